Background: an optimization exercise with open tools, aiming at small area. Do not read the settings as production practice.
At most, simulation tests tie the RTL to the original design; equivalence was not proved.
The runs stand in the order in which they began. Some may have run side by side, so a run need not build on the results above it, and the first need not be the original design.
The series may have gaps, and a smaller design here may also do less where the tests do not look.
Only the layout flow was run in runs 4 and 7; the RTL was not checked for function there.

**design/flow/config.mk**
```make
export PLATFORM = sky130hd
export DESIGN_NAME = BlackJack
export DESIGN_NICKNAME = BlackJack
export VERILOG_FILES = /design/flow/design.v
export SDC_FILE = /design/flow/constraint.sdc
export NUM_CORES = 4
export LEC_CHECK = 0
export CAP_MARGIN = 20
export CORE_MARGIN = 2
export CORE_UTILIZATION = 40
export PLACE_DENSITY = 0.6
export SLEW_MARGIN = 20
```
**design/flow/design.v**
```verilog
module EdgeDetector
#(parameter Type = 1)
(
    input sig,   
    input clk,   
    output reg detect  
);           
    reg sig_dly;  
    always @ (posedge clk)
    begin
        sig_dly <= sig;
    end
    always @(*) 
    begin
        case (Type) 
            1 : detect = sig & ~sig_dly;  
            0 : detect = ~sig & sig_dly;  
        endcase
    end
endmodule  
module Debouncer
(
    input i_Clk,        
    input i_Button,          
    output o_ButtonDeb,      
    output o_ButtonDown,     
    output o_ButtonUp        
);
    reg r_ButtonSync, r_Intermediario;
    always @(posedge i_Clk)
    begin
        r_Intermediario <= i_Button;
        r_ButtonSync <= r_Intermediario;
    end
    assign o_ButtonDeb = r_ButtonSync;
    EdgeDetector #(.Type(1)) PosEdge
    (
        .sig(r_ButtonSync),
        .clk(i_Clk),
        .detect(o_ButtonUp)
    );
    EdgeDetector #(.Type(0)) NegEdge
    (
        .sig(r_ButtonSync),
        .clk(i_Clk),
        .detect(o_ButtonDown)
    );
endmodule
module Counter
#(parameter WIDTH=12)
(
    input clk_2K,                
    input i_ActCounter,          
    input i_RstCounter,          
    input i_ResetNeg,            
    input i_ResetDeb,            
    output [WIDTH-1:0] o_Count,  
    output wire o_TwoSec,        
    output reg o_RstOK               
);
    reg [WIDTH-1:0] r_Count;
    always @ (posedge clk_2K)
    begin
        if (i_ResetNeg)
        begin
            r_Count <= 0;
            o_RstOK <= 1;
        end
        else if (!i_ResetDeb)
        begin
            r_Count <= r_Count + 1;
            o_RstOK <= 0;
        end
        else if (i_RstCounter)
        begin
            r_Count <= 0;
            o_RstOK <= 1;
        end
        else if ((i_ActCounter)&&(~&r_Count))
        begin
            r_Count <= r_Count + 1;
            o_RstOK <= 0;
        end
    end
    assign o_TwoSec = 1? ((i_ActCounter)&&(!i_ResetNeg)&&(!i_RstCounter)&&(&r_Count)): 0;
    assign o_Count = r_Count;
endmodule
module Nxt_Addr
(
    input wire [5:0] Addr_i,
    input wire [11:0] Count,  
    output reg [5:0] Addr_j
);
    always @(*)
    begin
        case (Addr_i)                                                                        
            6'b 000000 : Addr_j = (Addr_i + {Count[0], Count[1], Count[2], Count[3], Count[4], Count[5]})   % 6'b 110100;  
            6'b 000001 : Addr_j = (Addr_i + {Count[1], Count[2], Count[6], Count[7], Count[8], Count[9]})   % 6'b 110100;  
            6'b 000010 : Addr_j = (Addr_i + {Count[0], Count[3], Count[4], Count[5], Count[6], Count[10]})  % 6'b 110100;  
            6'b 000011 : Addr_j = (Addr_i + {Count[1], Count[2], Count[3], Count[4], Count[7], Count[8]})   % 6'b 110100;  
            6'b 000100 : Addr_j = (Addr_i + {Count[0], Count[3], Count[5], Count[6], Count[9], Count[10]})  % 6'b 110100;  
            6'b 000101 : Addr_j = (Addr_i + {Count[1], Count[2], Count[3], Count[4], Count[5], Count[7]})   % 6'b 110100;  
            6'b 000110 : Addr_j = (Addr_i + {Count[0], Count[3], Count[6], Count[8], Count[9], Count[10]})  % 6'b 110100;  
            6'b 000111 : Addr_j = (Addr_i + {Count[1], Count[2], Count[3], Count[4], Count[5], Count[6]})   % 6'b 110100;  
            6'b 001000 : Addr_j = (Addr_i + {Count[0], Count[3], Count[7], Count[8], Count[9], Count[10]})  % 6'b 110100;  
            6'b 001001 : Addr_j = (Addr_i + {Count[1], Count[2], Count[3], Count[4], Count[5], Count[11]})  % 6'b 110100;  
            6'b 001010 : Addr_j = (Addr_i + {Count[0], Count[3], Count[6], Count[7], Count[8], Count[9]})   % 6'b 110100;  
            6'b 001011 : Addr_j = (Addr_i + {Count[1], Count[2], Count[3], Count[4], Count[5], Count[10]})  % 6'b 110100;  
            6'b 001100 : Addr_j = (Addr_i + {Count[0], Count[3], Count[6], Count[7], Count[8], Count[11]})  % 6'b 110100;  
            6'b 001101 : Addr_j = (Addr_i + {Count[1], Count[2], Count[3], Count[4], Count[5], Count[9]})   % 6'b 110100;  
            6'b 001110 : Addr_j = (Addr_i + {Count[0], Count[3], Count[6], Count[7], Count[8], Count[10]})  % 6'b 110100;  
            6'b 001111 : Addr_j = (Addr_i + {Count[1], Count[2], Count[3], Count[4], Count[6], Count[9]})   % 6'b 110100;  
            6'b 010000 : Addr_j = (Addr_i + {Count[0], Count[3], Count[5], Count[7], Count[8], Count[10]})  % 6'b 110100;  
            6'b 010001 : Addr_j = (Addr_i + {Count[1], Count[2], Count[3], Count[4], Count[6], Count[11]})  % 6'b 110100;  
            6'b 010010 : Addr_j = (Addr_i + {Count[0], Count[3], Count[5], Count[7], Count[8], Count[9]})   % 6'b 110100;  
            6'b 010011 : Addr_j = (Addr_i + {Count[1], Count[2], Count[3], Count[4], Count[6], Count[10]})  % 6'b 110100;  
            6'b 010100 : Addr_j = (Addr_i + {Count[0], Count[3], Count[5], Count[7], Count[8], Count[11]})  % 6'b 110100;  
            6'b 010101 : Addr_j = (Addr_i + {Count[1], Count[2], Count[3], Count[4], Count[9], Count[10]})  % 6'b 110100;  
            6'b 010110 : Addr_j = (Addr_i + {Count[0], Count[3], Count[5], Count[6], Count[7], Count[8]})   % 6'b 110100;  
            6'b 010111 : Addr_j = (Addr_i + {Count[1], Count[2], Count[3], Count[4], Count[9], Count[11]})  % 6'b 110100;  
            6'b 011000 : Addr_j = (Addr_i + {Count[0], Count[3], Count[5], Count[6], Count[7], Count[10]})  % 6'b 110100;  
            6'b 011001 : Addr_j = (Addr_i + {Count[1], Count[2], Count[3], Count[4], Count[5], Count[8]})   % 6'b 110100;  
            6'b 011010 : Addr_j = (Addr_i + {Count[0], Count[3], Count[6], Count[7], Count[9], Count[10]})  % 6'b 110100;  
            6'b 011011 : Addr_j = (Addr_i + {Count[1], Count[2], Count[3], Count[4], Count[6], Count[8]})   % 6'b 110100;  
            6'b 011100 : Addr_j = (Addr_i + {Count[0], Count[3], Count[5], Count[7], Count[9], Count[10]})  % 6'b 110100;  
            6'b 011101 : Addr_j = (Addr_i + {Count[1], Count[2], Count[3], Count[4], Count[8], Count[11]})  % 6'b 110100;  
            6'b 011110 : Addr_j = (Addr_i + {Count[0], Count[3], Count[5], Count[6], Count[7], Count[9]})   % 6'b 110100;  
            6'b 011111 : Addr_j = (Addr_i + {Count[1], Count[2], Count[3], Count[4], Count[8], Count[10]})  % 6'b 110100;  
            6'b 100000 : Addr_j = (Addr_i + {Count[0], Count[3], Count[5], Count[6], Count[7], Count[11]})  % 6'b 110100;  
            6'b 100001 : Addr_j = (Addr_i + {Count[1], Count[2], Count[3], Count[4], Count[8], Count[9]})   % 6'b 110100;  
            6'b 100010 : Addr_j = (Addr_i + {Count[0], Count[3], Count[5], Count[6], Count[10], Count[11]}) % 6'b 110100;  
            6'b 100011 : Addr_j = (Addr_i + {Count[1], Count[2], Count[3], Count[4], Count[7], Count[9]})   % 6'b 110100;  
            6'b 100100 : Addr_j = (Addr_i + {Count[0], Count[3], Count[5], Count[6], Count[8], Count[10]})  % 6'b 110100;  
            6'b 100101 : Addr_j = (Addr_i + {Count[1], Count[2], Count[3], Count[4], Count[7], Count[11]})  % 6'b 110100;  
            6'b 100110 : Addr_j = (Addr_i + {Count[0], Count[3], Count[5], Count[6], Count[8], Count[9]})   % 6'b 110100;  
            6'b 100111 : Addr_j = (Addr_i + {Count[1], Count[2], Count[3], Count[4], Count[7], Count[10]})  % 6'b 110100;  
            6'b 101000 : Addr_j = (Addr_i + {Count[0], Count[3], Count[5], Count[6], Count[8], Count[11]})  % 6'b 110100;  
            6'b 101001 : Addr_j = (Addr_i + {Count[1], Count[2], Count[3], Count[5], Count[7], Count[9]})   % 6'b 110100;  
            6'b 101010 : Addr_j = (Addr_i + {Count[0], Count[3], Count[4], Count[6], Count[8], Count[10]})  % 6'b 110100;  
            6'b 101011 : Addr_j = (Addr_i + {Count[1], Count[2], Count[3], Count[5], Count[7], Count[11]})  % 6'b 110100;  
            6'b 101100 : Addr_j = (Addr_i + {Count[0], Count[3], Count[4], Count[6], Count[8], Count[9]})   % 6'b 110100;  
            6'b 101101 : Addr_j = (Addr_i + {Count[1], Count[2], Count[3], Count[4], Count[10], Count[11]}) % 6'b 110100;  
            6'b 101110 : Addr_j = (Addr_i + {Count[0], Count[5], Count[6], Count[7], Count[8], Count[9]})   % 6'b 110100;  
            6'b 101111 : Addr_j = (Addr_i + {Count[1], Count[2], Count[3], Count[4], Count[6], Count[7]})   % 6'b 110100;  
            6'b 110000 : Addr_j = (Addr_i + {Count[0], Count[3], Count[5], Count[8], Count[9], Count[10]})  % 6'b 110100;  
            6'b 110001 : Addr_j = (Addr_i + {Count[1], Count[2], Count[3], Count[5], Count[6], Count[7]})   % 6'b 110100;  
            6'b 110010 : Addr_j = (Addr_i + {Count[0], Count[3], Count[4], Count[8], Count[9], Count[10]})  % 6'b 110100;  
            6'b 110011 : Addr_j = (Addr_i + {Count[1], Count[2], Count[3], Count[5], Count[6], Count[11]})  % 6'b 110100;  
            default : Addr_j = 6'b 000000;
        endcase
    end
endmodule  
module Shuffler
(
    input [3:0] i_MemData,
    input i_ActShuffler,
    input [5:0] i_Addr_J,
    input clk,
    output reg o_Shuffled,
    output reg [3:0] o_Data,
    output reg [5:0] o_Address,
    output reg o_MemClk,
    output reg o_Write,
    output reg [5:0] vo_Addr_I
);
reg [3:0] vc_Data_I, vc_Data_J;
reg [3:0] A_State, F_State;
parameter   Start           = 4'b 0000,
            InitOutputs     = 4'b 0001,
            I_ReadMemOut    = 4'b 0010,
            I_StoreMemOut   = 4'b 0011,
            GetNxtAddr      = 4'b 0100,
            J_ReadMemOut    = 4'b 0101,
            J_StoreMemOut   = 4'b 0110,
            J_WriteMemAddr  = 4'b 0111,
            ChangeAddr      = 4'b 1000,
            I_WriteMemAddr  = 4'b 1001,
            IfState         = 4'b 1010,
            IncreaseAddr    = 4'b 1011,
            Shuffled        = 4'b 1100;
always @(posedge clk)
begin
    if(!i_ActShuffler)
    begin
        A_State <= Start;
        vo_Addr_I <= 0;
    end
    else
    begin
        A_State <= F_State;
        case (F_State)
            IncreaseAddr :
                vo_Addr_I <= vo_Addr_I + 1;
            I_StoreMemOut :
                vc_Data_I <= i_MemData;
            J_StoreMemOut :
                vc_Data_J = i_MemData;
        endcase
    end
end
always @(*)
begin
    case (A_State)
        Start :
            F_State = InitOutputs;
        InitOutputs :
            F_State = I_ReadMemOut;
        I_ReadMemOut :
            F_State = I_StoreMemOut;
        I_StoreMemOut :
            F_State = GetNxtAddr;
        GetNxtAddr :
            F_State = J_ReadMemOut;
        J_ReadMemOut :
            F_State = J_StoreMemOut;
        J_StoreMemOut :
            F_State = J_WriteMemAddr;
        J_WriteMemAddr :
            F_State = ChangeAddr;
        ChangeAddr :
            F_State = I_WriteMemAddr;
        I_WriteMemAddr :
            F_State = IfState;
        IfState :
            if (vo_Addr_I < 51)
                F_State = IncreaseAddr;
            else
                F_State = Shuffled;
        IncreaseAddr :
            F_State = InitOutputs;
        Shuffled :
            F_State = Shuffled;
        default : 
            F_State = Start;
    endcase
end
always @(*)
begin
    o_Shuffled = 0;
    o_MemClk = 0;
    o_Write = 0;
    o_Address = vo_Addr_I;
    o_Data = vc_Data_I;
    case (A_State)
        InitOutputs :
            o_Address = vo_Addr_I;
        I_ReadMemOut :
            begin
                o_MemClk = 1;
                o_Address = vo_Addr_I;
            end
        I_StoreMemOut :
            o_Address = vo_Addr_I;
        GetNxtAddr :
            o_Address = i_Addr_J;
        J_ReadMemOut :
            begin
                o_MemClk = 1;
                o_Address = i_Addr_J;
            end
        J_StoreMemOut :
            begin
                o_Data = vc_Data_I;
                o_MemClk = 0;
                o_Write = 1;
                o_Address = i_Addr_J;
            end
        J_WriteMemAddr :
            begin
                o_Data = vc_Data_I;
                o_MemClk = 1;
                o_Write = 1;
                o_Address = i_Addr_J;
            end
        ChangeAddr :
            begin
                o_Data = vc_Data_J;
                o_MemClk = 0;
                o_Write = 1;
                o_Address = vo_Addr_I;
            end
        I_WriteMemAddr :
            begin
                o_Data = vc_Data_J;
                o_MemClk = 1;
                o_Write = 1;
                o_Address = vo_Addr_I;
            end
        Shuffled :
            o_Shuffled = 1;
    endcase
end
endmodule  
module MemAcessMux
(
    input ActShuffler,
    input [5:0] i_ShufflerAddr,
    input [5:0] i_AdderAddress,
    output reg [5:0] o_Address,
    input i_ShufflerClk,
    input i_AdderClk,
    output reg o_MemClk
);
    always @(*)
    begin
        case (ActShuffler)
            1'b 1 :
                begin
                    o_Address = i_ShufflerAddr;
                    o_MemClk = i_ShufflerClk;
                end
            1'b 0 :
                begin
                    o_Address = i_AdderAddress;
                    o_MemClk = i_AdderClk;
                end
        endcase
    end
endmodule  
module RAM
(
    input        clock,
    input        i_Reset,
    input        strobe,
    input        wren,
    input  [5:0] address,
    input  [3:0] data,
    output reg [3:0] q
);
    reg [3:0] mem [0:63];
    integer n;
    always @(posedge clock)
    begin
        if (i_Reset)
        begin
            for (n = 0; n < 64; n = n + 1)
                mem[n] <= (n < 52) ? (n % 13) : 4'd0;
        end
        else if (strobe && wren)
            mem[address] <= data;
    end
    always @(posedge clock)
        q <= mem[address];
endmodule  
module CardEvaluator
(
    input wire [3:0] i_Card,
    output reg [3:0] o_Value
);
    always @(*)
    begin
        case (i_Card)                            
            4'b 0000    : o_Value = 4'b 0001;    
            4'b 0001    : o_Value = 4'b 0010;    
            4'b 0010    : o_Value = 4'b 0011;    
            4'b 0011    : o_Value = 4'b 0100;    
            4'b 0100    : o_Value = 4'b 0101;    
            4'b 0101    : o_Value = 4'b 0110;    
            4'b 0110    : o_Value = 4'b 0111;    
            4'b 0111    : o_Value = 4'b 1000;    
            4'b 1000    : o_Value = 4'b 1001;    
            4'b 1001    : o_Value = 4'b 1010;    
            4'b 1010    : o_Value = 4'b 1010;    
            4'b 1011    : o_Value = 4'b 1010;    
            4'b 1100    : o_Value = 4'b 1010;    
            default     : o_Value = 4'b 0000;
        endcase
    end
endmodule  
module CardAdder
(
    input [3:0] i_Card,          
    input [3:0] i_Value,         
    input i_Card2P,              
    input i_Card2D,              
    input i_Reset,               
    input i_Clock,               
    output [5:0] o_Address,      
    output reg o_MemClk,         
    output [5:0] o_DealerHnd,    
    output [5:0] o_PlayerHnd,    
    output reg o_CardOK          
);
reg [5:0] vc_HndD, vc_HndP;
reg vc_Ace_D, vc_Ace_P;
reg vc_Face_D, vc_Face_P;
reg [3:0] A_State, F_State;
reg [5:0] r_Addr;
parameter   Start           = 4'b 0000,
            Wait_FSM        = 4'b 0001,
            ReadMem         = 4'b 0010,
            Value2Dealer    = 4'b 0011,
            Value2Player    = 4'b 0100,
            DealerWithAce   = 4'b 0101,
            DealerWithFace  = 4'b 0110,
            PlayerWithAce   = 4'b 0111,
            PlayerWithFace  = 4'b 1000,
            PlusTenDealer   = 4'b 1001,
            PlusTenPlayer   = 4'b 1010,
            CardOK          = 4'b 1011;
always @(posedge i_Clock)
begin
    if(i_Reset)
    begin
        A_State <= Start;
        r_Addr <= 0;
        vc_HndD <= 0;
        vc_HndP <= 0;
        vc_Ace_D <= 0;
        vc_Ace_P <= 0;
        vc_Face_D <= 0;
        vc_Face_P <= 0;
    end
    else
    begin
        A_State <= F_State;
        case (F_State)
            Value2Dealer :
                begin
                    r_Addr <= r_Addr + 1;
                    vc_HndD <= vc_HndD + i_Value;
                end
            Value2Player :
                begin
                    r_Addr <= r_Addr + 1;
                    vc_HndP <= vc_HndP + i_Value;
                end
            PlusTenDealer :
                vc_HndD <= vc_HndD + 10;
            PlusTenPlayer :
                vc_HndP <= vc_HndP + 10;
            DealerWithAce :
                vc_Ace_D <= 1;
            DealerWithFace :
                vc_Face_D <= 1;
            PlayerWithAce :
                vc_Ace_P <= 1;
            PlayerWithFace :
                vc_Face_P <= 1;
        endcase
    end
end
always @(*)
begin
    case (A_State)
        Start:
            if (i_Reset)
                F_State = Start;
            else
                F_State = Wait_FSM;
        Wait_FSM :
            if (i_Card2D || i_Card2P)
                F_State = ReadMem;
            else
                F_State = Wait_FSM;
        ReadMem :
            if (r_Addr > 51)
                F_State = Start;
            else if (i_Card2D)
                F_State = Value2Dealer;
            else if (i_Card2P)
                F_State = Value2Player;
            else
                F_State = ReadMem;
        Value2Dealer :
            if (i_Card == 4'b 0000)
                F_State = DealerWithAce;
            else if (i_Card == 4'b 1010 || i_Card == 4'b 1011 || i_Card == 4'b 1100)
                F_State = DealerWithFace;
            else
                F_State = CardOK;
        Value2Player :
            if (i_Card == 4'b 0000)
                F_State = PlayerWithAce;
            else if (i_Card == 4'b 1010 || i_Card == 4'b 1011 || i_Card == 4'b 1100)
                F_State = PlayerWithFace;
            else
                F_State = CardOK;
        DealerWithAce :
            if (vc_Face_D)
                F_State = PlusTenDealer;
            else
                F_State = CardOK;
        DealerWithFace :
            if (vc_Ace_D)
                F_State = PlusTenDealer;
            else
                F_State = CardOK;
        PlayerWithAce :
            if (vc_Face_P)
                F_State = PlusTenPlayer;
            else
                F_State = CardOK;
        PlayerWithFace :
            if (vc_Ace_P)
                F_State = PlusTenPlayer;
            else
                F_State = CardOK;
        PlusTenDealer :
            F_State = CardOK;
        PlusTenPlayer :
            F_State = CardOK;
        CardOK :
            if (i_Card2D || i_Card2P)
                F_State = CardOK;
            else
                F_State = Wait_FSM;
        default :
            F_State = Start;
    endcase
end
always @(*)
begin
    o_CardOK = 0;
    o_MemClk = 0;
    case (A_State)        
        ReadMem:
            o_MemClk = 1;
        CardOK :
            o_CardOK = 1;
    endcase
end
assign o_Address = r_Addr;
assign o_DealerHnd = vc_HndD;
assign o_PlayerHnd = vc_HndP;
endmodule  
module BlackJackController
(
    input i_Clk,         
    input i_Reset,               
    input i_Stay,                
    input i_Hit,                 
    output reg o_Win,            
    output reg o_Lose,           
    output reg o_Tie,            
    output reg o_Hit_P,          
    output reg o_Hit_D,          
    output reg o_Stay_P,         
    output reg o_Stay_D,         
    output reg o_ShwHnd_P,
    output reg o_ShwHnd_D,
    input vi_TwoSec,             
    input vi_RstOK,              
    output reg vo_ActCounter,    
    output reg vo_RstCounter,    
    input vi_Shuffled,           
    output reg vo_ActShuffler,   
    input vi_CardOK,             
    input [5:0] vi_HandP,        
    input [5:0] vi_HandD,        
    output reg vo_Card2Player,   
    output reg vo_Card2Dealer    
);
reg vc_HitPlayer;    
reg vc_FirstTurn;    
reg [4:0] A_State, F_State;
parameter   Start           = 5'b 00000,
            ShuffleDeck     = 5'b 00001,
            PlayerWith1Card = 5'b 00010,
            D1_RstCardFSM   = 5'b 00011,         
            DealerWith1Card = 5'b 00100,
            P_RstCardFSM    = 5'b 00101,
            PlayerWith2Card = 5'b 00110,
            D2_RstCardFSM   = 5'b 00111,
            DealerWith2Card = 5'b 01000,
            PlayerTurn      = 5'b 01001,
            DealerTurn      = 5'b 01010,
            PlayerHit       = 5'b 01011,
            DealerHit       = 5'b 01100,
            PlayerStay      = 5'b 01101,
            DealerStay      = 5'b 01110,
            CardToPlayer    = 5'b 01111,
            CardToDealer    = 5'b 10000,
            WinState        = 5'b 10001,
            TieState        = 5'b 10010,
            LoseState       = 5'b 10011,
            Measurement     = 5'b 10100,
            DealerBlackJack = 5'b 10101;
always @(posedge i_Clk)
begin
    if(i_Reset)
    begin
        A_State <= Start;
        vc_HitPlayer <= 0;
        vc_FirstTurn <= 1;
    end
    else
    begin
        A_State <= F_State;
        if(F_State == DealerTurn)
            vc_FirstTurn <= 0;
        if(F_State == PlayerHit)
            vc_HitPlayer <= 1;
    end
end
always @(*)
begin
    case (A_State)
        Start :
            if(i_Reset)
                F_State = Start;
            else
                F_State = ShuffleDeck;
        ShuffleDeck :
            if(!vi_Shuffled)
                F_State = ShuffleDeck;
            else
                F_State = PlayerWith1Card;
        PlayerWith1Card :
            if(!vi_CardOK)
                F_State = PlayerWith1Card;
            else
                F_State = D1_RstCardFSM;
        D1_RstCardFSM :
            if(vi_CardOK)
                F_State = D1_RstCardFSM;
            else
                F_State = DealerWith1Card;
        DealerWith1Card :
            if(!vi_CardOK)
                F_State = DealerWith1Card;
            else
                F_State = P_RstCardFSM;
        P_RstCardFSM :
            if (vi_CardOK)
                F_State = P_RstCardFSM;
            else
                F_State = PlayerWith2Card;
        PlayerWith2Card :
            if(!vi_CardOK)
                F_State = PlayerWith2Card;
            else
                F_State = D2_RstCardFSM;
        D2_RstCardFSM :
            if (vi_CardOK)
                F_State = D2_RstCardFSM;
            else
                F_State = DealerWith2Card;
        DealerWith2Card :
            if(!vi_CardOK)
                F_State = DealerWith2Card;
            else
                F_State = PlayerTurn;
        PlayerTurn :
            if (!vi_RstOK)
                F_State = PlayerTurn;
            else if(i_Hit)  
                F_State = CardToPlayer;
            else if (i_Stay)
                F_State = PlayerStay;
            else
                F_State = PlayerTurn;
        DealerTurn :
            if (!vi_RstOK)
                F_State = DealerTurn;
            else if(vi_HandD <= 16)
                F_State = CardToDealer;
            else
                F_State = DealerStay;
        PlayerHit :
            if(!vi_TwoSec)
                F_State = PlayerHit;
            else if (vi_HandP <= 21)
                F_State = PlayerTurn;
            else
                F_State = LoseState;
        DealerHit :
            if(!vi_TwoSec)
                F_State = DealerHit;
            else if (vi_HandD <= 21)
                F_State = DealerTurn;
            else
                F_State = WinState;
        PlayerStay :
            if(!vi_TwoSec)
                F_State = PlayerStay;
            else if (!vc_FirstTurn)
                F_State = Measurement;
            else if (vi_HandD == 21)
                F_State = DealerBlackJack;
            else
                F_State = DealerTurn;
        DealerStay :
            if(!vi_TwoSec)
                F_State = DealerStay;
            else if (vc_HitPlayer || vi_HandP < 21)
                F_State = PlayerTurn;
            else if (vi_HandP == 21)
                F_State = WinState;
            else
                F_State = DealerStay;
        CardToPlayer :
            if(vi_CardOK)
                F_State = PlayerHit;
            else
                F_State = CardToPlayer;
        CardToDealer :
            if(vi_CardOK)
                F_State = DealerHit;
            else
                F_State = CardToDealer;
        WinState :
            if(i_Reset)
                F_State = Start;
            else
                F_State = WinState;
        TieState :
            if(i_Reset)
                F_State = Start;
            else
                F_State = TieState;
        LoseState :
            if(i_Reset)
                F_State = Start;
            else
                F_State = LoseState;
        Measurement :
            if(vi_HandP == vi_HandD)
                F_State = TieState;
            else if (vi_HandP < vi_HandD)
                F_State = LoseState;
            else
                F_State = WinState;
        DealerBlackJack :
            if(vc_HitPlayer)
                F_State = LoseState;
            else if (vi_HandP == vi_HandD)
                F_State = TieState;
            else
                F_State = LoseState;
        default :
            F_State = Start;
    endcase
end
always @(*)
begin
    o_Win = 0;
    o_Lose = 0;
    o_Tie = 0;
    o_Hit_P = 0;
    o_Hit_D = 0;
    o_Stay_P = 0;
    o_Stay_D = 0;
    o_ShwHnd_P = 1;
    o_ShwHnd_D = 0;
    vo_ActCounter = 0;
    vo_RstCounter = 0;
    vo_Card2Player = 0;
    vo_Card2Dealer = 0;
    vo_ActShuffler = 0;
    case (A_State)        
        ShuffleDeck :
            vo_ActShuffler = 1;
        PlayerWith1Card :
            vo_Card2Player = 1;
        DealerWith1Card :
            vo_Card2Dealer = 1;
        PlayerWith2Card :
            vo_Card2Player = 1;
        DealerWith2Card :
            vo_Card2Dealer = 1;
        PlayerTurn :
            vo_RstCounter = 1;
        DealerTurn :
            vo_RstCounter = 1;
        PlayerHit :
            begin
                o_Hit_P = 1;
                vo_ActCounter = 1;
            end
        DealerHit :
            begin
                o_Hit_D = 1;
                vo_ActCounter = 1;
            end
        PlayerStay :
            begin
                o_Stay_P = 1;
                vo_ActCounter = 1;
            end
        DealerStay :
            begin
                o_Stay_D = 1;
                vo_ActCounter = 1;
            end
        CardToPlayer :
            vo_Card2Player = 1;
        CardToDealer :
            vo_Card2Dealer = 1;
        WinState :
            begin
                o_Win = 1;
                o_ShwHnd_D = 1;
            end
        TieState :
            begin
                o_Tie = 1;
                o_ShwHnd_D = 1;
            end
        LoseState :
            begin
                o_Lose = 1;
                o_ShwHnd_D = 1;
            end
    endcase
    if (i_Reset)
    begin
        vo_ActCounter = 0;
        vo_RstCounter = 0;
    end
end
endmodule  
module displaydecoder (hand,enable,displayu,displayd);
input [5:0]hand;
input enable;
output [0:6]displayu;
output [0:6]displayd;
wire [5:0]hand;  
wire enable;  
reg [0:6]displayu;  
reg [0:6]displayd;  
always @(*)  
	begin
		if (enable==1'b1)  
			case(hand)
				6'b000000: displayu = 7'b0000001;  
				6'b000001: displayu = 7'b1001111;  
				6'b000010: displayu = 7'b0010010;  
				6'b000011: displayu = 7'b0000110;  
				6'b000100: displayu = 7'b1001100;  
				6'b000101: displayu = 7'b0100100;  
				6'b000110: displayu = 7'b0100000;  
				6'b000111: displayu = 7'b0001111;  
				6'b001000: displayu = 7'b0000000;  
				6'b001001: displayu = 7'b0000100;  
				6'b001010: displayu = 7'b0000001;  
				6'b001011: displayu = 7'b1001111;  
				6'b001100: displayu = 7'b0010010;  
				6'b001101: displayu = 7'b0000110;  
				6'b001110: displayu = 7'b1001100;  
				6'b001111: displayu = 7'b0100100;  
				6'b010000: displayu = 7'b0100000;  
				6'b010001: displayu = 7'b0001111;  
				6'b010010: displayu = 7'b0000000;  
				6'b010011: displayu = 7'b0000100;  
				6'b010100: displayu = 7'b0000001;  
				6'b010101: displayu = 7'b1001111;  
				6'b010110: displayu = 7'b0010010;  
				6'b010111: displayu = 7'b0000110;  
				6'b011000: displayu = 7'b1001100;  
				6'b011001: displayu = 7'b0100100;  
				6'b011010: displayu = 7'b0100000;  
				6'b011011: displayu = 7'b0001111;  
				6'b011100: displayu = 7'b0000000;  
				6'b011101: displayu = 7'b0000100;  
				6'b011110: displayu = 7'b0000001;  
				6'b011111: displayu = 7'b1001111;  
				6'b100000: displayu = 7'b0010010;  
				6'b100001: displayu = 7'b0000110;  
				6'b100010: displayu = 7'b1001100;  
				6'b100011: displayu = 7'b0100100;  
				6'b100100: displayu = 7'b0100000;  
				6'b100101: displayu = 7'b0001111;  
				6'b100110: displayu = 7'b0000000;  
				6'b100111: displayu = 7'b0000100;  
				6'b101000: displayu = 7'b0000001;  
				default: displayu = 7'b0110000;  
			endcase
		else
			displayu = 7'b1111111;  
	end	
always @(*)  
	begin
		if (enable==1'b1)  
			case(hand)
				6'b000000: displayd = 7'b0000001;  
				6'b000001: displayd = 7'b0000001;  
				6'b000010: displayd = 7'b0000001;  
				6'b000011: displayd = 7'b0000001;  
				6'b000100: displayd = 7'b0000001;  
				6'b000101: displayd = 7'b0000001;  
				6'b000110: displayd = 7'b0000001;  
				6'b000111: displayd = 7'b0000001;  
				6'b001000: displayd = 7'b0000001;  
				6'b001001: displayd = 7'b0000001;  
				6'b001010: displayd = 7'b1001111;  
				6'b001011: displayd = 7'b1001111;  
				6'b001100: displayd = 7'b1001111;  
				6'b001101: displayd = 7'b1001111;  
				6'b001110: displayd = 7'b1001111;  
				6'b001111: displayd = 7'b1001111;  
				6'b010000: displayd = 7'b1001111;  
				6'b010001: displayd = 7'b1001111;  
				6'b010010: displayd = 7'b1001111;  
				6'b010011: displayd = 7'b1001111;  
				6'b010100: displayd = 7'b0010010;  
				6'b010101: displayd = 7'b0010010;  
				6'b010110: displayd = 7'b0010010;  
				6'b010111: displayd = 7'b0010010;  
				6'b011000: displayd = 7'b0010010;  
				6'b011001: displayd = 7'b0010010;  
				6'b011010: displayd = 7'b0010010;  
				6'b011011: displayd = 7'b0010010;  
				6'b011100: displayd = 7'b0010010;  
				6'b011101: displayd = 7'b0010010;  
				6'b011110: displayd = 7'b0000110;  
				6'b011111: displayd = 7'b0000110;  
				6'b100000: displayd = 7'b0000110;  
				6'b100001: displayd = 7'b0000110;  
				6'b100010: displayd = 7'b0000110;  
				6'b100011: displayd = 7'b0000110;  
				6'b100100: displayd = 7'b0000110;  
				6'b100101: displayd = 7'b0000110;  
				6'b100110: displayd = 7'b0000110;  
				6'b100111: displayd = 7'b0000110;  
				6'b101000: displayd = 7'b1001100;  
				default: displayd = 7'b0110000;  
			endcase
		else
			displayd = 7'b1111111;  
	end
endmodule
module BlackJack(
	inclk0,
	i_Reset,
	i_Stay,
	i_Hit,
	o_Win,
	o_Lose,
	o_Tie,
	o_Hit_P,
	o_Hit_D,
	o_Stay_P,
	o_Stay_D,
	o_HitDeb,
	o_HitNE,
	o_StayDeb,
	o_StayNE,
	DealerHndDisplayD,
	DealerHndDisplayU,
	PlayerHndDisplayD,
	PlayerHndDisplayU
);
input wire	inclk0;
input wire	i_Reset;
input wire	i_Stay;
input wire	i_Hit;
output wire	o_Win;
output wire	o_Lose;
output wire	o_Tie;
output wire	o_Hit_P;
output wire	o_Hit_D;
output wire	o_Stay_P;
output wire	o_Stay_D;
output wire	o_HitDeb;
output wire	o_HitNE;
output wire	o_StayDeb;
output wire	o_StayNE;
output wire	[0:6] DealerHndDisplayD;
output wire	[0:6] DealerHndDisplayU;
output wire	[0:6] PlayerHndDisplayD;
output wire	[0:6] PlayerHndDisplayU;
wire	clk;
wire	clk_PLL;
wire	[5:0] w_A_Addr;
wire	w_A_MemClk;
wire	w_ActCounter;
wire	w_ActShuffler;
wire	w_Card2Dealer;
wire	w_Card2Player;
wire	w_CardOK;
wire	[3:0] w_CardValue;
wire	[11:0] w_Count;
wire	w_CountRstOK;
wire	[5:0] w_DealerHnd;
wire	w_HitPE;
wire	[5:0] w_MemAddr;
wire	w_MemClk;
wire	[3:0] w_MemData;
wire	[5:0] w_PlayerHnd;
wire	w_ResetDeb;
wire	w_ResetNE;
wire	w_ResetPE;
wire	w_RstCounter;
wire	[5:0] w_S_Addr;
wire	[5:0] w_S_Addr_I;
wire	[5:0] w_S_Addr_J;
wire	[3:0] w_S_Data;
wire	w_S_MemClk;
wire	w_ShowHndD;
wire	w_ShowHndP;
wire	w_Shuffled;
wire	w_StayPE;
wire	w_TwoSec;
wire	w_WriteEnable;
wire	w_HitDeb;
wire	w_HitNE;
wire	w_StayDeb;
wire	w_StayNE;
wire	w_MuxTestEnable;
wire	[5:0] w_TestAddr;
wire 	w_TestClk;
CardEvaluator	b2v_CardEvaluatorDecoder(
	.i_Card(w_MemData),
	.o_Value(w_CardValue));
Counter	b2v_Contador(
	.clk_2K(clk),
	.i_ActCounter(w_ActCounter),
	.i_RstCounter(w_RstCounter),
	.i_ResetNeg(w_ResetNE),
	.i_ResetDeb(w_ResetDeb),
	.o_TwoSec(w_TwoSec),
	.o_RstOK(w_CountRstOK),
	.o_Count(w_Count));
	defparam	b2v_Contador.WIDTH = 12;
displaydecoder	b2v_DealerHand(
	.enable(w_ShowHndD),
	.hand(w_DealerHnd),
	.displayd(DealerHndDisplayD),
	.displayu(DealerHndDisplayU));
CardAdder	b2v_FSM_CardAdder(
	.i_Card2P(w_Card2Player),
	.i_Card2D(w_Card2Dealer),
	.i_Reset(w_ResetPE),
	.i_Clock(clk),
	.i_Card(w_MemData),
	.i_Value(w_CardValue),
	.o_MemClk(w_A_MemClk),
	.o_CardOK(w_CardOK),
	.o_Address(w_A_Addr),
	.o_DealerHnd(w_DealerHnd),
	.o_PlayerHnd(w_PlayerHnd));
	defparam	b2v_FSM_CardAdder.CardOK = 4'b1011;
	defparam	b2v_FSM_CardAdder.DealerWithAce = 4'b0101;
	defparam	b2v_FSM_CardAdder.DealerWithFace = 4'b0110;
	defparam	b2v_FSM_CardAdder.PlayerWithAce = 4'b0111;
	defparam	b2v_FSM_CardAdder.PlayerWithFace = 4'b1000;
	defparam	b2v_FSM_CardAdder.PlusTenDealer = 4'b1001;
	defparam	b2v_FSM_CardAdder.PlusTenPlayer = 4'b1010;
	defparam	b2v_FSM_CardAdder.ReadMem = 4'b0010;
	defparam	b2v_FSM_CardAdder.Start = 4'b0000;
	defparam	b2v_FSM_CardAdder.Value2Dealer = 4'b0011;
	defparam	b2v_FSM_CardAdder.Value2Player = 4'b0100;
	defparam	b2v_FSM_CardAdder.Wait_FSM = 4'b0001;
Shuffler	b2v_FSM_Embaralhador(
	.i_ActShuffler(w_ActShuffler),
	.clk(clk),
	.i_Addr_J(w_S_Addr_J),
	.i_MemData(w_MemData),
	.o_Shuffled(w_Shuffled),
	.o_MemClk(w_S_MemClk),
	.o_Write(w_WriteEnable),
	.o_Address(w_S_Addr),
	.o_Data(w_S_Data),
	.vo_Addr_I(w_S_Addr_I));
	defparam	b2v_FSM_Embaralhador.ChangeAddr = 4'b1000;
	defparam	b2v_FSM_Embaralhador.GetNxtAddr = 4'b0100;
	defparam	b2v_FSM_Embaralhador.I_ReadMemOut = 4'b0010;
	defparam	b2v_FSM_Embaralhador.I_StoreMemOut = 4'b0011;
	defparam	b2v_FSM_Embaralhador.I_WriteMemAddr = 4'b1001;
	defparam	b2v_FSM_Embaralhador.IfState = 4'b1010;
	defparam	b2v_FSM_Embaralhador.IncreaseAddr = 4'b1011;
	defparam	b2v_FSM_Embaralhador.InitOutputs = 4'b0001;
	defparam	b2v_FSM_Embaralhador.J_ReadMemOut = 4'b0101;
	defparam	b2v_FSM_Embaralhador.J_StoreMemOut = 4'b0110;
	defparam	b2v_FSM_Embaralhador.J_WriteMemAddr = 4'b0111;
	defparam	b2v_FSM_Embaralhador.Shuffled = 4'b1100;
	defparam	b2v_FSM_Embaralhador.Start = 4'b0000;
BlackJackController	b2v_FSM_Global(
	.i_Clk(clk),
	.i_Reset(w_ResetPE),
	.i_Stay(w_StayPE),
	.i_Hit(w_HitPE),
	.vi_TwoSec(w_TwoSec),
	.vi_RstOK(w_CountRstOK),
	.vi_Shuffled(w_Shuffled),
	.vi_CardOK(w_CardOK),
	.vi_HandD(w_DealerHnd),
	.vi_HandP(w_PlayerHnd),
	.o_Win(o_Win),
	.o_Lose(o_Lose),
	.o_Tie(o_Tie),
	.o_Hit_P(o_Hit_P),
	.o_Hit_D(o_Hit_D),
	.o_Stay_P(o_Stay_P),
	.o_Stay_D(o_Stay_D),
	.o_ShwHnd_P(w_ShowHndP),
	.o_ShwHnd_D(w_ShowHndD),
	.vo_ActCounter(w_ActCounter),
	.vo_RstCounter(w_RstCounter),
	.vo_ActShuffler(w_ActShuffler),
	.vo_Card2Player(w_Card2Player),
	.vo_Card2Dealer(w_Card2Dealer));
	defparam	b2v_FSM_Global.CardToDealer = 5'b10000;
	defparam	b2v_FSM_Global.CardToPlayer = 5'b01111;
	defparam	b2v_FSM_Global.D1_RstCardFSM = 5'b00011;
	defparam	b2v_FSM_Global.D2_RstCardFSM = 5'b00111;
	defparam	b2v_FSM_Global.DealerBlackJack = 5'b10101;
	defparam	b2v_FSM_Global.DealerHit = 5'b01100;
	defparam	b2v_FSM_Global.DealerStay = 5'b01110;
	defparam	b2v_FSM_Global.DealerTurn = 5'b01010;
	defparam	b2v_FSM_Global.DealerWith1Card = 5'b00100;
	defparam	b2v_FSM_Global.DealerWith2Card = 5'b01000;
	defparam	b2v_FSM_Global.LoseState = 5'b10011;
	defparam	b2v_FSM_Global.Measurement = 5'b10100;
	defparam	b2v_FSM_Global.P_RstCardFSM = 5'b00101;
	defparam	b2v_FSM_Global.PlayerHit = 5'b01011;
	defparam	b2v_FSM_Global.PlayerStay = 5'b01101;
	defparam	b2v_FSM_Global.PlayerTurn = 5'b01001;
	defparam	b2v_FSM_Global.PlayerWith1Card = 5'b00010;
	defparam	b2v_FSM_Global.PlayerWith2Card = 5'b00110;
	defparam	b2v_FSM_Global.ShuffleDeck = 5'b00001;
	defparam	b2v_FSM_Global.Start = 5'b00000;
	defparam	b2v_FSM_Global.TieState = 5'b10010;
	defparam	b2v_FSM_Global.WinState = 5'b10001;
MemAcessMux	b2v_MemAcessMux(
	.ActShuffler(w_ActShuffler),
	.i_ShufflerClk(w_S_MemClk),
	.i_AdderClk(w_A_MemClk),
	.i_AdderAddress(w_A_Addr),
	.i_ShufflerAddr(w_S_Addr),
	.o_MemClk(w_MemClk),
	.o_Address(w_MemAddr));
Nxt_Addr	b2v_NxtAddr_Decoder(
	.Addr_i(w_S_Addr_I),
	.Count(w_Count),
	.Addr_j(w_S_Addr_J));
displaydecoder	b2v_PlayerHand(
	.enable(w_ShowHndP),
	.hand(w_PlayerHnd),
	.displayd(PlayerHndDisplayD),
	.displayu(PlayerHndDisplayU));
RAM	b2v_RAM(
	.wren(w_WriteEnable),
	.clock(clk),
	.strobe(w_MemClk),
	.i_Reset(w_ResetPE),
	.address(w_MemAddr),
	.data(w_S_Data),
	.q(w_MemData));
Debouncer	b2v_ResetButtonDebouncer(
	.i_Clk(clk),
	.i_Button(i_Reset),
	.o_ButtonDeb(w_ResetDeb),
	.o_ButtonDown(w_ResetNE),
	.o_ButtonUp(w_ResetPE));
Debouncer	b2v_HitButtonDebouncer(
	.i_Clk(clk),
	.i_Button(i_Hit),
	.o_ButtonDeb(w_HitDeb),
	.o_ButtonDown(w_HitNE),
	.o_ButtonUp(w_HitPE));
Debouncer	b2v_StayButtonDebouncer(
	.i_Clk(clk),
	.i_Button(i_Stay),
	.o_ButtonDeb(w_StayDeb),
	.o_ButtonDown(w_StayNE),
	.o_ButtonUp(w_StayPE));
assign	clk = inclk0;
assign	o_HitDeb = w_HitDeb;
assign	o_HitNE = w_HitNE;
assign	o_StayDeb = w_StayDeb;
assign	o_StayNE = w_StayNE;
endmodule
```
**design/flow/constraint.sdc**
```tcl
create_clock -name core_clock -period 10.0 [get_ports {inclk0}]
set_input_delay 2.0000 -clock core_clock [delete_from_list [all_inputs] [get_ports {inclk0}]]
set_output_delay 2.0000 -clock core_clock [all_outputs]
set_load 0.01 [all_outputs]
```
**design/flow/run.sh**
```bash
#!/bin/bash
# synth_recipe.tcl (not shown) runs the flow's synth.tcl, then flattens the netlist and writes it again
# the make line also repeats each setting of config.mk as NAME=value (left out here)
make -C /OpenROAD-flow-scripts/flow DESIGN_CONFIG=/design/flow/config.mk WORK_HOME=/design/flow/orfs CLKGATE_MAP_FILE= SYNTH_SCRIPT=/design/flow/synth_recipe.tcl finish
```
==> results of run 1 <==
## cell type report
| cell class | count | area (um2) | share of cell area (%) |
|---|---|---|---|
| clock inverters | 21 | 220 | 0.940 |
| well taps | 688 | 861 | 3.67 |
| clock buffers | 53 | 1110 | 4.76 |
| repair buffers | 72 | 646 | 2.76 |
| flip-flops and latches | 372 | 10100 | 43.1 |
| multi-input cells | 1815 | 10300 | 43.9 |
| inverters | 56 | 210 | 0.897 |
## sequential cells by signal (all words and copies together), names as in the netlist, 4 cells and up, named ones only
| signal | cells |
|---|---|
| b2v_FSM_Embaralhador.vc_Data_J | 4 |
| b2v_FSM_Embaralhador.vc_Data_I | 4 |
| b2v_FSM_CardAdder.A_State | 4 |
| b2v_RAM.q | 4 |
| b2v_FSM_Embaralhador.vo_Addr_I | 6 |
| b2v_FSM_CardAdder.vc_HndP | 6 |
| b2v_Contador.r_Count | 12 |
| b2v_FSM_CardAdder.r_Addr | 6 |
| b2v_RAM.mem | 256 |
| PlayerHndDisplayD | 6 |
| b2v_FSM_Embaralhador.A_State | 4 |
| PlayerHndDisplayU | 7 |
| b2v_FSM_Global.A_State | 5 |
| b2v_FSM_CardAdder.vc_HndD | 6 |
## per-layer routing
metal / global-route usage (%) / up-vias / wire length (um)
met1: 31.4 / 8793 / 27600
met4: 7.06 / 0 / 1690
met2: 36.3 / 863 / 29700
li1: - / 8546 / -
met5: 0 / - / 0
met3: 3.95 / 124 / 5320
## per-stage QoR
step	util (%)	setup slack, ps	area (um2)
3_5_place_dp	42.0	2640	22100
4_1_cts	44.5	2610	23400
2_1_floorplan	-	4190	21300
6_report	44.6	2470	23400
5_1_grt	44.6	2010	23400
3_3_place_gp	42.0	2850	22100
## cell usage after synthesis (7+ instances only)
master / count / area [um2]
o32ai_1: 8 / 70.1
edfxtp_1: 264 / 7930
o22ai_1: 28 / 175
a221oi_1: 9 / 78.8
mux2i_1: 47 / 470
inv_1: 49 / 184
a22oi_1: 10 / 75.1
buf_2: 35 / 175
a211oi_1: 22 / 165
nor3b_1: 10 / 75.1
nand4_1: 13 / 81.3
a21oi_1: 122 / 611
nor2_1: 321 / 1200
nand2_1: 449 / 1690
buf_4: 19 / 143
o21ai_0: 115 / 576
dfxtp_1: 108 / 2160
o31ai_1: 7 / 52.6
nand3_1: 97 / 485
clkbuf_1: 104 / 390
and3_1: 42 / 263
nor3_1: 51 / 255
a31oi_1: 32 / 200
nor2b_1: 26 / 163
a311o_1: 10 / 100
o221ai_1: 7 / 61.3
and2_1: 23 / 144
nand2b_1: 46 / 288
a21o_1: 13 / 97.6
o21ai_1: 32 / 160
mux2_2: 9 / 101
o21a_1: 7 / 52.6
ha_1: 49 / 613
o211ai_1: 17 / 128
or3_1: 8 / 50.1
a311oi_1: 13 / 114
xor2_1: 14 / 123
xnor2_1: 23 / 201
## final timing paths
| kind | endpoint | slack (ps) | cells past startpoint |
|---|---|---|---|
| min reg2reg | b2v_ResetButtonDebouncer.r_ButtonSync | 320 | 0 |
| max reg2reg | b2v_RAM.mem[60][1] | 2470 | 20 |
| max | b2v_RAM.mem[60][1] | 2470 | 20 |
| min | b2v_ResetButtonDebouncer.r_ButtonSync | 320 | 0 |
## worst register-to-register path, delay by kind of cell (launching register included)
| kind | cells | cell delay (ps) |
|---|---|---|
| AOI/OAI and AO/OA | 6 | 1930 |
| and+or+nand+nor | 11 | 3990 |
| buffers and inverters | 1 | 110 |
| DFF | 1 | 500 |
| adders and majority gates | 2 | 740 |
## cell families after synthesis
logic type,after synthesis,synth area share [%]
xor gates and xnor gates,37,1.52
buffers and inverters,226,4.76
muxes,57,2.79
AOI/OAI and AO/OA,539,16.6
DFF,372,47.4
and+or+nand+nor,1130,23.8
adders and majority gates,52,3.16
==> out/qor.csv, run 1 <==
metric,value,unit
status,"complete, no violations",
critical-path maximum fanout,24,
gr ovfl total,0,
hold_ws,324,ps
Final TNS setup,0,ps
cts hold-fix bufs,0,
Port Buffers,42,
Setup Buffers After CTS,0,
H-tree Lvls,2,
Setup crit end kind,flip-flop,
io pins,43,
slew margin rel.,17.6,%
skew final,21.3,ps
initial antenna violation count,0,
CP bufs+invs,1,
Antenna Cells,0,
worst-path cell chain,inv_1 -> ha_1 -> or2_1 -> nand3_1 -> o211ai_1 -> nor4_4 -> nand2_1 -> a21oi_1 -> ha_1 -> a21o_1 -> a21oi_1 -> nor4b_1 -> or3_1 -> o21ai_1 -> nand3_1 -> a31oi_4 -> nand2_2 -> nor2_1 -> nand3_1 -> nand2_1,
Antenna Nets Post-Route,0,
WS Path Type,flip-flop to flip-flop,
Final Hold Vio Count,0,
CP dominant cell by count,nand3_1,
FMAX,133,MHz
Hold WC Path Type,flip-flop to flip-flop,
fin cells,3077,
"CTS clk-pin slew, worst paths",60,ps
largest net degree at the start of global routing,73,
Worst Setup SP,b2v_FSM_Embaralhador.vo_Addr_I[1],
"most common cell after layout, fill and taps aside",nand2_1,
CTS tree,yes,
fin crit share,75.3,%
num rows,84,
Setup Viol. Count Final,0,
RSZ-0062 raised after global routing,false,
HPWL after DPL,43200,um
post-synthesis area per instance,8.83,um2
starting density of the core,40.5,%
Clock Latency Late Sink,570,ps
Die H,235,um
vias in the first global route,17600,
layout cells sized above 1,5.94,%
DRC Markers,0,
YS warnings,12,
number of synthesized flops with an enable pin,264,
Worst-Margin Slew,1230,ps
most frequent cells in the layout,"nand2_1 (449), nor2_1 (319), edfxtp_1 (264), a21oi_1 (122), o21ai_0 (114)",
crit-path leading delay family,simple AND/OR/NAND/NOR gates,
post-cts repair resize count,0,
CP required,10270,ps
DR WL/cell,20.9,um
DIE AREA,55100,um2
Startpoint Class,flip-flop,
Via density,5.96,
gpl congestion,0.935,
Placed Cells incl. Taps,3003,
Cells after Synth,2413,
DIE WIDTH,235,um
Core Region,52600,um2
Syn-to-layout area delta,9.99,%
Worst path max stage delay,990,ps
number of register bits inferred by synthesis,372,
CTS max path bufs,3,
register area share after synthesis,47.4,%
Max Slew Vio Count,0,
clock sink count,372,
DR pass1 iterations,6,
Post-Route WL,64300,um
TritonCTS buffer count,41,
Vias,18300,
max_cap viols,0,
"Distinct cells, synth",101,
Syn Std Cell Area,21300,um2
global-route wire length before repair,101000,um
"Top FF cell, synth",edfxtp_1,
Total GRT Usage,22.7,%
worst reg2reg path startpoint,b2v_FSM_Embaralhador.vo_Addr_I[1],
HP Start,b2v_ResetButtonDebouncer.r_Intermediario,
minimum clock period,7530,ps
Worst path slowest cell,nor2_1,
fillers,5117,
fin nets,2414,
DRT iter0 DRCs,1855,
CTS root buffer,clkbuf_16,
WP data arrival,7800,ps
Synth async-reset ratio,0,%
Power of run 1 is not shown: the default activity estimate is doubtful for this run.
==> run 2, diff against run 1 <==
--- a/design/flow/design.v
+++ b/design/flow/design.v
@@ -87,260 +87,213 @@
 endmodule
 module Nxt_Addr
 (
-    input wire [5:0] Addr_i,
-    input wire [11:0] Count,  
-    output reg [5:0] Addr_j
+    input  wire [5:0]  i,
+    input  wire [11:0] c,
+    output wire [5:0]  j
 );
+    reg [5:0] s;
     always @(*)
     begin
-        case (Addr_i)                                                                        
-            6'b 000000 : Addr_j = (Addr_i + {Count[0], Count[1], Count[2], Count[3], Count[4], Count[5]})   % 6'b 110100;  
-            6'b 000001 : Addr_j = (Addr_i + {Count[1], Count[2], Count[6], Count[7], Count[8], Count[9]})   % 6'b 110100;  
-            6'b 000010 : Addr_j = (Addr_i + {Count[0], Count[3], Count[4], Count[5], Count[6], Count[10]})  % 6'b 110100;  
-            6'b 000011 : Addr_j = (Addr_i + {Count[1], Count[2], Count[3], Count[4], Count[7], Count[8]})   % 6'b 110100;  
-            6'b 000100 : Addr_j = (Addr_i + {Count[0], Count[3], Count[5], Count[6], Count[9], Count[10]})  % 6'b 110100;  
-            6'b 000101 : Addr_j = (Addr_i + {Count[1], Count[2], Count[3], Count[4], Count[5], Count[7]})   % 6'b 110100;  
-            6'b 000110 : Addr_j = (Addr_i + {Count[0], Count[3], Count[6], Count[8], Count[9], Count[10]})  % 6'b 110100;  
-            6'b 000111 : Addr_j = (Addr_i + {Count[1], Count[2], Count[3], Count[4], Count[5], Count[6]})   % 6'b 110100;  
-            6'b 001000 : Addr_j = (Addr_i + {Count[0], Count[3], Count[7], Count[8], Count[9], Count[10]})  % 6'b 110100;  
-            6'b 001001 : Addr_j = (Addr_i + {Count[1], Count[2], Count[3], Count[4], Count[5], Count[11]})  % 6'b 110100;  
-            6'b 001010 : Addr_j = (Addr_i + {Count[0], Count[3], Count[6], Count[7], Count[8], Count[9]})   % 6'b 110100;  
-            6'b 001011 : Addr_j = (Addr_i + {Count[1], Count[2], Count[3], Count[4], Count[5], Count[10]})  % 6'b 110100;  
-            6'b 001100 : Addr_j = (Addr_i + {Count[0], Count[3], Count[6], Count[7], Count[8], Count[11]})  % 6'b 110100;  
-            6'b 001101 : Addr_j = (Addr_i + {Count[1], Count[2], Count[3], Count[4], Count[5], Count[9]})   % 6'b 110100;  
-            6'b 001110 : Addr_j = (Addr_i + {Count[0], Count[3], Count[6], Count[7], Count[8], Count[10]})  % 6'b 110100;  
-            6'b 001111 : Addr_j = (Addr_i + {Count[1], Count[2], Count[3], Count[4], Count[6], Count[9]})   % 6'b 110100;  
-            6'b 010000 : Addr_j = (Addr_i + {Count[0], Count[3], Count[5], Count[7], Count[8], Count[10]})  % 6'b 110100;  
-            6'b 010001 : Addr_j = (Addr_i + {Count[1], Count[2], Count[3], Count[4], Count[6], Count[11]})  % 6'b 110100;  
-            6'b 010010 : Addr_j = (Addr_i + {Count[0], Count[3], Count[5], Count[7], Count[8], Count[9]})   % 6'b 110100;  
-            6'b 010011 : Addr_j = (Addr_i + {Count[1], Count[2], Count[3], Count[4], Count[6], Count[10]})  % 6'b 110100;  
-            6'b 010100 : Addr_j = (Addr_i + {Count[0], Count[3], Count[5], Count[7], Count[8], Count[11]})  % 6'b 110100;  
-            6'b 010101 : Addr_j = (Addr_i + {Count[1], Count[2], Count[3], Count[4], Count[9], Count[10]})  % 6'b 110100;  
-            6'b 010110 : Addr_j = (Addr_i + {Count[0], Count[3], Count[5], Count[6], Count[7], Count[8]})   % 6'b 110100;  
-            6'b 010111 : Addr_j = (Addr_i + {Count[1], Count[2], Count[3], Count[4], Count[9], Count[11]})  % 6'b 110100;  
-            6'b 011000 : Addr_j = (Addr_i + {Count[0], Count[3], Count[5], Count[6], Count[7], Count[10]})  % 6'b 110100;  
-            6'b 011001 : Addr_j = (Addr_i + {Count[1], Count[2], Count[3], Count[4], Count[5], Count[8]})   % 6'b 110100;  
-            6'b 011010 : Addr_j = (Addr_i + {Count[0], Count[3], Count[6], Count[7], Count[9], Count[10]})  % 6'b 110100;  
-            6'b 011011 : Addr_j = (Addr_i + {Count[1], Count[2], Count[3], Count[4], Count[6], Count[8]})   % 6'b 110100;  
-            6'b 011100 : Addr_j = (Addr_i + {Count[0], Count[3], Count[5], Count[7], Count[9], Count[10]})  % 6'b 110100;  
-            6'b 011101 : Addr_j = (Addr_i + {Count[1], Count[2], Count[3], Count[4], Count[8], Count[11]})  % 6'b 110100;  
-            6'b 011110 : Addr_j = (Addr_i + {Count[0], Count[3], Count[5], Count[6], Count[7], Count[9]})   % 6'b 110100;  
-            6'b 011111 : Addr_j = (Addr_i + {Count[1], Count[2], Count[3], Count[4], Count[8], Count[10]})  % 6'b 110100;  
-            6'b 100000 : Addr_j = (Addr_i + {Count[0], Count[3], Count[5], Count[6], Count[7], Count[11]})  % 6'b 110100;  
-            6'b 100001 : Addr_j = (Addr_i + {Count[1], Count[2], Count[3], Count[4], Count[8], Count[9]})   % 6'b 110100;  
-            6'b 100010 : Addr_j = (Addr_i + {Count[0], Count[3], Count[5], Count[6], Count[10], Count[11]}) % 6'b 110100;  
-            6'b 100011 : Addr_j = (Addr_i + {Count[1], Count[2], Count[3], Count[4], Count[7], Count[9]})   % 6'b 110100;  
-            6'b 100100 : Addr_j = (Addr_i + {Count[0], Count[3], Count[5], Count[6], Count[8], Count[10]})  % 6'b 110100;  
-            6'b 100101 : Addr_j = (Addr_i + {Count[1], Count[2], Count[3], Count[4], Count[7], Count[11]})  % 6'b 110100;  
-            6'b 100110 : Addr_j = (Addr_i + {Count[0], Count[3], Count[5], Count[6], Count[8], Count[9]})   % 6'b 110100;  
-            6'b 100111 : Addr_j = (Addr_i + {Count[1], Count[2], Count[3], Count[4], Count[7], Count[10]})  % 6'b 110100;  
-            6'b 101000 : Addr_j = (Addr_i + {Count[0], Count[3], Count[5], Count[6], Count[8], Count[11]})  % 6'b 110100;  
-            6'b 101001 : Addr_j = (Addr_i + {Count[1], Count[2], Count[3], Count[5], Count[7], Count[9]})   % 6'b 110100;  
-            6'b 101010 : Addr_j = (Addr_i + {Count[0], Count[3], Count[4], Count[6], Count[8], Count[10]})  % 6'b 110100;  
-            6'b 101011 : Addr_j = (Addr_i + {Count[1], Count[2], Count[3], Count[5], Count[7], Count[11]})  % 6'b 110100;  
-            6'b 101100 : Addr_j = (Addr_i + {Count[0], Count[3], Count[4], Count[6], Count[8], Count[9]})   % 6'b 110100;  
-            6'b 101101 : Addr_j = (Addr_i + {Count[1], Count[2], Count[3], Count[4], Count[10], Count[11]}) % 6'b 110100;  
-            6'b 101110 : Addr_j = (Addr_i + {Count[0], Count[5], Count[6], Count[7], Count[8], Count[9]})   % 6'b 110100;  
-            6'b 101111 : Addr_j = (Addr_i + {Count[1], Count[2], Count[3], Count[4], Count[6], Count[7]})   % 6'b 110100;  
-            6'b 110000 : Addr_j = (Addr_i + {Count[0], Count[3], Count[5], Count[8], Count[9], Count[10]})  % 6'b 110100;  
-            6'b 110001 : Addr_j = (Addr_i + {Count[1], Count[2], Count[3], Count[5], Count[6], Count[7]})   % 6'b 110100;  
-            6'b 110010 : Addr_j = (Addr_i + {Count[0], Count[3], Count[4], Count[8], Count[9], Count[10]})  % 6'b 110100;  
-            6'b 110011 : Addr_j = (Addr_i + {Count[1], Count[2], Count[3], Count[5], Count[6], Count[11]})  % 6'b 110100;  
-            default : Addr_j = 6'b 000000;
+        case (i)
+            6'd0: s = {c[0], c[1], c[2], c[3], c[4], c[5]};
+            6'd1: s = {c[1], c[2], c[6], c[7], c[8], c[9]};
+            6'd2: s = {c[0], c[3], c[4], c[5], c[6], c[10]};
+            6'd3: s = {c[1], c[2], c[3], c[4], c[7], c[8]};
+            6'd4: s = {c[0], c[3], c[5], c[6], c[9], c[10]};
+            6'd5: s = {c[1], c[2], c[3], c[4], c[5], c[7]};
+            6'd6: s = {c[0], c[3], c[6], c[8], c[9], c[10]};
+            6'd7: s = {c[1], c[2], c[3], c[4], c[5], c[6]};
+            6'd8: s = {c[0], c[3], c[7], c[8], c[9], c[10]};
+            6'd9: s = {c[1], c[2], c[3], c[4], c[5], c[11]};
+            6'd10: s = {c[0], c[3], c[6], c[7], c[8], c[9]};
+            6'd11: s = {c[1], c[2], c[3], c[4], c[5], c[10]};
+            6'd12: s = {c[0], c[3], c[6], c[7], c[8], c[11]};
+            6'd13: s = {c[1], c[2], c[3], c[4], c[5], c[9]};
+            6'd14: s = {c[0], c[3], c[6], c[7], c[8], c[10]};
+            6'd15: s = {c[1], c[2], c[3], c[4], c[6], c[9]};
+            6'd16: s = {c[0], c[3], c[5], c[7], c[8], c[10]};
+            6'd17: s = {c[1], c[2], c[3], c[4], c[6], c[11]};
+            6'd18: s = {c[0], c[3], c[5], c[7], c[8], c[9]};
+            6'd19: s = {c[1], c[2], c[3], c[4], c[6], c[10]};
+            6'd20: s = {c[0], c[3], c[5], c[7], c[8], c[11]};
+            6'd21: s = {c[1], c[2], c[3], c[4], c[9], c[10]};
+            6'd22: s = {c[0], c[3], c[5], c[6], c[7], c[8]};
+            6'd23: s = {c[1], c[2], c[3], c[4], c[9], c[11]};
+            6'd24: s = {c[0], c[3], c[5], c[6], c[7], c[10]};
+            6'd25: s = {c[1], c[2], c[3], c[4], c[5], c[8]};
+            6'd26: s = {c[0], c[3], c[6], c[7], c[9], c[10]};
+            6'd27: s = {c[1], c[2], c[3], c[4], c[6], c[8]};
+            6'd28: s = {c[0], c[3], c[5], c[7], c[9], c[10]};
+            6'd29: s = {c[1], c[2], c[3], c[4], c[8], c[11]};
+            6'd30: s = {c[0], c[3], c[5], c[6], c[7], c[9]};
+            6'd31: s = {c[1], c[2], c[3], c[4], c[8], c[10]};
+            6'd32: s = {c[0], c[3], c[5], c[6], c[7], c[11]};
+            6'd33: s = {c[1], c[2], c[3], c[4], c[8], c[9]};
+            6'd34: s = {c[0], c[3], c[5], c[6], c[10], c[11]};
+            6'd35: s = {c[1], c[2], c[3], c[4], c[7], c[9]};
+            6'd36: s = {c[0], c[3], c[5], c[6], c[8], c[10]};
+            6'd37: s = {c[1], c[2], c[3], c[4], c[7], c[11]};
+            6'd38: s = {c[0], c[3], c[5], c[6], c[8], c[9]};
+            6'd39: s = {c[1], c[2], c[3], c[4], c[7], c[10]};
+            6'd40: s = {c[0], c[3], c[5], c[6], c[8], c[11]};
+            6'd41: s = {c[1], c[2], c[3], c[5], c[7], c[9]};
+            6'd42: s = {c[0], c[3], c[4], c[6], c[8], c[10]};
+            6'd43: s = {c[1], c[2], c[3], c[5], c[7], c[11]};
+            6'd44: s = {c[0], c[3], c[4], c[6], c[8], c[9]};
+            6'd45: s = {c[1], c[2], c[3], c[4], c[10], c[11]};
+            6'd46: s = {c[0], c[5], c[6], c[7], c[8], c[9]};
+            6'd47: s = {c[1], c[2], c[3], c[4], c[6], c[7]};
+            6'd48: s = {c[0], c[3], c[5], c[8], c[9], c[10]};
+            6'd49: s = {c[1], c[2], c[3], c[5], c[6], c[7]};
+            6'd50: s = {c[0], c[3], c[4], c[8], c[9], c[10]};
+            6'd51: s = {c[1], c[2], c[3], c[5], c[6], c[11]};
+            default: s = 6'd0;
         endcase
     end
-endmodule  
-module Shuffler
+    wire [5:0] t = i + s;
+    assign j = (t >= 6'd52) ? t - 6'd52 : t;
+endmodule
+module RAM
 (
-    input [3:0] i_MemData,
-    input i_ActShuffler,
-    input [5:0] i_Addr_J,
-    input clk,
-    output reg o_Shuffled,
-    output reg [3:0] o_Data,
-    output reg [5:0] o_Address,
-    output reg o_MemClk,
-    output reg o_Write,
-    output reg [5:0] vo_Addr_I
+    input             clock,
+    input             i_ResetPE,    
+    input             i_ResetNE,    
+    input             i_Start,      
+    input             i_Shuffle,    
+    input      [11:0] i_Count,      
+    input      [5:0]  i_Addr,       
+    output            o_Shuffled,
+    output reg [3:0]  q
 );
-reg [3:0] vc_Data_I, vc_Data_J;
-reg [3:0] A_State, F_State;
-parameter   Start           = 4'b 0000,
-            InitOutputs     = 4'b 0001,
-            I_ReadMemOut    = 4'b 0010,
-            I_StoreMemOut   = 4'b 0011,
-            GetNxtAddr      = 4'b 0100,
-            J_ReadMemOut    = 4'b 0101,
-            J_StoreMemOut   = 4'b 0110,
-            J_WriteMemAddr  = 4'b 0111,
-            ChangeAddr      = 4'b 1000,
-            I_WriteMemAddr  = 4'b 1001,
-            IfState         = 4'b 1010,
-            IncreaseAddr    = 4'b 1011,
-            Shuffled        = 4'b 1100;
-always @(posedge clk)
-begin
-    if(!i_ActShuffler)
-    begin
-        A_State <= Start;
-        vo_Addr_I <= 0;
-    end
-    else
-    begin
-        A_State <= F_State;
-        case (F_State)
-            IncreaseAddr :
-                vo_Addr_I <= vo_Addr_I + 1;
-            I_StoreMemOut :
-                vc_Data_I <= i_MemData;
-            J_StoreMemOut :
-                vc_Data_J = i_MemData;
+    localparam K0 = 47;
+    reg [9:0] u;
+    always @(posedge clock)
+        if (!i_Shuffle)
+            u <= 10'd0;
+        else if (u != 10'd572)
+            u <= u + 10'd1;
+    assign o_Shuffled = (u == 10'd572);
+    reg [11:0] seed;
+    reg signed [10:0] E;       
+    reg frz;
+    reg wmode;                 
+    reg tr_run;
+    reg [2:0] round;           
+    reg [5:0] tr_i;
+    reg tr_A;                  
+    reg skipI;
+    reg [5:0] pos0, pos1, pos2;
+    reg [3:0] R [0:9];         
+    reg [3:0] C5;
+    wire active = i_Start | i_Shuffle;
+    wire early = active & i_ResetNE & (E >= 11'sd52);
+    wire isA = wmode & (tr_i <= 6'd2) & ~tr_A;
+    wire signed [10:0] Ec = isA ? E : E + 11'sd3;
+    wire [11:0] c_tr = (wmode & ~Ec[10]) ? {1'b0, Ec} : seed;
+    wire fwd = i_Shuffle & ~wmode & (u == 10'd524 || u == 10'd535 || u == 10'd546 || u == 10'd557 || u == 10'd568);
+    reg [5:0] i_fwd;
+    always @(*)
+        case (u)
+            10'd524: i_fwd = 6'd47;
+            10'd535: i_fwd = 6'd48;
+            10'd546: i_fwd = 6'd49;
+            10'd557: i_fwd = 6'd50;
+            default: i_fwd = 6'd51;
         endcase
-    end
-end
-always @(*)
-begin
-    case (A_State)
-        Start :
-            F_State = InitOutputs;
-        InitOutputs :
-            F_State = I_ReadMemOut;
-        I_ReadMemOut :
-            F_State = I_StoreMemOut;
-        I_StoreMemOut :
-            F_State = GetNxtAddr;
-        GetNxtAddr :
-            F_State = J_ReadMemOut;
-        J_ReadMemOut :
-            F_State = J_StoreMemOut;
-        J_StoreMemOut :
-            F_State = J_WriteMemAddr;
-        J_WriteMemAddr :
-            F_State = ChangeAddr;
-        ChangeAddr :
-            F_State = I_WriteMemAddr;
-        I_WriteMemAddr :
-            F_State = IfState;
-        IfState :
-            if (vo_Addr_I < 51)
-                F_State = IncreaseAddr;
-            else
-                F_State = Shuffled;
-        IncreaseAddr :
-            F_State = InitOutputs;
-        Shuffled :
-            F_State = Shuffled;
-        default : 
-            F_State = Start;
-    endcase
-end
-always @(*)
-begin
-    o_Shuffled = 0;
-    o_MemClk = 0;
-    o_Write = 0;
-    o_Address = vo_Addr_I;
-    o_Data = vc_Data_I;
-    case (A_State)
-        InitOutputs :
-            o_Address = vo_Addr_I;
-        I_ReadMemOut :
-            begin
-                o_MemClk = 1;
-                o_Address = vo_Addr_I;
-            end
-        I_StoreMemOut :
-            o_Address = vo_Addr_I;
-        GetNxtAddr :
-            o_Address = i_Addr_J;
-        J_ReadMemOut :
-            begin
-                o_MemClk = 1;
-                o_Address = i_Addr_J;
-            end
-        J_StoreMemOut :
-            begin
-                o_Data = vc_Data_I;
-                o_MemClk = 0;
-                o_Write = 1;
-                o_Address = i_Addr_J;
-            end
-        J_WriteMemAddr :
+    wire [5:0] na_i = fwd ? i_fwd : tr_i;
+    wire [11:0] na_c = fwd ? i_Count : c_tr;
+    wire [5:0] j;
+    Nxt_Addr na(.i(na_i), .c(na_c), .j(j));
+    function [3:0] mod13(input [5:0] p);
+        mod13 = (p >= 6'd39) ? p - 6'd39 : (p >= 6'd26) ? p - 6'd26 : (p >= 6'd13) ? p - 6'd13 : p;
+    endfunction
+    function [3:0] cidx(input [5:0] p);    
+        cidx = (p <= 6'd4) ? p[3:0] : (p >= 6'd47 && p <= 6'd51) ? p - 6'd42 : 4'd15;
+    endfunction
+    reg [5:0] p0n, p1n, p2n;
+    always @(*)
+        case (round)
+            3'd0: begin p0n = 6'd3;  p1n = 6'd4;  p2n = 6'd47; end
+            3'd1: begin p0n = 6'd48; p1n = 6'd49; p2n = 6'd50; end
+            default: begin p0n = 6'd51; p1n = 6'd51; p2n = 6'd51; end
+        endcase
+    function [5:0] stepB(input [5:0] p, input skip);
+        stepB = skip ? p : (p == tr_i) ? j : (p == j) ? tr_i : p;
+    endfunction
+    integer k;
+    always @(posedge clock)
+    begin
+        if (i_ResetPE)
+            begin E <= 11'sd565; frz <= 1'b0; end
+        else if (tr_run & wmode & ~isA & (tr_i != 6'd63))
+            E <= E - 11'sd11;
+        else if (!frz)
+        begin
+            if (i_ResetNE) frz <= 1'b1;
+            else if (active) E <= E - 11'sd1;
+        end
+        if (i_ResetPE)
+            seed <= i_Count;
+        if (i_ResetPE)
+        begin
+            tr_run <= 1'b1; wmode <= 1'b0; round <= 3'd0; tr_i <= K0 - 1;
+            tr_A <= 1'b0; skipI <= 1'b0;
+            pos0 <= 6'd0; pos1 <= 6'd1; pos2 <= 6'd2;
+        end
+        else if (early)
+        begin
+            tr_run <= 1'b1; wmode <= 1'b1; round <= 3'd4; tr_i <= 6'd51;
+            tr_A <= 1'b0; skipI <= 1'b0;
+            pos0 <= 6'd0; pos1 <= 6'd1; pos2 <= 6'd2;
+        end
+        else if (tr_run)
+        begin
+            if (tr_i == 6'd63)
             begin
-                o_Data = vc_Data_I;
-                o_MemClk = 1;
-                o_Write = 1;
-                o_Address = i_Addr_J;
+                case (round)
+                    3'd0, 3'd4: begin R[0] <= mod13(pos0); R[1] <= mod13(pos1); R[2] <= mod13(pos2); end
+                    3'd1: begin R[3] <= mod13(pos0); R[4] <= mod13(pos1); R[5] <= mod13(pos2); end
+                    3'd2: begin R[6] <= mod13(pos0); R[7] <= mod13(pos1); R[8] <= mod13(pos2); end
+                    3'd3: R[9] <= mod13(pos0);
+                    default: C5 <= mod13(pos0);
+                endcase
+                if (round <= 3'd2)
+                begin
+                    round <= round + 3'd1; tr_i <= K0 - 1;
+                    pos0 <= p0n; pos1 <= p1n; pos2 <= p2n;
+                end
+                else
+                    tr_run <= 1'b0;
             end
-        ChangeAddr :
+            else if (isA)
             begin
-                o_Data = vc_Data_J;
-                o_MemClk = 0;
-                o_Write = 1;
-                o_Address = vo_Addr_I;
+                tr_A <= 1'b1;
+                case (tr_i[1:0])
+                    2'd0: if (pos0 == 6'd0) begin pos0 <= j; skipI <= 1'b1; end
+                    2'd1: if (pos1 == 6'd1) begin pos1 <= j; skipI <= 1'b1; end
+                    default: if (pos2 == 6'd2) begin pos2 <= j; skipI <= 1'b1; end
+                endcase
             end
-        I_WriteMemAddr :
+            else
             begin
-                o_Data = vc_Data_J;
-                o_MemClk = 1;
-                o_Write = 1;
-                o_Address = vo_Addr_I;
+                pos0 <= stepB(pos0, skipI & (tr_i == 6'd0));
+                pos1 <= stepB(pos1, skipI & (tr_i == 6'd1));
+                pos2 <= stepB(pos2, skipI & (tr_i == 6'd2));
+                tr_i <= tr_i - 6'd1;
+                tr_A <= 1'b0; skipI <= 1'b0;
             end
-        Shuffled :
-            o_Shuffled = 1;
-    endcase
-end
-endmodule  
-module MemAcessMux
-(
-    input ActShuffler,
-    input [5:0] i_ShufflerAddr,
-    input [5:0] i_AdderAddress,
-    output reg [5:0] o_Address,
-    input i_ShufflerClk,
-    input i_AdderClk,
-    output reg o_MemClk
-);
-    always @(*)
-    begin
-        case (ActShuffler)
-            1'b 1 :
-                begin
-                    o_Address = i_ShufflerAddr;
-                    o_MemClk = i_ShufflerClk;
-                end
-            1'b 0 :
-                begin
-                    o_Address = i_AdderAddress;
-                    o_MemClk = i_AdderClk;
-                end
-        endcase
-    end
-endmodule  
-module RAM
-(
-    input        clock,
-    input        i_Reset,
-    input        strobe,
-    input        wren,
-    input  [5:0] address,
-    input  [3:0] data,
-    output reg [3:0] q
-);
-    reg [3:0] mem [0:63];
-    integer n;
-    always @(posedge clock)
-    begin
-        if (i_Reset)
+        end
+        else if (!active)
         begin
-            for (n = 0; n < 64; n = n + 1)
-                mem[n] <= (n < 52) ? (n % 13) : 4'd0;
+            tr_run <= 1'b1; wmode <= 1'b0; round <= 3'd5; tr_i <= 6'd51;
+            tr_A <= 1'b0; skipI <= 1'b0;
+            pos0 <= i_Addr;
         end
-        else if (strobe && wren)
-            mem[address] <= data;
+        if (fwd && cidx(j) != 4'd15 && j != i_fwd)
+            R[cidx(j)] <= R[i_fwd - 6'd42];
     end
     always @(posedge clock)
-        q <= mem[address];
+        q <= (i_Addr <= 6'd4) ? R[i_Addr[2:0]] : C5;
 endmodule  
 module CardEvaluator
 (
@@ -545,6 +498,7 @@
     output reg vo_RstCounter,    
     input vi_Shuffled,           
     output reg vo_ActShuffler,   
+    output o_Start,              
     input vi_CardOK,             
     input [5:0] vi_HandP,        
     input [5:0] vi_HandD,        
@@ -576,6 +530,7 @@
             LoseState       = 5'b 10011,
             Measurement     = 5'b 10100,
             DealerBlackJack = 5'b 10101;
+assign o_Start = (A_State == Start);
 always @(posedge i_Clk)
 begin
     if(i_Reset)
@@ -966,6 +921,7 @@
 wire	w_A_MemClk;
 wire	w_ActCounter;
 wire	w_ActShuffler;
+wire	w_CtrlStart;
 wire	w_Card2Dealer;
 wire	w_Card2Player;
 wire	w_CardOK;
@@ -1042,30 +998,6 @@
 	defparam	b2v_FSM_CardAdder.Value2Dealer = 4'b0011;
 	defparam	b2v_FSM_CardAdder.Value2Player = 4'b0100;
 	defparam	b2v_FSM_CardAdder.Wait_FSM = 4'b0001;
-Shuffler	b2v_FSM_Embaralhador(
-	.i_ActShuffler(w_ActShuffler),
-	.clk(clk),
-	.i_Addr_J(w_S_Addr_J),
-	.i_MemData(w_MemData),
-	.o_Shuffled(w_Shuffled),
-	.o_MemClk(w_S_MemClk),
-	.o_Write(w_WriteEnable),
-	.o_Address(w_S_Addr),
-	.o_Data(w_S_Data),
-	.vo_Addr_I(w_S_Addr_I));
-	defparam	b2v_FSM_Embaralhador.ChangeAddr = 4'b1000;
-	defparam	b2v_FSM_Embaralhador.GetNxtAddr = 4'b0100;
-	defparam	b2v_FSM_Embaralhador.I_ReadMemOut = 4'b0010;
-	defparam	b2v_FSM_Embaralhador.I_StoreMemOut = 4'b0011;
-	defparam	b2v_FSM_Embaralhador.I_WriteMemAddr = 4'b1001;
-	defparam	b2v_FSM_Embaralhador.IfState = 4'b1010;
-	defparam	b2v_FSM_Embaralhador.IncreaseAddr = 4'b1011;
-	defparam	b2v_FSM_Embaralhador.InitOutputs = 4'b0001;
-	defparam	b2v_FSM_Embaralhador.J_ReadMemOut = 4'b0101;
-	defparam	b2v_FSM_Embaralhador.J_StoreMemOut = 4'b0110;
-	defparam	b2v_FSM_Embaralhador.J_WriteMemAddr = 4'b0111;
-	defparam	b2v_FSM_Embaralhador.Shuffled = 4'b1100;
-	defparam	b2v_FSM_Embaralhador.Start = 4'b0000;
 BlackJackController	b2v_FSM_Global(
 	.i_Clk(clk),
 	.i_Reset(w_ResetPE),
@@ -1089,6 +1021,7 @@
 	.vo_ActCounter(w_ActCounter),
 	.vo_RstCounter(w_RstCounter),
 	.vo_ActShuffler(w_ActShuffler),
+	.o_Start(w_CtrlStart),
 	.vo_Card2Player(w_Card2Player),
 	.vo_Card2Dealer(w_Card2Dealer));
 	defparam	b2v_FSM_Global.CardToDealer = 5'b10000;
@@ -1113,30 +1046,20 @@
 	defparam	b2v_FSM_Global.Start = 5'b00000;
 	defparam	b2v_FSM_Global.TieState = 5'b10010;
 	defparam	b2v_FSM_Global.WinState = 5'b10001;
-MemAcessMux	b2v_MemAcessMux(
-	.ActShuffler(w_ActShuffler),
-	.i_ShufflerClk(w_S_MemClk),
-	.i_AdderClk(w_A_MemClk),
-	.i_AdderAddress(w_A_Addr),
-	.i_ShufflerAddr(w_S_Addr),
-	.o_MemClk(w_MemClk),
-	.o_Address(w_MemAddr));
-Nxt_Addr	b2v_NxtAddr_Decoder(
-	.Addr_i(w_S_Addr_I),
-	.Count(w_Count),
-	.Addr_j(w_S_Addr_J));
 displaydecoder	b2v_PlayerHand(
 	.enable(w_ShowHndP),
 	.hand(w_PlayerHnd),
 	.displayd(PlayerHndDisplayD),
 	.displayu(PlayerHndDisplayU));
 RAM	b2v_RAM(
-	.wren(w_WriteEnable),
 	.clock(clk),
-	.strobe(w_MemClk),
-	.i_Reset(w_ResetPE),
-	.address(w_MemAddr),
-	.data(w_S_Data),
+	.i_ResetPE(w_ResetPE),
+	.i_ResetNE(w_ResetNE),
+	.i_Start(w_CtrlStart),
+	.i_Shuffle(w_ActShuffler),
+	.i_Count(w_Count),
+	.i_Addr(w_A_Addr),
+	.o_Shuffled(w_Shuffled),
 	.q(w_MemData));
 Debouncer	b2v_ResetButtonDebouncer(
 	.i_Clk(clk),
==> run 2 against run 1 <==
Still clean on timing, DRC and antenna. Via count fell by 13%. Non-clock buffer count decreased by 3. Die area shrank 17%. Sequential share of layout area down 14 points. First-iteration DRC count shrank 27%. Design area shrank 17%. Synthesized cell count is 14% lower. Clock-buffer cell count fell by 22. Sequential cell count down 134. Hold slack better by 1.5 ps. Register-to-register slack got worse by 610 ps. Global-route usage up 0.10 points. Critical endpoint is now b2v_RAM.R[2][0].
==> out/qor.csv, run 2 <==
metric,value,unit
gpl congestion,0.971,
DIE WIDTH,213,um
placed instance area,18500,um2
Synth async-reset ratio,0,%
Setup crit end kind,flip-flop,
FMAX,123,MHz
Syn Std Cell Area,17500,um2
YS warnings,10,
TritonCTS buffer count,28,
Setup Buffers After CTS,0,
Syn-to-layout area delta,10.8,%
Via density,5.93,
DRT iter0 DRCs,1346,
initial antenna violation count,0,
"CTS clk-pin slew, worst paths",60,ps
CTS root buffer,clkbuf_16,
io pins,43,
"most common cell after layout, fill and taps aside",nand2_1,
register area share after synthesis,31.7,%
Total GRT Usage,22.8,%
minimum clock period,8140,ps
Die H,213,um
gr ovfl total,0,
RSZ-0062 raised after global routing,false,
H-tree Lvls,1,
reg2reg path depth,24,
Post-Route WL,53000,um
Worst Setup SP,b2v_RAM.u[7],
global-route wire length before repair,82900,um
layout cells sized above 1,8.61,%
Core Region,43200,um2
Final Hold Vio Count,0,
post-synthesis area per instance,8.41,um2
"Distinct cells, synth",116,
cts hold-fix bufs,0,
skew final,34.4,ps
max_cap viols,0,
Area contributors post-synth,"dfxtp_1 (18%), edfxtp_1 (14%), ha_1 (6.0%), mux2i_1 (4.3%), nand2_1 (4.2%)",
Worst-Margin Slew,1010,ps
critical-path maximum fanout,33,
num rows,76,
DR WL/cell,19.7,um
Cells after Synth,2085,
clock sink count,238,
Port Buffers,42,
fillers,4272,
top post-synthesis cells by count,"nand2_1 (196), nor2_1 (183), dfxtp_1 (158)",
Synth top area share,18.0,%
Finished Core Util,45.0,%
Setup Viol. Count Final,0,
GR Layer Usage met1,32.3,%
fin nets,2172,
DRC Markers,0,
fin crit share,81.4,%
Hold Crit Depth,0,
most numerous cell in the Yosys netlist,nand2_1,
most frequent cells in the layout,"nand2_1 (196), nor2_1 (182), dfxtp_1 (158), a21oi_1 (140), o21ai_0 (135)",
DIE AREA,45500,um2
WS Path Type,flip-flop to flip-flop,
max reg flops,64,
post-cts repair resize count,0,
DR pass1 iterations,7,
CTS max path bufs,3,
vias in the first global route,14900,
most used routing layer,met2,
register name with the most flops,b2v_RAM.R,
WP data arrival,8460,ps
status,"complete, no violations",
met3 GRT Util,3.03,%
Antenna Cells,0,
CP required,10320,ps
largest net degree at the start of global routing,58,
"Top FF cell, synth",dfxtp_1,
met2 Usage GRT,36.7,%
Vias,15900,
"area leader, netlist",dfxtp_1,
worst reg2reg path startpoint,b2v_RAM.u[7],
CTS tree,yes,
Startpoint Class,flip-flop,
number of synthesized flops with an enable pin,80,
Final TNS setup,0,ps
hold_ws,325,ps
Max Slew Vio Count,0,
HP Start,b2v_ResetButtonDebouncer.r_Intermediario,
slew margin rel.,31.5,%
Finished Cell Area,19400,um2
starting density of the core,40.6,%
slack of the worst reg-to-reg path,1860,ps
Clock Latency Late Sink,570,ps
HPWL after DPL,38900,um
Antenna Nets Post-Route,0,
number of register bits inferred by synthesis,238,
Hold WC Path Type,flip-flop to flip-flop,
-- run 2: changes by cell type after synthesis, moves of 27 or more --
cell      change
inv_1        +47
edfxtp_1    -184
dfxtp_1      +50
o21ai_1      -27
nor2_1      -138
mux2i_1      +29
nand2_1     -253
ha_1         +35
xnor2_1      +30
-- run 2: worst max-delay path: stages, from the launching register on --
cell and delay, ps:
dfxtp_1 350, or4b_1 800, nor2_8 250, o31a_2 690, o21ai_1 110, buf_4 270, inv_2 280, a221oi_1 160
o31ai_1 280, o221ai_1 180, nor4_1 550, inv_1 130, ha_1 310, a21oi_1 340, maj3_1 260, xnor2_1 90
inv_1 180, ha_1 360, inv_1 160, a31oi_1 360, nor2_1 160, xnor2_1 580, and3b_1 370, and3_1 320
mux2_2 360
-- run 2: cell families (layout without fill, tap and decap cells) --
| family | count (synthesis) | after routing | share of synthesized area [%] |
|---|---|---|---|
| compound gates | 576 | 576 | 22.1 |
| flops | 238 | 238 | 31.7 |
| buf+inv | 229 | 223 | 5.25 |
| simple gates | 730 | 730 | 20.7 |
| fa+ha+maj | 90 | 90 | 6.56 |
| xor+xnor | 92 | 92 | 4.79 |
| other cells | 1 | 24 | 0.0214 |
| mux | 129 | 129 | 8.85 |
-- run 2: path summary, 6_finish.rpt --
| kind | end |
|---|---|
| worst max register to register | b2v_RAM.R[2][0] |
| worst min register to register | b2v_ResetButtonDebouncer.r_ButtonSync |
| worst min-delay path | b2v_ResetButtonDebouncer.r_ButtonSync |
| worst max-delay path | b2v_RAM.R[2][0] |
-- run 2: through the flow --
stage,setup slack [ps],std cells
global placement,2080,2635
floorplan,3150,2108
finish,1860,2687
CTS,2030,2687
detailed placement,2010,2635
global route,1360,2687
-- run 2: metal layers --
layer,vias to the layer above,wire length (um)
li1,7638,-
met1,7646,24300
met2,567,24100
met3,78,3480
met4,0,1090
met5,-,0
-- run 2: final cells by class --
type	count	area, um2	area share (%)
clock buffers	31	743	3.82
clock inverters	21	233	1.20
inverters	102	383	1.97
multi-input cells	1641	11200	57.4
flip-flops and latches	238	5570	28.6
well taps	585	732	3.77
repair buffers	69	623	3.21
Power of run 2 is not shown: the default activity estimate is doubtful for this run.
==> run 3, diff against run 2 <==
--- a/design/flow/config.mk
+++ b/design/flow/config.mk
@@ -5,6 +5,7 @@
 export SDC_FILE = /design/flow/constraint.sdc
 export NUM_CORES = 4
 export LEC_CHECK = 0
+export ABC_AREA = 1
 export CAP_MARGIN = 20
 export CORE_MARGIN = 2
 export CORE_UTILIZATION = 40
==> run 3 against run 2 <==
Largest cell class unchanged. Register-to-register slack got worse by 90 ps. Critical endpoint is now b2v_RAM.R[0][0]. Critical path depth rose by 12. Sequential share of layout area rose by 0.55 points.
==> out/qor.csv, run 3 <==
metric,value,unit
DR pass1 iterations,6,
status,"complete, no violations",
max reg flops,64,
Critical Path Sink,b2v_RAM.R[0][0],
post-synthesis area per instance,6.78,um2
HPWL after DPL,40500,um
WS Path Type,flip-flop to flip-flop,
Hold Crit Depth,0,
io pins,43,
Setup Viol. Count Final,0,
Synth async-reset ratio,0,%
Port Buffers,42,
Die H,211,um
CP bufs+invs,4,
"most common cell after layout, fill and taps aside",nand2_1,
Area contributors post-synth,"dfxtp_1 (18%), edfxtp_1 (14%), nand2_1 (12%), inv_1 (7.4%), nor2_1 (6.3%)",
"CTS clk-pin slew, worst paths",60,ps
Metal-1 WL,24400,um
number of register bits inferred by synthesis,238,
Startpoint Class,flip-flop,
CTS max path bufs,3,
Worst path max stage delay,820,ps
FMAX,121,MHz
fin nets,2660,
reg2reg path depth,36,
slack of the worst reg-to-reg path,1770,ps
register area share after synthesis,32.4,%
Setup crit end kind,flip-flop,
Vias,17200,
register name with the most flops,b2v_RAM.R,
DR WL/cell,17.0,um
DRT iter0 DRCs,1618,
gr ovfl total,0,
initial antenna violation count,1,
Worst-Margin Slew,1180,ps
Setup Buffers After CTS,0,
vias in the first global route,16100,
Clock Latency Late Sink,570,ps
post-cts repair resize count,0,
max_cap viols,0,
H-tree Lvls,1,
Synth top area share,18.4,%
Cells after Synth,2538,
num rows,75,
slew margin rel.,20.5,%
RSZ-0062 raised after global routing,false,
Hold WC Path Type,flip-flop to flip-flop,
most frequent cells in the layout,"nand2_1 (549), inv_1 (337), nor2_1 (286), a21oi_1 (178), o21ai_0 (171)",
metal2 WL,24000,um
clock sink count,238,
DRC Markers,0,
CTS root buffer,clkbuf_16,
cts hold-fix bufs,0,
global-route wire length before repair,85000,um
Via density,5.50,
fillers,4335,
Syn-to-layout area delta,10.9,%
"Top FF cell, synth",dfxtp_1,
DIE WIDTH,211,um
gpl congestion,0.944,
HP Start,b2v_StayButtonDebouncer.r_Intermediario,
CTS tree,yes,
"Distinct cells, synth",69,
Max Slew Vio Count,0,
CP dominant cell by count,nand2_1,
YS warnings,10,
DIE AREA,44700,um2
WP data arrival,8440,ps
Antenna Cells,0,
worst reg2reg endpoint,b2v_RAM.R[0][0],
crit-path leading delay family,simple AND/OR/NAND/NOR gates,
worst reg2reg path startpoint,b2v_RAM.u[0],
Post-Route WL,53200,um
Syn Std Cell Area,17200,um2
Final TNS setup,0,ps
skew final,26.2,ps
final setup margin,1770,ps
"area leader, netlist",dfxtp_1,
starting density of the core,40.7,%
number of synthesized flops with an enable pin,80,
largest net degree at the start of global routing,52,
fin crit share,82.3,%
Worst path slowest cell,fa_1,
critical-path maximum fanout,24,
Antenna Nets Post-Route,0,
Core Region,42200,um2
minimum clock period,8230,ps
top post-synthesis cells by count,"nand2_1 (549), inv_1 (337), nor2_1 (287)",
TritonCTS buffer count,28,
met3 WL,3040,um
layout cells sized above 1,6.29,%
CP required,10200,ps
Total GRT Usage,23.5,%
Final Hold Vio Count,0,
dpl ws,1730,ps
critical path depth,36,
most numerous cell in the Yosys netlist,nand2_1,
Worst Setup SP,b2v_RAM.u[0],
Top Layer Used,met4,
-- run 3: cell types whose count changed after synthesis, sizes merged, moves of 19 or more --
cell | previous run | this run
nand2 | 196 | 580
inv | 99 | 360
nor2 | 184 | 310
nand3 | 71 | 176
mux2i | 76 | 0
o21ai | 140 | 190
xnor2 | 54 | 10
clkbuf | 93 | 51
nand2b | 42 | 0
mux2 | 37 | 0
a21oi | 145 | 180
nor2b | 29 | 0
nand4 | 25 | 44
-- run 3: logic make-up (layout without fill, tap and decap cells) --
logic type | Yosys count | in the layout | share of synthesized area [%]
buffers and inverters | 444 | 473 | 10.1
and+or+nand+nor | 1203 | 1203 | 31.0
adders and majority gates | 88 | 88 | 6.58
DFF | 238 | 238 | 32.4
AOI/OAI and AO/OA | 526 | 526 | 18.0
xor gates and xnor gates | 38 | 38 | 1.98
other | 1 | 24 | 0.0218
-- run 3: cell type report --
class                           instances  area [um2]  share of cell area, %
Tap cell                              539         674                   3.54
Timing Repair Buffer                   54         515                   2.70
Clock buffer                           38         779                   4.09
Inverter                              367        1380                   7.22
Clock inverter                         14         153                  0.801
Multi-Input combinational cell       1879       10000                   52.5
Sequential cell                       238        5570                   29.2
-- run 3: layer usage --
metal,GRT usage (%),vias up
met5,0,-
met4,7.84,0
met3,2.54,136
met2,38.7,617
met1,32.2,7930
li1,-,8521
-- run 3: worst min path at each step --
stage,to,slack (ps)
2_1_floorplan,b2v_HitButtonDebouncer.r_ButtonSync,310
3_3_place_gp,b2v_HitButtonDebouncer.r_ButtonSync,310
3_5_place_dp,b2v_HitButtonDebouncer.r_ButtonSync,310
4_1_cts,b2v_HitButtonDebouncer.r_ButtonSync,330
5_1_grt,b2v_HitButtonDebouncer.r_ButtonSync,340
6_report,b2v_StayButtonDebouncer.r_ButtonSync,330
-- run 3: worst register-to-register path: cells and delay by family, from the launching register on --
family          cells  cell delay, ps
fa+ha+maj           3            1270
simple gates       24            4520
compound gates      5            1060
flops               1             390
buf+inv             4             620
-- run 3: metrics by stage --
step           cells  utilization [%]  hold slack, ps  area, um2
3_5_place_dp    3076             42.9             315      18100
3_3_place_gp    3076             42.9             311      18100
2_1_floorplan   2561                -             310      17300
6_report        3129             45.2             327      19100
5_1_grt         3129             45.2             337      19100
4_1_cts         3128             45.1             328      19000
Power of run 3 is not shown: the default activity estimate is doubtful for this run.
==> run 4, diff against run 3 <==
==> design/flow/design.v (replaced) <==
module BlackJack(
	inclk0,
	i_Reset,
	i_Stay,
	i_Hit,
	o_Win,
	o_Lose,
	o_Tie,
	o_Hit_P,
	o_Hit_D,
	o_Stay_P,
	o_Stay_D,
	o_HitDeb,
	o_HitNE,
	o_StayDeb,
	o_StayNE,
	DealerHndDisplayD,
	DealerHndDisplayU,
	PlayerHndDisplayD,
	PlayerHndDisplayU
);
input wire	inclk0;
input wire	i_Reset;
input wire	i_Stay;
input wire	i_Hit;
output wire	o_Win;
output wire	o_Lose;
output wire	o_Tie;
output wire	o_Hit_P;
output wire	o_Hit_D;
output wire	o_Stay_P;
output wire	o_Stay_D;
output wire	o_HitDeb;
output wire	o_HitNE;
output wire	o_StayDeb;
output wire	o_StayNE;
output wire	[0:6] DealerHndDisplayD;
output wire	[0:6] DealerHndDisplayU;
output wire	[0:6] PlayerHndDisplayD;
output wire	[0:6] PlayerHndDisplayU;
wire clk = inclk0;
reg rs1, rs2, rd, hs1, hs2, hd, ss1, ss2, sd;
always @(posedge clk)
begin
    rs1 <= i_Reset; rs2 <= rs1; rd <= rs2;
    hs1 <= i_Hit;   hs2 <= hs1; hd <= hs2;
    ss1 <= i_Stay;  ss2 <= ss1; sd <= ss2;
end
wire ResetPE = rs2 & ~rd;
wire ResetNE = ~rs2 & rd;
wire ResetDeb = rs2;
wire HitPE = hs2 & ~hd;
wire StayPE = ss2 & ~sd;
assign o_HitDeb = hs2;
assign o_HitNE = ~hs2 & hd;
assign o_StayDeb = ss2;
assign o_StayNE = ~ss2 & sd;
localparam  Start           = 5'd0,
            ShuffleDeck     = 5'd1,
            PlayerWith1Card = 5'd2,
            D1_RstCardFSM   = 5'd3,
            DealerWith1Card = 5'd4,
            P_RstCardFSM    = 5'd5,
            PlayerWith2Card = 5'd6,
            D2_RstCardFSM   = 5'd7,
            DealerWith2Card = 5'd8,
            PlayerTurn      = 5'd9,
            DealerTurn      = 5'd10,
            PlayerHit       = 5'd11,
            DealerHit       = 5'd12,
            PlayerStay      = 5'd13,
            DealerStay      = 5'd14,
            CardToPlayer    = 5'd15,
            CardToDealer    = 5'd16,
            WinState        = 5'd17,
            TieState        = 5'd18,
            LoseState       = 5'd19,
            Measurement     = 5'd20,
            DealerBlackJack = 5'd21;
reg [4:0] st, nst;
reg hitP, first;
reg [2:0] PT, DT;
reg [3:0] PU, DU;
wire Shuffled;
wire CardOK;
wire TwoSec;
reg  RstOK;
wire P_le21 = (PT < 3'd2) | ((PT == 3'd2) & (PU <= 4'd1));
wire P_lt21 = (PT < 3'd2) | ((PT == 3'd2) & (PU == 4'd0));
wire P_eq21 = (PT == 3'd2) & (PU == 4'd1);
wire D_le16 = (DT == 3'd0) | ((DT == 3'd1) & (DU <= 4'd6));
wire D_le21 = (DT < 3'd2) | ((DT == 3'd2) & (DU <= 4'd1));
wire D_eq21 = (DT == 3'd2) & (DU == 4'd1);
wire PD_eq = (PT == DT) & (PU == DU);
wire PD_lt = (PT < DT) | ((PT == DT) & (PU < DU));
always @(posedge clk)
begin
    if (ResetPE)
    begin
        st <= Start;
        hitP <= 1'b0;
        first <= 1'b1;
    end
    else
    begin
        st <= nst;
        if (nst == DealerTurn)
            first <= 1'b0;
        if (nst == PlayerHit)
            hitP <= 1'b1;
    end
end
always @(*)
begin
    case (st)
        Start:           nst = ShuffleDeck;
        ShuffleDeck:     nst = Shuffled ? PlayerWith1Card : ShuffleDeck;
        PlayerWith1Card: nst = CardOK ? D1_RstCardFSM : PlayerWith1Card;
        D1_RstCardFSM:   nst = CardOK ? D1_RstCardFSM : DealerWith1Card;
        DealerWith1Card: nst = CardOK ? P_RstCardFSM : DealerWith1Card;
        P_RstCardFSM:    nst = CardOK ? P_RstCardFSM : PlayerWith2Card;
        PlayerWith2Card: nst = CardOK ? D2_RstCardFSM : PlayerWith2Card;
        D2_RstCardFSM:   nst = CardOK ? D2_RstCardFSM : DealerWith2Card;
        DealerWith2Card: nst = CardOK ? PlayerTurn : DealerWith2Card;
        PlayerTurn:
            if (!RstOK)      nst = PlayerTurn;
            else if (HitPE)  nst = CardToPlayer;
            else if (StayPE) nst = PlayerStay;
            else             nst = PlayerTurn;
        DealerTurn:
            if (!RstOK)      nst = DealerTurn;
            else if (D_le16) nst = CardToDealer;
            else             nst = DealerStay;
        PlayerHit:
            if (!TwoSec)     nst = PlayerHit;
            else if (P_le21) nst = PlayerTurn;
            else             nst = LoseState;
        DealerHit:
            if (!TwoSec)     nst = DealerHit;
            else if (D_le21) nst = DealerTurn;
            else             nst = WinState;
        PlayerStay:
            if (!TwoSec)     nst = PlayerStay;
            else if (!first) nst = Measurement;
            else if (D_eq21) nst = DealerBlackJack;
            else             nst = DealerTurn;
        DealerStay:
            if (!TwoSec)     nst = DealerStay;
            else if (hitP || P_lt21) nst = PlayerTurn;
            else if (P_eq21) nst = WinState;
            else             nst = DealerStay;
        CardToPlayer:    nst = CardOK ? PlayerHit : CardToPlayer;
        CardToDealer:    nst = CardOK ? DealerHit : CardToDealer;
        WinState:        nst = WinState;
        TieState:        nst = TieState;
        LoseState:       nst = LoseState;
        Measurement:
            if (PD_eq)       nst = TieState;
            else if (PD_lt)  nst = LoseState;
            else             nst = WinState;
        DealerBlackJack:
            if (hitP)        nst = LoseState;
            else if (PD_eq)  nst = TieState;
            else             nst = LoseState;
        default:         nst = Start;
    endcase
end
assign o_Win    = (st == WinState);
assign o_Lose   = (st == LoseState);
assign o_Tie    = (st == TieState);
assign o_Hit_P  = (st == PlayerHit);
assign o_Hit_D  = (st == DealerHit);
assign o_Stay_P = (st == PlayerStay);
assign o_Stay_D = (st == DealerStay);
wire ShowD = o_Win | o_Lose | o_Tie;
wire ActC = (o_Hit_P | o_Hit_D | o_Stay_P | o_Stay_D) & ~ResetPE;
wire RstC = ((st == PlayerTurn) | (st == DealerTurn)) & ~ResetPE;
wire Card2P = (st == PlayerWith1Card) | (st == PlayerWith2Card) | (st == CardToPlayer);
wire Card2D = (st == DealerWith1Card) | (st == DealerWith2Card) | (st == CardToDealer);
wire c_Start = (st == Start);
wire c_Shuffle = (st == ShuffleDeck);
reg [11:0] cnt;
always @(posedge clk)
begin
    if (ResetNE)
        begin cnt <= 12'd0; RstOK <= 1'b1; end
    else if (!ResetDeb)
        begin cnt <= cnt + 12'd1; RstOK <= 1'b0; end
    else if (RstC)
        begin cnt <= 12'd0; RstOK <= 1'b1; end
    else if (ActC && ~&cnt)
        begin cnt <= cnt + 12'd1; RstOK <= 1'b0; end
end
assign TwoSec = ActC & ~ResetNE & ~RstC & (&cnt);
localparam  A_Start          = 4'd0,
            A_Wait           = 4'd1,
            A_ReadMem        = 4'd2,
            A_Value2Dealer   = 4'd3,
            A_Value2Player   = 4'd4,
            A_DealerWithAce  = 4'd5,
            A_DealerWithFace = 4'd6,
            A_PlayerWithAce  = 4'd7,
            A_PlayerWithFace = 4'd8,
            A_PlusTenDealer  = 4'd9,
            A_PlusTenPlayer  = 4'd10,
            A_CardOK         = 4'd11;
reg [3:0] ca, nca;
reg [4:0] addr;           
reg AceD, AceP, FaceD, FaceP;
reg clsAce, clsFace;      
wire [3:0] card;          
always @(*)
begin
    case (ca)
        A_Start:          nca = A_Wait;
        A_Wait:           nca = (Card2D | Card2P) ? A_ReadMem : A_Wait;
        A_ReadMem:        nca = Card2D ? A_Value2Dealer : Card2P ? A_Value2Player : A_ReadMem;
        A_Value2Dealer:   nca = clsAce ? A_DealerWithAce : clsFace ? A_DealerWithFace : A_CardOK;
        A_Value2Player:   nca = clsAce ? A_PlayerWithAce : clsFace ? A_PlayerWithFace : A_CardOK;
        A_DealerWithAce:  nca = FaceD ? A_PlusTenDealer : A_CardOK;
        A_DealerWithFace: nca = AceD ? A_PlusTenDealer : A_CardOK;
        A_PlayerWithAce:  nca = FaceP ? A_PlusTenPlayer : A_CardOK;
        A_PlayerWithFace: nca = AceP ? A_PlusTenPlayer : A_CardOK;
        A_PlusTenDealer:  nca = A_CardOK;
        A_PlusTenPlayer:  nca = A_CardOK;
        A_CardOK:         nca = (Card2D | Card2P) ? A_CardOK : A_Wait;
        default:          nca = A_Start;
    endcase
end
assign CardOK = (ca == A_CardOK);
wire toD = (nca == A_Value2Dealer) | (nca == A_PlusTenDealer);
wire toP = (nca == A_Value2Player) | (nca == A_PlusTenPlayer);
wire plus10 = (nca == A_PlusTenDealer) | (nca == A_PlusTenPlayer) | (card >= 4'd9);
wire [2:0] hT = toD ? DT : PT;
wire [3:0] hU = toD ? DU : PU;
wire [4:0] us = {1'b0, hU} + {1'b0, card} + 5'd1;
wire ucar = (us >= 5'd10);
wire [3:0] nU = plus10 ? hU : (ucar ? us[3:0] - 4'd10 : us[3:0]);
wire [2:0] nT = hT + {2'b0, plus10 | ucar};
always @(posedge clk)
begin
    clsAce <= (card == 4'd0);
    clsFace <= (card >= 4'd10);
    if (ResetPE)
    begin
        ca <= A_Start;
        addr <= 5'd0;
        DT <= 3'd0; DU <= 4'd0; PT <= 3'd0; PU <= 4'd0;
        AceD <= 1'b0; AceP <= 1'b0; FaceD <= 1'b0; FaceP <= 1'b0;
    end
    else
    begin
        ca <= nca;
        if ((nca == A_Value2Dealer) | (nca == A_Value2Player))
            addr <= addr + 5'd1;
        if (toD) begin DT <= nT; DU <= nU; end
        if (toP) begin PT <= nT; PU <= nU; end
        if (nca == A_DealerWithAce)  AceD <= 1'b1;
        if (nca == A_DealerWithFace) FaceD <= 1'b1;
        if (nca == A_PlayerWithAce)  AceP <= 1'b1;
        if (nca == A_PlayerWithFace) FaceP <= 1'b1;
    end
end
function [0:6] seg7(input [3:0] d);
    seg7 = (d == 4'd0) ? 7'b0000001 :
           (d == 4'd1) ? 7'b1001111 :
           (d == 4'd2) ? 7'b0010010 :
           (d == 4'd3) ? 7'b0000110 :
           (d == 4'd4) ? 7'b1001100 :
           (d == 4'd5) ? 7'b0100100 :
           (d == 4'd6) ? 7'b0100000 :
           (d == 4'd7) ? 7'b0001111 :
           (d == 4'd8) ? 7'b0000000 : 7'b0000100;
endfunction
reg [0:6] sPT, sPU, sDT, sDU;
always @(*)
begin
    sPT = seg7({1'b0, PT});
    sPU = seg7(PU);
    sDT = seg7({1'b0, DT});
    sDU = seg7(DU);
end
wire PErr = PT[2] & (PU != 4'd0);      
wire DErr = DT[2] & (DU != 4'd0);
assign PlayerHndDisplayD = PErr ? 7'b0110000 : sPT;
assign PlayerHndDisplayU = PErr ? 7'b0110000 : sPU;
assign DealerHndDisplayD = !ShowD ? 7'b1111111 : DErr ? 7'b0110000 : sDT;
assign DealerHndDisplayU = !ShowD ? 7'b1111111 : DErr ? 7'b0110000 : sDU;
wire active = c_Start | c_Shuffle;
reg [11:0] seed;
reg signed [10:0] E;
reg wmode;
reg tr_run;
reg [2:0] round;           
reg [5:0] tr_i;
reg tr_A;
reg skipI;
reg [5:0] pos0, pos1, pos2;
reg [3:0] R0, R1, R2, R3, R4, R47, R48, R49, R50, R51;
reg [3:0] C5;
wire early = active & ResetNE & (E >= 11'sd52);
wire isA = wmode & (tr_i <= 6'd2) & ~tr_A;
wire stepB = tr_run & (tr_i != 6'd63) & ~isA;
wire signed [10:0] Ec = isA ? E : E + 11'sd3;
wire [11:0] c_tr = (wmode & ~Ec[10]) ? {1'b0, Ec} : seed;
assign Shuffled = wmode ? (E == -11'sd523) : (E == -11'sd8);
reg fwd;
reg [5:0] i_fwd;
always @(*)
begin
    fwd = ~wmode & c_Shuffle;
    case (E)
        11'sd40: i_fwd = 6'd47;
        11'sd29: i_fwd = 6'd48;
        11'sd18: i_fwd = 6'd49;
        11'sd7:  i_fwd = 6'd50;
        -11'sd4: i_fwd = 6'd51;
        default: begin i_fwd = 6'd51; fwd = 1'b0; end
    endcase
end
wire [5:0] na_i = fwd ? i_fwd : tr_i;
wire [11:0] c = fwd ? cnt : c_tr;    
reg [5:0] na_s;
always @(*)
begin
    case (na_i)
            6'd0: na_s = {c[0], c[1], c[2], c[3], c[4], c[5]};
            6'd1: na_s = {c[1], c[2], c[6], c[7], c[8], c[9]};
            6'd2: na_s = {c[0], c[3], c[4], c[5], c[6], c[10]};
            6'd3: na_s = {c[1], c[2], c[3], c[4], c[7], c[8]};
            6'd4: na_s = {c[0], c[3], c[5], c[6], c[9], c[10]};
            6'd5: na_s = {c[1], c[2], c[3], c[4], c[5], c[7]};
            6'd6: na_s = {c[0], c[3], c[6], c[8], c[9], c[10]};
            6'd7: na_s = {c[1], c[2], c[3], c[4], c[5], c[6]};
            6'd8: na_s = {c[0], c[3], c[7], c[8], c[9], c[10]};
            6'd9: na_s = {c[1], c[2], c[3], c[4], c[5], c[11]};
            6'd10: na_s = {c[0], c[3], c[6], c[7], c[8], c[9]};
            6'd11: na_s = {c[1], c[2], c[3], c[4], c[5], c[10]};
            6'd12: na_s = {c[0], c[3], c[6], c[7], c[8], c[11]};
            6'd13: na_s = {c[1], c[2], c[3], c[4], c[5], c[9]};
            6'd14: na_s = {c[0], c[3], c[6], c[7], c[8], c[10]};
            6'd15: na_s = {c[1], c[2], c[3], c[4], c[6], c[9]};
            6'd16: na_s = {c[0], c[3], c[5], c[7], c[8], c[10]};
            6'd17: na_s = {c[1], c[2], c[3], c[4], c[6], c[11]};
            6'd18: na_s = {c[0], c[3], c[5], c[7], c[8], c[9]};
            6'd19: na_s = {c[1], c[2], c[3], c[4], c[6], c[10]};
            6'd20: na_s = {c[0], c[3], c[5], c[7], c[8], c[11]};
            6'd21: na_s = {c[1], c[2], c[3], c[4], c[9], c[10]};
            6'd22: na_s = {c[0], c[3], c[5], c[6], c[7], c[8]};
            6'd23: na_s = {c[1], c[2], c[3], c[4], c[9], c[11]};
            6'd24: na_s = {c[0], c[3], c[5], c[6], c[7], c[10]};
            6'd25: na_s = {c[1], c[2], c[3], c[4], c[5], c[8]};
            6'd26: na_s = {c[0], c[3], c[6], c[7], c[9], c[10]};
            6'd27: na_s = {c[1], c[2], c[3], c[4], c[6], c[8]};
            6'd28: na_s = {c[0], c[3], c[5], c[7], c[9], c[10]};
            6'd29: na_s = {c[1], c[2], c[3], c[4], c[8], c[11]};
            6'd30: na_s = {c[0], c[3], c[5], c[6], c[7], c[9]};
            6'd31: na_s = {c[1], c[2], c[3], c[4], c[8], c[10]};
            6'd32: na_s = {c[0], c[3], c[5], c[6], c[7], c[11]};
            6'd33: na_s = {c[1], c[2], c[3], c[4], c[8], c[9]};
            6'd34: na_s = {c[0], c[3], c[5], c[6], c[10], c[11]};
            6'd35: na_s = {c[1], c[2], c[3], c[4], c[7], c[9]};
            6'd36: na_s = {c[0], c[3], c[5], c[6], c[8], c[10]};
            6'd37: na_s = {c[1], c[2], c[3], c[4], c[7], c[11]};
            6'd38: na_s = {c[0], c[3], c[5], c[6], c[8], c[9]};
            6'd39: na_s = {c[1], c[2], c[3], c[4], c[7], c[10]};
            6'd40: na_s = {c[0], c[3], c[5], c[6], c[8], c[11]};
            6'd41: na_s = {c[1], c[2], c[3], c[5], c[7], c[9]};
            6'd42: na_s = {c[0], c[3], c[4], c[6], c[8], c[10]};
            6'd43: na_s = {c[1], c[2], c[3], c[5], c[7], c[11]};
            6'd44: na_s = {c[0], c[3], c[4], c[6], c[8], c[9]};
            6'd45: na_s = {c[1], c[2], c[3], c[4], c[10], c[11]};
            6'd46: na_s = {c[0], c[5], c[6], c[7], c[8], c[9]};
            6'd47: na_s = {c[1], c[2], c[3], c[4], c[6], c[7]};
            6'd48: na_s = {c[0], c[3], c[5], c[8], c[9], c[10]};
            6'd49: na_s = {c[1], c[2], c[3], c[5], c[6], c[7]};
            6'd50: na_s = {c[0], c[3], c[4], c[8], c[9], c[10]};
            6'd51: na_s = {c[1], c[2], c[3], c[5], c[6], c[11]};
        default: na_s = 6'd0;
    endcase
end
wire [5:0] na_t = na_i + na_s;
wire [5:0] j = (na_t >= 6'd52) ? na_t - 6'd52 : na_t;
function [3:0] mod13(input [5:0] p);
    mod13 = (p >= 6'd39) ? p - 6'd39 : (p >= 6'd26) ? p - 6'd26 : (p >= 6'd13) ? p - 6'd13 : p;
endfunction
function [5:0] stepP(input [5:0] p, input skip);
    stepP = skip ? p : (p == tr_i) ? j : (p == j) ? tr_i : p;
endfunction
reg [5:0] p0n, p1n, p2n;
always @(*)
    case (round)
        3'd0:    begin p0n = 6'd3;  p1n = 6'd4;  p2n = 6'd47; end
        3'd1:    begin p0n = 6'd48; p1n = 6'd49; p2n = 6'd50; end
        default: begin p0n = 6'd51; p1n = 6'd51; p2n = 6'd51; end
    endcase
reg [3:0] fsrc;
always @(*)
    case (E)
        11'sd40: fsrc = R47;
        11'sd29: fsrc = R48;
        11'sd18: fsrc = R49;
        11'sd7:  fsrc = R50;
        default: fsrc = R51;
    endcase
wire [3:0] m0 = mod13(pos0), m1 = mod13(pos1), m2 = mod13(pos2);
wire wb = tr_run & (tr_i == 6'd63);
always @(posedge clk)
begin
    if (ResetPE)
        E <= 11'sd565;
    else if (tr_run & wmode)
        begin if (stepB) E <= E - 11'sd11; end
    else if (active & ~early)
        E <= E - 11'sd1;
    if (ResetPE)
        seed <= cnt;
    if (ResetPE | early)
    begin
        tr_run <= 1'b1; wmode <= early; round <= early ? 3'd4 : 3'd0;
        tr_i <= early ? 6'd51 : 6'd46;
        tr_A <= 1'b0; skipI <= 1'b0;
        pos0 <= 6'd0; pos1 <= 6'd1; pos2 <= 6'd2;
    end
    else if (tr_run)
    begin
        if (wb)
        begin
            if (round <= 3'd2)
            begin
                round <= round + 3'd1; tr_i <= 6'd46;
                pos0 <= p0n; pos1 <= p1n; pos2 <= p2n;
            end
            else
                tr_run <= 1'b0;
        end
        else if (isA)
        begin
            tr_A <= 1'b1;
            case (tr_i[1:0])
                2'd0:    if (pos0 == 6'd0) begin pos0 <= j; skipI <= 1'b1; end
                2'd1:    if (pos1 == 6'd1) begin pos1 <= j; skipI <= 1'b1; end
                default: if (pos2 == 6'd2) begin pos2 <= j; skipI <= 1'b1; end
            endcase
        end
        else
        begin
            pos0 <= stepP(pos0, skipI & (tr_i == 6'd0));
            pos1 <= stepP(pos1, skipI & (tr_i == 6'd1));
            pos2 <= stepP(pos2, skipI & (tr_i == 6'd2));
            tr_i <= tr_i - 6'd1;
            tr_A <= 1'b0; skipI <= 1'b0;
        end
    end
    else if (!active)
    begin
        tr_run <= 1'b1; wmode <= 1'b0; round <= 3'd5; tr_i <= 6'd51;
        tr_A <= 1'b0; skipI <= 1'b0;
        pos0 <= {1'b0, addr};
    end
    if (wb & ((round == 3'd0) | (round == 3'd4))) begin R0 <= m0; R1 <= m1; R2 <= m2; end
    if (wb & (round == 3'd1)) begin R3 <= m0; R4 <= m1; R47 <= m2; end
    if (wb & (round == 3'd2)) begin R48 <= m0; R49 <= m1; R50 <= m2; end
    if (wb & (round == 3'd3)) R51 <= m0;
    if (wb & (round == 3'd5)) C5 <= m0;
    if (fwd & (j != i_fwd))
    begin
        case (j)
            6'd0:  R0  <= fsrc;
            6'd1:  R1  <= fsrc;
            6'd2:  R2  <= fsrc;
            6'd3:  R3  <= fsrc;
            6'd4:  R4  <= fsrc;
            6'd48: R48 <= fsrc;
            6'd49: R49 <= fsrc;
            6'd50: R50 <= fsrc;
            6'd51: R51 <= fsrc;
            default: ;
        endcase
    end
end
reg [3:0] cardr;
always @(*)
    case (addr)
        5'd0: cardr = R0;
        5'd1: cardr = R1;
        5'd2: cardr = R2;
        5'd3: cardr = R3;
        5'd4: cardr = R4;
        default: cardr = C5;
    endcase
assign card = cardr;
endmodule
==> run 4 against run 3 <==
Still clean on timing, DRC and antenna. Sequential share of layout area decreased by 6.3 points. Design area fell by 21%. Fmax grew 15%. Clock-buffer cell count down 19. Register-to-register slack improved by 1100 ps. Non-clock buffer count decreased by 6. Area after synthesis decreased by 20%. Critical path depth is 5 lower. Synthesized cell count shrank 15%. Global-route usage is 1.7 points higher. First-iteration DRC count fell by 10%. Final cell count shrank 15%. Largest cell class unchanged.
==> out/qor.csv, run 4 <==
metric,value,unit
YS warnings,1,
skew final,18.4,ps
Die H,189,um
CP bufs+invs,3,
post-synthesis area per instance,6.31,um2
FMAX,140,MHz
layout cells sized above 1,7.32,%
DRT iter0 DRCs,1449,
RSZ-0062 raised after global routing,false,
critical-path maximum fanout,18,
CTS tree,yes,
fin nets,2256,
DR pass1 iterations,6,
gpl congestion,1.00,
most frequent cells in the layout,"nand2_1 (509), inv_1 (292), nor2_1 (265), o21ai_0 (162), nand3_1 (147)",
Final TNS setup,0,ps
Synth top area share,18.4,%
worst reg2reg path startpoint,tr_i[0],
CP dominant cell by count,nand2_1,
DRC Markers,0,
"Top FF cell, synth",dfxtp_1,
post-cts repair resize count,0,
Setup Viol. Count Final,0,
Antenna Nets Post-Route,0,
CTS root buffer,clkbuf_16,
register area share after synthesis,25.0,%
Worst-Margin Slew,995,ps
Final Hold Vio Count,0,
global-route wire length before repair,72300,um
Core Region,33600,um2
Syn Std Cell Area,13700,um2
max_cap viols,0,
DR WL/cell,17.1,um
Cells after Synth,2167,
Clock Latency Late Sink,460,ps
number of synthesized flops with an enable pin,30,
Port Buffers,42,
starting density of the core,40.7,%
Worst path slowest cell,fa_1,
fin crit share,71.6,%
Synth async-reset ratio,0,%
TritonCTS buffer count,17,
status,"complete, no violations",
cts hold-fix bufs,0,
most numerous cell in the Yosys netlist,nand2_1,
largest net degree at the start of global routing,36,
Area contributors post-synth,"dfxtp_1 (18%), nand2_1 (14%), inv_1 (8.0%), nor2_1 (7.3%), edfxtp_1 (6.6%)",
H-tree Lvls,4,
vias in the first global route,13700,
minimum clock period,7160,ps
Post-Route WL,45400,um
top post-synthesis cells by count,"nand2_1 (509), inv_1 (292), nor2_1 (266)",
Vias,14700,
initial antenna violation count,0,
Antenna Cells,0,
Hold WC Path Type,flip-flop to flip-flop,
Setup crit end kind,flip-flop,
CTS max path bufs,2,
WP data arrival,7520,ps
HPWL after DPL,35200,um
Total GRT Usage,25.2,%
Startpoint Class,flip-flop,
Worst path max stage delay,710,ps
Max Slew Vio Count,0,
gr ovfl total,0,
crit-path leading delay family,simple AND/OR/NAND/NOR gates,
slew margin rel.,32.6,%
HP Start,rs1,
"area leader, netlist",dfxtp_1,
io pins,43,
DIE AREA,35700,um2
Setup Buffers After CTS,0,
CP required,10350,ps
"most common cell after layout, fill and taps aside",nand2_1,
Via density,5.54,
num rows,67,
Syn-to-layout area delta,9.52,%
"CTS clk-pin slew, worst paths",70,ps
DIE WIDTH,189,um
"Distinct cells, synth",68,
WS Path Type,flip-flop to flip-flop,
clock sink count,156,
Worst Setup SP,tr_i[0],
number of register bits inferred by synthesis,156,
[run 4: cell types whose count changed in the layout (fill, tap and decap cells not counted), sizes merged, moves of 9 or more]
cell / delta
a21oi: -87
dfxtp: -32
inv: -33
conb: -24
nand3: -14
nor2: -22
o21ai: -17
edfxtp: -50
o221ai: -9
ha: -21
clkbuf: -19
nand2: -27
o211ai: +10
[run 4: metal layers]
layer  up-vias  track usage, %  routed length, um
li1       7235               -                  -
met2       619            42.2              21100
met3       106            3.37               3080
met5         -               0                  0
met4         0            9.44               1360
met1      6707            33.1              19800
[run 4: cell type report]
cell class / count / area, um2
fill: 3568 / 18600
clock inverter: 13 / 120
timing repair buffer: 48 / 465
sequential: 156 / 3420
inverter: 324 / 1230
tap: 448 / 561
multi-input combinational: 1639 / 8740
clock buffer: 19 / 443
[run 4: cell families after synthesis]
logic type	Yosys count	share of synthesized area, %
adders and majority gates	66	6.20
and+or+nand+nor	1130	37.6
muxes	1	0.0732
AOI/OAI and AO/OA	407	17.7
buffers and inverters	372	11.2
DFF	156	25.0
xor gates and xnor gates	35	2.24
[run 4: path summary, 6_finish.rpt]
kind | endpoint | depth (start not counted) | slack (ps)
hold / removal | rs2 | 0 | 330
hold reg to reg | rs2 | 0 | 330
setup reg to reg | pos0[4] | 31 | 2840
setup / recovery | pos0[4] | 31 | 2840
[run 4: through the flow]
step | setup slack [ps] | instance area, um2 | utilization, % | std cells | hold slack (ps)
4_1_cts | 2970 | 15000 | 44.6 | 2647 | 335
5_1_grt | 2230 | 15000 | 44.6 | 2647 | 337
2_1_floorplan | 4950 | 13700 | - | 2167 | 310
3_3_place_gp | 2920 | 14400 | 42.9 | 2615 | 312
6_report | 2840 | 15000 | 44.6 | 2647 | 334
3_5_place_dp | 3020 | 14400 | 42.9 | 2615 | 319
Power of run 4 is not shown: the default activity estimate is doubtful for this run.
==> run 5, diff against run 4 <==
--- a/design/flow/design.v
+++ b/design/flow/design.v
@@ -209,6 +209,8 @@
 reg AceD, AceP, FaceD, FaceP;
 reg clsAce, clsFace;      
 wire [3:0] card;          
+wire deal = (ca == A_ReadMem) & (Card2D | Card2P);    
+wire [4:0] addr_inc = addr + 5'd1;
 always @(*)
 begin
     case (ca)
@@ -251,8 +253,8 @@
     else
     begin
         ca <= nca;
-        if ((nca == A_Value2Dealer) | (nca == A_Value2Player))
-            addr <= addr + 5'd1;
+        if (deal)
+            addr <= addr_inc;
         if (toD) begin DT <= nT; DU <= nU; end
         if (toP) begin PT <= nT; PU <= nU; end
         if (nca == A_DealerWithAce)  AceD <= 1'b1;
@@ -296,8 +298,7 @@
 reg tr_A;
 reg skipI;
 reg [5:0] pos0, pos1, pos2;
-reg [3:0] R0, R1, R2, R3, R4, R47, R48, R49, R50, R51;
-reg [3:0] C5;
+reg [3:0] R0, R1, R2, R47, R48, R49, R50, R51;
 wire early = active & ResetNE & (E >= 11'sd52);
 wire isA = wmode & (tr_i <= 6'd2) & ~tr_A;
 wire stepB = tr_run & (tr_i != 6'd63) & ~isA;
@@ -390,9 +391,9 @@
 reg [5:0] p0n, p1n, p2n;
 always @(*)
     case (round)
-        3'd0:    begin p0n = 6'd3;  p1n = 6'd4;  p2n = 6'd47; end
-        3'd1:    begin p0n = 6'd48; p1n = 6'd49; p2n = 6'd50; end
-        default: begin p0n = 6'd51; p1n = 6'd51; p2n = 6'd51; end
+        3'd0:    begin p0n = 6'd47; p1n = 6'd48; p2n = 6'd49; end
+        3'd1:    begin p0n = 6'd50; p1n = 6'd51; p2n = 6'd51; end
+        default: begin p0n = 6'd0;  p1n = 6'd3;  p2n = 6'd4;  end
     endcase
 reg [3:0] fsrc;
 always @(*)
@@ -422,13 +423,19 @@
         tr_A <= 1'b0; skipI <= 1'b0;
         pos0 <= 6'd0; pos1 <= 6'd1; pos2 <= 6'd2;
     end
+    else if (~active & deal)
+    begin
+        tr_run <= 1'b1; wmode <= 1'b0; round <= 3'd5; tr_i <= 6'd51;
+        tr_A <= 1'b0; skipI <= 1'b0;
+        pos0 <= {1'b0, addr_inc};
+    end
     else if (tr_run)
     begin
         if (wb)
         begin
             if (round <= 3'd2)
             begin
-                round <= round + 3'd1; tr_i <= 6'd46;
+                round <= round + 3'd1; tr_i <= (round == 3'd2) ? 6'd51 : 6'd46;
                 pos0 <= p0n; pos1 <= p1n; pos2 <= p2n;
             end
             else
@@ -446,31 +453,24 @@
         else
         begin
             pos0 <= stepP(pos0, skipI & (tr_i == 6'd0));
-            pos1 <= stepP(pos1, skipI & (tr_i == 6'd1));
-            pos2 <= stepP(pos2, skipI & (tr_i == 6'd2));
+            if (round != 3'd5)
+            begin
+                pos1 <= stepP(pos1, skipI & (tr_i == 6'd1));
+                pos2 <= stepP(pos2, skipI & (tr_i == 6'd2));
+            end
             tr_i <= tr_i - 6'd1;
             tr_A <= 1'b0; skipI <= 1'b0;
         end
     end
-    else if (!active)
-    begin
-        tr_run <= 1'b1; wmode <= 1'b0; round <= 3'd5; tr_i <= 6'd51;
-        tr_A <= 1'b0; skipI <= 1'b0;
-        pos0 <= {1'b0, addr};
-    end
     if (wb & ((round == 3'd0) | (round == 3'd4))) begin R0 <= m0; R1 <= m1; R2 <= m2; end
-    if (wb & (round == 3'd1)) begin R3 <= m0; R4 <= m1; R47 <= m2; end
-    if (wb & (round == 3'd2)) begin R48 <= m0; R49 <= m1; R50 <= m2; end
-    if (wb & (round == 3'd3)) R51 <= m0;
-    if (wb & (round == 3'd5)) C5 <= m0;
+    if (wb & (round == 3'd1)) begin R47 <= m0; R48 <= m1; R49 <= m2; end
+    if (wb & (round == 3'd2)) begin R50 <= m0; R51 <= m1; end
     if (fwd & (j != i_fwd))
     begin
         case (j)
             6'd0:  R0  <= fsrc;
             6'd1:  R1  <= fsrc;
             6'd2:  R2  <= fsrc;
-            6'd3:  R3  <= fsrc;
-            6'd4:  R4  <= fsrc;
             6'd48: R48 <= fsrc;
             6'd49: R49 <= fsrc;
             6'd50: R50 <= fsrc;
@@ -485,9 +485,9 @@
         5'd0: cardr = R0;
         5'd1: cardr = R1;
         5'd2: cardr = R2;
-        5'd3: cardr = R3;
-        5'd4: cardr = R4;
-        default: cardr = C5;
+        5'd3: cardr = m1;
+        5'd4: cardr = m2;
+        default: cardr = m0;
     endcase
 assign card = cardr;
 endmodule
==> run 5 against run 4 <==
Sequential cell count decreased by 12. Clock-buffer cell count increased by 6. Highest routed layer unchanged. Critical endpoint is now R51[1]. Die area decreased by 2.0%. Synthesized cell count decreased by 0.42%. Worst setup slack got worse by 120 ps. Clock skew decreased by 9.1 ps. Design area decreased by 1.7%. Core utilization decreased by 0.31 points.
==> out/qor.csv, run 5 <==
metric,value,unit
status,"complete, no violations",
DRC Markers,0,
Antenna Cells,0,
CTS tree,yes,
critical-path maximum fanout,17,
post-synthesis area per instance,6.21,um2
most numerous cell in the Yosys netlist,nand2_1,
DIE AREA,35000,um2
"area leader, netlist",dfxtp_1,
Die H,187,um
Setup Viol. Count Final,0,
Post-Route WL,44700,um
Total GRT Usage,25.2,%
Vias,14500,
Hold WC Path Type,flip-flop to flip-flop,
max_cap viols,0,
Via density,5.53,
"Top FF cell, synth",dfxtp_1,
register area share after synthesis,23.5,%
TritonCTS buffer count,17,
top post-synthesis cells by count,"nand2_1 (510), inv_1 (286), nor2_1 (265)",
skew final,9.29,ps
Port Buffers,42,
WS Path Type,flip-flop to flip-flop,
Syn Std Cell Area,13400,um2
Worst path slowest cell,fa_1,
DRT iter0 DRCs,1432,
io pins,43,
CP dominant cell by count,nand2_1,
global-route wire length before repair,71600,um
CTS root buffer,clkbuf_16,
clock sink count,144,
DR pass1 iterations,6,
gr ovfl total,0,
H-tree Lvls,4,
Final TNS setup,0,ps
WP data arrival,7650,ps
fin nets,2231,
vias in the first global route,13500,
largest net degree at the start of global routing,37,
number of synthesized flops with an enable pin,26,
"Distinct cells, synth",60,
Setup Buffers After CTS,0,
YS warnings,1,
Core Region,33300,um2
HPWL after DPL,34600,um
layout cells sized above 1,7.04,%
Synth async-reset ratio,0,%
FMAX,137,MHz
fin crit share,72.8,%
"CTS clk-pin slew, worst paths",60,ps
initial antenna violation count,0,
Finished Core Util,44.3,%
Setup crit end kind,flip-flop,
cts hold-fix bufs,0,
Worst path max stage delay,880,ps
minimum clock period,7280,ps
fillers,3554,
Clock Latency Late Sink,430,ps
gpl congestion,0.974,
Synth top area share,17.6,%
DIE WIDTH,187,um
CP required,10370,ps
DR WL/cell,17.0,um
Cells after Synth,2158,
Area contributors post-synth,"dfxtp_1 (18%), nand2_1 (14%), inv_1 (8.0%), nor2_1 (7.4%), o21ai_0 (6.1%)",
"most common cell after layout, fill and taps aside",nand2_1,
num rows,67,
most frequent cells in the layout,"nand2_1 (510), inv_1 (286), nor2_1 (264), o21ai_0 (162), nand3_1 (154)",
dpl ws,2880,ps
slew margin rel.,30.7,%
number of register bits inferred by synthesis,144,
Worst-Margin Slew,1030,ps
starting density of the core,40.3,%
CTS max path bufs,2,
Syn-to-layout area delta,9.95,%
post-cts repair resize count,0,
Max Slew Vio Count,0,
Antenna Nets Post-Route,0,
Final Hold Vio Count,0,
final setup margin,2720,ps
Startpoint Class,flip-flop,
RSZ-0062 raised after global routing,false,
run 5: logic make-up after synthesis:
logic type,synth area share [%]
XOR/XNOR,2.61
AO/OA/AOI/OAI,18.1
buffers and inverters,11.4
AND/OR/NAND/NOR,38.0
flip-flops,23.5
multiplexers,0.0747
adder cells (fa/ha/maj),6.33
run 5: final cells by class:
cell class	instances	area (um2)	area share, %
well taps	448	561	3.80
clock buffers	25	549	3.73
clock inverters	7	116	0.790
repair buffers	46	450	3.06
inverters	314	1180	8.02
multi-input cells	1638	8730	59.3
flip-flops and latches	144	3140	21.3
run 5: metal layers:
metal / vias to the layer above / track usage (%) / part of all wire, % / wire length (um)
li1: 7186 / - / - / -
met1: 6679 / 33.8 / 45 / 20100
met2: 528 / 41.1 / 46 / 20400
met3: 105 / 3.25 / 6.0 / 2680
met4: 0 / 9.95 / 3.4 / 1500
met5: - / 0 / 0 / 0
run 5: final timing paths:
kind,startpoint,end,slack (ps),cells after the start
worst max-delay path,tr_i[0],R51[1],2720,32
worst min register to register,hs1,hs2,320,0
worst max register to register,tr_i[0],R51[1],2720,32
worst min-delay path,hs1,hs2,320,0
run 5: through the flow:
step           cells  cell area, um2  hold WS [ps]
3_3_place_gp    2590           14100           315
4_1_cts         2622           14700           326
5_1_grt         2622           14700           338
3_5_place_dp    2590           14100           314
2_1_floorplan   2158           13400           310
6_report        2622           14700           325
run 5: critical path: cells and delay by family, from the launching register on:
kind	cells	cell delay [ps]
buffers and inverters	5	950
flip-flops	1	660
AND/OR/NAND/NOR	20	3130
AO/OA/AOI/OAI	4	1020
adder cells (fa/ha/maj)	3	1440
Power of run 5 is not shown: the default activity estimate is doubtful for this run.
==> run 6, diff against run 5 <==
==> design/flow/flow/run.sh (new file) <==
#!/bin/bash
# Own flow: the standard layout, except that the combinational logic of the
# standard synthesis is mapped again with a stronger ABC script for area.
# The registers of the standard synthesis (names and cell types) are kept
# as they are: they are black boxes while ABC runs.
set -uo pipefail
W=$(pwd)
R=$W/orfs/results/$FLOW_PLATFORM/BlackJack/base
LIB=$FLOW_HOME/platforms/sky130hd/lib/sky130_fd_sc_hd__tt_025C_1v80.lib
YOSYS=$FLOW_HOME/../tools/install/yosys/bin/yosys
[ -x "$YOSYS" ] || YOSYS=yosys

# 1. standard synthesis
bash standard.sh synth > $W/log_1_standard_synth.txt 2>&1 || exit 1
cp -p $R/1_2_yosys.v $W/std_1_2_yosys.v

# 2. map the combinational logic again
DONT_USE="sky130_fd_sc_hd__lpflow_bleeder_1 sky130_fd_sc_hd__lpflow_clkbufkapwr_1 sky130_fd_sc_hd__lpflow_clkbufkapwr_16 sky130_fd_sc_hd__lpflow_clkbufkapwr_2 sky130_fd_sc_hd__lpflow_clkbufkapwr_4 sky130_fd_sc_hd__lpflow_clkbufkapwr_8 sky130_fd_sc_hd__lpflow_clkinvkapwr_1 sky130_fd_sc_hd__lpflow_clkinvkapwr_16 sky130_fd_sc_hd__lpflow_clkinvkapwr_2 sky130_fd_sc_hd__lpflow_clkinvkapwr_4 sky130_fd_sc_hd__lpflow_clkinvkapwr_8 sky130_fd_sc_hd__lpflow_decapkapwr_12 sky130_fd_sc_hd__lpflow_decapkapwr_3 sky130_fd_sc_hd__lpflow_decapkapwr_4 sky130_fd_sc_hd__lpflow_decapkapwr_6 sky130_fd_sc_hd__lpflow_decapkapwr_8 sky130_fd_sc_hd__lpflow_inputiso0n_1 sky130_fd_sc_hd__lpflow_inputiso0p_1 sky130_fd_sc_hd__lpflow_inputiso1n_1 sky130_fd_sc_hd__lpflow_inputiso1p_1 sky130_fd_sc_hd__lpflow_inputisolatch_1 sky130_fd_sc_hd__lpflow_isobufsrc_1 sky130_fd_sc_hd__lpflow_isobufsrc_16 sky130_fd_sc_hd__lpflow_isobufsrc_2 sky130_fd_sc_hd__lpflow_isobufsrc_4 sky130_fd_sc_hd__lpflow_isobufsrc_8 sky130_fd_sc_hd__lpflow_isobufsrckapwr_16 sky130_fd_sc_hd__lpflow_lsbuf_lh_hl_isowell_tap_1 sky130_fd_sc_hd__lpflow_lsbuf_lh_hl_isowell_tap_2 sky130_fd_sc_hd__lpflow_lsbuf_lh_hl_isowell_tap_4 sky130_fd_sc_hd__lpflow_lsbuf_lh_isowell_4 sky130_fd_sc_hd__lpflow_lsbuf_lh_isowell_tap_1 sky130_fd_sc_hd__lpflow_lsbuf_lh_isowell_tap_2 sky130_fd_sc_hd__lpflow_lsbuf_lh_isowell_tap_4 sky130_fd_sc_hd__probe_p_8 sky130_fd_sc_hd__probec_p_8 "
DU=""
for c in $DONT_USE; do DU="$DU -dont_use $c"; done
cat > $W/remap.abc <<'EOT'
strash; &get -n; &deepsyn -T 20; &put; &get -n; &dch -f; &nf -R 1000; &put
EOT
cat > $W/remap.ys <<EOT
read_liberty -ignore_miss_func $LIB
read_verilog $W/std_1_2_yosys.v
hierarchy -top $FLOW_TOP
setattr -mod -set blackbox 1 sky130_fd_sc_hd__dfxtp_1 sky130_fd_sc_hd__edfxtp_1 sky130_fd_sc_hd__dfrtp_1 sky130_fd_sc_hd__dfstp_1
flatten
opt -purge
abc -liberty $LIB $DU -script $W/remap.abc
opt_clean -purge
insbuf -buf sky130_fd_sc_hd__buf_4 A X
hilomap -singleton -hicell sky130_fd_sc_hd__conb_1 HI -locell sky130_fd_sc_hd__conb_1 LO
stat -liberty $LIB
write_verilog -noattr -nohex -nodec $W/remap_1_2_yosys.v
EOT
ok=0
if $YOSYS -l $W/log_2_remap.txt $W/remap.ys > /dev/null 2>&1; then
  # the registers must be the same instances with the same cell types
  grep -oE '^ *sky130_fd_sc_hd__[a-z0-9]*dfx?[a-z]*_[0-9]+ +[^ ]+' $W/std_1_2_yosys.v | sed 's/^ *//' | sort > $W/regs_std.txt
  grep -oE '^ *sky130_fd_sc_hd__[a-z0-9]*dfx?[a-z]*_[0-9]+ +[^ ]+' $W/remap_1_2_yosys.v | sed 's/^ *//' | sort > $W/regs_remap.txt
  if [ -s $W/regs_std.txt ] && cmp -s $W/regs_std.txt $W/regs_remap.txt; then ok=1; fi
fi
echo "remap used: $ok" | tee $W/log_2_remap_result.txt
if [ $ok = 1 ]; then
  cp $W/remap_1_2_yosys.v $R/1_2_yosys.v
  rm -f $R/1_synth.odb $R/1_synth.sdc
fi

# 3. the rest of the standard layout
bash standard.sh > $W/log_3_standard_layout.txt 2>&1
==> design/flow/standard.sh (new file) <==
#!/bin/bash
# synth_recipe.tcl (not shown) runs the flow's synth.tcl, then flattens the netlist and writes it again
# the make line also repeats each setting of config.mk as NAME=value (left out here)
make -C /OpenROAD-flow-scripts/flow DESIGN_CONFIG=/design/flow/config.mk WORK_HOME=/design/flow/orfs CLKGATE_MAP_FILE= SYNTH_SCRIPT=/design/flow/synth_recipe.tcl "${@:-finish}"
removed: design/flow/run.sh
==> run 6 against run 5 <==
Clock skew rose by 3.0 ps. Still clean on timing, DRC and antenna. Critical path depth fell by 2. Register-to-register slack got worse by 1800 ps. Synthesized cell count fell by 38%.
==> out/qor.csv, run 6 <==
metric,value,unit
Clock Latency Late Sink,430,ps
DR WL/cell,18.7,um
crit-path leading delay family,simple AND/OR/NAND/NOR gates,
gr ovfl total,0,
CP required,10360,ps
H-tree Lvls,4,
Setup crit end kind,flip-flop,
DIE WIDTH,161,um
CTS max path bufs,2,
Final Hold Vio Count,0,
DIE AREA,25800,um2
TritonCTS buffer count,17,
skew final,12.3,ps
clock sink count,144,
Die H,161,um
Max Slew Vio Count,0,
Antenna Nets Post-Route,0,
Final TNS setup,0,ps
slew margin rel.,36.4,%
DR pass1 iterations,8,
dpl ws,552,ps
max_cap viols,0,
Port Buffers,42,
vias in the first global route,10100,
CP dominant cell by count,nand2_1,
HPWL after DPL,24300,um
Register Area,3140,um2
CP bufs+invs,0,
global-route wire length before repair,53300,um
DRT iter0 DRCs,1318,
final setup margin,893,ps
Post-Route WL,33100,um
WP data arrival,9460,ps
CTS root buffer,clkbuf_16,
Setup Viol. Count Final,0,
starting density of the core,40.5,%
fin crit share,91.1,%
Worst path max stage delay,720,ps
Total GRT Usage,25.3,%
post-synthesis area per instance,7.30,um2
DRC Markers,0,
Multi-input gate area,6530,um2
Cells after Synth,1347,
YS warnings,1,
WS Path Type,flip-flop to flip-flop,
Worst path slowest cell,a2111oi_0,
"CTS clk-pin slew, worst paths",70,ps
Core Region,24200,um2
fillers,2487,
Startpoint Class,flip-flop,
Finished Core Util,47.2,%
status,"complete, no violations",
layout cells sized above 1,4.08,%
critical-path maximum fanout,18,
cts hold-fix bufs,0,
RSZ-0062 raised after global routing,false,
Hold WC Path Type,flip-flop to flip-flop,
Hold Crit Depth,0,
fin nets,1436,
minimum clock period,9110,ps
num rows,57,
worst reg2reg path startpoint,E[6],
slack of the worst reg-to-reg path,890,ps
largest net degree at the start of global routing,38,
HP Start,rs1,
initial antenna violation count,0,
Hold Path End,rs2,
Worst-Margin Slew,945,ps
Vias,10900,
Antenna Cells,0,
"most common cell after layout, fill and taps aside",nor2_1,
most frequent cells in the layout,"nor2_1 (179), nand2_1 (178), dfxtp_1 (118), a21oi_1 (108), o21ai_0 (108)",
Setup Buffers After CTS,0,
Via density,6.19,
reg2reg path depth,30,
gpl congestion,0.981,
CTS tree,yes,
Syn-to-layout area delta,16.5,%
FMAX,110,MHz
io pins,43,
worst reg2reg endpoint,pos1[4],
Syn Std Cell Area,9830,um2
==> run 6: metal layers <==
metal / GRT usage, % / wire (um) / vias to the layer above
met5: 0 / 0 / -
met4: 8.93 / 967 / 0
met3: 3.54 / 2080 / 95
met2: 40.5 / 15000 / 448
met1: 34.9 / 15000 / 5138
li1: - / - / 5264
==> run 6: timing repair <==
item | in CTS | in global routing
gates resized for setup | 0 | 4
endpoints found under the setup margin | 0 | 6
endpoints found under the hold margin | 0 | 0
==> run 6: layout make-up <==
type	count	share of cell area, %
clock inverters	14	1.49
flip-flops and latches	144	27.4
well taps	324	3.54
multi-input cells	1155	57.0
repair buffers	66	5.24
inverters	48	1.57
clock buffers	18	3.75
==> run 6: worst max-delay path by stage <==
stage,start,endpoint,depth (start not counted)
finish,E[6],pos1[4],30
global route,E[6],pos1[4],27
global placement,E[8],pos1[5],28
CTS,E[6],pos1[5],27
floorplan,E[2],pos1[5],27
detailed placement,E[6],pos1[4],27
==> run 6: through the flow <==
stage / instances / hold WS, ps / area [um2]
after floorplan: 1347 / 310 / 9830
after global placement: 1737 / 311 / 10800
after detailed placement: 1737 / 315 / 10800
after CTS: 1769 / 326 / 11400
after global routing: 1769 / 327 / 11500
final: 1769 / 327 / 11500
Power of run 6 is not shown: the default activity estimate is doubtful for this run.
==> run 7, diff against run 6 <==
--- a/design/flow/design.v
+++ b/design/flow/design.v
@@ -192,60 +192,56 @@
         begin cnt <= cnt + 12'd1; RstOK <= 1'b0; end
 end
 assign TwoSec = ActC & ~ResetNE & ~RstC & (&cnt);
-localparam  A_Start          = 4'd0,
-            A_Wait           = 4'd1,
-            A_ReadMem        = 4'd2,
-            A_Value2Dealer   = 4'd3,
-            A_Value2Player   = 4'd4,
-            A_DealerWithAce  = 4'd5,
-            A_DealerWithFace = 4'd6,
-            A_PlayerWithAce  = 4'd7,
-            A_PlayerWithFace = 4'd8,
-            A_PlusTenDealer  = 4'd9,
-            A_PlusTenPlayer  = 4'd10,
-            A_CardOK         = 4'd11;
-reg [3:0] ca, nca;
+localparam  A_Wait    = 3'd0,
+            A_ReadMem = 3'd1,
+            A_Value2  = 3'd2,
+            A_Class   = 3'd3,
+            A_PlusTen = 3'd4,
+            A_CardOK  = 3'd5;
+reg [2:0] ca, nca;
 reg [4:0] addr;           
 reg AceD, AceP, FaceD, FaceP;
 reg clsAce, clsFace;      
 wire [3:0] card;          
-wire deal = (ca == A_ReadMem) & (Card2D | Card2P);    
+wire Card2 = Card2D | Card2P;
+wire deal = (ca == A_ReadMem) & Card2;    
 wire [4:0] addr_inc = addr + 5'd1;
+wire AceW = Card2D ? AceD : AceP;
+wire FaceW = Card2D ? FaceD : FaceP;
 always @(*)
 begin
     case (ca)
-        A_Start:          nca = A_Wait;
-        A_Wait:           nca = (Card2D | Card2P) ? A_ReadMem : A_Wait;
-        A_ReadMem:        nca = Card2D ? A_Value2Dealer : Card2P ? A_Value2Player : A_ReadMem;
-        A_Value2Dealer:   nca = clsAce ? A_DealerWithAce : clsFace ? A_DealerWithFace : A_CardOK;
-        A_Value2Player:   nca = clsAce ? A_PlayerWithAce : clsFace ? A_PlayerWithFace : A_CardOK;
-        A_DealerWithAce:  nca = FaceD ? A_PlusTenDealer : A_CardOK;
-        A_DealerWithFace: nca = AceD ? A_PlusTenDealer : A_CardOK;
-        A_PlayerWithAce:  nca = FaceP ? A_PlusTenPlayer : A_CardOK;
-        A_PlayerWithFace: nca = AceP ? A_PlusTenPlayer : A_CardOK;
-        A_PlusTenDealer:  nca = A_CardOK;
-        A_PlusTenPlayer:  nca = A_CardOK;
-        A_CardOK:         nca = (Card2D | Card2P) ? A_CardOK : A_Wait;
-        default:          nca = A_Start;
+        A_Wait:    nca = Card2 ? A_ReadMem : A_Wait;
+        A_ReadMem: nca = Card2 ? A_Value2 : A_ReadMem;
+        A_Value2:  nca = (clsAce | clsFace) ? A_Class : A_CardOK;
+        A_Class:   nca = ((clsAce & FaceW) | (clsFace & AceW)) ? A_PlusTen : A_CardOK;
+        A_PlusTen: nca = A_CardOK;
+        A_CardOK:  nca = Card2 ? A_CardOK : A_Wait;
+        default:   nca = A_Wait;
     endcase
 end
 assign CardOK = (ca == A_CardOK);
-wire toD = (nca == A_Value2Dealer) | (nca == A_PlusTenDealer);
-wire toP = (nca == A_Value2Player) | (nca == A_PlusTenPlayer);
-wire plus10 = (nca == A_PlusTenDealer) | (nca == A_PlusTenPlayer) | (card >= 4'd9);
-wire [2:0] hT = toD ? DT : PT;
-wire [3:0] hU = toD ? DU : PU;
+wire addv = deal | (nca == A_PlusTen);
+wire toD = addv & Card2D;
+wire toP = addv & Card2P;
+wire plus10 = (ca == A_Class) | (card >= 4'd9);
+wire [2:0] hT = Card2D ? DT : PT;
+wire [3:0] hU = Card2D ? DU : PU;
 wire [4:0] us = {1'b0, hU} + {1'b0, card} + 5'd1;
 wire ucar = (us >= 5'd10);
 wire [3:0] nU = plus10 ? hU : (ucar ? us[3:0] - 4'd10 : us[3:0]);
 wire [2:0] nT = hT + {2'b0, plus10 | ucar};
+wire setcls = (ca == A_Value2);
 always @(posedge clk)
 begin
-    clsAce <= (card == 4'd0);
-    clsFace <= (card >= 4'd10);
+    if (ca == A_ReadMem)
+    begin
+        clsAce <= (card == 4'd0);
+        clsFace <= (card >= 4'd10);
+    end
     if (ResetPE)
     begin
-        ca <= A_Start;
+        ca <= A_Wait;
         addr <= 5'd0;
         DT <= 3'd0; DU <= 4'd0; PT <= 3'd0; PU <= 4'd0;
         AceD <= 1'b0; AceP <= 1'b0; FaceD <= 1'b0; FaceP <= 1'b0;
@@ -257,10 +253,10 @@
             addr <= addr_inc;
         if (toD) begin DT <= nT; DU <= nU; end
         if (toP) begin PT <= nT; PU <= nU; end
-        if (nca == A_DealerWithAce)  AceD <= 1'b1;
-        if (nca == A_DealerWithFace) FaceD <= 1'b1;
-        if (nca == A_PlayerWithAce)  AceP <= 1'b1;
-        if (nca == A_PlayerWithFace) FaceP <= 1'b1;
+        if (setcls & Card2D & clsAce)  AceD <= 1'b1;
+        if (setcls & Card2D & clsFace) FaceD <= 1'b1;
+        if (setcls & Card2P & clsAce)  AceP <= 1'b1;
+        if (setcls & Card2P & clsFace) FaceP <= 1'b1;
     end
 end
 function [0:6] seg7(input [3:0] d);
@@ -290,7 +286,7 @@
 assign DealerHndDisplayU = !ShowD ? 7'b1111111 : DErr ? 7'b0110000 : sDU;
 wire active = c_Start | c_Shuffle;
 reg [11:0] seed;
-reg signed [10:0] E;
+reg signed [10:0] F;
 reg wmode;
 reg tr_run;
 reg [2:0] round;           
@@ -299,23 +295,22 @@
 reg skipI;
 reg [5:0] pos0, pos1, pos2;
 reg [3:0] R0, R1, R2, R47, R48, R49, R50, R51;
-wire early = active & ResetNE & (E >= 11'sd52);
+wire early = active & ResetNE & (F >= 11'sd55);
 wire isA = wmode & (tr_i <= 6'd2) & ~tr_A;
 wire stepB = tr_run & (tr_i != 6'd63) & ~isA;
-wire signed [10:0] Ec = isA ? E : E + 11'sd3;
-wire [11:0] c_tr = (wmode & ~Ec[10]) ? {1'b0, Ec} : seed;
-assign Shuffled = wmode ? (E == -11'sd523) : (E == -11'sd8);
+wire [11:0] c_tr = (wmode & ~F[10]) ? {1'b0, F} : seed;
+assign Shuffled = wmode ? (F == -11'sd520) : (F == -11'sd5);
 reg fwd;
 reg [5:0] i_fwd;
 always @(*)
 begin
     fwd = ~wmode & c_Shuffle;
-    case (E)
-        11'sd40: i_fwd = 6'd47;
-        11'sd29: i_fwd = 6'd48;
-        11'sd18: i_fwd = 6'd49;
-        11'sd7:  i_fwd = 6'd50;
-        -11'sd4: i_fwd = 6'd51;
+    case (F)
+        11'sd43: i_fwd = 6'd47;
+        11'sd32: i_fwd = 6'd48;
+        11'sd21: i_fwd = 6'd49;
+        11'sd10: i_fwd = 6'd50;
+        -11'sd1: i_fwd = 6'd51;
         default: begin i_fwd = 6'd51; fwd = 1'b0; end
     endcase
 end
@@ -397,11 +392,11 @@
     endcase
 reg [3:0] fsrc;
 always @(*)
-    case (E)
-        11'sd40: fsrc = R47;
-        11'sd29: fsrc = R48;
-        11'sd18: fsrc = R49;
-        11'sd7:  fsrc = R50;
+    case (F)
+        11'sd43: fsrc = R47;
+        11'sd32: fsrc = R48;
+        11'sd21: fsrc = R49;
+        11'sd10: fsrc = R50;
         default: fsrc = R51;
     endcase
 wire [3:0] m0 = mod13(pos0), m1 = mod13(pos1), m2 = mod13(pos2);
@@ -409,11 +404,16 @@
 always @(posedge clk)
 begin
     if (ResetPE)
-        E <= 11'sd565;
+        F <= 11'sd568;
     else if (tr_run & wmode)
-        begin if (stepB) E <= E - 11'sd11; end
+    begin
+        if (isA)
+            F <= F + 11'sd3;
+        else if (stepB)
+            F <= F - (((tr_i != 6'd0) & (tr_i <= 6'd3)) ? 11'sd14 : 11'sd11);
+    end
     else if (active & ~early)
-        E <= E - 11'sd1;
+        F <= F - 11'sd1;
     if (ResetPE)
         seed <= cnt;
     if (ResetPE | early)
--- a/design/flow/config.mk
+++ b/design/flow/config.mk
@@ -9,5 +9,6 @@
 export CAP_MARGIN = 20
 export CORE_MARGIN = 2
 export CORE_UTILIZATION = 40
+export CTS_BUF_LIST = sky130_fd_sc_hd__clkbuf_4 sky130_fd_sc_hd__clkbuf_8
 export PLACE_DENSITY = 0.6
 export SLEW_MARGIN = 20
==> run 7 against run 6 <==
Largest cell class unchanged. Clock skew is 7.6 ps higher. Core utilization decreased by 0.59 points. Final cell count down 2.7%. Critical endpoint is now pos2[5]. Still clean on timing, DRC and antenna. Fmax fell by 0.26%. Synthesized cell count shrank 3.0%.
==> out/qor.csv, run 7 <==
metric,value,unit
status,"complete, no violations",
fin crit share,91.3,%
vias in the first global route,9971,
slew margin rel.,34.4,%
minimum clock period,9130,ps
Setup Viol. Count Final,0,
Worst-Margin Slew,979,ps
Core Region,23500,um2
most used routing layer,met2,
initial antenna violation count,0,
HP Start,ss1,
Hold Path End,ss2,
Die H,159,um
Syn-to-layout area delta,14.2,%
TritonCTS buffer count,17,
CTS root buffer,clkbuf_8,
met3 GRT Util,4.86,%
DIE WIDTH,159,um
gr ovfl total,0,
YS warnings,1,
CTS tree,yes,
WP data arrival,9460,ps
Final TNS setup,0,ps
Cells after Synth,1307,
placed instance area,10600,um2
Setup crit end kind,flip-flop,
fin nets,1394,
Hold Crit Depth,0,
FMAX,110,MHz
Antenna Cells,0,
CTS max path bufs,2,
max_cap viols,0,
Antenna Nets Post-Route,0,
Syn Std Cell Area,9590,um2
DRC Markers,0,
Finished Cell Area,11000,um2
DR WL/cell,19.5,um
layout cells sized above 1,4.06,%
Total GRT Usage,26.2,%
met2 Usage GRT,43.6,%
Worst Setup SP,F[9],
"CTS clk-pin slew, worst paths",100,ps
Clock Latency Late Sink,460,ps
post-synthesis area per instance,7.33,um2
"most common cell after layout, fill and taps aside",nand2_1,
Max Slew Vio Count,0,
most frequent cells in the layout,"nand2_1 (203), nor2_1 (162), o21ai_0 (120), dfxtp_1 (115), a21oi_1 (109)",
skew final,19.9,ps
H-tree Lvls,4,
starting density of the core,40.8,%
DRT iter0 DRCs,1257,
Vias,10700,
num rows,56,
HPWL after DPL,25000,um
worst reg2reg path startpoint,F[9],
clock sink count,143,
Startpoint Class,flip-flop,
GR Layer Usage met1,33.4,%
Final Hold Vio Count,0,
Port Buffers,42,
Setup Buffers After CTS,0,
DR pass1 iterations,5,
reg2reg path depth,30,
io pins,43,
largest net degree at the start of global routing,33,
Post-Route WL,33700,um
Worst path max stage delay,680,ps
gpl congestion,1.02,
CP required,10330,ps
RSZ-0062 raised after global routing,false,
Worst path slowest cell,nor4_1,
DIE AREA,25200,um2
worst reg2reg endpoint,pos2[5],
slack of the worst reg-to-reg path,870,ps
WS Path Type,flip-flop to flip-flop,
Via density,6.21,
Hold WC Path Type,flip-flop to flip-flop,
critical-path maximum fanout,15,
global-route wire length before repair,53900,um
-- run 7: layout make-up --
| class | instances | area (um2) |
|---|---|---|
| repair buffers | 64 | 586 |
| well taps | 319 | 399 |
| clock buffers | 20 | 256 |
| clock inverters | 12 | 108 |
| fillers | 2395 | 12500 |
| multi-input cells | 1116 | 6280 |
| inverters | 48 | 180 |
| flip-flops and latches | 143 | 3140 |
-- run 7: layer usage --
metal  wire [um]  part of all wire [%]  vias to the layer above
li1            -                     -                     5096
met1       14200                    42                     4938
met2       15500                    46                      543
met3        2610                   7.7                      109
met4        1270                   3.8                        0
met5           0                     0                        -
-- run 7: critical path: cells and delay by family (launching register included) --
kind            cells  cell delay (ps)
simple gates       12             3400
xor+xnor            3              540
compound gates     12             3630
fa+ha+maj           2              820
buf+inv             1              220
flops               1              370
-- run 7: worst max path at each step --
stage | end | slack [ps] | depth (start not counted)
2_1_floorplan | pos1[4] | 1630 | 31
3_3_place_gp | pos2[5] | 1170 | 30
3_5_place_dp | pos2[5] | 1000 | 30
4_1_cts | pos1[5] | 830 | 29
5_1_grt | pos2[5] | 90 | 30
6_report | pos2[5] | 870 | 30
-- run 7: per-stage QoR --
stage | setup WS [ps] | hold WS, ps | utilization, % | std cells
global placement | 1170 | 310 | 45.1 | 1690
CTS | 830 | 327 | 46.6 | 1722
floorplan | 1630 | 310 | - | 1307
global route | 87.8 | 327 | 46.7 | 1722
detailed placement | 996 | 314 | 45.1 | 1690
finish | 869 | 320 | 46.7 | 1722
-- run 7: repair_timing --
item | CTS | global route
endpoints found under the setup margin | 0 | 1
gates resized for setup | 0 | 1
hold buffers | 0 | 0
Power of run 7 is not shown: the default activity estimate is doubtful for this run.
==> run 8, diff against run 7 <==
--- a/design/flow/design.v
+++ b/design/flow/design.v
@@ -300,22 +300,9 @@
 wire stepB = tr_run & (tr_i != 6'd63) & ~isA;
 wire [11:0] c_tr = (wmode & ~F[10]) ? {1'b0, F} : seed;
 assign Shuffled = wmode ? (F == -11'sd520) : (F == -11'sd5);
-reg fwd;
-reg [5:0] i_fwd;
-always @(*)
-begin
-    fwd = ~wmode & c_Shuffle;
-    case (F)
-        11'sd43: i_fwd = 6'd47;
-        11'sd32: i_fwd = 6'd48;
-        11'sd21: i_fwd = 6'd49;
-        11'sd10: i_fwd = 6'd50;
-        -11'sd1: i_fwd = 6'd51;
-        default: begin i_fwd = 6'd51; fwd = 1'b0; end
-    endcase
-end
-wire [5:0] na_i = fwd ? i_fwd : tr_i;
-wire [11:0] c = fwd ? cnt : c_tr;    
+wire fwd = ~wmode & c_Shuffle & ((F == 11'sd42) | (F == 11'sd31) | (F == 11'sd20) | (F == 11'sd9) | (F == -11'sd2));
+wire [5:0] na_i = tr_i;
+wire [11:0] c = c_tr;    
 reg [5:0] na_s;
 always @(*)
 begin
@@ -392,11 +379,11 @@
     endcase
 reg [3:0] fsrc;
 always @(*)
-    case (F)
-        11'sd43: fsrc = R47;
-        11'sd32: fsrc = R48;
-        11'sd21: fsrc = R49;
-        11'sd10: fsrc = R50;
+    case (tr_i[2:0])
+        3'd7:    fsrc = R47;
+        3'd0:    fsrc = R48;
+        3'd1:    fsrc = R49;
+        3'd2:    fsrc = R50;
         default: fsrc = R51;
     endcase
 wire [3:0] m0 = mod13(pos0), m1 = mod13(pos1), m2 = mod13(pos2);
@@ -414,7 +401,7 @@
     end
     else if (active & ~early)
         F <= F - 11'sd1;
-    if (ResetPE)
+    if (ResetPE | (active & ~wmode & ~early))
         seed <= cnt;
     if (ResetPE | early)
     begin
@@ -439,7 +426,9 @@
                 pos0 <= p0n; pos1 <= p1n; pos2 <= p2n;
             end
             else
-                tr_run <= 1'b0;
+            begin
+                tr_run <= 1'b0; tr_i <= 6'd47;
+            end
         end
         else if (isA)
         begin
@@ -462,10 +451,12 @@
             tr_A <= 1'b0; skipI <= 1'b0;
         end
     end
+    else if (fwd)
+        tr_i <= tr_i + 6'd1;
     if (wb & ((round == 3'd0) | (round == 3'd4))) begin R0 <= m0; R1 <= m1; R2 <= m2; end
     if (wb & (round == 3'd1)) begin R47 <= m0; R48 <= m1; R49 <= m2; end
     if (wb & (round == 3'd2)) begin R50 <= m0; R51 <= m1; end
-    if (fwd & (j != i_fwd))
+    if (fwd & (j != tr_i))
     begin
         case (j)
             6'd0:  R0  <= fsrc;
--- a/design/flow/flow/run.sh
+++ b/design/flow/flow/run.sh
@@ -49,4 +49,6 @@
 fi
 
 # 3. the rest of the standard layout
-bash standard.sh > $W/log_3_standard_layout.txt 2>&1
+# clock tree: small buffers, no dummy loads
+CTS="-sink_clustering_enable -repair_clock_nets -dont_use_dummy_load -buf_list sky130_fd_sc_hd__clkbuf_4 sky130_fd_sc_hd__clkbuf_8"
+bash standard.sh "CTS_ARGS=$CTS" finish > $W/log_3_standard_layout.txt 2>&1
--- a/design/flow/config.mk
+++ b/design/flow/config.mk
@@ -9,6 +9,6 @@
 export CAP_MARGIN = 20
 export CORE_MARGIN = 2
 export CORE_UTILIZATION = 40
-export CTS_BUF_LIST = sky130_fd_sc_hd__clkbuf_4 sky130_fd_sc_hd__clkbuf_8
+export GPL_TIMING_DRIVEN = 0
 export PLACE_DENSITY = 0.6
 export SLEW_MARGIN = 20
==> run 8 against run 7 <==
The run now fails in clock tree synthesis (4_1_cts). Area after synthesis down 0.72%. Synthesized cell count down 1.3%.
==> out/qor.csv, run 8 <==
metric,value,unit
post-synthesis area per instance,7.38,um2
starting density of the core,40.7,%
placed instance area,10400,um2
DIE WIDTH,158,um
io pins,43,
YS warnings,1,
Syn Std Cell Area,9520,um2
gpl congestion,1.02,
num rows,56,
status,did not finish,
Cells after Synth,1290,
error msg,[ERROR STA-0564] clock_tree_synthesis positional arguments not supported.,
HPWL after DPL,21900,um
Die H,158,um
Port Buffers,42,
Fail Step,clock tree synthesis (4_1_cts),
-- run 8: worst min-delay path by stage --
stage / startpoint / to
2_1_floorplan: hs1 / hs2
3_5_place_dp: ss1 / ss2
3_3_place_gp: rs1 / rs2
-- run 8: metrics by stage --
step,hold slack (ps),instances,setup slack [ps],utilization (%)
after floorplan,310,1290,3930,-
after global placement,310,1651,1980,44.2
after detailed placement,314,1655,2510,44.5
==> run 9, diff against run 8 <==
--- a/design/flow/flow/run.sh
+++ b/design/flow/flow/run.sh
@@ -50,5 +50,5 @@
 
 # 3. the rest of the standard layout
 # clock tree: small buffers, no dummy loads
-CTS="-sink_clustering_enable -repair_clock_nets -dont_use_dummy_load -buf_list sky130_fd_sc_hd__clkbuf_4 sky130_fd_sc_hd__clkbuf_8"
+CTS="-sink_clustering_enable -repair_clock_nets -dont_use_dummy_load -buf_list {sky130_fd_sc_hd__clkbuf_4 sky130_fd_sc_hd__clkbuf_8}"
 bash standard.sh "CTS_ARGS=$CTS" finish > $W/log_3_standard_layout.txt 2>&1
==> run 9 against run 8 <==
The run now finishes clean. Synthesized cell count unchanged. Area after synthesis did not move.
==> out/qor.csv, run 9 <==
metric,value,unit
fin crit share,76.9,%
Post-Route WL,30100,um
Core Region,23400,um2
io pins,43,
minimum clock period,7690,ps
slack of the worst reg-to-reg path,2310,ps
hold_ws,328,ps
max_cap viols,0,
Cells after Synth,1290,
cts hold-fix bufs,0,
Total GRT Usage,24.2,%
"most common cell after layout, fill and taps aside",nand2_1,
Antenna Cells,0,
HPWL after DPL,21900,um
Hold WC Path Type,flip-flop to flip-flop,
Worst path slowest cell,o21ai_0,
DR pass1 iterations,5,
critical-path maximum fanout,26,
post-synthesis area per instance,7.38,um2
initial antenna violation count,0,
gr ovfl total,0,
worst reg2reg path startpoint,tr_i[2],
DRC Markers,0,
Hold Crit Depth,0,
CTS root buffer,clkbuf_8,
vias in the first global route,9184,
Setup Buffers After CTS,0,
Worst path max stage delay,880,ps
layout cells sized above 1,2.14,%
Finished Core Util,45.6,%
Startpoint Class,flip-flop,
starting density of the core,40.7,%
CP dominant cell by count,nand2_1,
H-tree Lvls,4,
skew final,27.2,ps
Antenna Nets Post-Route,0,
fin nets,1360,
Setup crit end kind,flip-flop,
global-route wire length before repair,48300,um
CP required,10340,ps
YS warnings,1,
Setup Viol. Count Final,0,
DR WL/cell,18.0,um
fillers,2430,
Final Hold Vio Count,0,
WS Path Type,flip-flop to flip-flop,
"CTS clk-pin slew, worst paths",70,ps
Worst-Margin Slew,1130,ps
largest net degree at the start of global routing,31,
HP Start,ss1,
Via density,6.09,
Die H,158,um
CTS max path bufs,2,
CTS tree,yes,
Clock Latency Late Sink,450,ps
WP data arrival,8030,ps
clock sink count,143,
Hold Path End,ss2,
DRT iter0 DRCs,1108,
most frequent cells in the layout,"nand2_1 (178), nor2_1 (137), o21ai_0 (130), dfxtp_1 (115), a21oi_1 (111)",
RSZ-0062 raised after global routing,false,
reg2reg path depth,26,
Syn-to-layout area delta,12.1,%
num rows,56,
FMAX,130,MHz
slew margin rel.,22.9,%
Port Buffers,42,
DIE WIDTH,158,um
Syn Std Cell Area,9520,um2
gpl congestion,1.02,
status,"complete, no violations",
TritonCTS buffer count,17,
Max Slew Vio Count,0,
DIE AREA,25000,um2
post-cts repair resize count,0,
Vias,10200,
Final TNS setup,0,ps
worst reg2reg endpoint,pos0[3],
run 9: layer usage:
metal  share of wire, %  vias to the layer above  GRT usage (%)  wire length, um
met5                  0                        -              0                0
met4                3.1                        0           9.14              944
met3                7.1                       80           3.97             2140
met2                 44                      434           37.8            13300
met1                 46                     4735           33.5            13700
li1                   -                     4932              -                -
run 9: area by class of cell:
type,instances,area (um2),share of cell area (%)
clock buffer,17,234,2.19
inverter,51,191,1.79
multi-input combinational,1096,6230,58.4
sequential,143,3140,29.5
tap,319,399,3.74
timing repair buffer,47,477,4.47
run 9: worst max-delay path by stage:
stage,startpoint,to,slack [ps],depth (start not counted)
final,tr_i[2],pos0[3],2310,26
after floorplan,tr_i[0],pos0[3],3930,26
after global routing,tr_i[2],pos0[3],1770,25
after CTS,tr_i[1],pos0[3],2440,25
after global placement,tr_i[0],pos0[3],1980,26
after detailed placement,tr_i[1],pos0[3],2510,25
run 9: per-stage QoR:
step	area, um2	worst slack (ps)	cells
after global routing	10700	1770	1673
after CTS	10700	2440	1672
after floorplan	9520	3930	1290
after detailed placement	10400	2510	1655
final	10700	2310	1673
after global placement	10300	1980	1651
run 9: worst max-delay path, delay by kind of cell (launching register included):
kind / cells / cell delay, ps
xor+xnor: 2 / 360
buf+inv: 1 / 100
simple gates: 12 / 3190
flops: 1 / 820
compound gates: 8 / 1940
fa+ha+maj: 3 / 1180
Power of run 9 is not shown: the default activity estimate is doubtful for this run.
==> run 10, diff against run 9 <==
--- a/design/flow/flow/run.sh
+++ b/design/flow/flow/run.sh
@@ -49,6 +49,4 @@
 fi
 
 # 3. the rest of the standard layout
-# clock tree: small buffers, no dummy loads
-CTS="-sink_clustering_enable -repair_clock_nets -dont_use_dummy_load -buf_list {sky130_fd_sc_hd__clkbuf_4 sky130_fd_sc_hd__clkbuf_8}"
-bash standard.sh "CTS_ARGS=$CTS" finish > $W/log_3_standard_layout.txt 2>&1
+bash standard.sh > $W/log_3_standard_layout.txt 2>&1
--- a/design/flow/config.mk
+++ b/design/flow/config.mk
@@ -9,6 +9,6 @@
 export CAP_MARGIN = 20
 export CORE_MARGIN = 2
 export CORE_UTILIZATION = 40
-export GPL_TIMING_DRIVEN = 0
+export CTS_BUF_LIST = sky130_fd_sc_hd__clkbuf_4 sky130_fd_sc_hd__clkbuf_8
 export PLACE_DENSITY = 0.6
 export SLEW_MARGIN = 20
==> run 10 against run 9 <==
Clock-buffer cell count increased by 2. Critical path depth increased by 1. Synthesized cell count unchanged. Non-clock buffer count increased by 9. Area after synthesis unchanged. Wire length increased by 2.3%. Highest routed layer unchanged. Fmax increased by 8.3%. Critical endpoint unchanged. Worst setup slack improved by 590 ps. Clock skew decreased by 11 ps. Global-route usage increased by 1.0 points. Sequential share of layout area decreased by 0.44 points. Design area increased by 1.5%.
==> out/qor.csv, run 10 <==
metric,value,unit
"most common cell after layout, fill and taps aside",nand2_1,
Setup crit end kind,flip-flop,
global-route wire length before repair,50300,um
Hold WC Path Type,flip-flop to flip-flop,
Syn-to-layout area delta,13.8,%
Hold Path End,ss2,
largest net degree at the start of global routing,31,
DR WL/cell,18.1,um
starting density of the core,40.7,%
skew final,15.7,ps
Antenna Cells,0,
reg2reg path depth,27,
cts hold-fix bufs,0,
Hold Crit Depth,0,
HP Start,ss1,
DRT iter0 DRCs,967,
Final Hold Vio Count,0,
DIE WIDTH,158,um
Die H,158,um
vias in the first global route,9538,
WP data arrival,7450,ps
CTS max path bufs,2,
most frequent cells in the layout,"nand2_1 (178), nor2_1 (137), o21ai_0 (131), dfxtp_1 (115), a21oi_1 (111)",
H-tree Lvls,4,
CTS tree,yes,
Worst-Margin Slew,1140,ps
DRC Markers,0,
post-synthesis area per instance,7.38,um2
num rows,56,
Post-Route WL,30800,um
layout cells sized above 1,3.56,%
Startpoint Class,flip-flop,
DR pass1 iterations,5,
DIE AREA,25000,um2
Register Area,3140,um2
Worst Setup SP,tr_i[0],
initial antenna violation count,0,
Setup Buffers After CTS,0,
minimum clock period,7110,ps
status,"complete, no violations",
gpl congestion,0.991,
Cells after Synth,1290,
worst reg2reg path startpoint,tr_i[0],
io pins,43,
critical-path maximum fanout,20,
slack of the worst reg-to-reg path,2900,ps
CP required,10340,ps
HPWL after DPL,22800,um
RSZ-0062 raised after global routing,false,
Vias,10200,
Finished Cell Area,10800,um2
WS Path Type,flip-flop to flip-flop,
worst reg2reg endpoint,pos0[3],
Antenna Nets Post-Route,0,
fin nets,1369,
FMAX,141,MHz
Total GRT Usage,25.2,%
fin crit share,71.1,%
Final TNS setup,0,ps
Port Buffers,42,
Multi-input gate area,6200,um2
gr ovfl total,0,
clock sink count,143,
Max Slew Vio Count,0,
YS warnings,1,
Clock Latency Late Sink,460,ps
Core Region,23400,um2
"CTS clk-pin slew, worst paths",90,ps
post-cts repair resize count,0,
fillers,2438,
max_cap viols,0,
Via density,6.03,
CTS root buffer,clkbuf_8,
TritonCTS buffer count,17,
Setup Viol. Count Final,0,
Syn Std Cell Area,9520,um2
placed instance area,10500,um2
slew margin rel.,22.3,%
==> run 10: cell types whose count changed in the layout (fill, tap and decap cells not counted), sizes merged <==
cell and delta:
clkbuf +2, inv +9, clkinvlp +1, clkinv +3, buf +9
==> run 10: worst max-delay path by stage <==
stage,slack [ps],endpoint
final,2900,pos0[3]
after detailed placement,3070,pos0[3]
after global placement,3270,pos0[3]
after global routing,2290,pos0[3]
after CTS,3050,pos0[3]
after floorplan,3930,pos0[3]
==> run 10: worst max-delay path, stage by stage (launching register included) <==
cell      delay, ps
edfxtp_1        660
buf_4           340
nand2b_1        160
nor2_1          540
nand2_1         160
a22oi_1         230
nor3_1           90
nor2_1          120
o22ai_1          70
nor4_1          230
nand2_1         260
nand2_1         170
clkinv_1        100
maj3_1          400
maj3_1          410
maj3_1          400
xor2_1          220
o21ai_0         180
o21ai_0         700
xnor2_1         120
nor4_1          180
a31oi_1         140
nor3_1          340
nand2_1         130
or2_0           260
a21oi_1         120
o21ai_0         100
o211a_1         160
==> run 10: metrics by stage <==
stage                     utilization, %  worst slack, ps  hold WS (ps)  cells
after floorplan                        -             3930           310   1290
after global placement              44.7             3270           311   1665
after detailed placement            44.7             3070           315   1665
after CTS                           46.3             3050           337   1697
after global routing                46.3             2290           351   1697
final                               46.3             2900           333   1697
==> run 10: routing by layer <==
| layer | part of all wire, % | track usage (%) |
|---|---|---|
| met1 | 45 | 34.6 |
| met2 | 45 | 40.6 |
| met3 | 6.7 | 3.73 |
| met4 | 2.7 | 8.62 |
| met5 | 0 | 0 |
==> run 10: final cells by class <==
cell class,instances,area share (%)
Multi-Input combinational cell,1096,57.2
Tap cell,319,3.68
Sequential cell,143,29.0
Clock buffer,19,2.36
Timing Repair Buffer,56,4.85
Clock inverter,13,1.13
Inverter,51,1.77
Power of run 10 is not shown: the default activity estimate is doubtful for this run.
==> run 11, diff against run 10 <==
--- a/design/flow/flow/run.sh
+++ b/design/flow/flow/run.sh
@@ -49,4 +49,6 @@
 fi
 
 # 3. the rest of the standard layout
-bash standard.sh > $W/log_3_standard_layout.txt 2>&1
+# clock tree: small buffers, no dummy loads; ports buffered with buf_1
+CTS="-sink_clustering_enable -repair_clock_nets -dont_use_dummy_load -buf_list {sky130_fd_sc_hd__clkbuf_4 sky130_fd_sc_hd__clkbuf_8}"
+bash standard.sh "CTS_ARGS=$CTS" "BUFFER_PORTS_ARGS=-buffer_cell sky130_fd_sc_hd__buf_1" finish > $W/log_3_standard_layout.txt 2>&1
--- a/design/flow/config.mk
+++ b/design/flow/config.mk
@@ -9,6 +9,6 @@
 export CAP_MARGIN = 20
 export CORE_MARGIN = 2
 export CORE_UTILIZATION = 40
-export CTS_BUF_LIST = sky130_fd_sc_hd__clkbuf_4 sky130_fd_sc_hd__clkbuf_8
+export GPL_TIMING_DRIVEN = 0
 export PLACE_DENSITY = 0.6
 export SLEW_MARGIN = 20
==> run 11 against run 10 <==
Via count decreased by 2.3%. Hold slack worse by 4.0 ps. Final cell count down 1.4%. Fmax decreased by 9.7%. Area after synthesis did not move. Sequential share of layout area is 1.2 points higher. Still clean. Highest routed layer unchanged. Clock-buffer cell count decreased by 2. First-iteration DRC count decreased by 1.8%. Global-route usage fell by 1.4 points. Synthesized cell count unchanged. Die area unchanged.
==> out/qor.csv, run 11 <==
metric,value,unit
cts hold-fix bufs,0,
Worst path slowest cell,o21ai_0,
Port Buffers,42,
H-tree Lvls,4,
Multi-input gate area,6220,um2
CTS max path bufs,2,
TritonCTS buffer count,17,
DR pass1 iterations,5,
"CTS clk-pin slew, worst paths",70,ps
global-route wire length before repair,47600,um
post-synthesis area per instance,7.38,um2
CP dominant cell by count,nand2_1,
placed instance area,10200,um2
Finished Cell Area,10400,um2
GR Layer Usage met1,33.1,%
fillers,2472,
crit-path leading delay family,simple AND/OR/NAND/NOR gates,
slack of the worst reg-to-reg path,2130,ps
Setup crit end kind,flip-flop,
hold_ws,329,ps
worst reg2reg path startpoint,tr_i[2],
DRC Markers,0,
DR WL/cell,17.6,um
reg2reg path depth,26,
met3 GRT Util,3.51,%
Setup Buffers After CTS,0,
gr ovfl total,0,
io pins,43,
Die H,158,um
Register Area,3140,um2
DIE WIDTH,158,um
Setup Viol. Count Final,0,
DRT iter0 DRCs,950,
minimum clock period,7870,ps
DIE AREA,25000,um2
fin nets,1360,
worst reg2reg endpoint,pos0[3],
max_cap viols,0,
Worst path max stage delay,880,ps
Final TNS setup,0,ps
WP data arrival,8190,ps
FMAX,127,MHz
fin crit share,78.7,%
Antenna Nets Post-Route,0,
met2 Usage GRT,37.4,%
gpl congestion,0.939,
initial antenna violation count,0,
Startpoint Class,flip-flop,
CP bufs+invs,1,
Via density,5.97,
Total GRT Usage,23.8,%
CTS tree,yes,
RSZ-0062 raised after global routing,false,
CTS root buffer,clkbuf_8,
Hold WC Path Type,flip-flop to flip-flop,
starting density of the core,40.7,%
critical-path maximum fanout,26,
Syn Std Cell Area,9520,um2
WS Path Type,flip-flop to flip-flop,
Hold Path End,hs2,
Post-Route WL,29400,um
CP required,10320,ps
Clock Latency Late Sink,460,ps
HP Start,hs1,
Cells after Synth,1290,
YS warnings,1,
"most common cell after layout, fill and taps aside",nand2_1,
Core Region,23400,um2
HPWL after DPL,21500,um
Antenna Cells,0,
Max Slew Vio Count,0,
num rows,56,
vias in the first global route,9131,
skew final,36.9,ps
layout cells sized above 1,2.07,%
largest net degree at the start of global routing,31,
most frequent cells in the layout,"nand2_1 (178), nor2_1 (137), o21ai_0 (130), dfxtp_1 (115), a21oi_1 (111)",
post-cts repair resize count,0,
slew margin rel.,20.3,%
clock sink count,143,
Hold Crit Depth,0,
Final Hold Vio Count,0,
most used routing layer,met2,
Syn-to-layout area delta,9.33,%
status,"complete, no violations",
Vias,9996,
Worst-Margin Slew,1170,ps
-- run 11: layer usage --
layer,vias to the layer above,wire (um)
met5,-,0
met4,0,900
met3,62,1950
met2,425,13100
met1,4584,13400
li1,4925,-
-- run 11: worst max path at each step --
stage	startpoint	to	slack, ps	cells after the start
final	tr_i[2]	pos0[3]	2130	26
after floorplan	tr_i[0]	pos0[3]	3930	26
after detailed placement	tr_i[2]	pos0[3]	2370	26
after global placement	tr_i[0]	pos0[3]	1890	26
after global routing	tr_i[2]	pos0[3]	1630	26
after CTS	tr_i[2]	pos0[3]	2350	26
-- run 11: through the flow --
| step | setup WS, ps | util [%] | cells |
|---|---|---|---|
| after CTS | 2350 | 44.4 | 1672 |
| after global routing | 1630 | 44.5 | 1673 |
| after detailed placement | 2370 | 43.4 | 1655 |
| after global placement | 1890 | 43.0 | 1651 |
| final | 2130 | 44.5 | 1673 |
| after floorplan | 3930 | - | 1290 |
-- run 11: area by class of cell --
type                    count  share of cell area, %
inverters                  51                   1.84
clock buffers              17                   2.25
flip-flops and latches    143                   30.2
repair buffers             47                   2.06
multi-input cells        1096                   59.8
well taps                 319                   3.84
Power of run 11 is not shown: the default activity estimate is doubtful for this run.
==> run 12, diff against run 11 <==
--- a/design/flow/config.mk
+++ b/design/flow/config.mk
@@ -8,7 +8,7 @@
 export ABC_AREA = 1
 export CAP_MARGIN = 20
 export CORE_MARGIN = 2
-export CORE_UTILIZATION = 40
+export CORE_UTILIZATION = 55
 export GPL_TIMING_DRIVEN = 0
-export PLACE_DENSITY = 0.6
+export PLACE_DENSITY = 0.7
 export SLEW_MARGIN = 20
==> run 12 against run 11 <==
Still clean on timing, DRC and antenna. Global-route usage grew 7.6 points. Final cell count is 5.6% lower. Worst setup slack better by 93 ps. Sequential share of layout area rose by 0.35 points. Wire length is 2.6% lower. Synthesized cell count stayed put. Non-clock buffer count stayed put. Critical path depth decreased by 1. Fmax is 1.2% higher. Critical path type unchanged. Critical endpoint unchanged.
==> out/qor.csv, run 12 <==
metric,value,unit
clock sink count,143,
num rows,48,
Syn-to-layout area delta,8.07,%
global-route wire length before repair,46300,um
HP Start,hs1,
Clock Latency Late Sink,470,ps
io pins,43,
Startpoint Class,flip-flop,
minimum clock period,7770,ps
slack of the worst reg-to-reg path,2230,ps
DR WL/cell,18.1,um
FMAX,129,MHz
Hold WC Path Type,flip-flop to flip-flop,
max_cap viols,0,
DR pass1 iterations,5,
RSZ-0062 raised after global routing,false,
Vias,10200,
"CTS clk-pin slew, worst paths",70,ps
CTS root buffer,clkbuf_8,
H-tree Lvls,4,
Setup crit end kind,flip-flop,
reg2reg path depth,25,
DRC Markers,0,
YS warnings,1,
Total GRT Usage,31.4,%
Antenna Nets Post-Route,0,
skew final,45.3,ps
TritonCTS buffer count,17,
Setup Buffers After CTS,0,
DIE WIDTH,136,um
Antenna Cells,0,
largest net degree at the start of global routing,31,
Cells after Synth,1290,
Via density,6.47,
vias in the first global route,9037,
Core Region,17100,um2
layout cells sized above 1,2.22,%
fillers,1634,
Max Slew Vio Count,0,
initial antenna violation count,0,
gpl congestion,0.970,
fin crit share,77.7,%
CTS tree,yes,
gr ovfl total,0,
WS Path Type,flip-flop to flip-flop,
worst reg2reg path startpoint,tr_i[2],
slew margin rel.,28.9,%
Hold Path End,hs2,
CP required,10320,ps
most frequent cells in the layout,"nand2_1 (178), nor2_1 (137), o21ai_0 (130), dfxtp_1 (115), a21oi_1 (111)",
Post-Route WL,28700,um
critical-path maximum fanout,26,
Port Buffers,42,
Register Area,3140,um2
starting density of the core,55.6,%
fin nets,1360,
Syn Std Cell Area,9520,um2
HPWL after DPL,20600,um
"most common cell after layout, fill and taps aside",nand2_1,
CTS max path bufs,2,
Final TNS setup,0,ps
worst reg2reg endpoint,pos0[3],
Finished Core Util,60.1,%
DIE AREA,18400,um2
status,"complete, no violations",
WP data arrival,8090,ps
Hold Crit Depth,0,
Setup Viol. Count Final,0,
Worst-Margin Slew,1070,ps
cts hold-fix bufs,0,
Final Hold Vio Count,0,
Multi-input gate area,6230,um2
Die H,136,um
post-synthesis area per instance,7.38,um2
post-cts repair resize count,0,
DRT iter0 DRCs,1185,
## run 12: area by class of cell
cell class | count | area share, %
inverter | 51 | 1.86
timing repair buffer | 47 | 2.01
sequential | 143 | 30.6
multi-input combinational | 1096 | 60.6
clock buffer | 17 | 2.27
tap | 225 | 2.74
## run 12: worst max path at each step
stage,from,endpoint,slack (ps)
5_1_grt,tr_i[2],pos0[3],1780
3_5_place_dp,tr_i[0],pos0[3],1990
6_report,tr_i[2],pos0[3],2230
3_3_place_gp,tr_i[0],pos0[3],2040
4_1_cts,tr_i[0],pos0[3],1930
2_1_floorplan,tr_i[0],pos0[3],3930
## run 12: critical path, cell delays in order, from the launching register on
cell      delay (ps)
edfxtp_1        1050
nand2_1          310
nor3_1           510
a22oi_1          200
nor3_1           350
or3b_1           190
a21oi_1           60
a31oi_1          160
nand2_1          300
nand2_1          230
clkinv_1         100
maj3_1           390
maj3_1           410
maj3_1           400
xor2_1           220
o21ai_0          180
o21ai_0          860
xnor2_1          120
nor4_1           240
a31oi_1          180
nor3_1           390
nand2_1          150
or2_0            260
a21oi_1          120
o21ai_0          110
o211a_1          170
## run 12: per-layer routing
layer  part of all wire, %  global-route usage [%]
met5                     0                       0
met4                   3.7                    13.9
met3                   8.2                    6.77
met2                    44                    47.8
met1                    44                    42.9
## run 12: metrics by stage
stage	hold WS (ps)	worst slack, ps	instances	area, um2
finish	332	2230	1579	10300
global route	347	1780	1579	10300
CTS	334	1930	1577	10200
detailed placement	315	1990	1560	10000
global placement	311	2040	1557	9960
floorplan	310	3930	1290	9520
Power of run 12 is not shown: the default activity estimate is doubtful for this run.
==> run 13, diff against run 12 <==
--- a/design/flow/flow/run.sh
+++ b/design/flow/flow/run.sh
@@ -50,5 +50,5 @@
 
 # 3. the rest of the standard layout
 # clock tree: small buffers, no dummy loads; ports buffered with buf_1
-CTS="-sink_clustering_enable -repair_clock_nets -dont_use_dummy_load -buf_list {sky130_fd_sc_hd__clkbuf_4 sky130_fd_sc_hd__clkbuf_8}"
+CTS="-sink_clustering_enable -repair_clock_nets -dont_use_dummy_load -sink_clustering_size 40 -sink_clustering_max_diameter 150 -buf_list {sky130_fd_sc_hd__clkbuf_8}"
 bash standard.sh "CTS_ARGS=$CTS" "BUFFER_PORTS_ARGS=-buffer_cell sky130_fd_sc_hd__buf_1" finish > $W/log_3_standard_layout.txt 2>&1
--- a/design/flow/config.mk
+++ b/design/flow/config.mk
@@ -8,7 +8,7 @@
 export ABC_AREA = 1
 export CAP_MARGIN = 20
 export CORE_MARGIN = 2
-export CORE_UTILIZATION = 55
+export CORE_UTILIZATION = 40
 export GPL_TIMING_DRIVEN = 0
-export PLACE_DENSITY = 0.7
+export PLACE_DENSITY = 0.6
 export SLEW_MARGIN = 20
==> run 13 against run 12 <==
Sequential cell count unchanged. Register-to-register slack worse by 390 ps. Die area up 36%. Non-clock buffer count up 5. Worst setup slack worse by 390 ps. Clock-buffer cell count unchanged. Critical path depth down 1. Hold slack worse by 2.8 ps.
==> out/qor.csv, run 13 <==
metric,value,unit
vias in the first global route,9276,
Vias,10200,
"CTS clk-pin slew, worst paths",80,ps
DR pass1 iterations,6,
Post-Route WL,30600,um
CTS root buffer,clkbuf_8,
Worst-Margin Slew,1060,ps
HPWL after DPL,22400,um
io pins,43,
worst reg2reg path startpoint,tr_i[5],
CTS tree,yes,
Antenna Cells,0,
DR WL/cell,18.0,um
FMAX,122,MHz
critical-path maximum fanout,24,
Max Slew Vio Count,0,
Setup Viol. Count Final,0,
layout cells sized above 1,2.77,%
Critical Path Sink,pos0[4],
Clock Latency Late Sink,480,ps
minimum clock period,8160,ps
DRT iter0 DRCs,1070,
cts hold-fix bufs,0,
metal2 WL,13800,um
post-cts repair resize count,0,
Cells after Synth,1305,
Top Layer Used,met4,
DIE WIDTH,158,um
Port Buffers,42,
CTS max path bufs,2,
slew margin rel.,28.9,%
status,"complete, no violations",
"most common cell after layout, fill and taps aside",nand2_1,
clock sink count,143,
met3 WL,2090,um
Via density,6.04,
global-route wire length before repair,48600,um
DRC Markers,0,
reg2reg path depth,24,
gpl congestion,0.940,
DIE AREA,25000,um2
initial antenna violation count,0,
Final TNS setup,0,ps
H-tree Lvls,4,
fin nets,1380,
Core Region,23400,um2
num rows,56,
largest net degree at the start of global routing,28,
max_cap viols,0,
WS Path Type,flip-flop to flip-flop,
Metal-1 WL,14000,um
WP data arrival,8500,ps
Setup crit end kind,flip-flop,
Startpoint Class,flip-flop,
Hold WC Path Type,flip-flop to flip-flop,
gr ovfl total,0,
YS warnings,1,
Worst Setup SP,tr_i[5],
worst reg2reg endpoint,pos0[4],
fin crit share,81.6,%
RSZ-0062 raised after global routing,false,
Total GRT Usage,24.4,%
post-synthesis area per instance,7.29,um2
most frequent cells in the layout,"nand2_1 (193), nor2_1 (159), a21oi_1 (119), dfxtp_1 (115), o21ai_0 (115)",
Syn Std Cell Area,9510,um2
CP required,10330,ps
slack of the worst reg-to-reg path,1840,ps
skew final,40.2,ps
fillers,2502,
TritonCTS buffer count,17,
Antenna Nets Post-Route,0,
Setup Buffers After CTS,0,
Syn-to-layout area delta,10.1,%
Die H,158,um
starting density of the core,40.7,%
Final Hold Vio Count,0,
-- run 13: layer usage --
layer / vias up / track usage, %
li1: 5026 / -
met4: 0 / 7.21
met3: 53 / 4.13
met2: 451 / 38.9
met1: 4695 / 33.9
met5: - / 0
-- run 13: worst max-delay path: stages, from the launching register on --
cell       delay (ps)
edfxtp_1         1000
clkinv_1          590
nand2_1           250
a21oi_1            90
a2111oi_0         570
o21ai_0           180
a31oi_1           180
a21oi_1            90
a311oi_1          820
nand2b_1          230
nand2b_1          110
a21boi_0          340
maj3_1            280
o21ai_0           140
maj3_1            390
xnor2_1           220
nor2b_1           230
clkinv_1          120
o21ai_0           800
xnor2_1           210
nand4_1           150
a21oi_1           320
or2_0             300
nor2_1             60
a2111oi_0         360
-- run 13: how the worst min path moves through the flow --
stage | from | end | cells after the start | slack, ps
after floorplan | hs1 | hs2 | 0 | 310
after CTS | rs1 | rs2 | 0 | 330
after global routing | rs1 | rs2 | 0 | 330
final | rs1 | rs2 | 0 | 330
after detailed placement | rs1 | rs2 | 0 | 310
after global placement | rs1 | rs2 | 0 | 310
-- run 13: metrics by stage --
stage	setup slack (ps)	utilization, %	hold slack [ps]	cell area, um2	instances
2_1_floorplan	3770	-	310	9510	1305
3_3_place_gp	1560	43.0	311	10100	1666
3_5_place_dp	2020	43.6	312	10200	1675
4_1_cts	1950	44.6	330	10400	1692
5_1_grt	1320	44.7	332	10500	1693
6_report	1840	44.7	329	10500	1693
-- run 13: final cells by class --
type | instances | area (um2) | share of cell area [%]
clock buffers | 17 | 234 | 2.23
inverters | 51 | 191 | 1.83
multi-input cells | 1111 | 6240 | 59.6
flip-flops and latches | 143 | 3140 | 30.0
well taps | 319 | 399 | 3.81
repair buffers | 52 | 260 | 2.49
Power of run 13 is not shown: the default activity estimate is doubtful for this run.
==> run 14, diff against run 13 <==
--- a/design/flow/design.v
+++ b/design/flow/design.v
@@ -55,28 +55,29 @@
 assign o_HitNE = ~hs2 & hd;
 assign o_StayDeb = ss2;
 assign o_StayNE = ~ss2 & sd;
-localparam  Start           = 5'd0,
-            ShuffleDeck     = 5'd1,
-            PlayerWith1Card = 5'd2,
-            D1_RstCardFSM   = 5'd3,
-            DealerWith1Card = 5'd4,
-            P_RstCardFSM    = 5'd5,
-            PlayerWith2Card = 5'd6,
-            D2_RstCardFSM   = 5'd7,
-            DealerWith2Card = 5'd8,
-            PlayerTurn      = 5'd9,
-            DealerTurn      = 5'd10,
-            PlayerHit       = 5'd11,
-            DealerHit       = 5'd12,
-            PlayerStay      = 5'd13,
-            DealerStay      = 5'd14,
-            CardToPlayer    = 5'd15,
-            CardToDealer    = 5'd16,
-            WinState        = 5'd17,
-            TieState        = 5'd18,
-            LoseState       = 5'd19,
-            Measurement     = 5'd20,
-            DealerBlackJack = 5'd21;
+localparam
+            Start = 5'b00000,
+            ShuffleDeck = 5'b00001,
+            Measurement = 5'b00010,
+            DealerBlackJack = 5'b00011,
+            PlayerTurn = 5'b01000,
+            DealerTurn = 5'b01001,
+            CardToPlayer = 5'b01010,
+            CardToDealer = 5'b01011,
+            PlayerWith1Card = 5'b10000,
+            D1_RstCardFSM = 5'b10001,
+            DealerWith1Card = 5'b10010,
+            P_RstCardFSM = 5'b10011,
+            PlayerWith2Card = 5'b10100,
+            D2_RstCardFSM = 5'b10101,
+            DealerWith2Card = 5'b10110,
+            PlayerHit = 5'b11000,
+            DealerHit = 5'b11001,
+            PlayerStay = 5'b11010,
+            DealerStay = 5'b11011,
+            WinState = 5'b11100,
+            LoseState = 5'b11101,
+            TieState = 5'b11110;
 reg [4:0] st, nst;
 reg hitP, first;
 reg [2:0] PT, DT;
@@ -273,9 +274,9 @@
 reg [0:6] sPT, sPU, sDT, sDU;
 always @(*)
 begin
-    sPT = seg7({1'b0, PT});
+    sPT = PT[2] ? 7'b1001100 : seg7({2'b0, PT[1:0]});
     sPU = seg7(PU);
-    sDT = seg7({1'b0, DT});
+    sDT = DT[2] ? 7'b1001100 : seg7({2'b0, DT[1:0]});
     sDU = seg7(DU);
 end
 wire PErr = PT[2] & (PU != 4'd0);      
--- a/design/flow/flow/run.sh
+++ b/design/flow/flow/run.sh
@@ -50,5 +50,5 @@
 
 # 3. the rest of the standard layout
 # clock tree: small buffers, no dummy loads; ports buffered with buf_1
-CTS="-sink_clustering_enable -repair_clock_nets -dont_use_dummy_load -sink_clustering_size 40 -sink_clustering_max_diameter 150 -buf_list {sky130_fd_sc_hd__clkbuf_8}"
+CTS="-sink_clustering_enable -repair_clock_nets -dont_use_dummy_load -buf_list {sky130_fd_sc_hd__clkbuf_4 sky130_fd_sc_hd__clkbuf_8}"
 bash standard.sh "CTS_ARGS=$CTS" "BUFFER_PORTS_ARGS=-buffer_cell sky130_fd_sc_hd__buf_1" finish > $W/log_3_standard_layout.txt 2>&1
==> run 14 against run 13 <==
Die area shrank 2.4%. Fmax is 0.75% higher. Core utilization down 0.24 points. First-iteration DRC count is 1.4% higher. Highest routed layer unchanged. Area after synthesis decreased by 2.5%. Critical endpoint is now pos0[3].
==> out/qor.csv, run 14 <==
metric,value,unit
initial antenna violation count,0,
"most common cell after layout, fill and taps aside",nand2_1,
crit-path leading delay family,simple AND/OR/NAND/NOR gates,
largest net degree at the start of global routing,32,
H-tree Lvls,4,
Final Hold Vio Count,0,
post-synthesis area per instance,7.53,um2
gpl congestion,0.937,
fin crit share,81.0,%
CP bufs+invs,2,
Setup Buffers After CTS,0,
Syn-to-layout area delta,8.91,%
Core Region,22700,um2
Cells after Synth,1232,
"CTS clk-pin slew, worst paths",70,ps
DR pass1 iterations,8,
placed instance area,9840,um2
global-route wire length before repair,46000,um
fillers,2336,
HPWL after DPL,21000,um
Setup crit end kind,flip-flop,
Via density,6.15,
Setup Viol. Count Final,0,
Hold WC Path Type,flip-flop to flip-flop,
slew margin rel.,23.0,%
Clock Latency Late Sink,440,ps
Worst-Margin Slew,1140,ps
CP required,10270,ps
Syn Std Cell Area,9280,um2
layout cells sized above 1,2.24,%
starting density of the core,40.9,%
CP dominant cell by count,maj3_1,
slack of the worst reg-to-reg path,1900,ps
DIE AREA,24400,um2
max_cap viols,0,
gr ovfl total,0,
hold_ws,330,ps
vias in the first global route,8843,
Final TNS setup,0,ps
WP data arrival,8370,ps
FMAX,123,MHz
CTS max path bufs,2,
Antenna Nets Post-Route,0,
DRC Markers,0,
DR WL/cell,18.1,um
Finished Cell Area,10100,um2
DIE WIDTH,156,um
WS Path Type,flip-flop to flip-flop,
clock sink count,143,
status,"complete, no violations",
Vias,9720,
Port Buffers,42,
CTS tree,yes,
fin nets,1301,
io pins,43,
TritonCTS buffer count,17,
DRT iter0 DRCs,1085,
Die H,156,um
minimum clock period,8100,ps
critical-path maximum fanout,16,
post-cts repair resize count,0,
Post-Route WL,28500,um
CTS root buffer,clkbuf_8,
YS warnings,1,
RSZ-0062 raised after global routing,false,
Worst path slowest cell,edfxtp_1,
Total GRT Usage,23.4,%
num rows,55,
Worst path max stage delay,760,ps
Startpoint Class,flip-flop,
skew final,30.2,ps
most frequent cells in the layout,"nand2_1 (170), nor2_1 (162), dfxtp_1 (115), a21oi_1 (99), o21ai_0 (92)",
cts hold-fix bufs,0,
Antenna Cells,0,
Max Slew Vio Count,0,
run 14: cell count changes in the layout (fill, tap and decap cells not counted), moves of 13 or more:
cell	delta
a211oi_1	+14
a21oi_1	-20
a22o_1	+16
nand2_1	-23
nand3_1	-17
nor3_1	-13
o21ai_0	-23
run 14: stage by stage:
stage / std cells / worst slack [ps] / util, %
final: 1580 / 1900 / 44.5
after global routing: 1580 / 1470 / 44.5
after CTS: 1579 / 2020 / 44.4
after detailed placement: 1562 / 2070 / 43.3
after global placement: 1559 / 1590 / 43.1
after floorplan: 1232 / 3760 / -
run 14: cell type report:
type                            instances  area, um2  area share [%]
Buffer                                  2       15.0           0.149
Clock buffer                           17        234            2.31
Inverter                               50        188            1.86
Multi-Input combinational cell       1037       5960            59.0
Sequential cell                       143       3140            31.1
Tap cell                              285        357            3.53
Timing Repair Buffer                   46        209            2.07
run 14: worst paths after layout:
check / start / to / cells past startpoint
worst max-delay path: tr_i[2] / pos0[3] / 26
worst max register to register: tr_i[2] / pos0[3] / 26
worst min-delay path: hs1 / hs2 / 0
worst min register to register: hs1 / hs2 / 0
run 14: metal layers:
metal,share of wire [%],track usage (%)
met2,44,36.4
met1,45,32.4
met3,7.2,3.74
met4,3.3,9.44
met5,0,0
Power of run 14 is not shown: the default activity estimate is doubtful for this run.
==> run 15, diff against run 14 <==
--- a/design/flow/design.v
+++ b/design/flow/design.v
@@ -192,7 +192,7 @@
     else if (ActC && ~&cnt)
         begin cnt <= cnt + 12'd1; RstOK <= 1'b0; end
 end
-assign TwoSec = ActC & ~ResetNE & ~RstC & (&cnt);
+assign TwoSec = (o_Hit_P | o_Hit_D | o_Stay_P | o_Stay_D) & ~ResetNE & (&cnt);    
 localparam  A_Wait    = 3'd0,
             A_ReadMem = 3'd1,
             A_Value2  = 3'd2,
@@ -299,7 +299,8 @@
 wire early = active & ResetNE & (F >= 11'sd55);
 wire isA = wmode & (tr_i <= 6'd2) & ~tr_A;
 wire stepB = tr_run & (tr_i != 6'd63) & ~isA;
-wire [11:0] c_tr = (wmode & ~F[10]) ? {1'b0, F} : seed;
+wire signed [10:0] Fc = isA ? F - 11'sd3 : F;    
+wire [11:0] c_tr = (wmode & ~Fc[10]) ? {1'b0, Fc} : seed;
 assign Shuffled = wmode ? (F == -11'sd520) : (F == -11'sd5);
 wire fwd = ~wmode & c_Shuffle & ((F == 11'sd42) | (F == 11'sd31) | (F == 11'sd20) | (F == 11'sd9) | (F == -11'sd2));
 wire [5:0] na_i = tr_i;
@@ -395,10 +396,8 @@
         F <= 11'sd568;
     else if (tr_run & wmode)
     begin
-        if (isA)
-            F <= F + 11'sd3;
-        else if (stepB)
-            F <= F - (((tr_i != 6'd0) & (tr_i <= 6'd3)) ? 11'sd14 : 11'sd11);
+        if (stepB)
+            F <= F - 11'sd11;
     end
     else if (active & ~early)
         F <= F - 11'sd1;
--- a/design/flow/flow/run.sh
+++ b/design/flow/flow/run.sh
@@ -18,33 +18,43 @@
 DONT_USE="sky130_fd_sc_hd__lpflow_bleeder_1 sky130_fd_sc_hd__lpflow_clkbufkapwr_1 sky130_fd_sc_hd__lpflow_clkbufkapwr_16 sky130_fd_sc_hd__lpflow_clkbufkapwr_2 sky130_fd_sc_hd__lpflow_clkbufkapwr_4 sky130_fd_sc_hd__lpflow_clkbufkapwr_8 sky130_fd_sc_hd__lpflow_clkinvkapwr_1 sky130_fd_sc_hd__lpflow_clkinvkapwr_16 sky130_fd_sc_hd__lpflow_clkinvkapwr_2 sky130_fd_sc_hd__lpflow_clkinvkapwr_4 sky130_fd_sc_hd__lpflow_clkinvkapwr_8 sky130_fd_sc_hd__lpflow_decapkapwr_12 sky130_fd_sc_hd__lpflow_decapkapwr_3 sky130_fd_sc_hd__lpflow_decapkapwr_4 sky130_fd_sc_hd__lpflow_decapkapwr_6 sky130_fd_sc_hd__lpflow_decapkapwr_8 sky130_fd_sc_hd__lpflow_inputiso0n_1 sky130_fd_sc_hd__lpflow_inputiso0p_1 sky130_fd_sc_hd__lpflow_inputiso1n_1 sky130_fd_sc_hd__lpflow_inputiso1p_1 sky130_fd_sc_hd__lpflow_inputisolatch_1 sky130_fd_sc_hd__lpflow_isobufsrc_1 sky130_fd_sc_hd__lpflow_isobufsrc_16 sky130_fd_sc_hd__lpflow_isobufsrc_2 sky130_fd_sc_hd__lpflow_isobufsrc_4 sky130_fd_sc_hd__lpflow_isobufsrc_8 sky130_fd_sc_hd__lpflow_isobufsrckapwr_16 sky130_fd_sc_hd__lpflow_lsbuf_lh_hl_isowell_tap_1 sky130_fd_sc_hd__lpflow_lsbuf_lh_hl_isowell_tap_2 sky130_fd_sc_hd__lpflow_lsbuf_lh_hl_isowell_tap_4 sky130_fd_sc_hd__lpflow_lsbuf_lh_isowell_4 sky130_fd_sc_hd__lpflow_lsbuf_lh_isowell_tap_1 sky130_fd_sc_hd__lpflow_lsbuf_lh_isowell_tap_2 sky130_fd_sc_hd__lpflow_lsbuf_lh_isowell_tap_4 sky130_fd_sc_hd__probe_p_8 sky130_fd_sc_hd__probec_p_8 "
 DU=""
 for c in $DONT_USE; do DU="$DU -dont_use $c"; done
-cat > $W/remap.abc <<'EOT'
-strash; &get -n; &deepsyn -T 20; &put; &get -n; &dch -f; &nf -R 1000; &put
+grep -oE '^ *sky130_fd_sc_hd__[a-z0-9]*dfx?[a-z]*_[0-9]+ +[^ ]+' $W/std_1_2_yosys.v | sed 's/^ *//' | sort > $W/regs_std.txt
+# four ABC runs with different random seeds, in parallel; the smallest is used
+for k in 1 2 3 4; do
+cat > $W/remap_$k.abc <<EOT
+strash; &get -n; &deepsyn -S $k -T 30; &put; &get -n; &dch -f; &nf -R 1000; &put
 EOT
-cat > $W/remap.ys <<EOT
+cat > $W/remap_$k.ys <<EOT
 read_liberty -ignore_miss_func $LIB
 read_verilog $W/std_1_2_yosys.v
 hierarchy -top $FLOW_TOP
 setattr -mod -set blackbox 1 sky130_fd_sc_hd__dfxtp_1 sky130_fd_sc_hd__edfxtp_1 sky130_fd_sc_hd__dfrtp_1 sky130_fd_sc_hd__dfstp_1
 flatten
 opt -purge
-abc -liberty $LIB $DU -script $W/remap.abc
+abc -liberty $LIB $DU -script $W/remap_$k.abc
 opt_clean -purge
 insbuf -buf sky130_fd_sc_hd__buf_4 A X
 hilomap -singleton -hicell sky130_fd_sc_hd__conb_1 HI -locell sky130_fd_sc_hd__conb_1 LO
 stat -liberty $LIB
-write_verilog -noattr -nohex -nodec $W/remap_1_2_yosys.v
+write_verilog -noattr -nohex -nodec $W/remap_${k}_1_2_yosys.v
 EOT
-ok=0
-if $YOSYS -l $W/log_2_remap.txt $W/remap.ys > /dev/null 2>&1; then
+$YOSYS -l $W/log_2_remap_$k.txt $W/remap_$k.ys > /dev/null 2>&1 &
+done
+wait
+ok=0; best=""; barea=""
+for k in 1 2 3 4; do
+  [ -s $W/remap_${k}_1_2_yosys.v ] || continue
   # the registers must be the same instances with the same cell types
-  grep -oE '^ *sky130_fd_sc_hd__[a-z0-9]*dfx?[a-z]*_[0-9]+ +[^ ]+' $W/std_1_2_yosys.v | sed 's/^ *//' | sort > $W/regs_std.txt
-  grep -oE '^ *sky130_fd_sc_hd__[a-z0-9]*dfx?[a-z]*_[0-9]+ +[^ ]+' $W/remap_1_2_yosys.v | sed 's/^ *//' | sort > $W/regs_remap.txt
-  if [ -s $W/regs_std.txt ] && cmp -s $W/regs_std.txt $W/regs_remap.txt; then ok=1; fi
-fi
-echo "remap used: $ok" | tee $W/log_2_remap_result.txt
+  grep -oE '^ *sky130_fd_sc_hd__[a-z0-9]*dfx?[a-z]*_[0-9]+ +[^ ]+' $W/remap_${k}_1_2_yosys.v | sed 's/^ *//' | sort > $W/regs_remap_$k.txt
+  [ -s $W/regs_std.txt ] && cmp -s $W/regs_std.txt $W/regs_remap_$k.txt || continue
+  a=$(grep 'Chip area' $W/log_2_remap_$k.txt | tail -1 | awk '{print $NF}')
+  [ -n "$a" ] || continue
+  if [ -z "$barea" ] || awk -v x=$a -v y=$barea 'BEGIN{exit !(x<y)}'; then best=$k; barea=$a; fi
+done
+[ -n "$best" ] && ok=1
+echo "remap used: $ok (run $best, area $barea)" | tee $W/log_2_remap_result.txt
 if [ $ok = 1 ]; then
-  cp $W/remap_1_2_yosys.v $R/1_2_yosys.v
+  cp $W/remap_${best}_1_2_yosys.v $R/1_2_yosys.v
   rm -f $R/1_synth.odb $R/1_synth.sdc
 fi
 
==> run 15 against run 14 <==
Still clean on timing, DRC and antenna. Clock skew increased by 11 ps. Final cell count increased by 0.44%. Die area decreased by 0.80%. Global-route usage increased by 0.27 points. Clock-buffer cell count unchanged. Fmax decreased by 13%. Area after synthesis decreased by 0.82%. Largest cell class unchanged.
==> out/qor.csv, run 15 <==
metric,value,unit
H-tree Lvls,4,
Finished Core Util,44.5,%
HP Start,hs1,
DIE WIDTH,156,um
Worst-Margin Slew,1100,ps
Core Region,22600,um2
minimum clock period,9310,ps
global-route wire length before repair,46400,um
Worst path slowest cell,edfxtp_1,
Setup crit end kind,flip-flop,
FMAX,107,MHz
status,"complete, no violations",
DIE AREA,24200,um2
TritonCTS buffer count,17,
DRT iter0 DRCs,883,
Clock Latency Late Sink,450,ps
Finished Cell Area,10100,um2
Max Slew Vio Count,0,
fin cells,1587,
Total GRT Usage,23.7,%
fin nets,1308,
Startpoint Class,flip-flop,
io pins,43,
starting density of the core,40.7,%
vias in the first global route,8938,
WP data arrival,9610,ps
largest net degree at the start of global routing,30,
Via density,6.10,
worst reg2reg path startpoint,tr_i[4],
"CTS clk-pin slew, worst paths",100,ps
skew final,40.9,ps
Antenna Nets Post-Route,0,
Hold WC Path Type,flip-flop to flip-flop,
Syn Std Cell Area,9200,um2
YS warnings,1,
Antenna Cells,0,
placed instance area,9810,um2
Setup Viol. Count Final,0,
most frequent cells in the layout,"nand2_1 (172), nor2_1 (160), dfxtp_1 (115), a21oi_1 (110), o21ai_0 (110)",
Die H,156,um
clock sink count,143,
Final TNS setup,0,ps
Worst Setup SP,tr_i[4],
slew margin rel.,26.9,%
cts hold-fix bufs,0,
Placed Cells incl. Taps,1569,
Worst path max stage delay,820,ps
layout cells sized above 1,2.23,%
HPWL after DPL,21200,um
Cells after Synth,1239,
WS Path Type,flip-flop to flip-flop,
"most common cell after layout, fill and taps aside",nand2_1,
DR WL/cell,18.1,um
initial antenna violation count,0,
Post-Route WL,28700,um
post-synthesis area per instance,7.43,um2
Vias,9679,
CP required,10310,ps
Syn-to-layout area delta,9.42,%
Port Buffers,42,
max_cap viols,0,
Setup Buffers After CTS,0,
fin crit share,93.1,%
DRC Markers,0,
DR pass1 iterations,7,
gr ovfl total,0,
CTS root buffer,clkbuf_8,
RSZ-0062 raised after global routing,false,
CTS tree,yes,
Final Hold Vio Count,0,
num rows,55,
critical-path maximum fanout,24,
gpl congestion,0.955,
CTS max path bufs,2,
[run 15: path summary, 6_finish.rpt]
check	end	slack [ps]	cells past startpoint
worst max-delay path	pos1[0]	690	25
worst min-delay path	hs2	340	0
worst max register to register	pos1[0]	690	25
worst min register to register	hs2	340	0
[run 15: timing repair]
item | 4_1_cts | 5_1_grt
gates resized for setup | 0 | 3
endpoints found under the hold margin | 0 | 0
setup endpoints to repair | 0 | 6
[run 15: final cells by class]
class / instances / area, um2
fillers: 2307 / 12600
multi-input cells: 1053 / 5930
flip-flops and latches: 143 / 3140
well taps: 285 / 357
repair buffers: 46 / 235
clock buffers: 17 / 234
inverters: 41 / 154
plain buffers: 2 / 15.0
[run 15: layer usage]
layer	routed length, um	GRT usage (%)	up-vias	share of wire [%]
met1	13300	32.4	4537	46
met5	0	0	-	0
met2	12800	37.7	356	45
met3	1660	3.25	64	5.8
met4	923	9.70	0	3.2
li1	-	-	4722	-
[run 15: stage by stage]
step	setup WS [ps]	hold WS, ps
floorplan	2400	310
global placement	104	310
detailed placement	903	312
CTS	855	337
global route	62.6	342
finish	695	335
[run 15: worst max-delay path, delay by kind of cell (launching register included)]
| family | cells | cell delay, ps |
|---|---|---|
| flip-flops | 1 | 820 |
| AO/OA/AOI/OAI | 9 | 2780 |
| XOR/XNOR | 1 | 240 |
| adder cells (fa/ha/maj) | 3 | 1190 |
| AND/OR/NAND/NOR | 12 | 4110 |
Power of run 15 is not shown: the default activity estimate is doubtful for this run.
==> run 16, diff against run 15 <==
--- a/design/flow/design.v
+++ b/design/flow/design.v
@@ -370,7 +370,7 @@
     mod13 = (p >= 6'd39) ? p - 6'd39 : (p >= 6'd26) ? p - 6'd26 : (p >= 6'd13) ? p - 6'd13 : p;
 endfunction
 function [5:0] stepP(input [5:0] p, input skip);
-    stepP = skip ? p : (p == tr_i) ? j : (p == j) ? tr_i : p;
+    stepP = skip ? p : (p == tr_i) ? j : (~isA & (p == j)) ? tr_i : p;
 endfunction
 reg [5:0] p0n, p1n, p2n;
 always @(*)
@@ -430,15 +430,6 @@
                 tr_run <= 1'b0; tr_i <= 6'd47;
             end
         end
-        else if (isA)
-        begin
-            tr_A <= 1'b1;
-            case (tr_i[1:0])
-                2'd0:    if (pos0 == 6'd0) begin pos0 <= j; skipI <= 1'b1; end
-                2'd1:    if (pos1 == 6'd1) begin pos1 <= j; skipI <= 1'b1; end
-                default: if (pos2 == 6'd2) begin pos2 <= j; skipI <= 1'b1; end
-            endcase
-        end
         else
         begin
             pos0 <= stepP(pos0, skipI & (tr_i == 6'd0));
@@ -447,8 +438,16 @@
                 pos1 <= stepP(pos1, skipI & (tr_i == 6'd1));
                 pos2 <= stepP(pos2, skipI & (tr_i == 6'd2));
             end
-            tr_i <= tr_i - 6'd1;
-            tr_A <= 1'b0; skipI <= 1'b0;
+            if (isA)
+            begin
+                tr_A <= 1'b1;
+                skipI <= (pos0 == tr_i) | (pos1 == tr_i) | (pos2 == tr_i);
+            end
+            else
+            begin
+                tr_i <= tr_i - 6'd1;
+                tr_A <= 1'b0; skipI <= 1'b0;
+            end
         end
     end
     else if (fwd)
@@ -456,7 +455,7 @@
     if (wb & ((round == 3'd0) | (round == 3'd4))) begin R0 <= m0; R1 <= m1; R2 <= m2; end
     if (wb & (round == 3'd1)) begin R47 <= m0; R48 <= m1; R49 <= m2; end
     if (wb & (round == 3'd2)) begin R50 <= m0; R51 <= m1; end
-    if (fwd & (j != tr_i))
+    if (fwd)    
     begin
         case (j)
             6'd0:  R0  <= fsrc;
--- a/design/flow/flow/run.sh
+++ b/design/flow/flow/run.sh
@@ -19,8 +19,8 @@
 DU=""
 for c in $DONT_USE; do DU="$DU -dont_use $c"; done
 grep -oE '^ *sky130_fd_sc_hd__[a-z0-9]*dfx?[a-z]*_[0-9]+ +[^ ]+' $W/std_1_2_yosys.v | sed 's/^ *//' | sort > $W/regs_std.txt
-# four ABC runs with different random seeds, in parallel; the smallest is used
-for k in 1 2 3 4; do
+# eight ABC runs with different random seeds, four at a time; the smallest is used
+for k in 1 2 3 4 5 6 7 8; do
 cat > $W/remap_$k.abc <<EOT
 strash; &get -n; &deepsyn -S $k -T 30; &put; &get -n; &dch -f; &nf -R 1000; &put
 EOT
@@ -39,10 +39,11 @@
 write_verilog -noattr -nohex -nodec $W/remap_${k}_1_2_yosys.v
 EOT
 $YOSYS -l $W/log_2_remap_$k.txt $W/remap_$k.ys > /dev/null 2>&1 &
+[ $k = 4 ] && wait
 done
 wait
 ok=0; best=""; barea=""
-for k in 1 2 3 4; do
+for k in 1 2 3 4 5 6 7 8; do
   [ -s $W/remap_${k}_1_2_yosys.v ] || continue
   # the registers must be the same instances with the same cell types
   grep -oE '^ *sky130_fd_sc_hd__[a-z0-9]*dfx?[a-z]*_[0-9]+ +[^ ]+' $W/remap_${k}_1_2_yosys.v | sed 's/^ *//' | sort > $W/regs_remap_$k.txt
==> run 16 against run 15 <==
Synthesized cell count is 2.7% lower. Register-to-register slack better by 20 ps. Still clean. Sequential share of layout area is 0.42 points higher. Die area is 0.98% lower. Worst setup slack better by 18 ps. Critical path depth is 2 higher. Critical path type unchanged. Design area is 1.3% lower.
==> out/qor.csv, run 16 <==
metric,value,unit
status,"complete, no violations",
FMAX,108,MHz
Final TNS setup,0,ps
HP Start,rs1,
skew final,48.6,ps
initial antenna violation count,0,
crit-path leading delay family,simple AND/OR/NAND/NOR gates,
"most common cell after layout, fill and taps aside",nand2_1,
Clock Latency Late Sink,470,ps
Worst path max stage delay,730,ps
Via density,6.09,
Core Region,22500,um2
Max Slew Vio Count,0,
Register Area,3140,um2
Setup crit end kind,flip-flop,
hold_ws,330,ps
RSZ-0062 raised after global routing,false,
Setup Viol. Count Final,0,
worst reg2reg endpoint,pos0[1],
DIE AREA,24000,um2
fin cells,1554,
Vias,9463,
Antenna Nets Post-Route,0,
num rows,55,
HPWL after DPL,20900,um
clock sink count,143,
Port Buffers,42,
CTS tree,yes,
worst reg2reg path startpoint,tr_i[2],
WS Path Type,flip-flop to flip-flop,
Antenna Cells,0,
DR WL/cell,18.3,um
max_cap viols,0,
slew margin rel.,30.5,%
Hold Crit Depth,0,
Cells after Synth,1206,
Die H,155,um
Multi-input gate area,5820,um2
Startpoint Class,flip-flop,
DR pass1 iterations,6,
io pins,43,
reg2reg path depth,27,
DRT iter0 DRCs,964,
TritonCTS buffer count,17,
fin crit share,92.9,%
fin nets,1275,
minimum clock period,9290,ps
slack of the worst reg-to-reg path,710,ps
Post-Route WL,28400,um
Total GRT Usage,23.6,%
CP bufs+invs,1,
YS warnings,1,
DIE WIDTH,155,um
CP required,10320,ps
global-route wire length before repair,45600,um
largest net degree at the start of global routing,33,
Hold Path End,rs2,
CP dominant cell by count,nand2_1,
Syn Std Cell Area,9110,um2
Worst path slowest cell,or4_1,
Worst-Margin Slew,1040,ps
Syn-to-layout area delta,9.06,%
CTS max path bufs,2,
fillers,2329,
CTS root buffer,clkbuf_8,
Final Hold Vio Count,0,
"CTS clk-pin slew, worst paths",80,ps
layout cells sized above 1,2.21,%
most frequent cells in the layout,"nand2_1 (159), nor2_1 (153), o21ai_0 (118), dfxtp_1 (115), a21oi_1 (97)",
gpl congestion,0.947,
cts hold-fix bufs,0,
WP data arrival,9610,ps
critical-path maximum fanout,22,
H-tree Lvls,4,
DRC Markers,0,
starting density of the core,40.5,%
gr ovfl total,0,
vias in the first global route,8739,
Placed Cells incl. Taps,1535,
Hold WC Path Type,flip-flop to flip-flop,
post-synthesis area per instance,7.55,um2
[run 16: per-layer routing]
metal  routed length [um]  vias up  global-route usage (%)
met1                12800     4392                    31.6
met2                12600      388                    38.2
li1                     -     4611                       -
met4                  865        0                    8.07
met5                    0        -                       0
met3                 2130       72                    4.68
[run 16: stage by stage]
step	utilization [%]	setup WS, ps	cell area (um2)
final	44.2	713	9940
after detailed placement	43.0	153	9670
after global placement	42.8	212	9630
after global routing	44.2	188	9940
after floorplan	-	2540	9110
after CTS	44.0	145	9910
[run 16: cell type report]
cell class | count | share of cell area (%)
clock buffers | 17 | 2.35
well taps | 285 | 3.59
repair buffers | 46 | 2.17
plain buffers | 2 | 0.151
inverters | 42 | 1.59
multi-input cells | 1019 | 58.5
flip-flops and latches | 143 | 31.6
[run 16: worst max-delay path by stage]
stage | slack, ps | from | cells after the start | end
after floorplan | 2540 | tr_i[2] | 29 | pos0[1]
final | 710 | tr_i[2] | 27 | pos0[1]
after CTS | 140 | tr_i[3] | 29 | pos0[1]
after global routing | 190 | tr_i[2] | 29 | pos0[1]
after global placement | 210 | tr_i[2] | 26 | pos0[1]
after detailed placement | 150 | tr_i[3] | 29 | pos0[1]
[run 16: what timing repair did]
| action | CTS | global route |
|---|---|---|
| hold endpoints to repair | 0 | 0 |
| resized for setup | 0 | 6 |
| setup buffers | 0 | 2 |
| endpoints found under the setup margin | 0 | 31 |
Power of run 16 is not shown: the default activity estimate is doubtful for this run.
==> run 17, diff against run 16 <==
--- a/design/flow/flow/run.sh
+++ b/design/flow/flow/run.sh
@@ -19,8 +19,8 @@
 DU=""
 for c in $DONT_USE; do DU="$DU -dont_use $c"; done
 grep -oE '^ *sky130_fd_sc_hd__[a-z0-9]*dfx?[a-z]*_[0-9]+ +[^ ]+' $W/std_1_2_yosys.v | sed 's/^ *//' | sort > $W/regs_std.txt
-# eight ABC runs with different random seeds, four at a time; the smallest is used
-for k in 1 2 3 4 5 6 7 8; do
+# four ABC runs with different random seeds, in parallel; the smallest is used
+for k in 1 2 3 4; do
 cat > $W/remap_$k.abc <<EOT
 strash; &get -n; &deepsyn -S $k -T 30; &put; &get -n; &dch -f; &nf -R 1000; &put
 EOT
@@ -39,11 +39,10 @@
 write_verilog -noattr -nohex -nodec $W/remap_${k}_1_2_yosys.v
 EOT
 $YOSYS -l $W/log_2_remap_$k.txt $W/remap_$k.ys > /dev/null 2>&1 &
-[ $k = 4 ] && wait
 done
 wait
 ok=0; best=""; barea=""
-for k in 1 2 3 4 5 6 7 8; do
+for k in 1 2 3 4; do
   [ -s $W/remap_${k}_1_2_yosys.v ] || continue
   # the registers must be the same instances with the same cell types
   grep -oE '^ *sky130_fd_sc_hd__[a-z0-9]*dfx?[a-z]*_[0-9]+ +[^ ]+' $W/remap_${k}_1_2_yosys.v | sed 's/^ *//' | sort > $W/regs_remap_$k.txt
==> run 17 against run 16 <==
Still clean on timing, DRC and antenna. Die area stayed put. Hold slack stayed put. Sequential cell count stayed put. Fmax stayed put. Largest cell class unchanged.
==> out/qor.csv, run 17 <==
metric,value,unit
worst reg2reg endpoint,pos0[1],
fin nets,1275,
Total GRT Usage,23.6,%
placed instance area,9670,um2
DIE WIDTH,155,um
Via density,6.09,
num rows,55,
vias in the first global route,8739,
largest net degree at the start of global routing,33,
Final Hold Vio Count,0,
DIE AREA,24000,um2
Hold WC Path Type,flip-flop to flip-flop,
critical path depth,27,
initial antenna violation count,0,
Finished Cell Area,9940,um2
gr ovfl total,0,
RSZ-0062 raised after global routing,false,
DR WL/cell,18.3,um
Core Region,22500,um2
Final TNS setup,0,ps
WP data arrival,9610,ps
slew margin rel.,30.5,%
TritonCTS buffer count,17,
YS warnings,1,
Post-Route WL,28400,um
fin crit share,92.9,%
post-synthesis area per instance,7.55,um2
critical-path maximum fanout,22,
skew final,48.6,ps
DRT iter0 DRCs,964,
Port Buffers,42,
worst reg2reg path startpoint,tr_i[2],
DRC Markers,0,
FMAX,108,MHz
max_cap viols,0,
Vias,9463,
CP dominant cell by count,nand2_1,
Worst-Margin Slew,1040,ps
Worst Setup SP,tr_i[2],
Cells after Synth,1206,
"most common cell after layout, fill and taps aside",nand2_1,
slack of the worst reg-to-reg path,710,ps
Worst path slowest cell,or4_1,
CP required,10320,ps
"CTS clk-pin slew, worst paths",80,ps
H-tree Lvls,4,
crit-path leading delay family,simple AND/OR/NAND/NOR gates,
Antenna Cells,0,
CTS max path bufs,2,
hold_ws,330,ps
clock sink count,143,
global-route wire length before repair,45600,um
minimum clock period,9290,ps
layout cells sized above 1,2.21,%
Setup crit end kind,flip-flop,
Setup Viol. Count Final,0,
Max Slew Vio Count,0,
most frequent cells in the layout,"nand2_1 (159), nor2_1 (153), o21ai_0 (118), dfxtp_1 (115), a21oi_1 (97)",
Die H,155,um
gpl congestion,0.947,
CP bufs+invs,1,
Placed Cells incl. Taps,1535,
status,"complete, no violations",
Syn Std Cell Area,9110,um2
fin cells,1554,
HPWL after DPL,20900,um
io pins,43,
WS Path Type,flip-flop to flip-flop,
starting density of the core,40.5,%
Critical Path Sink,pos0[1],
reg2reg path depth,27,
CTS tree,yes,
Worst path max stage delay,730,ps
CTS root buffer,clkbuf_8,
Syn-to-layout area delta,9.06,%
Clock Latency Late Sink,470,ps
Startpoint Class,flip-flop,
Antenna Nets Post-Route,0,
DR pass1 iterations,6,
## run 17: area by class of cell
type	instances	area (um2)
Fill cell	2329	12600
Multi-Input combinational cell	1019	5820
Sequential cell	143	3140
Tap cell	285	357
Clock buffer	17	234
Timing Repair Buffer	46	215
Inverter	42	158
Buffer	2	15.0
## run 17: what timing repair did
| item | 4_1_cts | 5_1_grt |
|---|---|---|
| endpoints found under the setup margin | 0 | 31 |
| hold buffers | 0 | 0 |
| resized for setup | 0 | 6 |
| setup buffers | 0 | 2 |
## run 17: how the worst min path moves through the flow
stage / endpoint / start / cells after the start
after global placement: rs2 / rs1 / 0
final: rs2 / rs1 / 0
after CTS: rs2 / rs1 / 0
after floorplan: hs2 / hs1 / 0
after global routing: ss2 / ss1 / 0
after detailed placement: rs2 / rs1 / 0
## run 17: layer usage
| layer | up-vias | part of all wire (%) | track usage (%) |
|---|---|---|---|
| li1 | 4611 | - | - |
| met1 | 4392 | 45 | 31.6 |
| met2 | 388 | 44 | 38.2 |
| met3 | 72 | 7.5 | 4.68 |
| met4 | 0 | 3.0 | 8.07 |
| met5 | - | 0 | 0 |
## run 17: through the flow
stage / worst slack, ps / util, %
after floorplan: 2540 / -
after global placement: 212 / 42.8
after detailed placement: 153 / 43.0
after CTS: 145 / 44.0
after global routing: 188 / 44.2
final: 713 / 44.2
Power of run 17 is not shown: the default activity estimate is doubtful for this run.
==> run 18, diff against run 17 <==
--- a/design/flow/design.v
+++ b/design/flow/design.v
@@ -202,10 +202,12 @@
 reg [2:0] ca, nca;
 reg [4:0] addr;           
 reg AceD, AceP, FaceD, FaceP;
-reg clsAce, clsFace;      
 wire [3:0] card;          
 wire Card2 = Card2D | Card2P;
 wire deal = (ca == A_ReadMem) & Card2;    
+wire next = (nca == A_CardOK) & (ca != A_CardOK);
+wire clsAce = (card == 4'd0);
+wire clsFace = (card >= 4'd10);
 wire [4:0] addr_inc = addr + 5'd1;
 wire AceW = Card2D ? AceD : AceP;
 wire FaceW = Card2D ? FaceD : FaceP;
@@ -235,11 +237,6 @@
 wire setcls = (ca == A_Value2);
 always @(posedge clk)
 begin
-    if (ca == A_ReadMem)
-    begin
-        clsAce <= (card == 4'd0);
-        clsFace <= (card >= 4'd10);
-    end
     if (ResetPE)
     begin
         ca <= A_Wait;
@@ -250,7 +247,7 @@
     else
     begin
         ca <= nca;
-        if (deal)
+        if (next)
             addr <= addr_inc;
         if (toD) begin DT <= nT; DU <= nU; end
         if (toP) begin PT <= nT; PU <= nU; end
@@ -293,7 +290,7 @@
 reg [2:0] round;           
 reg [5:0] tr_i;
 reg tr_A;
-reg skipI;
+reg skip0, skip1, skip2;    
 reg [5:0] pos0, pos1, pos2;
 reg [3:0] R0, R1, R2, R47, R48, R49, R50, R51;
 wire early = active & ResetNE & (F >= 11'sd55);
@@ -407,13 +404,13 @@
     begin
         tr_run <= 1'b1; wmode <= early; round <= early ? 3'd4 : 3'd0;
         tr_i <= early ? 6'd51 : 6'd46;
-        tr_A <= 1'b0; skipI <= 1'b0;
+        tr_A <= 1'b0; skip0 <= 1'b0; skip1 <= 1'b0; skip2 <= 1'b0;
         pos0 <= 6'd0; pos1 <= 6'd1; pos2 <= 6'd2;
     end
-    else if (~active & deal)
+    else if (~active & next & ~ResetPE)
     begin
         tr_run <= 1'b1; wmode <= 1'b0; round <= 3'd5; tr_i <= 6'd51;
-        tr_A <= 1'b0; skipI <= 1'b0;
+        tr_A <= 1'b0; skip0 <= 1'b0; skip1 <= 1'b0; skip2 <= 1'b0;
         pos0 <= {1'b0, addr_inc};
     end
     else if (tr_run)
@@ -432,21 +429,23 @@
         end
         else
         begin
-            pos0 <= stepP(pos0, skipI & (tr_i == 6'd0));
+            pos0 <= stepP(pos0, skip0);
             if (round != 3'd5)
             begin
-                pos1 <= stepP(pos1, skipI & (tr_i == 6'd1));
-                pos2 <= stepP(pos2, skipI & (tr_i == 6'd2));
+                pos1 <= stepP(pos1, skip1);
+                pos2 <= stepP(pos2, skip2);
             end
             if (isA)
             begin
                 tr_A <= 1'b1;
-                skipI <= (pos0 == tr_i) | (pos1 == tr_i) | (pos2 == tr_i);
+                skip0 <= (pos0 == tr_i);
+                skip1 <= (pos1 == tr_i);
+                skip2 <= (pos2 == tr_i);
             end
             else
             begin
                 tr_i <= tr_i - 6'd1;
-                tr_A <= 1'b0; skipI <= 1'b0;
+                tr_A <= 1'b0; skip0 <= 1'b0; skip1 <= 1'b0; skip2 <= 1'b0;
             end
         end
     end
==> run 18 against run 17 <==
Design area rose by 1.2%. Global-route usage grew 0.16 points. First-iteration DRC count increased by 6.3%. Sequential cell count is the same. Area after synthesis grew 1.5%. Highest routed layer unchanged.
==> out/qor.csv, run 18 <==
metric,value,unit
status,"complete, no violations",
Worst-Margin Slew,1150,ps
gpl congestion,0.971,
Clock Latency Late Sink,460,ps
DIE WIDTH,156,um
DRT iter0 DRCs,1025,
FMAX,113,MHz
largest net degree at the start of global routing,32,
starting density of the core,40.8,%
vias in the first global route,9019,
Vias,9739,
Antenna Cells,0,
cts hold-fix bufs,0,
io pins,43,
CP bufs+invs,1,
clock sink count,143,
CTS tree,yes,
fin nets,1319,
Setup Viol. Count Final,0,
Hold WC Path Type,flip-flop to flip-flop,
"most common cell after layout, fill and taps aside",nor2_1,
initial antenna violation count,0,
minimum clock period,8860,ps
CTS max path bufs,2,
slew margin rel.,22.6,%
DR pass1 iterations,6,
num rows,55,
global-route wire length before repair,46600,um
Total GRT Usage,23.8,%
Worst path max stage delay,840,ps
Post-Route WL,28900,um
crit-path leading delay family,simple AND/OR/NAND/NOR gates,
Core Region,22600,um2
DIE AREA,24400,um2
fin cells,1598,
post-cts repair resize count,0,
placed instance area,9820,um2
max_cap viols,0,
layout cells sized above 1,1.90,%
DRC Markers,0,
most frequent cells in the layout,"nor2_1 (192), nand2_1 (166), dfxtp_1 (117), o21ai_0 (113), a21oi_1 (103)",
Finished Cell Area,10100,um2
CP required,10340,ps
CP dominant cell by count,nand2_1,
DR WL/cell,18.1,um
skew final,36.4,ps
Final Hold Vio Count,0,
critical-path maximum fanout,19,
CTS root buffer,clkbuf_8,
Cells after Synth,1251,
Port Buffers,42,
slack of the worst reg-to-reg path,1140,ps
RSZ-0062 raised after global routing,false,
H-tree Lvls,4,
Die H,156,um
WS Path Type,flip-flop to flip-flop,
gr ovfl total,0,
Syn-to-layout area delta,8.75,%
Placed Cells incl. Taps,1581,
post-synthesis area per instance,7.39,um2
YS warnings,1,
Via density,6.09,
TritonCTS buffer count,17,
"CTS clk-pin slew, worst paths",70,ps
HPWL after DPL,21400,um
fin crit share,88.6,%
WP data arrival,9200,ps
Setup crit end kind,flip-flop,
Antenna Nets Post-Route,0,
Syn Std Cell Area,9250,um2
Worst path slowest cell,edfxtp_1,
Final TNS setup,0,ps
fillers,2339,
Max Slew Vio Count,0,
Startpoint Class,flip-flop,
Setup Buffers After CTS,0,
-- run 18: changes by cell type in the layout (fill, tap and decap cells not counted), sizes merged, moves of 8 or more --
cell | previous run | this run
o221a | 1 | 9
o21ai | 123 | 114
nor3 | 54 | 45
nand2b | 18 | 28
o21a | 5 | 13
nor2 | 154 | 192
-- run 18: worst paths after layout --
path / from / endpoint / cells after the start
max reg2reg: tr_i[2] / pos2[2] / 29
min reg2reg: rs1 / rs2 / 0
max: tr_i[2] / pos2[2] / 29
min: rs1 / rs2 / 0
-- run 18: final cells by class --
class | instances | area, um2 | area share (%)
multi-input combinational | 1062 | 5960 | 59.3
sequential | 143 | 3120 | 31.1
tap | 285 | 357 | 3.55
clock buffer | 17 | 234 | 2.33
timing repair buffer | 45 | 200 | 1.99
inverter | 44 | 165 | 1.64
buffer | 2 | 15.0 | 0.149
-- run 18: per-layer routing --
layer	global-route usage [%]	share of wire, %
met4	8.26	2.6
met3	3.89	6.5
met1	32.8	46
met5	0	0
met2	37.8	45
-- run 18: stage by stage --
step	util [%]	hold WS, ps	setup slack (ps)
6_report	44.4	327	1140
5_1_grt	44.4	342	541
3_5_place_dp	43.4	315	1340
3_3_place_gp	43.1	311	1200
4_1_cts	44.4	329	1310
2_1_floorplan	-	310	3320
Power of run 18 is not shown: the default activity estimate is doubtful for this run.
==> run 19, diff against run 18 <==
--- a/design/flow/flow/run.sh
+++ b/design/flow/flow/run.sh
@@ -19,8 +19,8 @@
 DU=""
 for c in $DONT_USE; do DU="$DU -dont_use $c"; done
 grep -oE '^ *sky130_fd_sc_hd__[a-z0-9]*dfx?[a-z]*_[0-9]+ +[^ ]+' $W/std_1_2_yosys.v | sed 's/^ *//' | sort > $W/regs_std.txt
-# four ABC runs with different random seeds, in parallel; the smallest is used
-for k in 1 2 3 4; do
+# eight ABC runs with different random seeds, four at a time; the smallest is used
+for k in 1 2 3 4 5 6 7 8; do
 cat > $W/remap_$k.abc <<EOT
 strash; &get -n; &deepsyn -S $k -T 30; &put; &get -n; &dch -f; &nf -R 1000; &put
 EOT
@@ -39,10 +39,11 @@
 write_verilog -noattr -nohex -nodec $W/remap_${k}_1_2_yosys.v
 EOT
 $YOSYS -l $W/log_2_remap_$k.txt $W/remap_$k.ys > /dev/null 2>&1 &
+[ $k = 4 ] && wait
 done
 wait
 ok=0; best=""; barea=""
-for k in 1 2 3 4; do
+for k in 1 2 3 4 5 6 7 8; do
   [ -s $W/remap_${k}_1_2_yosys.v ] || continue
   # the registers must be the same instances with the same cell types
   grep -oE '^ *sky130_fd_sc_hd__[a-z0-9]*dfx?[a-z]*_[0-9]+ +[^ ]+' $W/remap_${k}_1_2_yosys.v | sed 's/^ *//' | sort > $W/regs_remap_$k.txt
==> run 19 against run 18 <==
Design area hardly changed. Non-clock buffer count is 3 higher. Clock-buffer cell count stayed put. Core utilization is 0.11 points higher. Clock skew hardly changed. Critical path type unchanged. Highest routed layer unchanged.
==> out/qor.csv, run 19 <==
metric,value,unit
DRC Markers,0,
Max Slew Vio Count,0,
Die H,156,um
fin crit share,90.4,%
Final Hold Vio Count,0,
TritonCTS buffer count,17,
"most common cell after layout, fill and taps aside",nor2_1,
met2 Usage GRT,37.1,%
Worst-Margin Slew,1180,ps
WS Path Type,flip-flop to flip-flop,
most frequent cells in the layout,"nor2_1 (174), nand2_1 (160), dfxtp_1 (117), o21ai_0 (113), a21oi_1 (109)",
Clock Latency Late Sink,470,ps
Vias,9892,
largest net degree at the start of global routing,32,
GR Layer Usage met1,32.6,%
vias in the first global route,9006,
CTS tree,yes,
num rows,55,
Core Region,22600,um2
"CTS clk-pin slew, worst paths",70,ps
io pins,43,
HPWL after DPL,20800,um
worst reg2reg endpoint,R48[3],
Worst path slowest cell,edfxtp_1,
Startpoint Class,flip-flop,
Multi-input gate area,5900,um2
global-route wire length before repair,46700,um
hold_ws,327,ps
gpl congestion,0.923,
Antenna Nets Post-Route,0,
clock sink count,143,
Finished Core Util,44.5,%
Syn-to-layout area delta,9.38,%
Register Area,3120,um2
DRT iter0 DRCs,958,
critical path depth,25,
Setup Viol. Count Final,0,
status,"complete, no violations",
Via density,6.18,
fillers,2313,
critical-path maximum fanout,31,
post-cts repair resize count,0,
WP data arrival,9380,ps
Port Buffers,42,
FMAX,111,MHz
Setup Buffers After CTS,0,
Syn Std Cell Area,9190,um2
Hold WC Path Type,flip-flop to flip-flop,
max_cap viols,0,
met3 GRT Util,4.78,%
most used routing layer,met2,
H-tree Lvls,4,
gr ovfl total,0,
CTS max path bufs,2,
fin nets,1321,
YS warnings,1,
slew margin rel.,21.6,%
Setup crit end kind,flip-flop,
slack of the worst reg-to-reg path,960,ps
RSZ-0062 raised after global routing,false,
CP bufs+invs,1,
CTS root buffer,clkbuf_8,
DR WL/cell,18.1,um
DIE AREA,24200,um2
Antenna Cells,0,
Final TNS setup,0,ps
Worst Setup SP,tr_i[3],
Worst path max stage delay,860,ps
DIE WIDTH,156,um
worst reg2reg path startpoint,tr_i[3],
CP dominant cell by count,nand2_1,
Critical Path Sink,R48[3],
crit-path leading delay family,simple AND/OR/NAND/NOR gates,
minimum clock period,9040,ps
skew final,36.0,ps
Total GRT Usage,23.9,%
Cells after Synth,1250,
starting density of the core,40.7,%
reg2reg path depth,25,
DR pass1 iterations,6,
post-synthesis area per instance,7.35,um2
Post-Route WL,28900,um
layout cells sized above 1,2.21,%
initial antenna violation count,0,
CP required,10330,ps
cts hold-fix bufs,0,
## run 19: metal layers
layer | routed length, um | vias to the layer above
li1 | - | 4832
met1 | 13200 | 4603
met2 | 13000 | 412
met3 | 1860 | 45
met4 | 888 | 0
met5 | 0 | -
## run 19: final cells by class
cell class,count,share of cell area (%)
Timing Repair Buffer,48,2.42
Inverter,49,1.83
Tap cell,285,3.55
Multi-Input combinational cell,1056,58.7
Buffer,2,0.149
Clock buffer,17,2.33
Sequential cell,143,31.1
## run 19: worst reg2reg max path, cell delays in order, from the launching register on
cell and delay, ps:
edfxtp_1 860, or3_1 650, nor4b_1 790, nand2_1 220
nor4_1 610, nand2_1 230, xnor2_2 600, nand3_1 130
o21ai_0 300, a21oi_1 110, or4_1 510, a21boi_0 170
maj3_1 420, maj3_1 400, nand2_1 80, o21ai_0 100
xnor2_1 220, nor3b_1 430, xnor2_1 470, nor2b_1 370
nand2b_1 110, or2_0 270, o21ai_0 520, clkinv_1 140
a22oi_1 160, nand2_1 70
## run 19: how the worst min path moves through the flow
stage	start	end	slack, ps	cells past startpoint
6_report	ss1	ss2	330	0
5_1_grt	rs1	rs2	340	0
4_1_cts	ss1	ss2	330	0
3_5_place_dp	ss1	ss2	310	0
3_3_place_gp	rs1	rs2	310	0
2_1_floorplan	hs1	hs2	310	0
## run 19: stage by stage
stage	setup slack, ps	instances	instance area (um2)
after floorplan	2560	1250	9190
after global placement	574	1577	9700
after detailed placement	523	1580	9770
after CTS	443	1597	10000
after global routing	249	1600	10100
final	956	1600	10100
Power of run 19 is not shown: the default activity estimate is doubtful for this run.

## re-timing with driven ports
How much do the figures lean on ideal ports? The routed layouts below were timed once more, with nothing changed but the port constraints.
Step 1 assumes that a clkbuf_16 drives the clock port and a buf_2 every other input.
Step 2 times the ports against the registers' clock, not the clock port: input delays grow and output delays shrink by t, the midpoint of the rising clock arrivals with the driver on.
Three values: ideal, step 1, step 2; two values: the first two.
| run | shift t [ns] | setup slack, ns | hold slack, ns | clock arrival spread, ns | slew at the worst register clock pin (ns) |
|---|---|---|---|---|---|
| run 1 | 0.627 | 2.471 / 2.471 / 2.471 | 0.324 / 0.324 / 0.324 | 0.021 / 0.022 | 0.07 / 0.07 |
| run 2 | 0.608 | 1.860 / 1.860 / 1.860 | 0.325 / 0.325 / 0.325 | 0.034 / 0.034 | 0.07 / 0.07 |
| run 3 | 0.616 | 1.768 / 1.768 / 1.768 | 0.327 / 0.327 / 0.327 | 0.026 / 0.026 | 0.06 / 0.06 |
| run 4 | 0.502 | 2.835 / 2.835 / 2.835 | 0.334 / 0.334 / 0.334 | 0.018 / 0.019 | 0.08 / 0.08 |
| run 5 | 0.482 | 2.720 / 2.720 / 2.720 | 0.325 / 0.325 / 0.325 | 0.009 / 0.010 | 0.06 / 0.06 |
| run 6 | 0.474 | 0.893 / 0.893 / 0.893 | 0.327 / 0.327 / 0.327 | 0.013 / 0.013 | 0.07 / 0.07 |
| run 7 | 0.499 | 0.869 / 0.869 / 0.869 | 0.320 / 0.320 / 0.320 | 0.020 / 0.020 | 0.10 / 0.10 |
| run 9 | 0.485 | 2.308 / 2.308 / 2.308 | 0.328 / 0.328 / 0.328 | 0.029 / 0.028 | 0.09 / 0.09 |
| run 10 | 0.491 | 2.895 / 2.895 / 2.895 | 0.333 / 0.333 / 0.333 | 0.017 / 0.017 | 0.10 / 0.10 |
| run 11 | 0.477 | 2.133 / 2.133 / 2.133 | 0.329 / 0.329 / 0.329 | 0.037 / 0.037 | 0.09 / 0.09 |
| run 12 | 0.491 | 2.226 / 2.226 / 2.226 | 0.332 / 0.332 / 0.332 | 0.045 / 0.046 | 0.10 / 0.10 |
| run 13 | 0.502 | 1.836 / 1.836 / 1.836 | 0.329 / 0.329 / 0.329 | 0.041 / 0.041 | 0.11 / 0.11 |
| run 14 | 0.467 | 1.897 / 1.897 / 1.897 | 0.330 / 0.330 / 0.330 | 0.030 / 0.031 | 0.09 / 0.09 |
| run 15 | 0.471 | 0.695 / 0.695 / 0.695 | 0.335 / 0.335 / 0.335 | 0.042 / 0.041 | 0.10 / 0.10 |
| run 16 | 0.485 | 0.713 / 0.713 / 0.713 | 0.330 / 0.330 / 0.330 | 0.050 / 0.050 | 0.11 / 0.11 |
| run 17 | 0.485 | 0.713 / 0.713 / 0.713 | 0.330 / 0.330 / 0.330 | 0.050 / 0.050 | 0.11 / 0.11 |
| run 18 | 0.483 | 1.141 / 1.141 / 1.141 | 0.327 / 0.327 / 0.327 | 0.037 / 0.037 | 0.10 / 0.10 |
| run 19 | 0.489 | 0.956 / 0.956 / 0.956 | 0.327 / 0.327 / 0.327 | 0.036 / 0.036 | 0.10 / 0.10 |
After both steps setup and hold are still met in every run listed.
